This design comes from an exercise in tuning for small area, a short achievable clock period and few clock cycles per item on the open sky130 flow, not from production work. At most, simulation tests tie the RTL to the original design; equivalence was not proved. Order is by start time. A run may have started before the one above it ended, and the first run may already hold edits. The series may have gaps, and a smaller design here may also do less where the tests do not look. The RTL of runs 2 to 5, 19, 21 and 24 was laid out without a check of its function.

$ cat run.sh
#!/bin/bash
# synth_recipe.tcl (not shown) runs the flow's synth.tcl, then flattens the netlist and writes it again
# the make line also repeats each setting of config.mk as NAME=value (left out here)
make -C /OpenROAD-flow-scripts/flow DESIGN_CONFIG=/design/flow/config.mk WORK_HOME=/design/flow/orfs CLKGATE_MAP_FILE= SYNTH_SCRIPT=/design/flow/synth_recipe.tcl finish
$ cat config.mk
export PLATFORM = sky130hd
export DESIGN_NAME = itch_decoder_top
export DESIGN_NICKNAME = itch_decoder_top
export VERILOG_FILES = /design/flow/design.v
export SDC_FILE = /design/flow/constraint.sdc
export NUM_CORES = 4
export LEC_CHECK = 0
export CAP_MARGIN = 20
export CORE_AREA = 5 5 455 455
export DIE_AREA = 0 0 460 460
export SLEW_MARGIN = 20
$ cat constraint.sdc
create_clock -name core_clock -period 3.3 [get_ports {clk}]
set_input_delay 0.6600 -clock core_clock [delete_from_list [all_inputs] [get_ports {clk}]]
set_output_delay 0.6600 -clock core_clock [all_outputs]
set_load 0.01 [all_outputs]
$ cat design.v
package t2t_pkg;
    parameter int unsigned MAC_CLK_FREQ_MHZ  = 156;     
    parameter int unsigned CORE_CLK_FREQ_MHZ = 300;     
    parameter int unsigned PCIE_CLK_FREQ_MHZ = 125;     
    parameter int unsigned CSR_CLK_FREQ_MHZ  = 100;     
    parameter int unsigned AXI_DATA_WIDTH    = 64;      
    parameter int unsigned AXI_KEEP_WIDTH    = AXI_DATA_WIDTH / 8;
    parameter int unsigned TIMESTAMP_WIDTH   = 64;      
    parameter int unsigned MAX_SYMBOLS       = 1024;
    parameter int unsigned SYMBOL_IDX_WIDTH  = $clog2(MAX_SYMBOLS);   
    parameter int unsigned SYMBOL_KEY_WIDTH  = 64;      
    parameter int unsigned BOOK_BANKS        = 4;
    parameter int unsigned PRICE_WIDTH       = 32;
    parameter int unsigned QTY_WIDTH         = 32;
    parameter int unsigned DMA_RECORD_BYTES  = 64;
    parameter int unsigned DMA_RING_DEPTH    = 65536;
    parameter int unsigned DMA_IDX_WIDTH     = $clog2(DMA_RING_DEPTH);   
    parameter int unsigned ITCH_SEQ_WIDTH    = 32;
    parameter int unsigned ITCH_ORDERID_WIDTH = 64;
    typedef enum logic [7:0] {
        ITCH_SYSTEM_EVENT       = 8'h53,   
        ITCH_STOCK_DIRECTORY    = 8'h52,   
        ITCH_STOCK_TRADING_ACTION = 8'h48,  
        ITCH_REG_SHO            = 8'h59,   
        ITCH_MARKET_PARTICIPANT = 8'h4C,   
        ITCH_MWCB_DECLINE       = 8'h56,   
        ITCH_MWCB_STATUS        = 8'h57,   
        ITCH_IPO_QUOTE          = 8'h4B,   
        ITCH_ADD_ORDER          = 8'h41,   
        ITCH_ADD_ORDER_MPID     = 8'h46,   
        ITCH_ORDER_EXECUTED     = 8'h45,   
        ITCH_ORDER_EXECUTED_PX  = 8'h43,   
        ITCH_ORDER_CANCEL       = 8'h58,   
        ITCH_ORDER_DELETE       = 8'h44,   
        ITCH_ORDER_REPLACE      = 8'h55,   
        ITCH_TRADE              = 8'h50,   
        ITCH_CROSS_TRADE        = 8'h51,   
        ITCH_BROKEN_TRADE       = 8'h42,   
        ITCH_NOII               = 8'h49,   
        ITCH_RPII               = 8'h4E,   
        ITCH_UNKNOWN            = 8'hFF
    } itch_msg_type_e;
    typedef enum logic {
        SIDE_BID = 1'b0,
        SIDE_ASK = 1'b1
    } side_e;
    typedef enum logic [3:0] {
        RISK_ACCEPT          = 4'h0,
        RISK_PRICE_BAND      = 4'h1,
        RISK_TOKEN_BUCKET    = 4'h2,
        RISK_POSITION_LIMIT  = 4'h3,
        RISK_KILL_SWITCH     = 4'h4,
        RISK_STALE_DATA      = 4'h5,
        RISK_SEQ_GAP         = 4'h6,
        RISK_HALT            = 4'h7,
        RISK_UNKNOWN_SYMBOL  = 4'h8,
        RISK_RESERVED        = 4'hF
    } risk_reason_e;
    typedef enum logic [3:0] {
        PARSE_OK             = 4'h0,
        PARSE_CRC_ERROR      = 4'h1,
        PARSE_LENGTH_ERROR   = 4'h2,
        PARSE_IP_CHECKSUM    = 4'h3,
        PARSE_UNSUPPORTED    = 4'h4,
        PARSE_TRUNCATED      = 4'h5
    } parse_error_e;
    typedef struct packed {
        logic [TIMESTAMP_WIDTH-1:0] ingress_ts;    
        logic                       crc_ok;         
        logic                       is_multicast;   
        logic [1:0]                 vlan_count;     
        logic [3:0]                 error_flags;    
    } mac_tuser_t;
    typedef struct packed {
        logic [TIMESTAMP_WIDTH-1:0] ingress_ts;
        logic [31:0]                src_ip;
        logic [31:0]                dst_ip;
        logic [15:0]                src_port;
        logic [15:0]                dst_port;
        logic [15:0]                udp_len;
        logic [15:0]                payload_offset;   
        logic [3:0]                 parse_error;
        logic                       is_valid;
    } parsed_pkt_t;
    typedef struct packed {
        logic [TIMESTAMP_WIDTH-1:0] ingress_ts;
        logic [TIMESTAMP_WIDTH-1:0] decode_ts;
        logic [ITCH_SEQ_WIDTH-1:0]  seq_num;
        itch_msg_type_e             msg_type;
        logic [SYMBOL_KEY_WIDTH-1:0] symbol_key;
        logic [SYMBOL_IDX_WIDTH-1:0] symbol_idx;
        logic                       symbol_valid;
        side_e                      side;
        logic [PRICE_WIDTH-1:0]     price;
        logic [QTY_WIDTH-1:0]       qty;
        logic [ITCH_ORDERID_WIDTH-1:0] order_id;
        logic                       is_book_update;   
        logic                       stale;            
        logic [3:0]                 error_flags;
    } itch_msg_t;
    typedef struct packed {
        logic [PRICE_WIDTH-1:0]     bid_px;
        logic [QTY_WIDTH-1:0]       bid_qty;
        logic [PRICE_WIDTH-1:0]     ask_px;
        logic [QTY_WIDTH-1:0]       ask_qty;
        logic [TIMESTAMP_WIDTH-1:0] last_update_ts;
        logic                       valid;
    } tob_entry_t;
    typedef struct packed {
        logic [TIMESTAMP_WIDTH-1:0] ingress_ts;
        logic [TIMESTAMP_WIDTH-1:0] book_ts;
        logic [SYMBOL_IDX_WIDTH-1:0] symbol_idx;
        tob_entry_t                 tob;
        logic [PRICE_WIDTH-1:0]     last_trade_px;
        logic [QTY_WIDTH-1:0]       last_trade_qty;
        logic                       tob_changed;
        logic                       trade_occurred;
        logic                       stale;
        itch_msg_type_e             trigger_msg_type;
    } book_event_t;
    typedef struct packed {
        book_event_t                book_event;
        logic [31:0]                ref_price;        
        logic signed [31:0]         position;         
        logic [31:0]                notional;         
    } risk_input_t;
    typedef struct packed {
        logic                       accept;
        risk_reason_e               reason;
        logic [TIMESTAMP_WIDTH-1:0] decision_ts;
        book_event_t                book_event;       
    } risk_output_t;
    typedef struct packed {
        logic [63:0]                reserved_hi;      
        logic [15:0]                pad;
        logic [15:0]                payload_crc16;
        logic [31:0]                feature2;         
        logic [31:0]                feature1;         
        logic [31:0]                feature0;         
        logic [31:0]                ref_px;
        logic [31:0]                price;
        logic [31:0]                qty;
        logic [7:0]                 flags;
        logic [7:0]                 side;
        logic [15:0]                sym_idx;
        logic [63:0]                ts_dec;
        logic [63:0]                ts_ing;
        logic [31:0]                reserved_lo;
        logic [31:0]                seq;
    } dma_record_t;
    typedef enum logic [11:0] {
        CSR_BUILD_ID        = 12'h000,
        CSR_CTRL            = 12'h004,
        CSR_PRICE_BAND_BPS  = 12'h008,
        CSR_TOKEN_RATE      = 12'h00C,
        CSR_POSITION_LIMIT  = 12'h010,
        CSR_STALE_USEC      = 12'h014,
        CSR_SEQ_GAP_THR     = 12'h018,
        CSR_KILL            = 12'h01C,
        CSR_SYMTAB_DATA     = 12'h020,
        CSR_SYMTAB_COMMIT   = 12'h040,
        CSR_LAT_HIST_BASE   = 12'h100,
        CSR_DROPS           = 12'h180,
        CSR_CRC_BAD         = 12'h184,
        CSR_SEQ_GAPS        = 12'h188,
        CSR_ACCEPTS         = 12'h18C,
        CSR_BLOCKS          = 12'h190,
        CSR_EVENT_LOG       = 12'h200,
        CSR_RING_BASE_LO    = 12'h300,
        CSR_RING_BASE_HI    = 12'h304,
        CSR_RING_LEN        = 12'h308,
        CSR_PROD_IDX        = 12'h320,
        CSR_CONS_IDX_SHADOW = 12'h324,
        CSR_MSIX_CFG        = 12'h328
    } csr_addr_e;
endpackage
module itch_decoder #(
    parameter int unsigned MAX_MSG_BYTES = 64
) (
    input  logic                    clk,
    input  logic                    rst_n,
    input  logic [MAX_MSG_BYTES*8-1:0] s_axis_tdata,
    input  logic [7:0]              s_axis_tkeep,       
    input  logic                    s_axis_tlast,
    input  logic [95:0]             s_axis_tuser,       
    input  logic                    s_axis_tvalid,
    output logic                    s_axis_tready,
    output t2t_pkg::itch_msg_t               decoded_msg,
    output logic                    decoded_valid,
    input  logic                    decoded_ready,
    output logic [t2t_pkg::SYMBOL_KEY_WIDTH-1:0] sym_lookup_key,
    output logic                    sym_lookup_valid,
    input  logic [t2t_pkg::SYMBOL_IDX_WIDTH-1:0] sym_lookup_idx,
    input  logic                    sym_lookup_hit,
    input  logic                    sym_lookup_ready,
    output logic [31:0]             stat_add_orders,
    output logic [31:0]             stat_executes,
    output logic [31:0]             stat_cancels,
    output logic [31:0]             stat_deletes,
    output logic [31:0]             stat_replaces,
    output logic [31:0]             stat_trades,
    output logic [31:0]             stat_unknown
);
    typedef enum logic [2:0] {
        DEC_IDLE,
        DEC_PARSE,
        DEC_LOOKUP,
        DEC_EMIT
    } dec_state_e;
    dec_state_e state;
    logic [MAX_MSG_BYTES*8-1:0] msg_data;
    logic [7:0]  msg_len;
    logic [31:0] msg_seq;
    logic [7:0]  msg_type;
    logic [7:0]  msg_flags;
    logic [63:0] ingress_ts;
    logic [15:0] stock_locate;
    logic [15:0] tracking_num;
    logic [47:0] itch_timestamp;
    logic [63:0] order_ref;
    logic [7:0]  side_char;
    logic [31:0] shares;
    logic [63:0] stock_symbol;
    logic [31:0] price;
    logic [63:0] new_order_ref;      
    logic [31:0] canceled_shares;    
    logic [31:0] executed_shares;    
    logic [31:0] execution_price;    
    logic [63:0] match_number;       
    t2t_pkg::itch_msg_t   decoded_reg;
    logic        decode_valid;
    always_ff @(posedge clk or negedge rst_n) begin
        if (!rst_n) begin
            state         <= DEC_IDLE;
            msg_data      <= '0;
            msg_len       <= '0;
            msg_seq       <= '0;
            msg_type      <= '0;
            msg_flags     <= '0;
            ingress_ts    <= '0;
            decoded_reg   <= '0;
            decode_valid  <= 1'b0;
        end else begin
            case (state)
                DEC_IDLE: begin
                    decode_valid <= 1'b0;
                    if (s_axis_tvalid && s_axis_tready) begin
                        msg_data   <= s_axis_tdata;
                        msg_len    <= s_axis_tkeep;
                        msg_seq    <= s_axis_tuser[95:64];
                        msg_type   <= s_axis_tuser[63:56];
                        msg_flags  <= s_axis_tuser[55:48];
                        ingress_ts <= s_axis_tuser[47:0];
                        state <= DEC_PARSE;
                    end
                end
                DEC_PARSE: begin
                    stock_locate   <= {msg_data[8 +: 8], msg_data[16 +: 8]};
                    tracking_num   <= {msg_data[24 +: 8], msg_data[32 +: 8]};
                    itch_timestamp <= {msg_data[40 +: 8], msg_data[48 +: 8], msg_data[56 +: 8], msg_data[64 +: 8], msg_data[72 +: 8], msg_data[80 +: 8]};
                    decoded_reg.ingress_ts   <= ingress_ts;
                    decoded_reg.decode_ts    <= '0;   
                    decoded_reg.seq_num      <= msg_seq;
                    decoded_reg.msg_type     <= t2t_pkg::itch_msg_type_e'(msg_type);
                    decoded_reg.stale        <= msg_flags[7];   
                    decoded_reg.error_flags  <= msg_flags[3:0];
                    case (msg_type)
                        8'h41: begin   
                            order_ref    <= {msg_data[88 +: 8], msg_data[96 +: 8], msg_data[104 +: 8], msg_data[112 +: 8], msg_data[120 +: 8], msg_data[128 +: 8], msg_data[136 +: 8], msg_data[144 +: 8]};
                            side_char    <= msg_data[152 +: 8];
                            shares       <= {msg_data[160 +: 8], msg_data[168 +: 8], msg_data[176 +: 8], msg_data[184 +: 8]};
                            stock_symbol <= {msg_data[192 +: 8], msg_data[200 +: 8], msg_data[208 +: 8], msg_data[216 +: 8], msg_data[224 +: 8], msg_data[232 +: 8], msg_data[240 +: 8], msg_data[248 +: 8]};
                            price        <= {msg_data[256 +: 8], msg_data[264 +: 8], msg_data[272 +: 8], msg_data[280 +: 8]};
                            decoded_reg.order_id      <= {msg_data[88 +: 8], msg_data[96 +: 8], msg_data[104 +: 8], msg_data[112 +: 8], msg_data[120 +: 8], msg_data[128 +: 8], msg_data[136 +: 8], msg_data[144 +: 8]};
                            decoded_reg.side          <= (msg_data[152 +: 8] == 8'h42) ? t2t_pkg::SIDE_BID : t2t_pkg::SIDE_ASK;
                            decoded_reg.qty           <= {msg_data[160 +: 8], msg_data[168 +: 8], msg_data[176 +: 8], msg_data[184 +: 8]};
                            decoded_reg.symbol_key    <= {msg_data[192 +: 8], msg_data[200 +: 8], msg_data[208 +: 8], msg_data[216 +: 8], msg_data[224 +: 8], msg_data[232 +: 8], msg_data[240 +: 8], msg_data[248 +: 8]};
                            decoded_reg.price         <= {msg_data[256 +: 8], msg_data[264 +: 8], msg_data[272 +: 8], msg_data[280 +: 8]};
                            decoded_reg.is_book_update <= 1'b1;
                            state <= DEC_LOOKUP;
                        end
                        8'h46: begin   
                            order_ref    <= {msg_data[88 +: 8], msg_data[96 +: 8], msg_data[104 +: 8], msg_data[112 +: 8], msg_data[120 +: 8], msg_data[128 +: 8], msg_data[136 +: 8], msg_data[144 +: 8]};
                            side_char    <= msg_data[152 +: 8];
                            shares       <= {msg_data[160 +: 8], msg_data[168 +: 8], msg_data[176 +: 8], msg_data[184 +: 8]};
                            stock_symbol <= {msg_data[192 +: 8], msg_data[200 +: 8], msg_data[208 +: 8], msg_data[216 +: 8], msg_data[224 +: 8], msg_data[232 +: 8], msg_data[240 +: 8], msg_data[248 +: 8]};
                            price        <= {msg_data[256 +: 8], msg_data[264 +: 8], msg_data[272 +: 8], msg_data[280 +: 8]};
                            decoded_reg.order_id      <= {msg_data[88 +: 8], msg_data[96 +: 8], msg_data[104 +: 8], msg_data[112 +: 8], msg_data[120 +: 8], msg_data[128 +: 8], msg_data[136 +: 8], msg_data[144 +: 8]};
                            decoded_reg.side          <= (msg_data[152 +: 8] == 8'h42) ? t2t_pkg::SIDE_BID : t2t_pkg::SIDE_ASK;
                            decoded_reg.qty           <= {msg_data[160 +: 8], msg_data[168 +: 8], msg_data[176 +: 8], msg_data[184 +: 8]};
                            decoded_reg.symbol_key    <= {msg_data[192 +: 8], msg_data[200 +: 8], msg_data[208 +: 8], msg_data[216 +: 8], msg_data[224 +: 8], msg_data[232 +: 8], msg_data[240 +: 8], msg_data[248 +: 8]};
                            decoded_reg.price         <= {msg_data[256 +: 8], msg_data[264 +: 8], msg_data[272 +: 8], msg_data[280 +: 8]};
                            decoded_reg.is_book_update <= 1'b1;
                            state <= DEC_LOOKUP;
                        end
                        8'h45: begin   
                            order_ref       <= {msg_data[88 +: 8], msg_data[96 +: 8], msg_data[104 +: 8], msg_data[112 +: 8], msg_data[120 +: 8], msg_data[128 +: 8], msg_data[136 +: 8], msg_data[144 +: 8]};
                            executed_shares <= {msg_data[152 +: 8], msg_data[160 +: 8], msg_data[168 +: 8], msg_data[176 +: 8]};
                            match_number    <= {msg_data[184 +: 8], msg_data[192 +: 8], msg_data[200 +: 8], msg_data[208 +: 8], msg_data[216 +: 8], msg_data[224 +: 8], msg_data[232 +: 8], msg_data[240 +: 8]};
                            decoded_reg.order_id      <= {msg_data[88 +: 8], msg_data[96 +: 8], msg_data[104 +: 8], msg_data[112 +: 8], msg_data[120 +: 8], msg_data[128 +: 8], msg_data[136 +: 8], msg_data[144 +: 8]};
                            decoded_reg.qty           <= {msg_data[152 +: 8], msg_data[160 +: 8], msg_data[168 +: 8], msg_data[176 +: 8]};
                            decoded_reg.is_book_update <= 1'b1;
                            state <= DEC_EMIT;   
                        end
                        8'h43: begin   
                            order_ref       <= {msg_data[88 +: 8], msg_data[96 +: 8], msg_data[104 +: 8], msg_data[112 +: 8], msg_data[120 +: 8], msg_data[128 +: 8], msg_data[136 +: 8], msg_data[144 +: 8]};
                            executed_shares <= {msg_data[152 +: 8], msg_data[160 +: 8], msg_data[168 +: 8], msg_data[176 +: 8]};
                            match_number    <= {msg_data[184 +: 8], msg_data[192 +: 8], msg_data[200 +: 8], msg_data[208 +: 8], msg_data[216 +: 8], msg_data[224 +: 8], msg_data[232 +: 8], msg_data[240 +: 8]};
                            execution_price <= {msg_data[256 +: 8], msg_data[264 +: 8], msg_data[272 +: 8], msg_data[280 +: 8]};
                            decoded_reg.order_id      <= {msg_data[88 +: 8], msg_data[96 +: 8], msg_data[104 +: 8], msg_data[112 +: 8], msg_data[120 +: 8], msg_data[128 +: 8], msg_data[136 +: 8], msg_data[144 +: 8]};
                            decoded_reg.qty           <= {msg_data[152 +: 8], msg_data[160 +: 8], msg_data[168 +: 8], msg_data[176 +: 8]};
                            decoded_reg.price         <= {msg_data[256 +: 8], msg_data[264 +: 8], msg_data[272 +: 8], msg_data[280 +: 8]};
                            decoded_reg.is_book_update <= 1'b1;
                            state <= DEC_EMIT;
                        end
                        8'h58: begin   
                            order_ref        <= {msg_data[88 +: 8], msg_data[96 +: 8], msg_data[104 +: 8], msg_data[112 +: 8], msg_data[120 +: 8], msg_data[128 +: 8], msg_data[136 +: 8], msg_data[144 +: 8]};
                            canceled_shares  <= {msg_data[152 +: 8], msg_data[160 +: 8], msg_data[168 +: 8], msg_data[176 +: 8]};
                            decoded_reg.order_id      <= {msg_data[88 +: 8], msg_data[96 +: 8], msg_data[104 +: 8], msg_data[112 +: 8], msg_data[120 +: 8], msg_data[128 +: 8], msg_data[136 +: 8], msg_data[144 +: 8]};
                            decoded_reg.qty           <= {msg_data[152 +: 8], msg_data[160 +: 8], msg_data[168 +: 8], msg_data[176 +: 8]};
                            decoded_reg.is_book_update <= 1'b1;
                            state <= DEC_EMIT;
                        end
                        8'h44: begin   
                            order_ref <= {msg_data[88 +: 8], msg_data[96 +: 8], msg_data[104 +: 8], msg_data[112 +: 8], msg_data[120 +: 8], msg_data[128 +: 8], msg_data[136 +: 8], msg_data[144 +: 8]};
                            decoded_reg.order_id      <= {msg_data[88 +: 8], msg_data[96 +: 8], msg_data[104 +: 8], msg_data[112 +: 8], msg_data[120 +: 8], msg_data[128 +: 8], msg_data[136 +: 8], msg_data[144 +: 8]};
                            decoded_reg.qty           <= '0;
                            decoded_reg.is_book_update <= 1'b1;
                            state <= DEC_EMIT;
                        end
                        8'h55: begin   
                            order_ref     <= {msg_data[88 +: 8], msg_data[96 +: 8], msg_data[104 +: 8], msg_data[112 +: 8], msg_data[120 +: 8], msg_data[128 +: 8], msg_data[136 +: 8], msg_data[144 +: 8]};
                            new_order_ref <= {msg_data[152 +: 8], msg_data[160 +: 8], msg_data[168 +: 8], msg_data[176 +: 8], msg_data[184 +: 8], msg_data[192 +: 8], msg_data[200 +: 8], msg_data[208 +: 8]};
                            shares        <= {msg_data[216 +: 8], msg_data[224 +: 8], msg_data[232 +: 8], msg_data[240 +: 8]};
                            price         <= {msg_data[248 +: 8], msg_data[256 +: 8], msg_data[264 +: 8], msg_data[272 +: 8]};
                            decoded_reg.order_id      <= {msg_data[152 +: 8], msg_data[160 +: 8], msg_data[168 +: 8], msg_data[176 +: 8], msg_data[184 +: 8], msg_data[192 +: 8], msg_data[200 +: 8], msg_data[208 +: 8]};   
                            decoded_reg.qty           <= {msg_data[216 +: 8], msg_data[224 +: 8], msg_data[232 +: 8], msg_data[240 +: 8]};
                            decoded_reg.price         <= {msg_data[248 +: 8], msg_data[256 +: 8], msg_data[264 +: 8], msg_data[272 +: 8]};
                            decoded_reg.is_book_update <= 1'b1;
                            state <= DEC_EMIT;
                        end
                        8'h50: begin   
                            order_ref    <= {msg_data[88 +: 8], msg_data[96 +: 8], msg_data[104 +: 8], msg_data[112 +: 8], msg_data[120 +: 8], msg_data[128 +: 8], msg_data[136 +: 8], msg_data[144 +: 8]};
                            side_char    <= msg_data[152 +: 8];
                            shares       <= {msg_data[160 +: 8], msg_data[168 +: 8], msg_data[176 +: 8], msg_data[184 +: 8]};
                            stock_symbol <= {msg_data[192 +: 8], msg_data[200 +: 8], msg_data[208 +: 8], msg_data[216 +: 8], msg_data[224 +: 8], msg_data[232 +: 8], msg_data[240 +: 8], msg_data[248 +: 8]};
                            price        <= {msg_data[256 +: 8], msg_data[264 +: 8], msg_data[272 +: 8], msg_data[280 +: 8]};
                            match_number <= {msg_data[288 +: 8], msg_data[296 +: 8], msg_data[304 +: 8], msg_data[312 +: 8], msg_data[320 +: 8], msg_data[328 +: 8], msg_data[336 +: 8], msg_data[344 +: 8]};
                            decoded_reg.order_id      <= {msg_data[88 +: 8], msg_data[96 +: 8], msg_data[104 +: 8], msg_data[112 +: 8], msg_data[120 +: 8], msg_data[128 +: 8], msg_data[136 +: 8], msg_data[144 +: 8]};
                            decoded_reg.side          <= (msg_data[152 +: 8] == 8'h42) ? t2t_pkg::SIDE_BID : t2t_pkg::SIDE_ASK;
                            decoded_reg.qty           <= {msg_data[160 +: 8], msg_data[168 +: 8], msg_data[176 +: 8], msg_data[184 +: 8]};
                            decoded_reg.symbol_key    <= {msg_data[192 +: 8], msg_data[200 +: 8], msg_data[208 +: 8], msg_data[216 +: 8], msg_data[224 +: 8], msg_data[232 +: 8], msg_data[240 +: 8], msg_data[248 +: 8]};
                            decoded_reg.price         <= {msg_data[256 +: 8], msg_data[264 +: 8], msg_data[272 +: 8], msg_data[280 +: 8]};
                            decoded_reg.is_book_update <= 1'b1;
                            state <= DEC_LOOKUP;
                        end
                        8'h53: begin   
                            decoded_reg.is_book_update <= 1'b0;
                            state <= DEC_EMIT;
                        end
                        8'h52: begin   
                            stock_symbol <= {msg_data[88 +: 8], msg_data[96 +: 8], msg_data[104 +: 8], msg_data[112 +: 8], msg_data[120 +: 8], msg_data[128 +: 8], msg_data[136 +: 8], msg_data[144 +: 8]};
                            decoded_reg.symbol_key    <= {msg_data[88 +: 8], msg_data[96 +: 8], msg_data[104 +: 8], msg_data[112 +: 8], msg_data[120 +: 8], msg_data[128 +: 8], msg_data[136 +: 8], msg_data[144 +: 8]};
                            decoded_reg.is_book_update <= 1'b0;
                            state <= DEC_LOOKUP;
                        end
                        default: begin
                            decoded_reg.is_book_update <= 1'b0;
                            decoded_reg.error_flags   <= 4'hF;
                            state <= DEC_EMIT;
                        end
                    endcase
                end
                DEC_LOOKUP: begin
                    if (sym_lookup_ready) begin
                        decoded_reg.symbol_idx   <= sym_lookup_idx;
                        decoded_reg.symbol_valid <= sym_lookup_hit;
                        state <= DEC_EMIT;
                    end
                end
                DEC_EMIT: begin
                    decode_valid <= 1'b1;
                    if (decoded_ready) begin
                        state <= DEC_IDLE;
                    end
                end
            endcase
        end
    end
    assign sym_lookup_key   = decoded_reg.symbol_key;
    assign sym_lookup_valid = (state == DEC_LOOKUP);
    assign decoded_msg   = decoded_reg;
    assign decoded_valid = (state == DEC_EMIT);
    assign s_axis_tready = (state == DEC_IDLE);
    always_ff @(posedge clk or negedge rst_n) begin
        if (!rst_n) begin
            stat_add_orders <= '0;
            stat_executes   <= '0;
            stat_cancels    <= '0;
            stat_deletes    <= '0;
            stat_replaces   <= '0;
            stat_trades     <= '0;
            stat_unknown    <= '0;
        end else if (decoded_valid && decoded_ready) begin
            case (decoded_reg.msg_type)
                t2t_pkg::ITCH_ADD_ORDER, t2t_pkg::ITCH_ADD_ORDER_MPID:
                    stat_add_orders <= stat_add_orders + 1'b1;
                t2t_pkg::ITCH_ORDER_EXECUTED, t2t_pkg::ITCH_ORDER_EXECUTED_PX:
                    stat_executes <= stat_executes + 1'b1;
                t2t_pkg::ITCH_ORDER_CANCEL:
                    stat_cancels <= stat_cancels + 1'b1;
                t2t_pkg::ITCH_ORDER_DELETE:
                    stat_deletes <= stat_deletes + 1'b1;
                t2t_pkg::ITCH_ORDER_REPLACE:
                    stat_replaces <= stat_replaces + 1'b1;
                t2t_pkg::ITCH_TRADE:
                    stat_trades <= stat_trades + 1'b1;
                default:
                    stat_unknown <= stat_unknown + 1'b1;
            endcase
        end
    end
endmodule
module itch_decoder_top (
    input  logic          clk,
    input  logic          rst_n,
    input  logic [511:0]  s_axis_tdata,
    input  logic [7:0]    s_axis_tkeep,
    input  logic          s_axis_tlast,
    input  logic [95:0]   s_axis_tuser,
    input  logic          s_axis_tvalid,
    output logic          s_axis_tready,
    output logic [63:0]   dec_ingress_ts,
    output logic [63:0]   dec_decode_ts,
    output logic [31:0]   dec_seq_num,
    output logic [7:0]    dec_msg_type,
    output logic [63:0]   dec_symbol_key,
    output logic [9:0]    dec_symbol_idx,
    output logic          dec_symbol_valid,
    output logic          dec_side,
    output logic [31:0]   dec_price,
    output logic [31:0]   dec_qty,
    output logic [63:0]   dec_order_id,
    output logic          dec_is_book_update,
    output logic          dec_stale,
    output logic [3:0]    dec_error_flags,
    output logic          decoded_valid,
    input  logic          decoded_ready,
    output logic [63:0]   sym_lookup_key,
    output logic          sym_lookup_valid,
    input  logic [9:0]    sym_lookup_idx,
    input  logic          sym_lookup_hit,
    input  logic          sym_lookup_ready,
    output logic [31:0]   stat_add_orders,
    output logic [31:0]   stat_executes,
    output logic [31:0]   stat_cancels,
    output logic [31:0]   stat_deletes,
    output logic [31:0]   stat_replaces,
    output logic [31:0]   stat_trades,
    output logic [31:0]   stat_unknown
);
    t2t_pkg::itch_msg_t decoded_msg;
    itch_decoder #(
        .MAX_MSG_BYTES (64)
    ) u_decoder (
        .clk              (clk),
        .rst_n            (rst_n),
        .s_axis_tdata     (s_axis_tdata),
        .s_axis_tkeep     (s_axis_tkeep),
        .s_axis_tlast     (s_axis_tlast),
        .s_axis_tuser     (s_axis_tuser),
        .s_axis_tvalid    (s_axis_tvalid),
        .s_axis_tready    (s_axis_tready),
        .decoded_msg      (decoded_msg),
        .decoded_valid    (decoded_valid),
        .decoded_ready    (decoded_ready),
        .sym_lookup_key   (sym_lookup_key),
        .sym_lookup_valid (sym_lookup_valid),
        .sym_lookup_idx   (sym_lookup_idx),
        .sym_lookup_hit   (sym_lookup_hit),
        .sym_lookup_ready (sym_lookup_ready),
        .stat_add_orders  (stat_add_orders),
        .stat_executes    (stat_executes),
        .stat_cancels     (stat_cancels),
        .stat_deletes     (stat_deletes),
        .stat_replaces    (stat_replaces),
        .stat_trades      (stat_trades),
        .stat_unknown     (stat_unknown)
    );
    assign dec_ingress_ts     = decoded_msg.ingress_ts;
    assign dec_decode_ts      = decoded_msg.decode_ts;
    assign dec_seq_num        = decoded_msg.seq_num;
    assign dec_msg_type       = decoded_msg.msg_type;
    assign dec_symbol_key     = decoded_msg.symbol_key;
    assign dec_symbol_idx     = decoded_msg.symbol_idx;
    assign dec_symbol_valid   = decoded_msg.symbol_valid;
    assign dec_side           = decoded_msg.side;
    assign dec_price          = decoded_msg.price;
    assign dec_qty            = decoded_msg.qty;
    assign dec_order_id       = decoded_msg.order_id;
    assign dec_is_book_update = decoded_msg.is_book_update;
    assign dec_stale          = decoded_msg.stale;
    assign dec_error_flags    = decoded_msg.error_flags;
endmodule
==> results_dict.tcl, run 1 <==
set metrics [dict create \
    clock_latency_ns 0.77 \
    ys_seq_elements 817 \
    num_vias 26900 \
    fmax_ghz 0.321 \
    cp_top_family "buffers and inverters" \
    cts_max_level 3 \
    fin_crit_sh_pct 94.4 \
    path_class "register to output port" \
    fin_nets 4473 \
    critPathMaxFanout 4 \
    r2r_start "u_decoder.decoded_reg[215]" \
    layout_commonest_cell "clkdlybuf4s50_1" \
    portBuffers 897 \
    tightest_slew_ns 0.861 \
    slowest_delay_ns 0.88 \
    synth-main-ff-cell "dfrtp_1" \
    dr.first_iter.drc_count 2057 \
    drcViolationCount 0 \
    cts_inserted_buffers 99 \
    slew_headroom_pct 42.1 \
    ys_seq_area_share_pct 58.0 \
    slowest_stage "clkdlybuf4s50_1" \
    postSynthAreaPerCell_um2 12.0 \
    drtPass1Iterations 8 \
    core-area_mm2 0.202 \
    rsz0062_at_grt "no" \
    cts_tree "yes" \
    crit_buf_inv 2 \
    netlist_top_cells_area "dfrtp_1, mux2_2, xnor2_1, nand2_1, buf_4" \
    crit_arrival_ns 2.45 \
    outcome "finished clean" \
    start_util_pct 17.4 \
    postCtsSetupRepairBufs 0 \
    reg2reg_to "u_decoder.stat_replaces[21]" \
    worst_ep_required_time_ns 2.64 \
    fin_crit_ns 3.11 \
    synth_warnings 1 \
    hold_viol_final 0 \
    clk_path_buf_depth 3 \
    grtUsageTotal_pct 15.2 \
    routed_via_density 4.08 \
    core.rowCount 165 \
    r2r_slack_ns 0.50 \
    end_kind "output port" \
    drv_slew 0 \
    drt-total-wl_um 166000 \
    synth-edff-count 0 \
    syn-cell-area_mm2 0.0352 \
    wl_per_cell_um 25.1 \
    antenna_found_initial 98 \
    dp_hpwl_um 132000 \
    clockRootBuffer "clkbuf_16" \
    ios 1302 \
    fp.dieH_um 460 \
    reg2reg_depth 6 \
    ant_nets 0 \
    clkTransAtPathRegs_ns 0.06 \
    layout-drive-gt1-share_pct 17.7 \
    mostFrequentLayoutCells "clkdlybuf4s50_1, dfrtp_1, mux2_2" \
    largest_register_ffs 298 \
    grt_max_degree 129 \
    synth_top_area_cell "dfrtp_1" \
    hold_path_class "input pin to async pin" \
    grt_pass1_wl_um 227000 \
    die_area_mm2 0.212 \
    stdcell_area_mm2 0.0508 \
    synthArstFlopShare_pct 100 \
    clock-sinks 817 \
    skew_ns 0.0793 \
    grt_pass1_vias 27500 \
    dpl_cell_area_mm2 0.0474 \
    grt_overflow 0 \
    maxCapViolations 0 \
    ys_types 63 \
    die_x_um 460 \
    areaGrowthSynthToFinish_pct 44.3 \
    gp_congestion 0.884 \
    syn_inst 2941 \
    setup.worst_path.start_class "register" \
    crit_chain "inv_1 > ha_1 > clkdlybuf4s50_1" \
    setup_viol_count_final 0 \
    synth_top_area_share_pct 58.0 \
    fin_tns_setup_ns 0 \
]
==> cells by family after synthesis <==
group,after synthesis,share of synthesized area (%)
flops,817,58.0
mux,462,14.5
other cells,1,0.0106
compound gates,285,4.87
fa+ha+maj,12,0.426
simple gates,817,11.5
xor+xnor,221,5.49
buf+inv,326,5.16
==> layout make-up <==
class,count,area (um^2)
Clock inverter,45,556
Timing Repair Buffer,997,10100
Sequential cell,817,20400
Antenna cell,22,55.1
Multi-Input combinational cell,1877,13300
Tap cell,2672,3340
Clock buffer,138,2810
Inverter,36,135
Fill cell,21300,151000
==> cells in the mapped netlist, types with 2 or more instances <==
cell	number
a21oi_1	69
nor4b_1	3
buf_6	2
and2_1	9
nor4b_2	2
a21o_1	2
o21ai_0	73
and4_1	28
buf_2	30
mux2i_1	64
nand4_1	56
ha_1	12
or3_1	2
o22a_1	5
nor3_1	36
and3_1	66
or2_2	2
and3b_1	3
a222oi_1	33
o211ai_1	3
nand3b_1	3
or3b_1	2
nor2b_1	5
xor2_1	87
buf_4	144
buf_1	12
nor3_2	6
nor3b_1	7
nand2_1	312
a31oi_1	65
clkbuf_1	102
nor2_1	160
nand3_1	71
inv_1	36
nor4_4	2
o21ai_1	30
nand2b_1	8
nor4bb_1	2
nor4_1	17
mux2_2	398
dfrtp_1	817
xnor2_1	134
==> stage by stage <==
| stage | setup slack, ns | utilization [%] | hold slack, ns | std cells |
|---|---|---|---|---|
| global route | 0.00530 | 25.2 | 0.428 | 6589 |
| global placement | 0.121 | 23.5 | 0.458 | 6398 |
| finish | 0.186 | 25.2 | 0.443 | 6604 |
| floorplan | 1.02 | - | 0.364 | 3020 |
| detailed placement | 0.122 | 23.5 | 0.459 | 6398 |
| CTS | 0.0939 | 25.1 | 0.393 | 6582 |
==> layer usage <==
metal  GRT usage, %  part of all wire (%)  routed length [um]
met5              0                  0.27                 442
met4           5.52                   4.0                6560
met3           6.76                    11               18600
met2           22.9                    43               71800
met1           19.1                    41               68400
==> worst max path at each step <==
stage / startpoint / end / slack (ns) / depth (start not counted)
after detailed placement: decoded_ready / u_decoder.stat_replaces[29] / 0.12 / 8
after floorplan: u_decoder.decoded_reg[214] / u_decoder.stat_unknown[5] / 1.02 / 6
final: u_decoder.state[0] / sym_lookup_valid / 0.19 / 3
after global placement: decoded_ready / u_decoder.stat_replaces[31] / 0.12 / 8
after global routing: u_decoder.state[0] / sym_lookup_valid / 0.005 / 3
after CTS: u_decoder.decoded_reg[211] / dec_msg_type[1] / 0.09 / 2
==> repair_timing <==
item,4_1_cts,5_1_grt
endpoints found under the setup margin,2,0
hold endpoints to repair,42,0
hold buffers,1,0
resized for setup,2,0
Testbench counts, summed over its fixed seeds: cycles 56,782, items 16,000.
Power of run 1 is not shown: the default activity estimate is doubtful for this run.
==> inputs of run 2 (changes only) <==
==> design.v (replaced) <==
package t2t_pkg;
    parameter int unsigned MAC_CLK_FREQ_MHZ  = 156;     
    parameter int unsigned CORE_CLK_FREQ_MHZ = 300;     
    parameter int unsigned PCIE_CLK_FREQ_MHZ = 125;     
    parameter int unsigned CSR_CLK_FREQ_MHZ  = 100;     
    parameter int unsigned AXI_DATA_WIDTH    = 64;      
    parameter int unsigned AXI_KEEP_WIDTH    = AXI_DATA_WIDTH / 8;
    parameter int unsigned TIMESTAMP_WIDTH   = 64;      
    parameter int unsigned MAX_SYMBOLS       = 1024;
    parameter int unsigned SYMBOL_IDX_WIDTH  = $clog2(MAX_SYMBOLS);   
    parameter int unsigned SYMBOL_KEY_WIDTH  = 64;      
    parameter int unsigned BOOK_BANKS        = 4;
    parameter int unsigned PRICE_WIDTH       = 32;
    parameter int unsigned QTY_WIDTH         = 32;
    parameter int unsigned DMA_RECORD_BYTES  = 64;
    parameter int unsigned DMA_RING_DEPTH    = 65536;
    parameter int unsigned DMA_IDX_WIDTH     = $clog2(DMA_RING_DEPTH);   
    parameter int unsigned ITCH_SEQ_WIDTH    = 32;
    parameter int unsigned ITCH_ORDERID_WIDTH = 64;
    typedef enum logic [7:0] {
        ITCH_SYSTEM_EVENT       = 8'h53,   
        ITCH_STOCK_DIRECTORY    = 8'h52,   
        ITCH_STOCK_TRADING_ACTION = 8'h48,  
        ITCH_REG_SHO            = 8'h59,   
        ITCH_MARKET_PARTICIPANT = 8'h4C,   
        ITCH_MWCB_DECLINE       = 8'h56,   
        ITCH_MWCB_STATUS        = 8'h57,   
        ITCH_IPO_QUOTE          = 8'h4B,   
        ITCH_ADD_ORDER          = 8'h41,   
        ITCH_ADD_ORDER_MPID     = 8'h46,   
        ITCH_ORDER_EXECUTED     = 8'h45,   
        ITCH_ORDER_EXECUTED_PX  = 8'h43,   
        ITCH_ORDER_CANCEL       = 8'h58,   
        ITCH_ORDER_DELETE       = 8'h44,   
        ITCH_ORDER_REPLACE      = 8'h55,   
        ITCH_TRADE              = 8'h50,   
        ITCH_CROSS_TRADE        = 8'h51,   
        ITCH_BROKEN_TRADE       = 8'h42,   
        ITCH_NOII               = 8'h49,   
        ITCH_RPII               = 8'h4E,   
        ITCH_UNKNOWN            = 8'hFF
    } itch_msg_type_e;
    typedef enum logic {
        SIDE_BID = 1'b0,
        SIDE_ASK = 1'b1
    } side_e;
    typedef enum logic [3:0] {
        RISK_ACCEPT          = 4'h0,
        RISK_PRICE_BAND      = 4'h1,
        RISK_TOKEN_BUCKET    = 4'h2,
        RISK_POSITION_LIMIT  = 4'h3,
        RISK_KILL_SWITCH     = 4'h4,
        RISK_STALE_DATA      = 4'h5,
        RISK_SEQ_GAP         = 4'h6,
        RISK_HALT            = 4'h7,
        RISK_UNKNOWN_SYMBOL  = 4'h8,
        RISK_RESERVED        = 4'hF
    } risk_reason_e;
    typedef enum logic [3:0] {
        PARSE_OK             = 4'h0,
        PARSE_CRC_ERROR      = 4'h1,
        PARSE_LENGTH_ERROR   = 4'h2,
        PARSE_IP_CHECKSUM    = 4'h3,
        PARSE_UNSUPPORTED    = 4'h4,
        PARSE_TRUNCATED      = 4'h5
    } parse_error_e;
    typedef struct packed {
        logic [TIMESTAMP_WIDTH-1:0] ingress_ts;    
        logic                       crc_ok;         
        logic                       is_multicast;   
        logic [1:0]                 vlan_count;     
        logic [3:0]                 error_flags;    
    } mac_tuser_t;
    typedef struct packed {
        logic [TIMESTAMP_WIDTH-1:0] ingress_ts;
        logic [31:0]                src_ip;
        logic [31:0]                dst_ip;
        logic [15:0]                src_port;
        logic [15:0]                dst_port;
        logic [15:0]                udp_len;
        logic [15:0]                payload_offset;   
        logic [3:0]                 parse_error;
        logic                       is_valid;
    } parsed_pkt_t;
    typedef struct packed {
        logic [TIMESTAMP_WIDTH-1:0] ingress_ts;
        logic [TIMESTAMP_WIDTH-1:0] decode_ts;
        logic [ITCH_SEQ_WIDTH-1:0]  seq_num;
        itch_msg_type_e             msg_type;
        logic [SYMBOL_KEY_WIDTH-1:0] symbol_key;
        logic [SYMBOL_IDX_WIDTH-1:0] symbol_idx;
        logic                       symbol_valid;
        side_e                      side;
        logic [PRICE_WIDTH-1:0]     price;
        logic [QTY_WIDTH-1:0]       qty;
        logic [ITCH_ORDERID_WIDTH-1:0] order_id;
        logic                       is_book_update;   
        logic                       stale;            
        logic [3:0]                 error_flags;
    } itch_msg_t;
    typedef struct packed {
        logic [PRICE_WIDTH-1:0]     bid_px;
        logic [QTY_WIDTH-1:0]       bid_qty;
        logic [PRICE_WIDTH-1:0]     ask_px;
        logic [QTY_WIDTH-1:0]       ask_qty;
        logic [TIMESTAMP_WIDTH-1:0] last_update_ts;
        logic                       valid;
    } tob_entry_t;
    typedef struct packed {
        logic [TIMESTAMP_WIDTH-1:0] ingress_ts;
        logic [TIMESTAMP_WIDTH-1:0] book_ts;
        logic [SYMBOL_IDX_WIDTH-1:0] symbol_idx;
        tob_entry_t                 tob;
        logic [PRICE_WIDTH-1:0]     last_trade_px;
        logic [QTY_WIDTH-1:0]       last_trade_qty;
        logic                       tob_changed;
        logic                       trade_occurred;
        logic                       stale;
        itch_msg_type_e             trigger_msg_type;
    } book_event_t;
    typedef struct packed {
        book_event_t                book_event;
        logic [31:0]                ref_price;        
        logic signed [31:0]         position;         
        logic [31:0]                notional;         
    } risk_input_t;
    typedef struct packed {
        logic                       accept;
        risk_reason_e               reason;
        logic [TIMESTAMP_WIDTH-1:0] decision_ts;
        book_event_t                book_event;       
    } risk_output_t;
    typedef struct packed {
        logic [63:0]                reserved_hi;      
        logic [15:0]                pad;
        logic [15:0]                payload_crc16;
        logic [31:0]                feature2;         
        logic [31:0]                feature1;         
        logic [31:0]                feature0;         
        logic [31:0]                ref_px;
        logic [31:0]                price;
        logic [31:0]                qty;
        logic [7:0]                 flags;
        logic [7:0]                 side;
        logic [15:0]                sym_idx;
        logic [63:0]                ts_dec;
        logic [63:0]                ts_ing;
        logic [31:0]                reserved_lo;
        logic [31:0]                seq;
    } dma_record_t;
    typedef enum logic [11:0] {
        CSR_BUILD_ID        = 12'h000,
        CSR_CTRL            = 12'h004,
        CSR_PRICE_BAND_BPS  = 12'h008,
        CSR_TOKEN_RATE      = 12'h00C,
        CSR_POSITION_LIMIT  = 12'h010,
        CSR_STALE_USEC      = 12'h014,
        CSR_SEQ_GAP_THR     = 12'h018,
        CSR_KILL            = 12'h01C,
        CSR_SYMTAB_DATA     = 12'h020,
        CSR_SYMTAB_COMMIT   = 12'h040,
        CSR_LAT_HIST_BASE   = 12'h100,
        CSR_DROPS           = 12'h180,
        CSR_CRC_BAD         = 12'h184,
        CSR_SEQ_GAPS        = 12'h188,
        CSR_ACCEPTS         = 12'h18C,
        CSR_BLOCKS          = 12'h190,
        CSR_EVENT_LOG       = 12'h200,
        CSR_RING_BASE_LO    = 12'h300,
        CSR_RING_BASE_HI    = 12'h304,
        CSR_RING_LEN        = 12'h308,
        CSR_PROD_IDX        = 12'h320,
        CSR_CONS_IDX_SHADOW = 12'h324,
        CSR_MSIX_CFG        = 12'h328
    } csr_addr_e;
endpackage
module itch_decoder #(
    parameter int unsigned MAX_MSG_BYTES = 64
) (
    input  logic                    clk,
    input  logic                    rst_n,
    input  logic [MAX_MSG_BYTES*8-1:0] s_axis_tdata,
    input  logic [7:0]              s_axis_tkeep,
    input  logic                    s_axis_tlast,
    input  logic [95:0]             s_axis_tuser,
    input  logic                    s_axis_tvalid,
    output logic                    s_axis_tready,
    output t2t_pkg::itch_msg_t      decoded_msg,
    output logic                    decoded_valid,
    input  logic                    decoded_ready,
    output logic [t2t_pkg::SYMBOL_KEY_WIDTH-1:0] sym_lookup_key,
    output logic                    sym_lookup_valid,
    input  logic [t2t_pkg::SYMBOL_IDX_WIDTH-1:0] sym_lookup_idx,
    input  logic                    sym_lookup_hit,
    input  logic                    sym_lookup_ready,
    output logic [31:0]             stat_add_orders,
    output logic [31:0]             stat_executes,
    output logic [31:0]             stat_cancels,
    output logic [31:0]             stat_deletes,
    output logic [31:0]             stat_replaces,
    output logic [31:0]             stat_trades,
    output logic [31:0]             stat_unknown
);
    logic [7:0] in_type;
    logic       in_u, in_r, in_d, in_ecx;
    logic [63:0] in_order_id, in_symbol;
    logic [31:0] in_qty, in_price;
    logic        in_side;
    assign in_type = s_axis_tuser[63:56];
    assign in_u    = (in_type == 8'h55);
    assign in_r    = (in_type == 8'h52);
    assign in_d    = (in_type == 8'h44);
    assign in_ecx  = (in_type == 8'h45) || (in_type == 8'h43) || (in_type == 8'h58);
    assign in_order_id = in_u ?
        {s_axis_tdata[152 +: 8], s_axis_tdata[160 +: 8], s_axis_tdata[168 +: 8], s_axis_tdata[176 +: 8],
         s_axis_tdata[184 +: 8], s_axis_tdata[192 +: 8], s_axis_tdata[200 +: 8], s_axis_tdata[208 +: 8]} :
        {s_axis_tdata[88 +: 8],  s_axis_tdata[96 +: 8],  s_axis_tdata[104 +: 8], s_axis_tdata[112 +: 8],
         s_axis_tdata[120 +: 8], s_axis_tdata[128 +: 8], s_axis_tdata[136 +: 8], s_axis_tdata[144 +: 8]};
    assign in_symbol = in_r ?
        {s_axis_tdata[88 +: 8],  s_axis_tdata[96 +: 8],  s_axis_tdata[104 +: 8], s_axis_tdata[112 +: 8],
         s_axis_tdata[120 +: 8], s_axis_tdata[128 +: 8], s_axis_tdata[136 +: 8], s_axis_tdata[144 +: 8]} :
        {s_axis_tdata[192 +: 8], s_axis_tdata[200 +: 8], s_axis_tdata[208 +: 8], s_axis_tdata[216 +: 8],
         s_axis_tdata[224 +: 8], s_axis_tdata[232 +: 8], s_axis_tdata[240 +: 8], s_axis_tdata[248 +: 8]};
    always_comb begin
        if (in_u)
            in_qty = {s_axis_tdata[216 +: 8], s_axis_tdata[224 +: 8], s_axis_tdata[232 +: 8], s_axis_tdata[240 +: 8]};
        else if (in_d)
            in_qty = '0;
        else if (in_ecx)
            in_qty = {s_axis_tdata[152 +: 8], s_axis_tdata[160 +: 8], s_axis_tdata[168 +: 8], s_axis_tdata[176 +: 8]};
        else
            in_qty = {s_axis_tdata[160 +: 8], s_axis_tdata[168 +: 8], s_axis_tdata[176 +: 8], s_axis_tdata[184 +: 8]};
    end
    assign in_price = in_u ?
        {s_axis_tdata[248 +: 8], s_axis_tdata[256 +: 8], s_axis_tdata[264 +: 8], s_axis_tdata[272 +: 8]} :
        {s_axis_tdata[256 +: 8], s_axis_tdata[264 +: 8], s_axis_tdata[272 +: 8], s_axis_tdata[280 +: 8]};
    assign in_side = (s_axis_tdata[152 +: 8] != 8'h42);
    logic        full;         
    logic        lk_done;      
    logic [47:0] r_ts;
    logic [31:0] r_seq;
    logic [7:0]  r_type;
    logic        r_stale;
    logic [3:0]  r_flags;
    logic [63:0] r_order_id;
    logic [63:0] r_symbol;
    logic [31:0] r_qty;
    logic [31:0] r_price;
    logic        r_side;
    logic        r_needs_lk;   
    logic [9:0]  r_idx;
    logic        r_hit;
    logic r_a, r_f, r_e, r_c, r_x, r_dl, r_u, r_p, r_s, r_r;
    logic r_known, ans_ok, take;
    assign r_a  = (r_type == 8'h41);
    assign r_f  = (r_type == 8'h46);
    assign r_e  = (r_type == 8'h45);
    assign r_c  = (r_type == 8'h43);
    assign r_x  = (r_type == 8'h58);
    assign r_dl = (r_type == 8'h44);
    assign r_u  = (r_type == 8'h55);
    assign r_p  = (r_type == 8'h50);
    assign r_s  = (r_type == 8'h53);
    assign r_r  = (r_type == 8'h52);
    assign r_known    = r_a | r_f | r_e | r_c | r_x | r_dl | r_u | r_p | r_s | r_r;
    assign ans_ok        = !r_needs_lk || lk_done || sym_lookup_ready;
    assign decoded_valid = full && ans_ok;
    assign take          = decoded_valid && decoded_ready;
    assign s_axis_tready = !full || take;
    always_ff @(posedge clk or negedge rst_n) begin
        if (!rst_n) begin
            full    <= 1'b0;
            lk_done <= 1'b0;
        end else if (s_axis_tready) begin
            full    <= s_axis_tvalid;
            lk_done <= 1'b0;
        end else if (sym_lookup_ready) begin
            lk_done <= 1'b1;
        end
    end
    always_ff @(posedge clk) begin
        if (s_axis_tready) begin
            r_ts       <= s_axis_tuser[47:0];
            r_seq      <= s_axis_tuser[95:64];
            r_type     <= in_type;
            r_stale    <= s_axis_tuser[55];
            r_flags    <= s_axis_tuser[51:48];
            r_order_id <= in_order_id;
            r_symbol   <= in_symbol;
            r_qty      <= in_qty;
            r_price    <= in_price;
            r_side     <= in_side;
            r_needs_lk <= (in_type == 8'h41) || (in_type == 8'h46) || (in_type == 8'h50) || in_r;
        end
        if (!lk_done) begin
            r_idx <= sym_lookup_idx;
            r_hit <= sym_lookup_hit;
        end
    end
    assign sym_lookup_valid = full && r_needs_lk && !lk_done;
    assign sym_lookup_key   = r_symbol;
    always_comb begin
        decoded_msg                = '0;
        decoded_msg.ingress_ts     = {16'h0, r_ts};
        decoded_msg.decode_ts      = '0;
        decoded_msg.seq_num        = r_seq;
        decoded_msg.msg_type       = t2t_pkg::itch_msg_type_e'(r_type);
        decoded_msg.symbol_key     = r_symbol;
        decoded_msg.symbol_idx     = lk_done ? r_idx : sym_lookup_idx;
        decoded_msg.symbol_valid   = lk_done ? r_hit : sym_lookup_hit;
        decoded_msg.side           = t2t_pkg::side_e'(r_side);
        decoded_msg.price          = r_price;
        decoded_msg.qty            = r_qty;
        decoded_msg.order_id       = r_order_id;
        decoded_msg.is_book_update = r_known && !r_s && !r_r;
        decoded_msg.stale          = r_stale;
        decoded_msg.error_flags    = r_known ? r_flags : 4'hF;
    end
    always_ff @(posedge clk or negedge rst_n) begin
        if (!rst_n) begin
            stat_add_orders <= '0;
            stat_executes   <= '0;
            stat_cancels    <= '0;
            stat_deletes    <= '0;
            stat_replaces   <= '0;
            stat_trades     <= '0;
            stat_unknown    <= '0;
        end else if (take) begin
            if (r_a || r_f)      stat_add_orders <= stat_add_orders + 1'b1;
            else if (r_e || r_c) stat_executes   <= stat_executes + 1'b1;
            else if (r_x)        stat_cancels    <= stat_cancels + 1'b1;
            else if (r_dl)       stat_deletes    <= stat_deletes + 1'b1;
            else if (r_u)        stat_replaces   <= stat_replaces + 1'b1;
            else if (r_p)        stat_trades     <= stat_trades + 1'b1;
            else                 stat_unknown    <= stat_unknown + 1'b1;
        end
    end
endmodule
module itch_decoder_top (
    input  logic          clk,
    input  logic          rst_n,
    input  logic [511:0]  s_axis_tdata,
    input  logic [7:0]    s_axis_tkeep,
    input  logic          s_axis_tlast,
    input  logic [95:0]   s_axis_tuser,
    input  logic          s_axis_tvalid,
    output logic          s_axis_tready,
    output logic [63:0]   dec_ingress_ts,
    output logic [63:0]   dec_decode_ts,
    output logic [31:0]   dec_seq_num,
    output logic [7:0]    dec_msg_type,
    output logic [63:0]   dec_symbol_key,
    output logic [9:0]    dec_symbol_idx,
    output logic          dec_symbol_valid,
    output logic          dec_side,
    output logic [31:0]   dec_price,
    output logic [31:0]   dec_qty,
    output logic [63:0]   dec_order_id,
    output logic          dec_is_book_update,
    output logic          dec_stale,
    output logic [3:0]    dec_error_flags,
    output logic          decoded_valid,
    input  logic          decoded_ready,
    output logic [63:0]   sym_lookup_key,
    output logic          sym_lookup_valid,
    input  logic [9:0]    sym_lookup_idx,
    input  logic          sym_lookup_hit,
    input  logic          sym_lookup_ready,
    output logic [31:0]   stat_add_orders,
    output logic [31:0]   stat_executes,
    output logic [31:0]   stat_cancels,
    output logic [31:0]   stat_deletes,
    output logic [31:0]   stat_replaces,
    output logic [31:0]   stat_trades,
    output logic [31:0]   stat_unknown
);
    t2t_pkg::itch_msg_t decoded_msg;
    itch_decoder #(
        .MAX_MSG_BYTES (64)
    ) u_decoder (
        .clk              (clk),
        .rst_n            (rst_n),
        .s_axis_tdata     (s_axis_tdata),
        .s_axis_tkeep     (s_axis_tkeep),
        .s_axis_tlast     (s_axis_tlast),
        .s_axis_tuser     (s_axis_tuser),
        .s_axis_tvalid    (s_axis_tvalid),
        .s_axis_tready    (s_axis_tready),
        .decoded_msg      (decoded_msg),
        .decoded_valid    (decoded_valid),
        .decoded_ready    (decoded_ready),
        .sym_lookup_key   (sym_lookup_key),
        .sym_lookup_valid (sym_lookup_valid),
        .sym_lookup_idx   (sym_lookup_idx),
        .sym_lookup_hit   (sym_lookup_hit),
        .sym_lookup_ready (sym_lookup_ready),
        .stat_add_orders  (stat_add_orders),
        .stat_executes    (stat_executes),
        .stat_cancels     (stat_cancels),
        .stat_deletes     (stat_deletes),
        .stat_replaces    (stat_replaces),
        .stat_trades      (stat_trades),
        .stat_unknown     (stat_unknown)
    );
    assign dec_ingress_ts     = decoded_msg.ingress_ts;
    assign dec_decode_ts      = decoded_msg.decode_ts;
    assign dec_seq_num        = decoded_msg.seq_num;
    assign dec_msg_type       = decoded_msg.msg_type;
    assign dec_symbol_key     = decoded_msg.symbol_key;
    assign dec_symbol_idx     = decoded_msg.symbol_idx;
    assign dec_symbol_valid   = decoded_msg.symbol_valid;
    assign dec_side           = decoded_msg.side;
    assign dec_price          = decoded_msg.price;
    assign dec_qty            = decoded_msg.qty;
    assign dec_order_id       = decoded_msg.order_id;
    assign dec_is_book_update = decoded_msg.is_book_update;
    assign dec_stale          = decoded_msg.stale;
    assign dec_error_flags    = decoded_msg.error_flags;
endmodule
--- a/config.mk
+++ b/config.mk
@@ -7,5 +7,5 @@
 export LEC_CHECK = 0
 export CAP_MARGIN = 20
-export CORE_AREA = 5 5 455 455
-export DIE_AREA = 0 0 460 460
+export CORE_MARGIN = 2
+export CORE_UTILIZATION = 45
 export SLEW_MARGIN = 20
==> run 2 against run 1 <==
  * The run now fails in 3_2_place_iop
  * Area after synthesis decreased by 34%
  * Synthesized cell count is 42% lower
==> results_dict.tcl, run 2 <==
set metrics [dict create \
    outcome "aborted with a tool error" \
    haltStage "3_2_place_iop" \
    error "[ERROR PPL-0024] Number of IO pins (1302) exceeds maximum number of available positions (834). Increase the die perimeter from 927.24um to 1770.72um." \
    start_util_pct 45.5 \
    synth_compound_area_share_pct 1.55 \
    synth_top_area_share_pct 36.9 \
    synth-adder-area-share_pct 0.375 \
    netlist_top_cells_area "edfxtp_1, dfrtp_1, mux2_2, xnor2_1, buf_4" \
    syn-cell-area_mm2 0.0234 \
    synth_top_area_cell "edfxtp_1" \
    synth_xor_area_share_pct 8.21 \
    core.rowCount 83 \
    synth-edff-count 287 \
    die_x_um 232 \
    synth_common_cells "edfxtp_1, dfrtp_1, mux2_2, buf_4, xnor2_1" \
    fp.dieH_um 232 \
    syn_inst 1707 \
    synth_mux_area_share_pct 9.86 \
    synth_warnings 1 \
    synth.most_common_cell "edfxtp_1" \
    ys_types 54 \
    synth-main-ff-cell "edfxtp_1" \
    synth-simple-area-share_pct 11.8 \
    ys_seq_elements 524 \
    synthArstFlopShare_pct 43.1 \
    synth_top_family_by_area "simple AND/OR/NAND/NOR gates" \
    postSynthAreaPerCell_um2 13.7 \
    ys_seq_area_share_pct 62.1 \
]
run 2: cell types whose count changed after synthesis, sizes merged, moves of 64 or more:
cell / before / now
nand2: 312 / 78
edfxtp: 0 / 287
a21oi: 69 / 5
mux2: 398 / 176
o21ai: 103 / 2
a31oi: 65 / 0
dfrtp: 817 / 226
nor2: 160 / 64
clkbuf: 102 / 24
run 2: kinds of logic after synthesis:
| kind of cell | after synthesis |
|---|---|
| compound gates | 44 |
| xor+xnor | 219 |
| fa+ha+maj | 7 |
| buf+inv | 222 |
| flops | 524 |
| mux | 208 |
| other cells | 1 |
| simple gates | 482 |
==> inputs of run 3 (changes only) <==
--- a/config.mk
+++ b/config.mk
@@ -8,4 +8,5 @@
 export CAP_MARGIN = 20
 export CORE_MARGIN = 2
-export CORE_UTILIZATION = 45
+export CORE_UTILIZATION = 60
+export SETUP_SLACK_MARGIN = 1.0
 export SLEW_MARGIN = 20
==> run 3 against run 2 <==
  * The run again fails in 3_2_place_iop
  * Synthesized cell count stayed put
  * Area after synthesis stayed put
==> results_dict.tcl, run 3 <==
set metrics [dict create \
    outcome "aborted with a tool error" \
    haltStage "3_2_place_iop" \
    error "[ERROR PPL-0024] Number of IO pins (1302) exceeds maximum number of available positions (722). Increase the die perimeter from 805.16um to 1770.72um." \
    fp.dieH_um 201 \
    start_util_pct 60.6 \
    synth_warnings 1 \
    ys_types 54 \
    synth-main-ff-cell "edfxtp_1" \
    ys_seq_elements 524 \
    synth-edff-count 287 \
    syn-cell-area_mm2 0.0234 \
    syn_inst 1707 \
    synth.most_common_cell "edfxtp_1" \
    postSynthAreaPerCell_um2 13.7 \
    synth_top_area_cell "edfxtp_1" \
    die_x_um 201 \
    synth_common_cells "edfxtp_1, dfrtp_1, mux2_2, buf_4, xnor2_1" \
    synth_top_area_share_pct 36.9 \
    ys_seq_area_share_pct 62.1 \
    netlist_top_cells_area "edfxtp_1, dfrtp_1, mux2_2, xnor2_1, buf_4" \
    core.rowCount 72 \
    synthArstFlopShare_pct 43.1 \
]
## run 3: cell counts after synthesis
Identical to the previous run, type by type.
## run 3: kinds of logic after synthesis
group / Yosys count / share of synthesized area, %
flops: 524 / 62.1
buf+inv: 222 / 6.13
xor+xnor: 219 / 8.21
other cells: 1 / 0.0161
simple gates: 482 / 11.8
mux: 208 / 9.86
fa+ha+maj: 7 / 0.375
compound gates: 44 / 1.55
==> inputs of run 4 (changes only) <==
--- a/design.v
+++ b/design.v
@@ -203,5 +203,5 @@
 );
     logic [7:0] in_type;
-    logic       in_u, in_r, in_d, in_ecx;
+    logic       in_u, in_r, in_d, in_ecx, in_s, in_book;
     logic [63:0] in_order_id, in_symbol;
     logic [31:0] in_qty, in_price;
@@ -212,4 +212,6 @@
     assign in_d    = (in_type == 8'h44);
     assign in_ecx  = (in_type == 8'h45) || (in_type == 8'h43) || (in_type == 8'h58);
+    assign in_s    = (in_type == 8'h53);
+    assign in_book = (in_type == 8'h41) || (in_type == 8'h46) || (in_type == 8'h50) || in_ecx || in_d || in_u;
     assign in_order_id = in_u ?
         {s_axis_tdata[152 +: 8], s_axis_tdata[160 +: 8], s_axis_tdata[168 +: 8], s_axis_tdata[176 +: 8],
@@ -236,11 +238,12 @@
         {s_axis_tdata[256 +: 8], s_axis_tdata[264 +: 8], s_axis_tdata[272 +: 8], s_axis_tdata[280 +: 8]};
     assign in_side = (s_axis_tdata[152 +: 8] != 8'h42);
-    logic        full;         
-    logic        lk_done;      
+    logic        emit_r;
+    logic        look_r;
     logic [47:0] r_ts;
     logic [31:0] r_seq;
     logic [7:0]  r_type;
     logic        r_stale;
-    logic [3:0]  r_flags;
+    logic [3:0]  r_err;        
+    logic        r_book;       
     logic [63:0] r_order_id;
     logic [63:0] r_symbol;
@@ -248,9 +251,8 @@
     logic [31:0] r_price;
     logic        r_side;
-    logic        r_needs_lk;   
     logic [9:0]  r_idx;
     logic        r_hit;
-    logic r_a, r_f, r_e, r_c, r_x, r_dl, r_u, r_p, r_s, r_r;
-    logic r_known, ans_ok, take;
+    logic in_needs_lk, take;
+    logic r_a, r_f, r_e, r_c, r_x, r_dl, r_u, r_p;
     assign r_a  = (r_type == 8'h41);
     assign r_f  = (r_type == 8'h46);
@@ -261,20 +263,18 @@
     assign r_u  = (r_type == 8'h55);
     assign r_p  = (r_type == 8'h50);
-    assign r_s  = (r_type == 8'h53);
-    assign r_r  = (r_type == 8'h52);
-    assign r_known    = r_a | r_f | r_e | r_c | r_x | r_dl | r_u | r_p | r_s | r_r;
-    assign ans_ok        = !r_needs_lk || lk_done || sym_lookup_ready;
-    assign decoded_valid = full && ans_ok;
+    assign in_needs_lk = (in_type == 8'h41) || (in_type == 8'h46) || (in_type == 8'h50) || in_r;
+    assign decoded_valid = emit_r || (look_r && sym_lookup_ready);
     assign take          = decoded_valid && decoded_ready;
-    assign s_axis_tready = !full || take;
+    assign s_axis_tready = !(emit_r || look_r) || take;
     always_ff @(posedge clk or negedge rst_n) begin
         if (!rst_n) begin
-            full    <= 1'b0;
-            lk_done <= 1'b0;
+            emit_r <= 1'b0;
+            look_r <= 1'b0;
         end else if (s_axis_tready) begin
-            full    <= s_axis_tvalid;
-            lk_done <= 1'b0;
-        end else if (sym_lookup_ready) begin
-            lk_done <= 1'b1;
+            emit_r <= s_axis_tvalid && !in_needs_lk;
+            look_r <= s_axis_tvalid && in_needs_lk;
+        end else if (look_r && sym_lookup_ready) begin
+            emit_r <= 1'b1;
+            look_r <= 1'b0;
         end
     end
@@ -285,5 +285,6 @@
             r_type     <= in_type;
             r_stale    <= s_axis_tuser[55];
-            r_flags    <= s_axis_tuser[51:48];
+            r_err      <= (in_book || in_s || in_r) ? s_axis_tuser[51:48] : 4'hF;
+            r_book     <= in_book;
             r_order_id <= in_order_id;
             r_symbol   <= in_symbol;
@@ -291,12 +292,11 @@
             r_price    <= in_price;
             r_side     <= in_side;
-            r_needs_lk <= (in_type == 8'h41) || (in_type == 8'h46) || (in_type == 8'h50) || in_r;
         end
-        if (!lk_done) begin
+        if (!emit_r) begin
             r_idx <= sym_lookup_idx;
             r_hit <= sym_lookup_hit;
         end
     end
-    assign sym_lookup_valid = full && r_needs_lk && !lk_done;
+    assign sym_lookup_valid = look_r;
     assign sym_lookup_key   = r_symbol;
     always_comb begin
@@ -307,13 +307,13 @@
         decoded_msg.msg_type       = t2t_pkg::itch_msg_type_e'(r_type);
         decoded_msg.symbol_key     = r_symbol;
-        decoded_msg.symbol_idx     = lk_done ? r_idx : sym_lookup_idx;
-        decoded_msg.symbol_valid   = lk_done ? r_hit : sym_lookup_hit;
+        decoded_msg.symbol_idx     = emit_r ? r_idx : sym_lookup_idx;
+        decoded_msg.symbol_valid   = emit_r ? r_hit : sym_lookup_hit;
         decoded_msg.side           = t2t_pkg::side_e'(r_side);
         decoded_msg.price          = r_price;
         decoded_msg.qty            = r_qty;
         decoded_msg.order_id       = r_order_id;
-        decoded_msg.is_book_update = r_known && !r_s && !r_r;
+        decoded_msg.is_book_update = r_book;
         decoded_msg.stale          = r_stale;
-        decoded_msg.error_flags    = r_known ? r_flags : 4'hF;
+        decoded_msg.error_flags    = r_err;
     end
     always_ff @(posedge clk or negedge rst_n) begin
==> flow/run.sh (new file) <==
#!/bin/bash
# Own layout flow: the standard flow (standard.sh) with these changes:
#  - port buffers are buf_2 cells instead of the delay buffer buffer_ports picks by default
#    (every port still gets its own buffer);
#  - pins may sit one routing track apart, so the die can be much smaller than the pin count
#    would otherwise allow; the clock pin is placed alone mid-left (pins_pre.tcl).
# Each ORFS step logs to orfs/logs/...; standard.sh's own output goes to standard.log.
set -euo pipefail
here=$(pwd)
half=$(awk '/^export DIE_AREA/ {print ($5 + $7) / 2}' config.mk)
export BUFFER_PORTS_ARGS="-buffer_cell sky130_fd_sc_hd__buf_2"
export PLACE_PINS_ARGS="-min_distance 1 -min_distance_in_tracks -corner_avoidance 15 -exclude left:$(( ${half%.*} - 8 ))-$(( ${half%.*} + 8 ))"
export PRE_IO_PLACEMENT_TCL="$here/flow/pins_pre.tcl"
echo "PLACE_PINS_ARGS=$PLACE_PINS_ARGS" > run.log
bash standard.sh > standard.log 2>&1
==> flow/pins_pre.tcl (new file) <==
# Put the clock pin alone in the middle of the left edge; place_pins keeps the
# stretch around it free (see PLACE_PINS_ARGS in run.sh), so no other pin sits
# one track from it.
set die [ord::get_die_area]
set ymid [expr {([lindex $die 1] + [lindex $die 3]) / 2.0}]
place_pin -pin_name clk -layer met3 -location [list 0.4 $ymid] -force_to_die_boundary
==> standard.sh (new file) <==
#!/bin/bash
# synth_recipe.tcl (not shown) runs the flow's synth.tcl, then flattens the netlist and writes it again
# the make line also repeats each setting of config.mk as NAME=value (left out here)
make -C /OpenROAD-flow-scripts/flow DESIGN_CONFIG=/design/flow/config.mk WORK_HOME=/design/flow/orfs CLKGATE_MAP_FILE= SYNTH_SCRIPT=/design/flow/synth_recipe.tcl "${@:-finish}"
--- a/config.mk
+++ b/config.mk
@@ -7,6 +7,8 @@
 export LEC_CHECK = 0
 export CAP_MARGIN = 20
-export CORE_MARGIN = 2
-export CORE_UTILIZATION = 60
-export SETUP_SLACK_MARGIN = 1.0
+export CORE_AREA = 5 5 235 235
+export CTS_CLUSTER_DIAMETER = 100
+export CTS_CLUSTER_SIZE = 30
+export DIE_AREA = 0 0 240 240
+export SETUP_SLACK_MARGIN = 1.2
 export SLEW_MARGIN = 20
removed: run.sh
==> run 4 against run 3 <==
  * Now clean on timing, DRC and antenna
  * Synthesized cell count is 16% higher
  * Area after synthesis about the same
==> results_dict.tcl, run 4 <==
set metrics [dict create \
    gp_congestion 0.963 \
    cts_tree "yes" \
    synth_top_area_cell "edfxtp_1" \
    grt_max_degree 109 \
    setup.worst_path.start_class "register" \
    die_x_um 240 \
    dp_hpwl_um 69600 \
    syn-cell-area_mm2 0.0234 \
    ys_seq_area_share_pct 62.0 \
    ant_nets 0 \
    hold_viol_final 0 \
    synth_top_area_share_pct 36.9 \
    postSynthAreaPerCell_um2 11.8 \
    tightest_slew_ns 1.00 \
    worst_ep_required_time_ns 3.77 \
    die_area_mm2 0.0576 \
    skew_ns 0.0669 \
    synth_top_family_by_area "simple AND/OR/NAND/NOR gates" \
    synth_warnings 1 \
    num_vias 19400 \
    end_kind "register" \
    synth_xor_area_share_pct 8.24 \
    fmax_ghz 0.394 \
    drv_slew 0 \
    clock-sinks 524 \
    areaGrowthSynthToFinish_pct 34.7 \
    slew_headroom_pct 33.2 \
    critPathMaxFanout 5 \
    synth_mux_area_share_pct 3.85 \
    clk_path_buf_depth 3 \
    ios 1301 \
    fp.dieH_um 240 \
    grtUsageTotal_pct 29.0 \
    start_util_pct 44.6 \
    clockRootBuffer "clkbuf_16" \
    path_class "register to register" \
    synth_compound_area_share_pct 1.60 \
    layout-drive-gt1-share_pct 45.8 \
    setup_viol_count_final 0 \
    n_fill_cell 4405 \
    drt-total-wl_um 91300 \
    maxCapViolations 0 \
    synth_common_cells "nand2_1, edfxtp_1, dfrtp_1, buf_4, xnor2_1" \
    cts_hold_buffers 0 \
    syn_inst 1980 \
    grt_pass1_wl_um 125000 \
    routed_via_density 5.32 \
    synthArstFlopShare_pct 43.1 \
    hold_path_class "input pin to async pin" \
    fin_crit_sh_pct 76.9 \
    fin_crit_ns 2.54 \
    fin_nets 3547 \
    synth.most_common_cell "nand2_1" \
    core-area_mm2 0.0524 \
    dr.first_iter.drc_count 1186 \
    wl_per_cell_um 25.0 \
    core.rowCount 84 \
    synth-edff-count 287 \
    layout_commonest_cell "buf_2" \
    grt_pass1_vias 18800 \
    ys_types 58 \
    grt_overflow 0 \
    cts_max_level 1 \
    mostFrequentLayoutCells "buf_2, nand2_1, edfxtp_1" \
    rsz0062_at_grt "yes" \
    outcome "finished clean" \
    netlist_top_cells_area "edfxtp_1, dfrtp_1, nand2_1, xnor2_1, buf_4" \
    r2r_slack_ns 0.76 \
    synth-adder-area-share_pct 0.375 \
    clock_latency_ns 0.61 \
    drtPass1Iterations 5 \
    final_util_pct 60.0 \
    ys_seq_elements 524 \
    portBuffers 897 \
    antenna_found_initial 44 \
    drcViolationCount 0 \
    crit_arrival_ns 3.00 \
    synth-simple-area-share_pct 17.7 \
    synth-main-ff-cell "edfxtp_1" \
    clkTransAtPathRegs_ns 0.11 \
    cts_inserted_buffers 23 \
]
==> run 4: cell types whose count changed after synthesis, moves of 11 or more <==
cell / before / now
o211ai_1: 1 / 32
nor2_1: 64 / 52
o2bb2ai_1: 32 / 0
mux2i_1: 32 / 1
mux2_2: 176 / 79
buf_2: 19 / 3
nand2_1: 76 / 469
and4_1: 16 / 27
clkbuf_1: 24 / 57
==> run 4: critical path, stage by stage, from the launching register on <==
cell and delay, ns:
edfxtp_1 0.40, or4b_4 0.55, or4_4 0.46, buf_12 0.15, buf_4 0.15, nor4_4 0.28
buf_6 0.20, nand4_1 0.12, xnor2_1 0.15
==> run 4: layout make-up <==
| type | instances | area [um^2] | share of cell area (%) |
|---|---|---|---|
| sequential | 524 | 14500 | 46.0 |
| multi-input combinational | 1301 | 9110 | 28.9 |
| timing repair buffer | 1029 | 6040 | 19.2 |
| tap | 688 | 861 | 2.73 |
| clock buffer | 32 | 619 | 1.97 |
| clock inverter | 10 | 156 | 0.497 |
| inverter | 28 | 109 | 0.346 |
| antenna | 32 | 80.1 | 0.254 |
==> run 4: cells by family (layout without fill, tap and decap cells) <==
group           after synthesis  after routing
mux                          80             80
flops                       524            524
buf+inv                     237           1099
other cells                   1            112
fa+ha+maj                     7              7
compound gates               53             53
simple gates                858            861
xor+xnor                    220            220
==> run 4: repair_timing <==
action / in CTS / in global routing
setup endpoints to repair: 503 / 241
gates resized for setup: 98 / 150
gates cloned: 7 / 4
setup buffers: 63 / 31
pin swaps: 50 / 81
==> run 4: path summary, 6_finish.rpt <==
kind | cells after the start | start | to
max in group asynchronous | 2 | rst_n | u_decoder.stat_cancels[21]
min | 1 | rst_n | u_decoder.stat_deletes[8]
min reg2reg | 1 | u_decoder.stat_cancels[31] | u_decoder.stat_cancels[31]
max | 8 | u_decoder.r_type[4] | u_decoder.stat_executes[29]
min in group core_clock | 1 | s_axis_tuser[39] | u_decoder.r_ts[39]
max reg2reg | 8 | u_decoder.r_type[4] | u_decoder.stat_executes[29]
==> run 4: stage by stage <==
step	cell area (um^2)	cells	setup WS (ns)	hold WS, ns	TNS (ns)
final	31500	3644	0.763	0.0123	0
after global routing	31400	3629	0.688	0.0453	0
after CTS	30400	3577	0.700	0.0106	0
after detailed placement	28600	3465	0.482	0.453	0
after global placement	28600	3465	0.501	0.455	0
after floorplan	24600	2059	-2.38	0.364	-666.12
==> run 4: routing by layer <==
| metal | up-vias | GRT usage (%) | share of wire, % |
|---|---|---|---|
| li1 | 8519 | - | - |
| met1 | 9481 | 35.8 | 36 |
| met2 | 1090 | 42.2 | 42 |
| met3 | 269 | 16.0 | 15 |
| met4 | 22 | 12.8 | 6.1 |
| met5 | - | 0 | 0.13 |
Power of run 4 is not shown: the default activity estimate is doubtful for this run.
==> inputs of run 5 (changes only) <==
--- a/config.mk
+++ b/config.mk
@@ -8,6 +8,4 @@
 export CAP_MARGIN = 20
 export CORE_AREA = 5 5 235 235
-export CTS_CLUSTER_DIAMETER = 100
-export CTS_CLUSTER_SIZE = 30
 export DIE_AREA = 0 0 240 240
 export SETUP_SLACK_MARGIN = 1.2
==> run 5 against run 4 <==
  * Still clean on timing, DRC and antenna
  * Routed wire length increased by 1.8%
  * Design area rose by 4.5%
  * Die area stayed put
==> results_dict.tcl, run 5 <==
set metrics [dict create \
    r2r_start "u_decoder.r_type[4]" \
    outcome "finished clean" \
    layout-drive-gt1-share_pct 47.2 \
    hold_path_class "input pin to async pin" \
    synth-main-ff-cell "edfxtp_1" \
    clkTransAtPathRegs_ns 0.06 \
    grt_pass1_vias 19400 \
    synth_top_area_share_pct 36.9 \
    synthArstFlopShare_pct 43.1 \
    slew_headroom_pct 33.3 \
    wl_per_cell_um 25.0 \
    skew_ns 0.0240 \
    cts_max_level 2 \
    clock_latency_ns 0.62 \
    core-area_mm2 0.0524 \
    ys_types 58 \
    layout_commonest_cell "buf_2" \
    pre_cts_ws_ns 0.482 \
    layout_setup_ws_ns 0.770 \
    cts_inserted_buffers 56 \
    ys_seq_area_share_pct 62.0 \
    end_kind "register" \
    fmax_ghz 0.395 \
    fp.dieH_um 240 \
    cts_tree "yes" \
    dr.first_iter.drc_count 1439 \
    maxCapViolations 0 \
    ant_nets 0 \
    areaGrowthSynthToFinish_pct 40.7 \
    hold_viol_final 0 \
    grt_max_degree 109 \
    reg2reg_depth 6 \
    final_util_pct 62.7 \
    tightest_slew_ns 1.00 \
    fin_nets 3581 \
    start_util_pct 44.6 \
    syn-cell-area_mm2 0.0234 \
    gp_congestion 0.963 \
    n_fill_cell 4220 \
    dp_hpwl_um 69600 \
    portBuffers 897 \
    reg2reg_to "u_decoder.stat_deletes[11]" \
    synth_common_cells "nand2_1, edfxtp_1, dfrtp_1, buf_4, xnor2_1" \
    setup.worst_path.start_class "register" \
    synth_warnings 1 \
    worst_ep_required_time_ns 3.84 \
    dpl_cell_area_mm2 0.0286 \
    fin_tns_setup_ns 0 \
    grt_overflow 0 \
    grt_pass1_wl_um 128000 \
    rsz0062_at_grt "yes" \
    die_x_um 240 \
    die_area_mm2 0.0576 \
    drcViolationCount 0 \
    drtPass1Iterations 5 \
    clockRootBuffer "clkbuf_16" \
    setup_viol_count_final 0 \
    drt-total-wl_um 92900 \
    synth.most_common_cell "nand2_1" \
    drv_slew 0 \
    ys_seq_elements 524 \
    fin_crit_ns 2.53 \
    ios 1301 \
    cts_hold_buffers 0 \
    netlist_top_cells_area "edfxtp_1, dfrtp_1, nand2_1, xnor2_1, buf_4" \
    path_class "register to register" \
    core.rowCount 84 \
    synth_top_area_cell "edfxtp_1" \
    fin_crit_sh_pct 76.7 \
    mostFrequentLayoutCells "buf_2, nand2_1, edfxtp_1" \
    postSynthAreaPerCell_um2 11.8 \
    r2r_slack_ns 0.77 \
    grtUsageTotal_pct 29.7 \
    synth-edff-count 287 \
    crit_arrival_ns 3.07 \
    clk_path_buf_depth 3 \
    antenna_found_initial 49 \
    num_vias 19800 \
    stdcell_area_mm2 0.0329 \
    syn_inst 1980 \
    clock-sinks 524 \
    critPathMaxFanout 5 \
    routed_via_density 5.33 \
]
==> run 5: per-layer routing <==
| layer | vias up | wire [um] | global-route usage [%] |
|---|---|---|---|
| li1 | 8643 | - | - |
| met5 | - | 163 | 0 |
| met1 | 9562 | 33300 | 36.2 |
| met4 | 24 | 5450 | 14.1 |
| met3 | 289 | 14500 | 16.9 |
| met2 | 1254 | 39500 | 42.7 |
==> run 5: critical path, cell delays in order, from the launching register on <==
cell	delay (ns)
edfxtp_1	0.40
or4b_4	0.55
buf_4	0.17
or4b_4	0.55
or3_4	0.43
nor4_2	0.20
xnor2_1	0.15
==> run 5: stage by stage <==
step / hold slack [ns] / cells
after floorplan: 0.364 / 2059
after global placement: 0.455 / 3465
after detailed placement: 0.453 / 3465
after CTS: 0.00521 / 3654
after global routing: 0.0466 / 3694
final: 0.00877 / 3709
==> run 5: cells by family (layout without fill, tap and decap cells) <==
kind of cell | Yosys count | after routing | share of synthesized area (%)
simple gates | 858 | 861 | 17.7
flops | 524 | 524 | 62.0
buf+inv | 237 | 1162 | 6.20
xor+xnor | 220 | 220 | 8.25
mux | 80 | 80 | 3.85
compound gates | 53 | 53 | 1.60
fa+ha+maj | 7 | 7 | 0.375
other cells | 1 | 114 | 0.0160
==> run 5: how the worst max path moves through the flow <==
stage | start | endpoint | slack (ns) | cells after the start
global route | u_decoder.r_type[4] | u_decoder.stat_executes[18] | 0.69 | 7
CTS | u_decoder.r_type[4] | u_decoder.stat_add_orders[26] | 0.71 | 5
global placement | u_decoder.r_type[4] | u_decoder.stat_deletes[11] | 0.50 | 5
finish | u_decoder.r_type[4] | u_decoder.stat_deletes[11] | 0.77 | 6
detailed placement | u_decoder.r_type[4] | u_decoder.stat_deletes[11] | 0.48 | 5
floorplan | u_decoder.emit_r | s_axis_tready | -2.38 | 1
==> run 5: cell type report <==
| cell class | instances | area, um^2 | share of cell area (%) |
|---|---|---|---|
| Sequential cell | 524 | 14500 | 44.1 |
| Multi-Input combinational cell | 1301 | 9310 | 28.3 |
| Timing Repair Buffer | 1030 | 6150 | 18.7 |
| Clock buffer | 72 | 1540 | 4.69 |
| Tap cell | 688 | 861 | 2.62 |
| Clock inverter | 32 | 335 | 1.02 |
| Inverter | 28 | 109 | 0.331 |
| Antenna cell | 34 | 85.1 | 0.259 |
==> run 5: timing repair <==
| action | in CTS | in global routing |
|---|---|---|
| gates cloned | 6 | 4 |
| pin swaps | 79 | 104 |
| resized for setup | 171 | 127 |
| buffers inserted | 79 | 17 |
| setup endpoints to repair | 508 | 291 |
Power of run 5 is not shown: the default activity estimate is doubtful for this run.
==> inputs of run 6 (changes only) <==
--- a/design.v
+++ b/design.v
@@ -254,13 +254,17 @@
     logic        r_hit;
     logic in_needs_lk, take;
-    logic r_a, r_f, r_e, r_c, r_x, r_dl, r_u, r_p;
-    assign r_a  = (r_type == 8'h41);
-    assign r_f  = (r_type == 8'h46);
-    assign r_e  = (r_type == 8'h45);
-    assign r_c  = (r_type == 8'h43);
-    assign r_x  = (r_type == 8'h58);
-    assign r_dl = (r_type == 8'h44);
-    assign r_u  = (r_type == 8'h55);
-    assign r_p  = (r_type == 8'h50);
+    logic [6:0] r_cls, in_cls;
+    always_comb begin
+        in_cls = 7'b1000000;
+        case (in_type)
+            8'h41, 8'h46: in_cls = 7'b0000001;
+            8'h45, 8'h43: in_cls = 7'b0000010;
+            8'h58:        in_cls = 7'b0000100;
+            8'h44:        in_cls = 7'b0001000;
+            8'h55:        in_cls = 7'b0010000;
+            8'h50:        in_cls = 7'b0100000;
+            default:      in_cls = 7'b1000000;
+        endcase
+    end
     assign in_needs_lk = (in_type == 8'h41) || (in_type == 8'h46) || (in_type == 8'h50) || in_r;
     assign decoded_valid = emit_r || (look_r && sym_lookup_ready);
@@ -284,4 +288,5 @@
             r_seq      <= s_axis_tuser[95:64];
             r_type     <= in_type;
+            r_cls      <= in_cls;
             r_stale    <= s_axis_tuser[55];
             r_err      <= (in_book || in_s || in_r) ? s_axis_tuser[51:48] : 4'hF;
@@ -326,12 +331,12 @@
             stat_trades     <= '0;
             stat_unknown    <= '0;
-        end else if (take) begin
-            if (r_a || r_f)      stat_add_orders <= stat_add_orders + 1'b1;
-            else if (r_e || r_c) stat_executes   <= stat_executes + 1'b1;
-            else if (r_x)        stat_cancels    <= stat_cancels + 1'b1;
-            else if (r_dl)       stat_deletes    <= stat_deletes + 1'b1;
-            else if (r_u)        stat_replaces   <= stat_replaces + 1'b1;
-            else if (r_p)        stat_trades     <= stat_trades + 1'b1;
-            else                 stat_unknown    <= stat_unknown + 1'b1;
+        end else begin
+            if (take && r_cls[0]) stat_add_orders <= stat_add_orders + 1'b1;
+            if (take && r_cls[1]) stat_executes   <= stat_executes + 1'b1;
+            if (take && r_cls[2]) stat_cancels    <= stat_cancels + 1'b1;
+            if (take && r_cls[3]) stat_deletes    <= stat_deletes + 1'b1;
+            if (take && r_cls[4]) stat_replaces   <= stat_replaces + 1'b1;
+            if (take && r_cls[5]) stat_trades     <= stat_trades + 1'b1;
+            if (take && r_cls[6]) stat_unknown    <= stat_unknown + 1'b1;
         end
     end
==> run 6 against run 5 <==
  * Still clean
  * Maximum frequency increased by 5.7%
  * Via count shrank 12%
  * Flip-flop and latch count rose by 7
  * Routed wire length is 7.9% lower
  * First-iteration DRC count is 5.1% lower
  * Synthesized cell count down 15%
  * Clock-buffer cell count up 1
  * Sequential share of layout area increased by 3.6 points
  * Critical path depth down 2
  * Hold slack improved by 0.072 ns
  * Register-to-register slack better by 0.20 ns
  * Critical path type is now register to output port
  * Critical endpoint is now dec_symbol_idx[9]
==> results_dict.tcl, run 6 <==
set metrics [dict create \
    drv_slew 0 \
    dr.first_iter.drc_count 1366 \
    fp.dieH_um 240 \
    fmax_ghz 0.418 \
    setup_viol_count_final 0 \
    layout-drive-gt1-share_pct 48.9 \
    cts_inserted_buffers 56 \
    num_vias 17500 \
    clockRootBuffer "clkbuf_16" \
    clock-sinks 531 \
    areaGrowthSynthToFinish_pct 33.4 \
    clk_path_buf_depth 3 \
    cts_tree "yes" \
    mostFrequentLayoutCells "buf_2, edfxtp_1, dfrtp_1" \
    synth_compound_area_share_pct 2.00 \
    layout_commonest_cell "buf_2" \
    worst_ep_required_time_ns 2.64 \
    synth_mux_area_share_pct 8.71 \
    crit_arrival_ns 1.73 \
    crit_path_frequent_cell "buf_6" \
    synth-adder-area-share_pct 0.379 \
    synth-edff-count 294 \
    fin_crit_ns 2.39 \
    synth_common_cells "edfxtp_1, dfrtp_1, mux2_2, buf_4, xnor2_1" \
    core-area_mm2 0.0524 \
    stdcell_area_mm2 0.0308 \
    die_area_mm2 0.0576 \
    critPathMaxFanout 8 \
    cp_top_family "flip-flops" \
    hold_viol_final 0 \
    ys_seq_elements 531 \
    postSynthAreaPerCell_um2 13.7 \
    ant_nets 0 \
    crit_buf_inv 3 \
    synth_top_family_by_area "simple AND/OR/NAND/NOR gates" \
    fin_crit_sh_pct 72.6 \
    syn-cell-area_mm2 0.0231 \
    drcViolationCount 0 \
    n_fill_cell 4365 \
    synth-main-ff-cell "edfxtp_1" \
    slew_headroom_pct 59.7 \
    end_kind "output port" \
    syn_inst 1688 \
    slowest_stage "dfrtp_2" \
    hold_path_class "input pin to async pin" \
    clkTransAtPathRegs_ns 0.06 \
    drtPass1Iterations 5 \
    drt-total-wl_um 85600 \
    path_class "register to output port" \
    outcome "finished clean" \
    ios 1301 \
    gp_congestion 0.969 \
    grt_pass1_vias 17200 \
    setup.worst_path.start_class "register" \
    dp_hpwl_um 67500 \
    grt_max_degree 135 \
    grt_pass1_wl_um 117000 \
    tightest_slew_ns 0.599 \
    synth_xor_area_share_pct 8.26 \
    routed_via_density 5.22 \
    synthArstFlopShare_pct 42.6 \
    fin_nets 3218 \
    netlist_top_cells_area "edfxtp_1, dfrtp_1, mux2_2, xnor2_1, buf_4" \
    ys_seq_area_share_pct 63.6 \
    core.rowCount 84 \
    reg2reg_depth 7 \
    cts_max_level 2 \
    synth_top_area_cell "edfxtp_1" \
    cp_num_cells 4 \
    rsz0062_at_grt "yes" \
    synth_top_area_share_pct 38.2 \
    die_x_um 240 \
    cts_hold_buffers 0 \
    wl_per_cell_um 25.5 \
    grt_overflow 0 \
    skew_ns 0.0161 \
    ys_types 53 \
    dpl_cell_area_mm2 0.0283 \
    maxCapViolations 0 \
    crit_chain "buf_12 > buf_6 > mux2_4 > buf_6" \
    synth.most_common_cell "edfxtp_1" \
    clock_latency_ns 0.61 \
    portBuffers 897 \
    grtUsageTotal_pct 27.5 \
    antenna_found_initial 63 \
    start_util_pct 44.1 \
    synth-simple-area-share_pct 11.1 \
    slowest_delay_ns 0.44 \
    synth_warnings 1 \
]
run 6: layout make-up:
type / count / area (um^2) / area share [%]
Inverter: 26 / 100 / 0.324
Clock inverter: 31 / 283 / 0.917
Tap cell: 688 / 861 / 2.79
Clock buffer: 73 / 1590 / 5.15
Sequential cell: 531 / 14700 / 47.7
Antenna cell: 40 / 100 / 0.324
Timing Repair Buffer: 945 / 5140 / 16.7
Multi-Input combinational cell: 1018 / 8070 / 26.1
run 6: metrics by stage:
stage	util, %	hold slack (ns)	TNS [ns]	worst slack (ns)	instances
floorplan	-	0.364	-721.14	-2.51	1767
global placement	53.9	0.450	0	0.554	3184
detailed placement	53.9	0.456	0	0.569	3184
CTS	57.8	0.0619	0	0.884	3297
global route	58.7	0.0987	0	0.829	3330
finish	58.8	0.0808	0	0.905	3352
run 6: final timing paths:
check                                                   start                             to  slack (ns)
worst max-delay path                         u_decoder.emit_r              dec_symbol_idx[9]        0.91
worst min-delay path                                    rst_n      u_decoder.stat_trades[25]        0.08
worst max register to register               u_decoder.emit_r      u_decoder.stat_trades[26]        0.97
worst min register to register  u_decoder.stat_add_orders[31]  u_decoder.stat_add_orders[31]        0.46
max in group asynchronous                               rst_n     u_decoder.stat_executes[0]        2.36
min in group core_clock                      s_axis_tuser[27]             u_decoder.r_ts[27]        0.23
run 6: cell families (layout without fill, tap and decap cells):
| kind of cell | count (synthesis) | in the layout |
|---|---|---|
| AO/OA/AOI/OAI | 53 | 53 |
| XOR/XNOR | 218 | 218 |
| adder cells (fa/ha/maj) | 7 | 7 |
| buffers and inverters | 218 | 1075 |
| flip-flops | 531 | 531 |
| multiplexers | 179 | 179 |
| other | 1 | 120 |
| AND/OR/NAND/NOR | 481 | 481 |
run 6: what timing repair did:
| item | 4_1_cts | 5_1_grt |
|---|---|---|
| pin swaps | 5 | 14 |
| gates resized for setup | 22 | 65 |
| endpoints found under the setup margin | 64 | 340 |
| gates cloned | 0 | 3 |
| buffers inserted | 9 | 12 |
run 6: metal layers:
layer | wire length (um) | vias to the layer above | track usage [%] | part of all wire, %
li1 | - | 7679 | - | -
met1 | 29900 | 8521 | 31.9 | 35
met2 | 38000 | 1009 | 41.3 | 44
met3 | 11800 | 240 | 14.9 | 14
met4 | 5580 | 46 | 14.1 | 6.5
met5 | 269 | - | 0 | 0.31
Testbench counts for the RTL of run 6, summed over its fixed seeds: cycles 17,920, items 16,000.
Power of run 6 is not shown: the default activity estimate is doubtful for this run.
==> inputs of run 7 (changes only) <==
--- a/config.mk
+++ b/config.mk
@@ -8,4 +8,6 @@
 export CAP_MARGIN = 20
 export CORE_AREA = 5 5 235 235
+export CTS_CLUSTER_DIAMETER = 100
+export CTS_CLUSTER_SIZE = 30
 export DIE_AREA = 0 0 240 240
 export SETUP_SLACK_MARGIN = 1.2
==> run 7 against run 6 <==
  * Still clean
  * Final cell count down 2.1%
  * Hold slack better by 0.0087 ns
  * Setup slack better by 0.0095 ns
==> results_dict.tcl, run 7 <==
set metrics [dict create \
    outcome "finished clean" \
    drcViolationCount 0 \
    clkTransAtPathRegs_ns 0.12 \
    fin_crit_sh_pct 72.3 \
    dr.first_iter.drc_count 1335 \
    antenna_found_initial 65 \
    ios 1301 \
    mostFrequentLayoutCells "buf_2, edfxtp_1, dfrtp_1" \
    layout_commonest_cell "buf_2" \
    die_area_mm2 0.0576 \
    cts_max_level 1 \
    ant_nets 0 \
    drtPass1Iterations 5 \
    rsz0062_at_grt "yes" \
    hold_path_class "input pin to async pin" \
    seq_area_mm2 0.0147 \
    portBuffers 897 \
    grt_max_degree 135 \
    dp.cells 3184 \
    synthArstFlopShare_pct 42.6 \
    synth_common_cells "edfxtp_1, dfrtp_1, mux2_2, buf_4, xnor2_1" \
    stdcell_area_mm2 0.0297 \
    clock_latency_ns 0.60 \
    clk_path_buf_depth 3 \
    syn_inst 1688 \
    cts_inserted_buffers 23 \
    maxCapViolations 0 \
    netlist_top_cells_area "edfxtp_1, dfrtp_1, mux2_2, xnor2_1, buf_4" \
    layout-drive-gt1-share_pct 47.9 \
    drv_slew 0 \
    setup_viol_count_final 0 \
    synth-adder-area-share_pct 0.379 \
    synth_warnings 1 \
    core.rowCount 84 \
    dp_hpwl_um 67500 \
    synth-main-ff-cell "edfxtp_1" \
    fp.dieH_um 240 \
    areaGrowthSynthToFinish_pct 28.5 \
    layout_setup_ws_ns 0.915 \
    cts_hold_buffers 0 \
    start_util_pct 44.1 \
    multi_input_area_mm2 0.00808 \
    grt_overflow 0 \
    clock-sinks 531 \
    stdcell_count 3282 \
    ys_types 53 \
    path_class "register to output port" \
    core-area_mm2 0.0524 \
    routed_via_density 5.24 \
    ys_seq_area_share_pct 63.6 \
    die_x_um 240 \
    fmax_ghz 0.419 \
    synth-simple-area-share_pct 11.1 \
    postSynthAreaPerCell_um2 13.7 \
    synth.most_common_cell "edfxtp_1" \
    synth_top_area_cell "edfxtp_1" \
    slew_headroom_pct 60.0 \
    synth_top_family_by_area "simple AND/OR/NAND/NOR gates" \
    dpl_cell_area_mm2 0.0283 \
    critPathMaxFanout 7 \
    fin_crit_ns 2.39 \
    fin_tns_setup_ns 0 \
    drt-total-wl_um 84500 \
    setup.worst_path.start_class "register" \
    n_fill_cell 4456 \
    ys_seq_elements 531 \
    syn-cell-area_mm2 0.0231 \
    synth_top_area_share_pct 38.2 \
    synth_compound_area_share_pct 2.00 \
    grt_pass1_vias 16900 \
    tightest_slew_ns 0.594 \
    gp_congestion 0.969 \
    hold_viol_final 0 \
    skew_ns 0.0429 \
    synth-edff-count 294 \
    crit_arrival_ns 1.73 \
    num_vias 17200 \
    cts_tree "yes" \
    grtUsageTotal_pct 27.0 \
    worst_ep_required_time_ns 2.64 \
    synth_xor_area_share_pct 8.26 \
    clockRootBuffer "clkbuf_16" \
    end_kind "output port" \
    wl_per_cell_um 25.7 \
    synth_mux_area_share_pct 8.71 \
    grt_pass1_wl_um 116000 \
    fin_nets 3185 \
    pre_cts_ws_ns 0.569 \
]
run 7: cell counts after synthesis:
No cell type changed its count.
run 7: final cells by class:
cell class                      count  area share, %
Sequential cell                   531           49.5
Multi-Input combinational cell   1018           27.2
Timing Repair Buffer              945           17.4
Tap cell                          688           2.90
Clock buffer                       26           1.97
Clock inverter                      9          0.362
Inverter                           26          0.337
Antenna cell                       39          0.328
run 7: logic make-up after synthesis:
family | Yosys count
xor gates and xnor gates | 218
buffers and inverters | 218
muxes | 179
DFF | 531
AOI/OAI and AO/OA | 53
other | 1
adders and majority gates | 7
and+or+nand+nor | 481
run 7: repair_timing:
action | 4_1_cts | 5_1_grt
gates resized for setup | 61 | 37
pin swaps | 8 | 15
endpoints found under the setup margin | 69 | 391
setup buffers | 10 | 11
gates cloned | 1 | 2
run 7: critical path: stages, from the launching register on:
cell and delay [ns]:
dfrtp_2 0.46, buf_12 0.14, buf_16 0.13, mux2_2 0.29
buf_6 0.14
run 7: path summary, 6_finish.rpt:
kind / startpoint / end / slack (ns) / cells after the start
worst max-delay path: u_decoder.emit_r / dec_symbol_idx[4] / 0.91 / 4
worst min-delay path: rst_n / u_decoder.stat_trades[27] / 0.09 / 1
worst max register to register: u_decoder.emit_r / u_decoder.stat_trades[31] / 0.99 / 8
worst min register to register: u_decoder.stat_cancels[31] / u_decoder.stat_cancels[31] / 0.47 / 1
max in group asynchronous: rst_n / u_decoder.stat_replaces[7] / 2.34 / 2
min in group core_clock: s_axis_tuser[39] / u_decoder.r_ts[39] / 0.23 / 1
run 7: routing by layer:
metal | wire length, um | GRT usage, % | vias to the layer above | share of wire, %
met2 | 37700 | 40.9 | 924 | 45
li1 | - | - | 7554 | -
met4 | 5590 | 13.2 | 50 | 6.6
met1 | 29700 | 32.2 | 8469 | 35
met3 | 11300 | 13.4 | 215 | 13
met5 | 276 | 0 | - | 0.33
run 7: metrics by stage:
stage	util, %	hold WS (ns)
after floorplan	-	0.364
after global placement	53.9	0.450
after detailed placement	53.9	0.456
after CTS	55.9	0.0838
after global routing	56.6	0.125
final	56.7	0.0895
Power of run 7 is not shown: the default activity estimate is doubtful for this run.
==> inputs of run 8 (changes only) <==
--- a/flow/run.sh
+++ b/flow/run.sh
@@ -1,5 +1,5 @@
 #!/bin/bash
 # Own layout flow: the standard flow (standard.sh) with these changes:
-#  - port buffers are buf_2 cells instead of the delay buffer buffer_ports picks by default
+#  - port buffers are buf_1 cells instead of the delay buffer buffer_ports picks by default
 #    (every port still gets its own buffer);
 #  - pins may sit one routing track apart, so the die can be much smaller than the pin count
@@ -9,5 +9,5 @@
 here=$(pwd)
 half=$(awk '/^export DIE_AREA/ {print ($5 + $7) / 2}' config.mk)
-export BUFFER_PORTS_ARGS="-buffer_cell sky130_fd_sc_hd__buf_2"
+export BUFFER_PORTS_ARGS="-buffer_cell sky130_fd_sc_hd__buf_1"
 export PLACE_PINS_ARGS="-min_distance 1 -min_distance_in_tracks -corner_avoidance 15 -exclude left:$(( ${half%.*} - 8 ))-$(( ${half%.*} + 8 ))"
 export PRE_IO_PLACEMENT_TCL="$here/flow/pins_pre.tcl"
--- a/config.mk
+++ b/config.mk
@@ -8,6 +8,5 @@
 export CAP_MARGIN = 20
 export CORE_AREA = 5 5 235 235
-export CTS_CLUSTER_DIAMETER = 100
-export CTS_CLUSTER_SIZE = 30
+export CTS_BUF_LIST = sky130_fd_sc_hd__clkbuf_4 sky130_fd_sc_hd__clkbuf_8
 export DIE_AREA = 0 0 240 240
 export SETUP_SLACK_MARGIN = 1.2
==> run 8 against run 7 <==
  * Still clean on timing, DRC and antenna
  * Clock skew fell by 0.0090 ns
  * Core utilization fell by 0.40 points
  * First-iteration DRC count fell by 0.82%
==> results_dict.tcl, run 8 <==
set metrics [dict create \
    ys_seq_elements 531 \
    fin_tns_setup_ns 0 \
    hold_path_class "input pin to register" \
    clockRootBuffer "clkbuf_8" \
    fin_crit_sh_pct 74.0 \
    cts_max_level 3 \
    clkTransAtPathRegs_ns 0.06 \
    multi_input_area_mm2 0.00799 \
    dp.cells 3190 \
    grt-busiest-layer "met2" \
    grtUsageTotal_pct 27.0 \
    clock-sinks 531 \
    stdcell_count 3398 \
    end_kind "register" \
    grt_pass1_wl_um 115000 \
    netlist_top_cells_area "edfxtp_1, dfrtp_1, mux2_2, xnor2_1, buf_4" \
    cts_inserted_buffers 91 \
    grt_pass1_vias 17500 \
    ys_types 53 \
    rsz0062_at_grt "yes" \
    ys_seq_area_share_pct 63.6 \
    maxCapViolations 0 \
    final_util_pct 56.3 \
    wl_per_cell_um 24.6 \
    n_fill_cell 4594 \
    syn-cell-area_mm2 0.0231 \
    drv_slew 0 \
    hold_viol_final 0 \
    crit_arrival_ns 2.98 \
    drtPass1Iterations 5 \
    skew_ns 0.0339 \
    layout_commonest_cell "buf_1" \
    fin_crit_ns 2.44 \
    postSynthAreaPerCell_um2 13.7 \
    fin_nets 3251 \
    path_class "register to register" \
    grt_max_degree 118 \
    die_x_um 240 \
    gp_congestion 0.963 \
    start_util_pct 44.1 \
    critPathMaxFanout 16 \
    dp_hpwl_um 65800 \
    drcViolationCount 0 \
    routed_via_density 5.17 \
    synth_top_area_cell "edfxtp_1" \
    grt_overflow 0 \
    grtUsageMet1_pct 31.0 \
    die_area_mm2 0.0576 \
    r2r_slack_ns 0.86 \
    core.rowCount 84 \
    synth.most_common_cell "edfxtp_1" \
    slew_headroom_pct 49.5 \
    synth-main-ff-cell "edfxtp_1" \
    whs_ns 0.143 \
    tightest_slew_ns 0.758 \
    core-area_mm2 0.0524 \
    syn_inst 1688 \
    num_vias 17600 \
    clk_path_buf_depth 3 \
    seq_area_mm2 0.0147 \
    cts_tree "yes" \
    worst_ep_required_time_ns 3.84 \
    areaGrowthSynthToFinish_pct 27.6 \
    setup_viol_count_final 0 \
    use_met2_pct 39.4 \
    setup.worst_path.start_class "register" \
    dr.first_iter.drc_count 1324 \
    portBuffers 897 \
    ant_nets 0 \
    layout-drive-gt1-share_pct 18.1 \
    synth_warnings 1 \
    drt-total-wl_um 83500 \
    ios 1301 \
    met3_usage_pct 14.7 \
    clock_latency_ns 0.68 \
    synth_top_area_share_pct 38.2 \
    antenna_found_initial 38 \
    fp.dieH_um 240 \
    mostFrequentLayoutCells "buf_1, edfxtp_1, dfrtp_1" \
    synthArstFlopShare_pct 42.6 \
    synth-edff-count 294 \
    fmax_ghz 0.409 \
    outcome "finished clean" \
    synth_common_cells "edfxtp_1, dfrtp_1, mux2_2, buf_4, xnor2_1" \
]
## run 8: critical path, cell delays in order (launching register included)
cell and delay [ns]:
dfrtp_1 0.37, buf_12 0.17, a21oi_4 0.04, buf_4 0.19
or4_4 0.59, or4_4 0.62, nand2b_4 0.19, xnor2_2 0.15
## run 8: timing repair
item / 4_1_cts / 5_1_grt
resized for setup: 46 / 36
setup endpoints to repair: 96 / 103
endpoints found under the hold margin: 29 / 0
pin swaps: 5 / 2
hold buffers: 1 / 0
setup buffers: 8 / 7
## run 8: worst paths after layout
path                                                  from                          end  cells after the start
worst max-delay path                      u_decoder.emit_r    u_decoder.stat_trades[26]                      7
worst min-delay path                      s_axis_tuser[30]           u_decoder.r_ts[30]                      1
worst max register to register            u_decoder.emit_r    u_decoder.stat_trades[26]                      7
worst min register to register  u_decoder.stat_unknown[31]   u_decoder.stat_unknown[31]                      1
max in group asynchronous                            rst_n  u_decoder.stat_executes[17]                      3
min in group asynchronous                            rst_n    u_decoder.stat_trades[30]                      2
## run 8: cell families (layout without fill, tap and decap cells)
family	count (synthesis)	in the layout	synth area share (%)
other	1	104	0.0162
flip-flops	531	531	63.6
adder cells (fa/ha/maj)	7	7	0.379
AND/OR/NAND/NOR	481	481	11.1
XOR/XNOR	218	218	8.26
buffers and inverters	218	1137	5.96
AO/OA/AOI/OAI	53	53	2.00
multiplexers	179	179	8.71
## run 8: routing by layer
metal | wire, um | up-vias | share of wire [%]
li1 | - | 7731 | -
met1 | 29200 | 8528 | 35
met2 | 36000 | 1029 | 43
met3 | 11700 | 251 | 14
met4 | 6390 | 32 | 7.7
met5 | 188 | - | 0.23
## run 8: layout make-up
type / instances / share of cell area [%]
clock inverters: 34 / 0.810
inverters: 26 / 0.348
diodes: 24 / 0.204
flip-flops and latches: 531 / 49.9
repair buffers: 943 / 13.3
clock buffers: 134 / 5.51
well taps: 688 / 2.92
multi-input cells: 1018 / 27.1
## run 8: per-stage QoR
step	instance area [um^2]	worst slack, ns
after floorplan	24200	-2.51
after global placement	27200	0.491
after detailed placement	27200	0.504
after CTS	29300	0.831
after global routing	29500	0.783
final	29500	0.856
Power of run 8 is not shown: the default activity estimate is doubtful for this run.
==> inputs of run 9 (changes only) <==
--- a/design.v
+++ b/design.v
@@ -238,6 +238,9 @@
         {s_axis_tdata[256 +: 8], s_axis_tdata[264 +: 8], s_axis_tdata[272 +: 8], s_axis_tdata[280 +: 8]};
     assign in_side = (s_axis_tdata[152 +: 8] != 8'h42);
-    logic        emit_r;
-    logic        look_r;
+    logic        emit_r, look_r, empty_r;
+    logic        emit_i, look_i;
+    logic        hold_r;
+    logic        load;         
+    logic        take_i;       
     logic [47:0] r_ts;
     logic [31:0] r_seq;
@@ -270,23 +273,44 @@
     assign decoded_valid = emit_r || (look_r && sym_lookup_ready);
     assign take          = decoded_valid && decoded_ready;
-    assign s_axis_tready = !(emit_r || look_r) || take;
+    assign s_axis_tready = empty_r || take;
+    assign take_i = decoded_ready && (emit_i || (look_i && sym_lookup_ready));
+    assign load   = empty_r || take_i;
     always_ff @(posedge clk or negedge rst_n) begin
         if (!rst_n) begin
-            emit_r <= 1'b0;
-            look_r <= 1'b0;
+            emit_r  <= 1'b0;
+            look_r  <= 1'b0;
+            empty_r <= 1'b1;
         end else if (s_axis_tready) begin
-            emit_r <= s_axis_tvalid && !in_needs_lk;
-            look_r <= s_axis_tvalid && in_needs_lk;
+            emit_r  <= s_axis_tvalid && !in_needs_lk;
+            look_r  <= s_axis_tvalid && in_needs_lk;
+            empty_r <= !s_axis_tvalid;
         end else if (look_r && sym_lookup_ready) begin
-            emit_r <= 1'b1;
-            look_r <= 1'b0;
+            emit_r  <= 1'b1;
+            look_r  <= 1'b0;
+        end
+    end
+    always_ff @(posedge clk or negedge rst_n) begin
+        if (!rst_n) begin
+            emit_i <= 1'b0;
+            look_i <= 1'b0;
+            hold_r <= 1'b0;
+        end else if (load) begin
+            emit_i <= !in_needs_lk;
+            look_i <= in_needs_lk;
+            hold_r <= 1'b0;
+        end else if (sym_lookup_ready) begin
+            if (look_i) begin
+                emit_i <= 1'b1;
+                look_i <= 1'b0;
+            end
+            hold_r <= 1'b1;
         end
     end
     always_ff @(posedge clk) begin
-        if (s_axis_tready) begin
+        if (load) begin
             r_ts       <= s_axis_tuser[47:0];
             r_seq      <= s_axis_tuser[95:64];
             r_type     <= in_type;
-            r_cls      <= in_cls;
+            r_cls      <= s_axis_tvalid ? in_cls : 7'b0;
             r_stale    <= s_axis_tuser[55];
             r_err      <= (in_book || in_s || in_r) ? s_axis_tuser[51:48] : 4'hF;
@@ -298,5 +322,5 @@
             r_side     <= in_side;
         end
-        if (!emit_r) begin
+        if (!hold_r) begin
             r_idx <= sym_lookup_idx;
             r_hit <= sym_lookup_hit;
@@ -312,6 +336,6 @@
         decoded_msg.msg_type       = t2t_pkg::itch_msg_type_e'(r_type);
         decoded_msg.symbol_key     = r_symbol;
-        decoded_msg.symbol_idx     = emit_r ? r_idx : sym_lookup_idx;
-        decoded_msg.symbol_valid   = emit_r ? r_hit : sym_lookup_hit;
+        decoded_msg.symbol_idx     = hold_r ? r_idx : sym_lookup_idx;
+        decoded_msg.symbol_valid   = hold_r ? r_hit : sym_lookup_hit;
         decoded_msg.side           = t2t_pkg::side_e'(r_side);
         decoded_msg.price          = r_price;
@@ -332,11 +356,11 @@
             stat_unknown    <= '0;
         end else begin
-            if (take && r_cls[0]) stat_add_orders <= stat_add_orders + 1'b1;
-            if (take && r_cls[1]) stat_executes   <= stat_executes + 1'b1;
-            if (take && r_cls[2]) stat_cancels    <= stat_cancels + 1'b1;
-            if (take && r_cls[3]) stat_deletes    <= stat_deletes + 1'b1;
-            if (take && r_cls[4]) stat_replaces   <= stat_replaces + 1'b1;
-            if (take && r_cls[5]) stat_trades     <= stat_trades + 1'b1;
-            if (take && r_cls[6]) stat_unknown    <= stat_unknown + 1'b1;
+            if (take_i && r_cls[0]) stat_add_orders <= stat_add_orders + 1'b1;
+            if (take_i && r_cls[1]) stat_executes   <= stat_executes + 1'b1;
+            if (take_i && r_cls[2]) stat_cancels    <= stat_cancels + 1'b1;
+            if (take_i && r_cls[3]) stat_deletes    <= stat_deletes + 1'b1;
+            if (take_i && r_cls[4]) stat_replaces   <= stat_replaces + 1'b1;
+            if (take_i && r_cls[5]) stat_trades     <= stat_trades + 1'b1;
+            if (take_i && r_cls[6]) stat_unknown    <= stat_unknown + 1'b1;
         end
     end
==> run 9 against run 8 <==
  * Still clean on timing, DRC and antenna
  * Hold slack improved by 0.0096 ns
  * Setup slack better by 0.10 ns
  * Synthesized cell count shrank 1.0%
  * Core utilization up 0.26 points
  * First-iteration DRC count is 2.0% higher
  * Final cell count down 0.18%
  * Design area rose by 0.45%
  * Maximum frequency increased by 4.3%
  * Die area unchanged
  * Non-clock buffer count rose by 11
==> results_dict.tcl, run 9 <==
set metrics [dict create \
    worst_ep_required_time_ns 2.64 \
    cts_tree "yes" \
    hold_viol_final 0 \
    synth_warnings 1 \
    synth_top_area_share_pct 37.9 \
    synthArstFlopShare_pct 43.0 \
    setup.worst_path.start_class "register" \
    syn-cell-area_mm2 0.0233 \
    grt_overflow 0 \
    cts_max_level 3 \
    clockRootBuffer "clkbuf_8" \
    clock-sinks 535 \
    crit_arrival_ns 1.68 \
    die_x_um 240 \
    wl_per_cell_um 26.6 \
    routed_via_density 5.32 \
    hold_path_class "input pin to register" \
    fin_nets 3248 \
    synth-main-ff-cell "edfxtp_1" \
    syn_inst 1671 \
    drt-total-wl_um 90300 \
    setup_viol_count_final 0 \
    clk_path_buf_depth 3 \
    fmax_ghz 0.427 \
    path_class "register to output port" \
    layout-drive-gt1-share_pct 17.7 \
    portBuffers 897 \
    synth_common_cells "edfxtp_1, dfrtp_1, mux2_2, xnor2_1, buf_4" \
    netlist_top_cells_area "edfxtp_1, dfrtp_1, mux2_2, xnor2_1, buf_4" \
    ys_types 57 \
    grt_pass1_wl_um 124000 \
    core-area_mm2 0.0524 \
    ys_seq_elements 535 \
    n_fill_cell 4627 \
    stdcell_area_mm2 0.0296 \
    clkTransAtPathRegs_ns 0.06 \
    fp.dieH_um 240 \
    postSynthAreaPerCell_um2 13.9 \
    synth.most_common_cell "edfxtp_1" \
    grt_max_degree 73 \
    synth-edff-count 294 \
    outcome "finished clean" \
    synth_top_area_cell "edfxtp_1" \
    ios 1301 \
    fin_crit_ns 2.34 \
    core.rowCount 84 \
    slew_headroom_pct 55.5 \
    end_kind "output port" \
    fin_crit_sh_pct 71.0 \
    grtUsageTotal_pct 29.4 \
    antenna_found_initial 45 \
    rsz0062_at_grt "yes" \
    dp_hpwl_um 71900 \
    ant_nets 0 \
    dpl_cell_area_mm2 0.0274 \
    critPathMaxFanout 6 \
    drtPass1Iterations 5 \
    ys_seq_area_share_pct 63.6 \
    clock_latency_ns 0.67 \
    tightest_slew_ns 0.659 \
    drcViolationCount 0 \
    areaGrowthSynthToFinish_pct 27.3 \
    maxCapViolations 0 \
    r2r_slack_ns 1.30 \
    grt_pass1_vias 17800 \
    skew_ns 0.0236 \
    num_vias 18000 \
    die_area_mm2 0.0576 \
    drv_slew 0 \
    gp_congestion 1.03 \
    dr.first_iter.drc_count 1350 \
    mostFrequentLayoutCells "buf_1, edfxtp_1, dfrtp_1" \
    start_util_pct 44.4 \
    cts_inserted_buffers 91 \
    layout_commonest_cell "buf_1" \
]
==> run 9: path summary, 6_finish.rpt <==
path                                      startpoint                          to  cells after the start
max                                 u_decoder.hold_r           dec_symbol_idx[6]                      3
min                                  s_axis_tuser[9]           u_decoder.r_ts[9]                      1
max reg2reg                u_decoder.stat_unknown[5]  u_decoder.stat_unknown[28]                      5
min reg2reg                u_decoder.stat_trades[31]   u_decoder.stat_trades[31]                      1
max in group asynchronous                      rst_n  u_decoder.stat_deletes[13]                      3
min in group asynchronous                      rst_n   u_decoder.stat_trades[31]                      2
==> run 9: kinds of logic (layout without fill, tap and decap cells) <==
| kind of cell | Yosys count | in the layout | share of synthesized area, % |
|---|---|---|---|
| xor+xnor | 218 | 218 | 8.20 |
| compound gates | 51 | 51 | 1.89 |
| buf+inv | 201 | 1131 | 5.78 |
| fa+ha+maj | 7 | 7 | 0.376 |
| simple gates | 479 | 479 | 11.5 |
| flops | 535 | 535 | 63.6 |
| other cells | 1 | 104 | 0.0161 |
| mux | 179 | 179 | 8.65 |
==> run 9: critical path, cell delays in order (launching register included) <==
cell,delay (ns)
dfrtp_2,0.42
buf_6,0.15
mux2_4,0.31
buf_6,0.13
==> run 9: metrics by stage <==
step | setup WS (ns) | utilization [%] | cells | TNS (ns) | hold slack, ns
2_1_floorplan | -0.0638 | - | 1750 | -18.81 | 0.364
3_3_place_gp | 0.453 | 52.2 | 3183 | 0 | 0.456
3_5_place_dp | 0.446 | 52.2 | 3183 | 0 | 0.462
4_1_cts | 0.911 | 56.1 | 3361 | 0 | 0.0886
5_1_grt | 0.865 | 56.5 | 3378 | 0 | 0.0947
6_report | 0.957 | 56.5 | 3392 | 0 | 0.152
==> run 9: layout make-up <==
class	instances	area [um^2]	share of cell area [%]
clock buffer	134	1630	5.48
inverter	12	45.0	0.152
multi-input combinational	1014	7960	26.8
sequential	535	14800	50.0
clock inverter	31	161	0.544
tap	688	861	2.90
antenna	24	60.1	0.203
timing repair buffer	954	4120	13.9
==> run 9: routing by layer <==
layer,vias to the layer above,share of wire [%],wire (um),track usage (%)
li1,7797,-,-,-
met1,8889,35,31900,34.5
met2,1059,45,40200,44.3
met3,253,13,11800,15.0
met4,36,6.8,6120,15.6
met5,-,0.22,198,0
==> run 9: timing repair <==
item | 4_1_cts | 5_1_grt
hold buffers | 1 | 0
pin swaps | 4 | 5
cloned | 0 | 0
endpoints found under the hold margin | 24 | 0
resized for setup | 75 | 40
setup buffers | 12 | 7
setup endpoints to repair | 74 | 74
Testbench counts for the RTL of run 9, summed over its fixed seeds: cycles 17,920, items 16,000.
Power of run 9 is not shown: the default activity estimate is doubtful for this run.
==> inputs of run 10 (changes only) <==
--- a/config.mk
+++ b/config.mk
@@ -8,5 +8,6 @@
 export CAP_MARGIN = 20
 export CORE_AREA = 5 5 235 235
-export CTS_BUF_LIST = sky130_fd_sc_hd__clkbuf_4 sky130_fd_sc_hd__clkbuf_8
+export CTS_CLUSTER_DIAMETER = 100
+export CTS_CLUSTER_SIZE = 30
 export DIE_AREA = 0 0 240 240
 export SETUP_SLACK_MARGIN = 1.2
==> run 10 against run 9 <==
  * Flip-flop and latch count is the same
  * Critical endpoint is now dec_symbol_idx[7]
  * Highest routed layer unchanged
  * Routed wire length shrank 1.2%
  * Register-to-register slack lost 0.02 ns
  * Clock-buffer cell count shrank 107
  * Hold slack lost 0.10 ns
  * Design area shrank 3.8%
  * Critical path depth is the same
==> results_dict.tcl, run 10 <==
set metrics [dict create \
    cts_hold_buffers 0 \
    postSynthAreaPerCell_um2 13.9 \
    tightest_slew_ns 0.670 \
    synth_common_cells "edfxtp_1, dfrtp_1, mux2_2, xnor2_1, buf_4" \
    outcome "finished clean" \
    ios 1301 \
    fin_crit_sh_pct 69.0 \
    grt_overflow 0 \
    fp.dieH_um 240 \
    grt_pass1_vias 17200 \
    syn-cell-area_mm2 0.0233 \
    start_util_pct 44.4 \
    layout-drive-gt1-share_pct 12.6 \
    layout_commonest_cell "buf_1" \
    ant_nets 0 \
    gp_congestion 1.03 \
    areaGrowthSynthToFinish_pct 22.4 \
    synth_top_area_cell "edfxtp_1" \
    stdcell_area_mm2 0.0285 \
    synth_warnings 1 \
    fin_nets 3176 \
    clock-sinks 535 \
    grt_pass1_wl_um 121000 \
    ys_seq_elements 535 \
    netlist_top_cells_area "edfxtp_1, dfrtp_1, mux2_2, xnor2_1, buf_4" \
    path_class "register to output port" \
    clk_path_buf_depth 3 \
    synth_mux_area_share_pct 8.65 \
    drcViolationCount 0 \
    die_x_um 240 \
    synth-simple-area-share_pct 11.5 \
    synth-adder-area-share_pct 0.376 \
    setup.worst_path.start_class "register" \
    fin_crit_ns 2.28 \
    drv_slew 0 \
    drtPass1Iterations 5 \
    cts_inserted_buffers 23 \
    synth.most_common_cell "edfxtp_1" \
    die_area_mm2 0.0576 \
    grt_max_degree 73 \
    fmax_ghz 0.439 \
    final_util_pct 54.4 \
    slew_headroom_pct 54.7 \
    hold_path_class "input pin to async pin" \
    setup_viol_count_final 0 \
    worst_ep_required_time_ns 2.64 \
    core-area_mm2 0.0524 \
    synth_top_area_share_pct 37.9 \
    cts_tree "yes" \
    dp_hpwl_um 71900 \
    cts_max_level 1 \
    rsz0062_at_grt "yes" \
    ys_seq_area_share_pct 63.6 \
    mostFrequentLayoutCells "buf_1, edfxtp_1, dfrtp_1" \
    synth_top_family_by_area "simple AND/OR/NAND/NOR gates" \
    clockRootBuffer "clkbuf_16" \
    drt-total-wl_um 89200 \
    syn_inst 1671 \
    num_vias 17600 \
    dr.first_iter.drc_count 1418 \
    seq_area_mm2 0.0148 \
    ys_types 57 \
    antenna_found_initial 46 \
    hold_viol_final 0 \
    routed_via_density 5.41 \
    synthArstFlopShare_pct 43.0 \
    dpl_cell_area_mm2 0.0274 \
    multi_input_area_mm2 0.00794 \
    reg2reg_depth 5 \
    portBuffers 897 \
    end_kind "output port" \
    maxCapViolations 0 \
    synth-edff-count 294 \
    wl_per_cell_um 27.4 \
    n_fill_cell 4689 \
    skew_ns 0.0308 \
    clock_latency_ns 0.59 \
    critPathMaxFanout 6 \
    clkTransAtPathRegs_ns 0.12 \
    synth-main-ff-cell "edfxtp_1" \
    synth_compound_area_share_pct 1.89 \
    grtUsageTotal_pct 28.6 \
    fin_tns_setup_ns 0 \
    synth_xor_area_share_pct 8.20 \
    crit_arrival_ns 1.62 \
    core.rowCount 84 \
]
run 10: cell types whose count changed in the layout (fill, tap and decap cells not counted), moves of 6 or more:
| cell | previous run | this run |
|---|---|---|
| clkbuf_4 | 36 | 1 |
| buf_2 | 19 | 4 |
| clkbuf_8 | 99 | 0 |
| buf_1 | 845 | 878 |
| clkbuf_2 | 18 | 1 |
| buf_4 | 40 | 34 |
| clkinv_1 | 20 | 0 |
| clkbuf_16 | 0 | 25 |
run 10: area by class of cell:
cell class,instances,area share [%]
clock buffer,27,2.07
antenna,22,0.193
timing repair buffer,950,14.4
inverter,12,0.158
clock inverter,6,0.377
multi-input combinational,1014,27.9
sequential,535,51.9
tap,688,3.02
run 10: worst max-delay path, stage by stage, from the launching register on:
cell and delay (ns):
dfrtp_2 0.39, buf_6 0.16, mux2_2 0.36, buf_6 0.14
run 10: routing by layer:
layer	global-route usage [%]	wire (um)
met3	12.7	11100
met4	15.4	6170
met5	0	275
met2	43.4	39800
met1	34.4	31900
run 10: cell families (layout without fill, tap and decap cells):
family | count (synthesis) | after routing
fa+ha+maj | 7 | 7
compound gates | 51 | 51
buf+inv | 201 | 995
simple gates | 479 | 479
xor+xnor | 218 | 218
other cells | 1 | 102
flops | 535 | 535
mux | 179 | 179
run 10: timing repair:
| item | CTS | global route |
|---|---|---|
| resized for setup | 52 | 24 |
| setup buffers | 7 | 7 |
| pin swaps | 4 | 6 |
| gates cloned | 0 | 2 |
| setup endpoints to repair | 161 | 92 |
run 10: metrics by stage:
stage	setup slack (ns)	hold slack, ns	std cells
2_1_floorplan	-0.0638	0.364	1750
3_3_place_gp	0.453	0.456	3183
3_5_place_dp	0.446	0.462	3183
4_1_cts	1.02	0.0321	3223
5_1_grt	0.971	0.0480	3243
6_report	1.02	0.0522	3254
run 10: worst paths after layout:
| path | startpoint | endpoint | slack (ns) |
|---|---|---|---|
| worst max-delay path | u_decoder.hold_r | dec_symbol_idx[7] | 1.02 |
| worst min-delay path | rst_n | u_decoder.stat_trades[24] | 0.05 |
| worst max register to register | u_decoder.stat_unknown[5] | u_decoder.stat_unknown[27] | 1.28 |
| worst min register to register | u_decoder.stat_trades[31] | u_decoder.stat_trades[31] | 0.48 |
| max in group asynchronous | rst_n | u_decoder.stat_deletes[26] | 2.34 |
| min in group core_clock | s_axis_tuser[18] | u_decoder.r_ts[18] | 0.23 |
Power of run 10 is not shown: the default activity estimate is doubtful for this run.
==> inputs of run 11 (changes only) <==
--- a/design.v
+++ b/design.v
@@ -322,5 +322,5 @@
             r_side     <= in_side;
         end
-        if (!hold_r) begin
+        if (look_i) begin
             r_idx <= sym_lookup_idx;
             r_hit <= sym_lookup_hit;
--- a/config.mk
+++ b/config.mk
@@ -8,6 +8,6 @@
 export CAP_MARGIN = 20
 export CORE_AREA = 5 5 235 235
-export CTS_CLUSTER_DIAMETER = 100
-export CTS_CLUSTER_SIZE = 30
+export CTS_CLUSTER_DIAMETER = 80
+export CTS_CLUSTER_SIZE = 24
 export DIE_AREA = 0 0 240 240
 export SETUP_SLACK_MARGIN = 1.2
==> run 11 against run 10 <==
  * Design area up 2.7%
  * Non-clock buffer count is 16 higher
  * Register-to-register slack is essentially flat
  * Routed wire length decreased by 0.76%
  * Global-route usage decreased by 0.36 points
  * Core utilization increased by 1.5 points
  * Hold slack better by 0.14 ns
  * Flip-flop and latch count stayed put
  * Critical path depth stayed put
  * Maximum frequency about the same
  * Synthesized cell count unchanged
==> results_dict.tcl, run 11 <==
set metrics [dict create \
    mostFrequentLayoutCells "buf_1, edfxtp_1, dfrtp_1" \
    start_util_pct 44.6 \
    drv_slew 0 \
    drt-total-wl_um 88500 \
    final_util_pct 55.8 \
    crit_arrival_ns 1.62 \
    clock_latency_ns 0.63 \
    synth_common_cells "edfxtp_1, dfrtp_1, mux2_2, xnor2_1, buf_4" \
    hold_viol_final 0 \
    portBuffers 897 \
    wl_per_cell_um 26.9 \
    cts_max_level 1 \
    setup.worst_path.start_class "register" \
    num_vias 17700 \
    grt_pass1_wl_um 120000 \
    areaGrowthSynthToFinish_pct 25.1 \
    grt_pass1_vias 17300 \
    drtPass1Iterations 5 \
    ys_seq_area_share_pct 63.7 \
    clock-sinks 535 \
    ys_types 56 \
    antenna_found_initial 34 \
    synth-main-ff-cell "edfxtp_1" \
    ant_nets 0 \
    crit_chain "buf_6 > mux2_2 > buf_6" \
    critPathMaxFanout 6 \
    drcViolationCount 0 \
    grt_max_degree 59 \
    fin_crit_sh_pct 69.0 \
    syn-cell-area_mm2 0.0234 \
    n_fill_cell 4640 \
    synth_top_area_share_pct 39.1 \
    cts_hold_buffers 0 \
    cp_top_family "flip-flops" \
    netlist_top_cells_area "edfxtp_1, dfrtp_1, mux2_2, xnor2_1, buf_4" \
    skew_ns 0.0352 \
    worst_ep_required_time_ns 2.64 \
    synth.most_common_cell "edfxtp_1" \
    grt_overflow 0 \
    fin_crit_ns 2.28 \
    fmax_ghz 0.439 \
    clkTransAtPathRegs_ns 0.10 \
    layout_commonest_cell "buf_1" \
    routed_via_density 5.36 \
    fp.dieH_um 240 \
    dp_hpwl_um 70100 \
    core.rowCount 84 \
    dr.first_iter.drc_count 1388 \
    core-area_mm2 0.0524 \
    ys_seq_elements 535 \
    r2r_slack_ns 1.27 \
    synthArstFlopShare_pct 43.0 \
    gp_congestion 1.02 \
    syn_inst 1671 \
    path_class "register to output port" \
    grtUsageTotal_pct 28.2 \
    crit_path_frequent_cell "buf_6" \
    layout-drive-gt1-share_pct 14.4 \
    setup_viol_count_final 0 \
    maxCapViolations 0 \
    die_x_um 240 \
    clk_path_buf_depth 3 \
    synth-edff-count 305 \
    hold_path_class "input pin to register" \
    outcome "finished clean" \
    ios 1301 \
    slowest_delay_ns 0.39 \
    end_kind "output port" \
    slew_headroom_pct 39.1 \
    cts_tree "yes" \
    rsz0062_at_grt "yes" \
    tightest_slew_ns 0.913 \
    synth_warnings 1 \
    fin_nets 3203 \
    cts_inserted_buffers 31 \
    postSynthAreaPerCell_um2 14.0 \
    crit_buf_inv 2 \
    clockRootBuffer "clkbuf_16" \
    synth_top_area_cell "edfxtp_1" \
    die_area_mm2 0.0576 \
    slowest_stage "dfrtp_2" \
]
## run 11: changes by cell type after synthesis
cell and delta:
edfxtp_1 +11, dfxtp_1 -11
## run 11: cell families (layout without fill, tap and decap cells)
| family | Yosys count | in the layout | synth area share [%] |
|---|---|---|---|
| flops | 535 | 535 | 63.7 |
| compound gates | 51 | 51 | 1.88 |
| simple gates | 479 | 482 | 11.5 |
| xor+xnor | 218 | 218 | 8.16 |
| fa+ha+maj | 7 | 7 | 0.374 |
| buf+inv | 201 | 1036 | 5.75 |
| mux | 179 | 179 | 8.61 |
| other cells | 1 | 96 | 0.0160 |
## run 11: final timing paths
path / start / end / depth (start not counted)
max: u_decoder.hold_r / dec_symbol_idx[5] / 3
min: s_axis_tuser[18] / u_decoder.r_ts[18] / 1
max reg2reg: u_decoder.stat_unknown[11] / u_decoder.stat_unknown[27] / 5
min reg2reg: u_decoder.stat_trades[31] / u_decoder.stat_trades[31] / 1
max in group asynchronous: rst_n / u_decoder.stat_replaces[21] / 2
min in group asynchronous: rst_n / u_decoder.stat_unknown[21] / 1
## run 11: area by class of cell
class / count / area, um^2 / area share (%)
Antenna cell: 16 / 40.0 / 0.137
Timing Repair Buffer: 966 / 4390 / 15.0
Multi-Input combinational cell: 1017 / 8010 / 27.4
Inverter: 12 / 45.0 / 0.154
Clock buffer: 37 / 808 / 2.76
Clock inverter: 21 / 206 / 0.705
Tap cell: 688 / 861 / 2.94
Sequential cell: 535 / 14900 / 51.0
## run 11: stage by stage
step	instances	worst slack [ns]	TNS, ns	hold WS [ns]	cell area (um^2)
after global routing	3280	0.960	0	0.159	29300
after global placement	3184	0.288	0	0.454	27600
after detailed placement	3184	0.276	0	0.457	27600
final	3292	1.02	0	0.187	29300
after CTS	3259	0.985	0	0.154	29000
after floorplan	1750	-0.0687	-20.25	0.364	24300
## run 11: layer usage
layer	routed length [um]	vias up	GRT usage, %
li1	-	7657	-
met3	11300	237	13.7
met1	32700	8745	34.5
met2	38100	980	41.6
met4	6180	42	14.8
met5	254	-	0
## run 11: repair_timing
action                                  4_1_cts  5_1_grt
pin swaps                                     4       10
endpoints found under the setup margin      433      240
setup buffers                                14       10
gates cloned                                  3        7
gates resized for setup                      57       27
Testbench counts for the RTL of run 11, summed over its fixed seeds: cycles 17,920, items 16,000.
Power of run 11 is not shown: the default activity estimate is doubtful for this run.
==> inputs of run 12 (changes only) <==
--- a/config.mk
+++ b/config.mk
@@ -11,4 +11,4 @@
 export CTS_CLUSTER_SIZE = 24
 export DIE_AREA = 0 0 240 240
-export SETUP_SLACK_MARGIN = 1.2
+export SETUP_SLACK_MARGIN = 1.5
 export SLEW_MARGIN = 20
==> run 12 against run 11 <==
  * Flip-flop and latch count stayed put
  * Core utilization increased by 13 points
  * Highest routed layer unchanged
  * Critical endpoint is now dec_symbol_idx[2]
  * Synthesized cell count did not move
  * Clock skew shrank 0.0096 ns
==> results_dict.tcl, run 12 <==
set metrics [dict create \
    drt-total-wl_um 98500 \
    grt_pass1_wl_um 132000 \
    dpl_cell_area_mm2 0.0278 \
    postSynthAreaPerCell_um2 14.0 \
    use_met2_pct 48.1 \
    fin_nets 3566 \
    fp.dieH_um 240 \
    synthArstFlopShare_pct 43.0 \
    fmax_ghz 0.443 \
    grt_overflow 0 \
    cts_inserted_buffers 35 \
    maxCapViolations 0 \
    worst_ep_required_time_ns 2.64 \
    reg2reg_to "u_decoder.stat_deletes[31]" \
    layout_setup_ws_ns 1.04 \
    core.rowCount 84 \
    ys_types 56 \
    pre_cts_ws_ns 0.342 \
    critPathMaxFanout 6 \
    grtUsageTotal_pct 31.1 \
    ios 1301 \
    die_x_um 240 \
    setup_viol_count_final 0 \
    dp_hpwl_um 69900 \
    ys_seq_elements 535 \
    drcViolationCount 0 \
    r2r_slack_ns 1.36 \
    end_kind "output port" \
    wl_per_cell_um 26.9 \
    grtUsageMet1_pct 36.5 \
    ys_seq_area_share_pct 63.7 \
    met3_usage_pct 12.7 \
    tightest_slew_ns 0.681 \
    cts_max_level 2 \
    r2r_start "u_decoder.stat_deletes[5]" \
    syn_inst 1671 \
    drv_slew 0 \
    crit_arrival_ns 1.60 \
    portBuffers 897 \
    gp_congestion 1.03 \
    synth_top_area_share_pct 39.1 \
    stdcell_area_mm2 0.0360 \
    cts_tree "yes" \
    path_class "register to output port" \
    clockRootBuffer "clkbuf_16" \
    ant_nets 0 \
    synth.most_common_cell "edfxtp_1" \
    core-area_mm2 0.0524 \
    fin_tns_setup_ns 0 \
    synth-edff-count 305 \
    num_vias 19800 \
    routed_via_density 5.40 \
    die_area_mm2 0.0576 \
    areaGrowthSynthToFinish_pct 53.7 \
    setup.worst_path.start_class "register" \
    slew_headroom_pct 54.6 \
    reg2reg_depth 6 \
    fin_crit_ns 2.26 \
    layout-drive-gt1-share_pct 47.7 \
    clkTransAtPathRegs_ns 0.09 \
    grt-busiest-layer "met2" \
    antenna_found_initial 34 \
    hold_viol_final 0 \
    synth-main-ff-cell "edfxtp_1" \
    synth_warnings 1 \
    synth_top_area_cell "edfxtp_1" \
    outcome "finished clean" \
    grt_pass1_vias 19500 \
    skew_ns 0.0256 \
    drtPass1Iterations 5 \
    clock-sinks 535 \
    hold_path_class "input pin to async pin" \
    netlist_top_cells_area "edfxtp_1, dfrtp_1, mux2_2, xnor2_1, buf_4" \
    start_util_pct 44.6 \
    syn-cell-area_mm2 0.0234 \
    fin_crit_sh_pct 68.5 \
    dr.first_iter.drc_count 1381 \
    synth_common_cells "edfxtp_1, dfrtp_1, mux2_2, xnor2_1, buf_4" \
    mostFrequentLayoutCells "buf_1, buf_4, buf_6" \
    clk_path_buf_depth 3 \
    rsz0062_at_grt "yes" \
    grt_max_degree 71 \
    layout_commonest_cell "buf_1" \
    clock_latency_ns 0.59 \
]
[run 12: cell families after synthesis]
logic type | Yosys count | share of synthesized area (%)
AND/OR/NAND/NOR | 479 | 11.5
buffers and inverters | 201 | 5.75
multiplexers | 179 | 8.61
XOR/XNOR | 218 | 8.16
other | 1 | 0.0160
adder cells (fa/ha/maj) | 7 | 0.374
AO/OA/AOI/OAI | 51 | 1.88
flip-flops | 535 | 63.7
[run 12: area by class of cell]
type / instances / area [um^2]
multi-input combinational: 1017 / 8970
clock buffer: 39 / 912
inverter: 12 / 45.0
fill: 3782 / 16500
sequential: 535 / 15000
tap: 688 / 861
clock inverter: 22 / 214
timing repair buffer: 1325 / 9950
antenna: 20 / 50.0
[run 12: routing by layer]
metal | vias up | routed length [um]
met5 | - | 166
met4 | 28 | 7240
met3 | 278 | 12000
met2 | 1187 | 45100
met1 | 9847 | 33900
li1 | 8425 | -
[run 12: worst max-delay path by stage]
stage	start	end	cells after the start
CTS	u_decoder.hold_r	dec_symbol_idx[0]	3
finish	u_decoder.hold_r	dec_symbol_idx[2]	3
global route	u_decoder.hold_r	dec_symbol_idx[0]	3
global placement	s_axis_tuser[63]	u_decoder.r_order_id[27]	6
detailed placement	s_axis_tuser[62]	u_decoder.r_order_id[35]	6
floorplan	sym_lookup_ready	u_decoder.r_book	3
[run 12: timing repair]
action | in CTS | in global routing
gates resized for setup | 883 | 392
gates cloned | 22 | 2
pin swaps | 38 | 102
endpoints found under the setup margin | 1183 | 959
buffers inserted | 300 | 71
hold buffers | 0 | 0
[run 12: worst max-delay path, stage by stage (launching register included)]
cell and delay (ns):
dfrtp_2 0.43, buf_6 0.15, mux2_4 0.30, buf_6 0.14
[run 12: through the flow]
step	hold WS [ns]	util (%)	std cells
2_1_floorplan	0.364	-	1750
3_3_place_gp	0.452	53.0	3182
3_5_place_dp	0.459	53.0	3182
4_1_cts	0.113	65.1	3565
5_1_grt	0.160	68.5	3647
6_report	0.137	68.6	3658
Power of run 12 is not shown: the default activity estimate is doubtful for this run.
==> inputs of run 13 (changes only) <==
--- a/config.mk
+++ b/config.mk
@@ -11,4 +11,4 @@
 export CTS_CLUSTER_SIZE = 24
 export DIE_AREA = 0 0 240 240
-export SETUP_SLACK_MARGIN = 1.5
+export SETUP_SLACK_MARGIN = 1.0
 export SLEW_MARGIN = 20
==> run 13 against run 12 <==
  * Sequential share of layout area increased by 9.7 points
  * Routed wire length is 14% lower
  * Final cell count fell by 10%
  * Area after synthesis unchanged
  * Clock skew decreased by 0.0017 ns
  * Critical path depth stayed put
  * Design area down 19%
  * Core utilization is 13 points lower
  * Synthesized cell count is the same
  * Largest cell class unchanged
  * Flip-flop and latch count unchanged
  * Critical endpoint is now dec_symbol_idx[4]
  * Clock-buffer cell count grew 10
==> results_dict.tcl, run 13 <==
set metrics [dict create \
    drtPass1Iterations 5 \
    areaGrowthSynthToFinish_pct 24.3 \
    fin_nets 3187 \
    drt-total-wl_um 84600 \
    outcome "finished clean" \
    skew_ns 0.0239 \
    fp.dieH_um 240 \
    cts_tree "yes" \
    ant_nets 0 \
    dr.first_iter.drc_count 1283 \
    synth_top_area_share_pct 39.1 \
    setup_viol_count_final 0 \
    grt_max_degree 95 \
    ios 1301 \
    pre_cts_ws_ns 0.346 \
    die_area_mm2 0.0576 \
    mostFrequentLayoutCells "buf_1, edfxtp_1, dfrtp_1" \
    fin_crit_sh_pct 68.8 \
    start_util_pct 44.6 \
    grt_pass1_vias 17100 \
    clock_latency_ns 0.59 \
    synth-edff-count 305 \
    worst_ep_required_time_ns 2.64 \
    wl_per_cell_um 25.8 \
    hold_viol_final 0 \
    netlist_top_cells_area "edfxtp_1, dfrtp_1, mux2_2, xnor2_1, buf_4" \
    synth_warnings 1 \
    gp_congestion 0.978 \
    die_x_um 240 \
    grtUsageTotal_pct 27.3 \
    slew_headroom_pct 55.6 \
    tightest_slew_ns 0.659 \
    grt_overflow 0 \
    ys_types 56 \
    layout-drive-gt1-share_pct 13.4 \
    antenna_found_initial 29 \
    fin_crit_ns 2.27 \
    path_class "register to output port" \
    portBuffers 897 \
    end_kind "output port" \
    postSynthAreaPerCell_um2 14.0 \
    layout_commonest_cell "buf_1" \
    synth_common_cells "edfxtp_1, dfrtp_1, mux2_2, xnor2_1, buf_4" \
    crit_arrival_ns 1.61 \
    maxCapViolations 0 \
    final_util_pct 55.5 \
    hold_path_class "input pin to async pin" \
    rsz0062_at_grt "yes" \
    setup.worst_path.start_class "register" \
    clockRootBuffer "clkbuf_16" \
    layout_setup_ws_ns 1.03 \
    drv_slew 0 \
    num_vias 17400 \
    synth_top_area_cell "edfxtp_1" \
    syn_inst 1671 \
    synth-main-ff-cell "edfxtp_1" \
    cts_max_level 2 \
    clock-sinks 535 \
    syn-cell-area_mm2 0.0234 \
    clkTransAtPathRegs_ns 0.08 \
    clk_path_buf_depth 3 \
    fmax_ghz 0.440 \
    synthArstFlopShare_pct 43.0 \
    n_fill_cell 4580 \
    routed_via_density 5.29 \
    cts_inserted_buffers 38 \
    dp_hpwl_um 68000 \
    grt_pass1_wl_um 116000 \
    drcViolationCount 0 \
    core-area_mm2 0.0524 \
    synth.most_common_cell "edfxtp_1" \
    ys_seq_area_share_pct 63.7 \
    core.rowCount 84 \
    critPathMaxFanout 6 \
    ys_seq_elements 535 \
]
## run 13: layout make-up
type	instances	area, um^2	area share, %
timing repair buffer	946	4010	13.8
tap	688	861	2.96
sequential	535	14900	51.3
multi-input combinational	1014	7890	27.1
inverter	12	45.0	0.155
antenna	22	55.1	0.189
clock inverter	16	208	0.714
clock buffer	49	1100	3.77
## run 13: routing by layer
layer  vias to the layer above  share of wire [%]  track usage [%]
li1                       7640                  -                -
met4                        24                6.8             14.2
met5                         -               0.17            0.589
met1                      8547                 35             31.3
met2                       952                 46             43.2
met3                       208                 13             12.4
## run 13: cell families after synthesis
group,Yosys count,synth area share [%]
xor+xnor,218,8.16
buf+inv,201,5.75
compound gates,51,1.88
mux,179,8.61
fa+ha+maj,7,0.374
other cells,1,0.0160
simple gates,479,11.5
flops,535,63.7
## run 13: per-stage QoR
step	area, um^2	setup TNS [ns]	hold WS, ns	cells
floorplan	24200	-20.25	0.364	1750
global placement	27500	0	0.457	3186
detailed placement	27500	0	0.457	3186
CTS	28900	0	0.117	3258
global route	29100	0	0.152	3270
finish	29100	0	0.124	3282
## run 13: path summary, 6_finish.rpt
path	from	to	slack [ns]	depth (start not counted)
min in group core_clock	s_axis_tuser[32]	u_decoder.r_ts[32]	0.23	1
setup reg to reg	u_decoder.stat_unknown[11]	u_decoder.stat_unknown[27]	1.16	5
max in group asynchronous	rst_n	u_decoder.stat_deletes[21]	2.15	2
setup / recovery	u_decoder.hold_r	dec_symbol_idx[4]	1.03	3
hold reg to reg	u_decoder.stat_executes[31]	u_decoder.stat_executes[31]	0.47	1
hold / removal	rst_n	u_decoder.stat_trades[13]	0.12	1
## run 13: repair_timing
item / in CTS / in global routing
buffers inserted: 7 / 2
endpoints found under the hold margin: 0 / 0
pin swaps: 4 / 1
hold buffers: 0 / 0
resized for setup: 14 / 46
setup endpoints to repair: 48 / 251
## run 13: worst max-delay path, cell delays in order, from the launching register on
cell      delay (ns)
dfrtp_2         0.40
buf_12          0.12
mux2_2          0.33
clkbuf_2        0.19
Power of run 13 is not shown: the default activity estimate is doubtful for this run.
==> inputs of run 14 (changes only) <==
--- a/config.mk
+++ b/config.mk
@@ -7,8 +7,8 @@
 export LEC_CHECK = 0
 export CAP_MARGIN = 20
-export CORE_AREA = 5 5 235 235
+export CORE_AREA = 5 5 221 221
 export CTS_CLUSTER_DIAMETER = 80
 export CTS_CLUSTER_SIZE = 24
-export DIE_AREA = 0 0 240 240
-export SETUP_SLACK_MARGIN = 1.0
+export DIE_AREA = 0 0 226 226
+export SETUP_SLACK_MARGIN = 1.2
 export SLEW_MARGIN = 20
==> run 14 against run 13 <==
  * Still clean on timing, DRC and antenna
  * Setup slack gained 0.059 ns
  * Design area is 0.49% higher
  * Clock skew shrank 0.0049 ns
  * Critical path type unchanged
  * Critical endpoint unchanged
  * Largest cell class unchanged
==> results_dict.tcl, run 14 <==
set metrics [dict create \
    outcome "finished clean" \
    cts_hold_buffers 0 \
    mostFrequentLayoutCells "buf_1, edfxtp_1, dfrtp_1" \
    crit_chain "buf_6 > mux2_2 > buf_6" \
    grt_overflow 0 \
    reg2reg_depth 6 \
    path_class "register to output port" \
    dp.cells 3101 \
    synth_top_area_cell "edfxtp_1" \
    ys_seq_area_share_pct 63.7 \
    wl_per_cell_um 28.7 \
    grt_pass1_wl_um 124000 \
    ys_seq_elements 535 \
    synth_xor_area_share_pct 8.16 \
    slowest_stage "dfrtp_2" \
    ios 1301 \
    cp_top_family "flip-flops" \
    synth_common_cells "edfxtp_1, dfrtp_1, mux2_2, xnor2_1, buf_4" \
    crit_path_frequent_cell "buf_6" \
    drt-total-wl_um 92800 \
    hold_viol_final 0 \
    clock-sinks 535 \
    drv_slew 0 \
    synth_top_family_by_area "simple AND/OR/NAND/NOR gates" \
    stdcell_count 3232 \
    crit_arrival_ns 1.55 \
    synth_mux_area_share_pct 8.61 \
    fin_nets 3197 \
    clock_latency_ns 0.57 \
    die_area_mm2 0.0511 \
    fin_crit_ns 2.21 \
    cts_tree "yes" \
    tightest_slew_ns 0.884 \
    cts_inserted_buffers 34 \
    dp_hpwl_um 74400 \
    hold_path_class "input pin to async pin" \
    drcViolationCount 0 \
    postSynthAreaPerCell_um2 14.0 \
    fp.dieH_um 226 \
    slowest_delay_ns 0.38 \
    end_kind "output port" \
    ys_types 56 \
    drtPass1Iterations 5 \
    synth_compound_area_share_pct 1.88 \
    fmax_ghz 0.452 \
    netlist_top_cells_area "edfxtp_1, dfrtp_1, mux2_2, xnor2_1, buf_4" \
    die_x_um 226 \
    dr.first_iter.drc_count 1577 \
    maxCapViolations 0 \
    core-area_mm2 0.0464 \
    synthArstFlopShare_pct 43.0 \
    final_util_pct 63.0 \
    clk_path_buf_depth 3 \
    layout_commonest_cell "buf_1" \
    slew_headroom_pct 40.5 \
    critPathMaxFanout 6 \
    syn_inst 1671 \
    synth-adder-area-share_pct 0.374 \
    grt_pass1_vias 17300 \
    ant_nets 0 \
    grt_max_degree 116 \
    setup_viol_count_final 0 \
    cts_max_level 2 \
    synth-edff-count 305 \
    cp_num_cells 3 \
    skew_ns 0.0190 \
    crit_buf_inv 2 \
    core.rowCount 79 \
    synth_warnings 1 \
    synth_top_area_share_pct 39.1 \
    clkTransAtPathRegs_ns 0.09 \
    routed_via_density 5.59 \
    fin_crit_sh_pct 67.0 \
    clockRootBuffer "clkbuf_16" \
    synth-simple-area-share_pct 11.5 \
    start_util_pct 50.5 \
    layout-drive-gt1-share_pct 14.4 \
    areaGrowthSynthToFinish_pct 24.9 \
    syn-cell-area_mm2 0.0234 \
    gp_congestion 1.04 \
    setup.worst_path.start_class "register" \
    antenna_found_initial 65 \
    rsz0062_at_grt "yes" \
    portBuffers 897 \
    synth.most_common_cell "edfxtp_1" \
    synth-main-ff-cell "edfxtp_1" \
    worst_ep_required_time_ns 2.64 \
    num_vias 18100 \
    grtUsageTotal_pct 34.1 \
]
run 14: cell counts after synthesis:
No cell type changed its count.
run 14: path summary, 6_finish.rpt:
kind	start	to	slack, ns
max	u_decoder.hold_r	dec_symbol_idx[4]	1.09
min	rst_n	u_decoder.stat_add_orders[7]	0.22
max reg2reg	u_decoder.look_i	u_decoder.r_ts[24]	1.30
min reg2reg	u_decoder.stat_trades[31]	u_decoder.stat_trades[31]	0.47
max in group asynchronous	rst_n	u_decoder.hold_r	2.54
min in group core_clock	s_axis_tuser[86]	u_decoder.r_seq[22]	0.26
run 14: timing repair:
| item | 4_1_cts | 5_1_grt |
|---|---|---|
| gates resized for setup | 63 | 33 |
| gates cloned | 1 | 0 |
| pin swaps | 8 | 8 |
| setup buffers | 13 | 13 |
| endpoints found under the setup margin | 519 | 298 |
| hold endpoints to repair | 0 | 0 |
run 14: per-layer routing:
| layer | up-vias | GRT usage (%) | part of all wire [%] |
|---|---|---|---|
| met5 | - | 0 | 0.11 |
| met4 | 18 | 26.5 | 9.8 |
| met3 | 340 | 16.9 | 13 |
| met2 | 1106 | 49.6 | 43 |
| met1 | 8937 | 38.1 | 34 |
| li1 | 7676 | - | - |
run 14: layout make-up:
class	count	area, um^2
flip-flops and latches	535	14900
clock buffers	37	926
repair buffers	959	4160
diodes	43	108
multi-input cells	1015	8010
fillers	3790	17100
inverters	12	45.0
well taps	607	759
clock inverters	24	295
run 14: stage by stage:
| stage | setup WS (ns) | TNS, ns | hold WS [ns] | cell area [um^2] |
|---|---|---|---|---|
| 6_report | 1.09 | 0 | 0.220 | 29200 |
| 5_1_grt | 1.02 | 0 | 0.228 | 29200 |
| 4_1_cts | 1.04 | 0 | 0.228 | 28900 |
| 3_5_place_dp | 0.279 | 0 | 0.456 | 27400 |
| 3_3_place_gp | 0.285 | 0 | 0.457 | 27400 |
| 2_1_floorplan | -0.0687 | -20.25 | 0.364 | 24300 |
run 14: cell families (layout without fill, tap and decap cells):
kind of cell / count (synthesis) / count (layout)
flops: 535 / 535
mux: 179 / 179
compound gates: 51 / 52
buf+inv: 201 / 1032
xor+xnor: 218 / 218
fa+ha+maj: 7 / 7
other cells: 1 / 123
simple gates: 479 / 479
Power of run 14 is not shown: the default activity estimate is doubtful for this run.
==> inputs of run 15 (changes only) <==
--- a/flow/run.sh
+++ b/flow/run.sh
@@ -10,5 +10,5 @@
 half=$(awk '/^export DIE_AREA/ {print ($5 + $7) / 2}' config.mk)
 export BUFFER_PORTS_ARGS="-buffer_cell sky130_fd_sc_hd__buf_1"
-export PLACE_PINS_ARGS="-min_distance 1 -min_distance_in_tracks -corner_avoidance 15 -exclude left:$(( ${half%.*} - 8 ))-$(( ${half%.*} + 8 ))"
+export PLACE_PINS_ARGS="-min_distance 1 -min_distance_in_tracks -corner_avoidance 10 -exclude left:$(( ${half%.*} - 8 ))-$(( ${half%.*} + 8 ))"
 export PRE_IO_PLACEMENT_TCL="$here/flow/pins_pre.tcl"
 echo "PLACE_PINS_ARGS=$PLACE_PINS_ARGS" > run.log
--- a/config.mk
+++ b/config.mk
@@ -7,8 +7,8 @@
 export LEC_CHECK = 0
 export CAP_MARGIN = 20
-export CORE_AREA = 5 5 221 221
+export CORE_AREA = 5 5 209 209
 export CTS_CLUSTER_DIAMETER = 80
 export CTS_CLUSTER_SIZE = 24
-export DIE_AREA = 0 0 226 226
+export DIE_AREA = 0 0 214 214
 export SETUP_SLACK_MARGIN = 1.2
 export SLEW_MARGIN = 20
==> run 15 against run 14 <==
  * Maximum frequency is 2.8% lower
  * Via count is 1.5% higher
  * Global-route usage is 4.1 points higher
  * Still clean on timing, DRC and antenna
==> results_dict.tcl, run 15 <==
set metrics [dict create \
    ys_types 56 \
    netlist_top_cells_area "edfxtp_1, dfrtp_1, mux2_2, xnor2_1, buf_4" \
    syn-cell-area_mm2 0.0234 \
    clock-sinks 535 \
    multi_input_area_mm2 0.00803 \
    num_vias 18400 \
    seq_area_mm2 0.0149 \
    synth_top_area_share_pct 39.1 \
    drcViolationCount 0 \
    reg2reg_to "u_decoder.emit_r" \
    drt-total-wl_um 93400 \
    ys_seq_elements 535 \
    synth-adder-area-share_pct 0.374 \
    ant_nets 0 \
    slew_headroom_pct 52.6 \
    synth_compound_area_share_pct 1.88 \
    r2r_slack_ns 1.20 \
    fp.dieH_um 214 \
    drtPass1Iterations 5 \
    whs_ns 0.0558 \
    drv_slew 0 \
    mostFrequentLayoutCells "buf_1, edfxtp_1, dfrtp_1" \
    areaGrowthSynthToFinish_pct 24.4 \
    postSynthAreaPerCell_um2 14.0 \
    cts_tree "yes" \
    dr.first_iter.drc_count 1853 \
    gp_congestion 1.07 \
    critPathMaxFanout 3 \
    tightest_slew_ns 0.704 \
    fin_tns_setup_ns 0 \
    start_util_pct 57.1 \
    fin_nets 3204 \
    fin_crit_sh_pct 68.9 \
    synth_top_area_cell "edfxtp_1" \
    grtUsageTotal_pct 38.2 \
    outcome "finished clean" \
    dp_hpwl_um 74600 \
    layout-drive-gt1-share_pct 14.9 \
    hold_viol_final 0 \
    worst_ep_required_time_ns 2.64 \
    r2r_start "u_decoder.look_r" \
    synth-edff-count 305 \
    n_fill_cell 3079 \
    crit_arrival_ns 1.62 \
    skew_ns 0.0239 \
    ys_seq_area_share_pct 63.7 \
    rsz0062_at_grt "yes" \
    setup_viol_count_final 0 \
    dp.cells 3024 \
    cts_inserted_buffers 31 \
    synth_warnings 1 \
    grt_pass1_wl_um 128000 \
    antenna_found_initial 58 \
    stdcell_count 3175 \
    clockRootBuffer "clkbuf_16" \
    clkTransAtPathRegs_ns 0.09 \
    die_area_mm2 0.0458 \
    clk_path_buf_depth 3 \
    syn_inst 1671 \
    synth_xor_area_share_pct 8.16 \
    synth_top_family_by_area "simple AND/OR/NAND/NOR gates" \
    grt_max_degree 86 \
    hold_path_class "input pin to async pin" \
    fmax_ghz 0.440 \
    synth-main-ff-cell "edfxtp_1" \
    core.rowCount 74 \
    grt_overflow 0 \
    clock_latency_ns 0.63 \
    cp-endpoint "dec_symbol_idx[9]" \
    critPathLaunch "u_decoder.hold_r" \
    synthArstFlopShare_pct 43.0 \
    ios 1301 \
    wl_per_cell_um 29.4 \
    reg2reg_depth 13 \
    synth_mux_area_share_pct 8.61 \
    layout_commonest_cell "buf_1" \
    portBuffers 897 \
    core-area_mm2 0.0410 \
    die_x_um 214 \
    synth-simple-area-share_pct 11.5 \
    fin_crit_ns 2.28 \
    synth_common_cells "edfxtp_1, dfrtp_1, mux2_2, xnor2_1, buf_4" \
    routed_via_density 5.78 \
    path_class "register to output port" \
    synth.most_common_cell "edfxtp_1" \
    maxCapViolations 0 \
    grt_pass1_vias 18100 \
    cts_max_level 1 \
    setup.worst_path.start_class "register" \
    end_kind "output port" \
]
## run 15: repair_timing
action	in CTS	in global routing
gates cloned	0	3
buffers inserted	20	16
hold buffers	0	0
endpoints found under the setup margin	512	346
resized for setup	63	42
pin swaps	4	9
## run 15: final cells by class
type                            count  area share, %
Multi-Input combinational cell   1015           27.6
Sequential cell                   535           51.3
Timing Repair Buffer              969           14.9
Clock inverter                     19          0.627
Clock buffer                       39           2.77
Tap cell                          532           2.29
Inverter                           12          0.155
Antenna cell                       54          0.464
## run 15: logic make-up after synthesis
kind of cell | after synthesis
flip-flops | 535
AND/OR/NAND/NOR | 479
XOR/XNOR | 218
buffers and inverters | 201
multiplexers | 179
AO/OA/AOI/OAI | 51
adder cells (fa/ha/maj) | 7
other | 1
## run 15: worst min path at each step
stage,startpoint,endpoint,slack [ns]
CTS,rst_n,u_decoder.stat_trades[26],0.06
floorplan,rst_n,u_decoder.emit_i,0.36
global placement,u_decoder.stat_trades[31],u_decoder.stat_trades[31],0.45
detailed placement,u_decoder.stat_replaces[31],u_decoder.stat_replaces[31],0.46
finish,rst_n,u_decoder.stat_trades[26],0.06
global route,rst_n,u_decoder.stat_trades[26],0.08
## run 15: layer usage
metal	global-route usage [%]	wire [um]	vias up
li1	-	-	7725
met1	40.1	29400	8864
met2	52.3	39100	1376
met3	20.9	13500	373
met4	39.6	11300	12
met5	1.15	76	-
## run 15: worst max-delay path, cell delays in order, from the launching register on
cell and delay, ns:
dfrtp_2 0.39, buf_4 0.13, mux2_2 0.35, buf_6 0.14
## run 15: through the flow
step           worst slack, ns  utilization, %  area (um^2)
2_1_floorplan          -0.0687               -        24300
3_3_place_gp             0.428            66.5        27300
3_5_place_dp             0.376            66.5        27300
4_1_cts                   1.02            69.7        28600
5_1_grt                  0.968            70.9        29100
6_report                  1.02            71.0        29100
Power of run 15 is not shown: the default activity estimate is doubtful for this run.
==> inputs of run 16 (changes only) <==
--- a/flow/run.sh
+++ b/flow/run.sh
@@ -10,5 +10,5 @@
 half=$(awk '/^export DIE_AREA/ {print ($5 + $7) / 2}' config.mk)
 export BUFFER_PORTS_ARGS="-buffer_cell sky130_fd_sc_hd__buf_1"
-export PLACE_PINS_ARGS="-min_distance 1 -min_distance_in_tracks -corner_avoidance 10 -exclude left:$(( ${half%.*} - 8 ))-$(( ${half%.*} + 8 ))"
+export PLACE_PINS_ARGS="-min_distance 1 -min_distance_in_tracks -corner_avoidance 15 -exclude left:$(( ${half%.*} - 8 ))-$(( ${half%.*} + 8 ))"
 export PRE_IO_PLACEMENT_TCL="$here/flow/pins_pre.tcl"
 echo "PLACE_PINS_ARGS=$PLACE_PINS_ARGS" > run.log
--- a/config.mk
+++ b/config.mk
@@ -7,8 +7,9 @@
 export LEC_CHECK = 0
 export CAP_MARGIN = 20
-export CORE_AREA = 5 5 209 209
+export CORE_AREA = 5 5 221 221
 export CTS_CLUSTER_DIAMETER = 80
 export CTS_CLUSTER_SIZE = 24
-export DIE_AREA = 0 0 214 214
-export SETUP_SLACK_MARGIN = 1.2
+export DIE_AREA = 0 0 226 226
+export PLACE_DENSITY = 0.7
+export SETUP_SLACK_MARGIN = 1.1
 export SLEW_MARGIN = 20
==> run 16 against run 15 <==
  * Still clean on timing, DRC and antenna
  * Clock skew fell by 0.0012 ns
  * Routed wire length barely moved
  * First-iteration DRC count fell by 13%
  * Non-clock buffer count fell by 17
  * Hold slack improved by 0.11 ns
  * Critical endpoint is now dec_symbol_idx[0]
==> results_dict.tcl, run 16 <==
set metrics [dict create \
    clock_latency_ns 0.61 \
    fmax_ghz 0.440 \
    r2r_start "u_decoder.look_i" \
    routed_via_density 5.63 \
    cts_tree "yes" \
    gp_congestion 1.11 \
    cts_inserted_buffers 31 \
    areaGrowthSynthToFinish_pct 23.3 \
    syn-cell-area_mm2 0.0234 \
    grt_pass1_wl_um 125000 \
    hold_path_class "input pin to async pin" \
    layout_commonest_cell "buf_1" \
    met3_usage_pct 16.2 \
    ant_nets 0 \
    critPathLaunch "u_decoder.hold_r" \
    outcome "finished clean" \
    fin_crit_ns 2.27 \
    portBuffers 897 \
    clkTransAtPathRegs_ns 0.10 \
    clock-sinks 535 \
    grtUsageTotal_pct 34.0 \
    slew_headroom_pct 42.8 \
    mostFrequentLayoutCells "buf_1, edfxtp_1, dfrtp_1" \
    drtPass1Iterations 5 \
    crit_chain "buf_6 > mux2_2 > buf_6" \
    synth_common_cells "edfxtp_1, dfrtp_1, mux2_2, xnor2_1, buf_4" \
    num_vias 18200 \
    dr.first_iter.drc_count 1620 \
    ys_types 56 \
    maxCapViolations 0 \
    start_util_pct 50.5 \
    fin_tns_setup_ns 0 \
    die_x_um 226 \
    r2r_slack_ns 1.21 \
    cp-endpoint "dec_symbol_idx[0]" \
    drt-total-wl_um 93300 \
    reg2reg_to "u_decoder.r_seq[24]" \
    grt_max_degree 66 \
    worst_ep_required_time_ns 2.64 \
    antenna_found_initial 63 \
    cts_max_level 1 \
    syn_inst 1671 \
    wl_per_cell_um 28.9 \
    synth_top_area_share_pct 39.1 \
    reg2reg_depth 4 \
    synth_warnings 1 \
    crit_path_frequent_cell "buf_6" \
    fp.dieH_um 226 \
    drv_slew 0 \
    path_class "register to output port" \
    setup_viol_count_final 0 \
    rsz0062_at_grt "yes" \
    synth_top_area_cell "edfxtp_1" \
    ys_seq_elements 535 \
    setup.worst_path.start_class "register" \
    clk_path_buf_depth 3 \
    ios 1301 \
    clockRootBuffer "clkbuf_16" \
    layout-drive-gt1-share_pct 13.2 \
    netlist_top_cells_area "edfxtp_1, dfrtp_1, mux2_2, xnor2_1, buf_4" \
    end_kind "output port" \
    dp.cells 3104 \
    fin_nets 3187 \
    ys_seq_area_share_pct 63.7 \
    synth-main-ff-cell "edfxtp_1" \
    n_fill_cell 3752 \
    skew_ns 0.0227 \
    dp_hpwl_um 74900 \
    core.rowCount 79 \
    stdcell_count 3232 \
    fin_crit_sh_pct 68.9 \
    grt_pass1_vias 17700 \
    synth-edff-count 305 \
    cts_hold_buffers 0 \
    tightest_slew_ns 0.858 \
    grt-busiest-layer "met2" \
    core-area_mm2 0.0464 \
    critPathMaxFanout 6 \
    grt_overflow 0 \
    die_area_mm2 0.0511 \
    synth.most_common_cell "edfxtp_1" \
    drcViolationCount 0 \
    grtUsageMet1_pct 36.9 \
    postSynthAreaPerCell_um2 14.0 \
    hold_viol_final 0 \
    synthArstFlopShare_pct 43.0 \
    slowest_stage "dfrtp_2" \
    crit_arrival_ns 1.61 \
    use_met2_pct 50.2 \
    slowest_delay_ns 0.39 \
]
run 16: cell counts after synthesis:
No cell type changed its count.
run 16: cell families after synthesis:
logic type,share of synthesized area [%]
DFF,63.7
buffers and inverters,5.75
xor gates and xnor gates,8.16
muxes,8.61
other,0.0160
and+or+nand+nor,11.5
adders and majority gates,0.374
AOI/OAI and AO/OA,1.88
run 16: what timing repair did:
action                     CTS  global route
setup buffers               11             5
gates resized for setup     26            38
setup endpoints to repair  234            94
pin swaps                    3             3
cloned                       0             1
run 16: worst min path at each step:
| stage | depth (start not counted) | end | slack (ns) |
|---|---|---|---|
| finish | 1 | u_decoder.stat_executes[12] | 0.17 |
| global route | 1 | u_decoder.r_seq[26] | 0.19 |
| CTS | 1 | u_decoder.stat_executes[12] | 0.18 |
| detailed placement | 1 | u_decoder.stat_executes[31] | 0.47 |
| global placement | 1 | u_decoder.stat_cancels[31] | 0.46 |
| floorplan | 0 | u_decoder.emit_i | 0.36 |
run 16: layout make-up:
type | count | area [um^2] | area share (%)
Sequential cell | 535 | 14900 | 51.7
Multi-Input combinational cell | 1015 | 7920 | 27.5
Timing Repair Buffer | 952 | 4050 | 14.0
Clock buffer | 40 | 831 | 2.88
Tap cell | 607 | 759 | 2.63
Clock inverter | 17 | 190 | 0.659
Antenna cell | 54 | 135 | 0.468
Inverter | 12 | 45.0 | 0.156
run 16: through the flow:
| step | worst slack (ns) | util [%] | area, um^2 | hold WS (ns) |
|---|---|---|---|---|
| floorplan | -0.0687 | - | 24300 | 0.364 |
| global placement | 0.439 | 59.1 | 27400 | 0.458 |
| detailed placement | 0.401 | 59.1 | 27400 | 0.470 |
| CTS | 0.929 | 61.6 | 28600 | 0.178 |
| global route | 0.977 | 62.1 | 28800 | 0.186 |
| finish | 1.03 | 62.2 | 28900 | 0.167 |
run 16: layer usage:
metal | share of wire [%] | vias to the layer above
met2 | 44 | 1271
met1 | 32 | 8891
li1 | - | 7684
met4 | 10 | 10
met3 | 14 | 352
met5 | 0.060 | -
run 16: critical path: cells and delay by family, from the launching register on:
| family | cells | cell delay, ns |
|---|---|---|
| buffers and inverters | 2 | 0.27 |
| DFF | 1 | 0.39 |
| muxes | 1 | 0.35 |
Power of run 16 is not shown: the default activity estimate is doubtful for this run.
==> inputs of run 17 (changes only) <==
--- a/config.mk
+++ b/config.mk
@@ -8,8 +8,7 @@
 export CAP_MARGIN = 20
 export CORE_AREA = 5 5 221 221
-export CTS_CLUSTER_DIAMETER = 80
-export CTS_CLUSTER_SIZE = 24
+export CTS_CLUSTER_DIAMETER = 90
+export CTS_CLUSTER_SIZE = 27
 export DIE_AREA = 0 0 226 226
-export PLACE_DENSITY = 0.7
-export SETUP_SLACK_MARGIN = 1.1
+export SETUP_SLACK_MARGIN = 1.2
 export SLEW_MARGIN = 20
==> run 17 against run 16 <==
  * Core utilization shrank 0.21 points
  * Die area unchanged
  * Area after synthesis is the same
  * Design area down 0.33%
  * Final cell count shrank 0.46%
  * Routed wire length fell by 1.1%
  * Setup slack better by 0.034 ns
  * Maximum frequency increased by 1.5%
  * Non-clock buffer count increased by 4
  * First-iteration DRC count is 1.6% higher
  * Synthesized cell count unchanged
  * Hold slack improved by 0.016 ns
==> results_dict.tcl, run 17 <==
set metrics [dict create \
    dr.first_iter.drc_count 1646 \
    hold_path_class "input pin to async pin" \
    setup.worst_path.start_class "register" \
    hold_viol_final 0 \
    cts_max_level 1 \
    synthArstFlopShare_pct 43.0 \
    clock-sinks 535 \
    fin_crit_sh_pct 67.8 \
    dp_hpwl_um 74400 \
    postSynthAreaPerCell_um2 14.0 \
    end_kind "output port" \
    slew_headroom_pct 47.0 \
    mostFrequentLayoutCells "buf_1, edfxtp_1, dfrtp_1" \
    areaGrowthSynthToFinish_pct 22.9 \
    skew_ns 0.0190 \
    grt_max_degree 116 \
    ys_types 56 \
    pre_cts_ws_ns 0.279 \
    core-area_mm2 0.0464 \
    synth_top_area_share_pct 39.1 \
    crit_path_frequent_cell "buf_6" \
    syn-cell-area_mm2 0.0234 \
    fin_crit_ns 2.24 \
    ios 1301 \
    ys_seq_elements 535 \
    die_x_um 226 \
    stdcell_area_mm2 0.0288 \
    start_util_pct 50.5 \
    num_vias 17900 \
    cts_tree "yes" \
    drtPass1Iterations 5 \
    layout_setup_ws_ns 1.06 \
    wl_per_cell_um 28.7 \
    slowest_delay_ns 0.43 \
    layout-drive-gt1-share_pct 13.5 \
    crit_arrival_ns 1.58 \
    core.rowCount 79 \
    tightest_slew_ns 0.787 \
    final_util_pct 62.0 \
    crit_chain "buf_6 > mux2_4 > buf_6" \
    synth.most_common_cell "edfxtp_1" \
    die_area_mm2 0.0511 \
    cts_inserted_buffers 25 \
    synth-edff-count 305 \
    grt_pass1_wl_um 124000 \
    synth-main-ff-cell "edfxtp_1" \
    netlist_top_cells_area "edfxtp_1, dfrtp_1, mux2_2, xnor2_1, buf_4" \
    clock_latency_ns 0.60 \
    clkTransAtPathRegs_ns 0.10 \
    dpl_cell_area_mm2 0.0274 \
    path_class "register to output port" \
    drt-total-wl_um 92300 \
    synth_top_area_cell "edfxtp_1" \
    fmax_ghz 0.447 \
    worst_ep_required_time_ns 2.64 \
    portBuffers 897 \
    critPathMaxFanout 6 \
    drcViolationCount 0 \
    setup_viol_count_final 0 \
    synth_warnings 1 \
    fp.dieH_um 226 \
    maxCapViolations 0 \
    ys_seq_area_share_pct 63.7 \
    layout_commonest_cell "buf_1" \
    grtUsageTotal_pct 33.8 \
    routed_via_density 5.57 \
    outcome "finished clean" \
    cts_hold_buffers 0 \
    fin_nets 3185 \
    syn_inst 1671 \
    grt_pass1_vias 17200 \
    rsz0062_at_grt "yes" \
    grt_overflow 0 \
    slowest_stage "dfrtp_2" \
    synth_common_cells "edfxtp_1, dfrtp_1, mux2_2, xnor2_1, buf_4" \
    drv_slew 0 \
    clk_path_buf_depth 3 \
    ant_nets 0 \
    antenna_found_initial 65 \
    clockRootBuffer "clkbuf_16" \
    gp_congestion 1.04 \
]
run 17: cell counts after synthesis:
No cell type changed its count.
run 17: cell families (layout without fill, tap and decap cells):
group | after synthesis | in the layout | synth area share (%)
xor gates and xnor gates | 218 | 218 | 8.16
DFF | 535 | 535 | 63.7
adders and majority gates | 7 | 7 | 0.374
muxes | 179 | 179 | 8.61
other | 1 | 127 | 0.0160
buffers and inverters | 201 | 1013 | 5.75
and+or+nand+nor | 479 | 479 | 11.5
AOI/OAI and AO/OA | 51 | 52 | 1.88
run 17: layer usage:
| metal | global-route usage [%] | up-vias | share of wire (%) |
|---|---|---|---|
| li1 | - | 7652 | - |
| met1 | 38.6 | 8759 | 34 |
| met2 | 48.9 | 1151 | 43 |
| met3 | 15.9 | 340 | 13 |
| met4 | 26.1 | 22 | 10 |
| met5 | 0.949 | - | 0.13 |
run 17: critical path, delay by kind of cell (launching register included):
family / cells / cell delay (ns)
buf+inv: 2 / 0.27
flops: 1 / 0.43
mux: 1 / 0.30
run 17: layout make-up:
class,count,area [um^2]
timing repair buffer,956,4160
fill,3835,17600
sequential,535,14900
clock buffer,37,671
multi-input combinational,1015,8020
inverter,12,45.0
antenna,47,118
tap,607,759
clock inverter,8,67.6
run 17: metrics by stage:
step / setup TNS (ns) / instances / hold WS (ns)
after CTS: 0 / 3161 / 0.200
after global routing: 0 / 3202 / 0.205
after detailed placement: 0 / 3101 / 0.456
final: 0 / 3217 / 0.183
after floorplan: -20.25 / 1750 / 0.364
after global placement: 0 / 3101 / 0.457
run 17: path summary, 6_finish.rpt:
| kind | startpoint | depth (start not counted) | slack [ns] | endpoint |
|---|---|---|---|---|
| max reg2reg | u_decoder.look_i | 5 | 1.26 | u_decoder.r_order_id[59] |
| min in group core_clock | s_axis_tuser[73] | 1 | 0.24 | u_decoder.r_seq[9] |
| max in group asynchronous | rst_n | 2 | 2.60 | u_decoder.stat_unknown[5] |
| min | rst_n | 2 | 0.18 | u_decoder.stat_unknown[12] |
| max | u_decoder.hold_r | 3 | 1.06 | dec_symbol_idx[0] |
| min reg2reg | u_decoder.stat_trades[31] | 1 | 0.47 | u_decoder.stat_trades[31] |
run 17: timing repair:
item	in CTS	in global routing
pin swaps	8	9
buffers inserted	14	9
hold endpoints to repair	0	0
resized for setup	67	33
cloned	1	0
setup endpoints to repair	527	309
Power of run 17 is not shown: the default activity estimate is doubtful for this run.
==> inputs of run 18 (changes only) <==
--- a/config.mk
+++ b/config.mk
@@ -7,8 +7,8 @@
 export LEC_CHECK = 0
 export CAP_MARGIN = 20
-export CORE_AREA = 5 5 221 221
+export CORE_AREA = 5 5 215 215
 export CTS_CLUSTER_DIAMETER = 90
 export CTS_CLUSTER_SIZE = 27
-export DIE_AREA = 0 0 226 226
+export DIE_AREA = 0 0 220 220
 export SETUP_SLACK_MARGIN = 1.2
 export SLEW_MARGIN = 20
==> run 18 against run 17 <==
  * Largest cell class unchanged
  * Critical endpoint is now dec_symbol_idx[5]
  * Register-to-register slack better by 0.02 ns
  * Maximum frequency is 1.2% lower
  * Critical path type unchanged
  * Via count is 1.8% higher
  * Clock skew is 0.0097 ns higher
  * Flip-flop and latch count stayed put
==> results_dict.tcl, run 18 <==
set metrics [dict create \
    reg2reg_depth 5 \
    synth_common_cells "edfxtp_1, dfrtp_1, mux2_2, xnor2_1, buf_4" \
    cp_num_cells 3 \
    gp_congestion 1.05 \
    crit_path_frequent_cell "buf_6" \
    clock-sinks 535 \
    ys_seq_elements 535 \
    crit_chain "buf_6 > mux2_4 > buf_6" \
    die_x_um 220 \
    path_class "register to output port" \
    slew_headroom_pct 40.2 \
    crit_arrival_ns 1.61 \
    synth-simple-area-share_pct 11.5 \
    slowest_delay_ns 0.43 \
    clkTransAtPathRegs_ns 0.11 \
    fin_crit_ns 2.27 \
    die_area_mm2 0.0484 \
    cts_tree "yes" \
    slowest_stage "dfrtp_2" \
    stdcell_area_mm2 0.0289 \
    synth-adder-area-share_pct 0.374 \
    end_kind "output port" \
    core.rowCount 77 \
    synth_compound_area_share_pct 1.88 \
    setup.worst_path.start_class "register" \
    cts_max_level 1 \
    clockRootBuffer "clkbuf_16" \
    critPathLaunch "u_decoder.hold_r" \
    dpl_cell_area_mm2 0.0274 \
    clock_latency_ns 0.60 \
    drt-total-wl_um 96900 \
    cts_inserted_buffers 25 \
    areaGrowthSynthToFinish_pct 23.4 \
    grt_max_degree 96 \
    drtPass1Iterations 5 \
    hold_viol_final 0 \
    syn_inst 1671 \
    start_util_pct 53.3 \
    synth_top_area_cell "edfxtp_1" \
    grt_overflow 0 \
    grtUsageTotal_pct 37.3 \
    grt_pass1_vias 17300 \
    wl_per_cell_um 30.3 \
    dp.cells 3086 \
    fmax_ghz 0.441 \
    r2r_start "u_decoder.look_i" \
    drv_slew 0 \
    mostFrequentLayoutCells "buf_1, edfxtp_1, dfrtp_1" \
    routed_via_density 5.70 \
    tightest_slew_ns 0.887 \
    critPathMaxFanout 6 \
    synth_top_area_share_pct 39.1 \
    fp.dieH_um 220 \
    layout-drive-gt1-share_pct 14.4 \
    antenna_found_initial 59 \
    outcome "finished clean" \
    synth_top_family_by_area "simple AND/OR/NAND/NOR gates" \
    portBuffers 897 \
    crit_buf_inv 2 \
    synth.most_common_cell "edfxtp_1" \
    fin_nets 3193 \
    num_vias 18200 \
    pre_cts_ws_ns 0.279 \
    setup_viol_count_final 0 \
    hold_path_class "input pin to async pin" \
    dr.first_iter.drc_count 1848 \
    maxCapViolations 0 \
    grt_pass1_wl_um 127000 \
    synth_warnings 1 \
    clk_path_buf_depth 3 \
    ios 1301 \
    layout_setup_ws_ns 1.03 \
    layout_commonest_cell "buf_1" \
    skew_ns 0.0287 \
    netlist_top_cells_area "edfxtp_1, dfrtp_1, mux2_2, xnor2_1, buf_4" \
    core-area_mm2 0.0439 \
    syn-cell-area_mm2 0.0234 \
    stdcell_count 3202 \
    worst_ep_required_time_ns 2.64 \
    drcViolationCount 0 \
    ys_seq_area_share_pct 63.7 \
    r2r_slack_ns 1.28 \
    ant_nets 0 \
    postSynthAreaPerCell_um2 14.0 \
    synthArstFlopShare_pct 43.0 \
    cp_top_family "flip-flops" \
    synth_mux_area_share_pct 8.61 \
    cts_hold_buffers 0 \
    ys_types 56 \
    synth-main-ff-cell "edfxtp_1" \
    synth-edff-count 305 \
    synth_xor_area_share_pct 8.16 \
    dp_hpwl_um 77600 \
    fin_crit_sh_pct 68.7 \
    rsz0062_at_grt "yes" \
]
[run 18: final cells by class]
type                    instances  area (um^2)
repair buffers                961         4210
clock buffers                  31          689
flip-flops and latches        535        14900
clock inverters                 7         96.3
multi-input cells            1018         8060
fillers                      3634        15000
diodes                         46          115
well taps                     592          741
inverters                      12         45.0
[run 18: metrics by stage]
stage	TNS [ns]	utilization [%]	hold WS [ns]
finish	0	65.7	0.206
global route	0	65.7	0.205
CTS	0	65.0	0.196
detailed placement	0	62.3	0.458
global placement	0	62.3	0.459
floorplan	-20.25	-	0.364
[run 18: worst paths after layout]
| path | endpoint |
|---|---|
| setup / recovery | dec_symbol_idx[5] |
| hold / removal | u_decoder.stat_trades[14] |
| hold reg to reg | u_decoder.stat_add_orders[31] |
| min in group core_clock | u_decoder.r_ts[11] |
| setup reg to reg | u_decoder.r_order_id[53] |
| max in group asynchronous | u_decoder.stat_trades[29] |
[run 18: kinds of logic (layout without fill, tap and decap cells)]
kind of cell	after synthesis	count (layout)
DFF	535	535
and+or+nand+nor	479	480
xor gates and xnor gates	218	218
buffers and inverters	201	1011
muxes	179	179
AOI/OAI and AO/OA	51	54
adders and majority gates	7	7
other	1	126
[run 18: repair_timing]
action / CTS / global route
setup buffers: 18 / 8
pin swaps: 8 / 9
cloned: 3 / 3
gates resized for setup: 73 / 31
endpoints found under the setup margin: 266 / 168
[run 18: worst reg2reg max path, stage by stage (launching register included)]
cell      delay, ns
dfrtp_1        0.42
a21o_1         0.16
buf_4          0.21
nand2_4        0.13
nand2b_4       0.31
buf_4          0.47
[run 18: metal layers]
metal  global-route usage (%)  vias up  share of wire [%]
li1                         -     7667                  -
met1                     41.4     8893                 33
met2                     53.7     1272                 42
met3                     18.3      390                 14
met4                     31.3       22                 11
met5                    0.729        -               0.14
Power of run 18 is not shown: the default activity estimate is doubtful for this run.
==> inputs of run 19 (changes only) <==
--- a/design.v
+++ b/design.v
@@ -322,5 +322,10 @@
             r_side     <= in_side;
         end
-        if (look_i) begin
+    end
+    always_ff @(posedge clk) begin
+        if (load) begin
+            r_idx <= '0;
+            r_hit <= 1'b0;
+        end else if (look_i && sym_lookup_ready) begin
             r_idx <= sym_lookup_idx;
             r_hit <= sym_lookup_hit;
@@ -336,6 +341,6 @@
         decoded_msg.msg_type       = t2t_pkg::itch_msg_type_e'(r_type);
         decoded_msg.symbol_key     = r_symbol;
-        decoded_msg.symbol_idx     = hold_r ? r_idx : sym_lookup_idx;
-        decoded_msg.symbol_valid   = hold_r ? r_hit : sym_lookup_hit;
+        decoded_msg.symbol_idx     = r_idx | (sym_lookup_idx & {10{!hold_r}});
+        decoded_msg.symbol_valid   = r_hit | (sym_lookup_hit & !hold_r);
         decoded_msg.side           = t2t_pkg::side_e'(r_side);
         decoded_msg.price          = r_price;
--- a/config.mk
+++ b/config.mk
@@ -7,8 +7,8 @@
 export LEC_CHECK = 0
 export CAP_MARGIN = 20
-export CORE_AREA = 5 5 215 215
+export CORE_AREA = 5 5 221 221
 export CTS_CLUSTER_DIAMETER = 90
 export CTS_CLUSTER_SIZE = 27
-export DIE_AREA = 0 0 220 220
+export DIE_AREA = 0 0 226 226
 export SETUP_SLACK_MARGIN = 1.2
 export SLEW_MARGIN = 20
==> run 19 against run 18 <==
  * Via count increased by 0.21%
  * Non-clock buffer count increased by 2
  * Area after synthesis is essentially flat
  * Routed wire length increased by 2.3%
  * Design area fell by 0.19%
  * Setup slack better by 0.095 ns
  * Sequential share of layout area decreased by 0.31 points
  * Maximum frequency up 4.4%
  * Clock skew is 0.011 ns lower
  * Hold slack lost 0.017 ns
  * Critical path type is now input pin to register
  * Critical path depth up 4
  * Global-route usage down 1.5 points
==> results_dict.tcl, run 19 <==
set metrics [dict create \
    clock-sinks 535 \
    worst_ep_required_time_ns 3.67 \
    fin_tns_setup_ns 0 \
    skew_ns 0.0174 \
    stdcell_count 3273 \
    setup_viol_count_final 0 \
    slew_headroom_pct 41.9 \
    ys_seq_area_share_pct 63.3 \
    mostFrequentLayoutCells "buf_1, edfxtp_1, dfrtp_1" \
    syn-cell-area_mm2 0.0234 \
    clkTransAtPathRegs_ns 0.11 \
    core-area_mm2 0.0464 \
    n_fill_cell 3884 \
    drv_slew 0 \
    num_vias 18300 \
    cts_inserted_buffers 26 \
    fmax_ghz 0.460 \
    antenna_found_initial 77 \
    tightest_slew_ns 0.863 \
    start_util_pct 50.5 \
    cts_hold_buffers 0 \
    pre_cts_ws_ns 0.466 \
    layout_setup_ws_ns 1.13 \
    rsz0062_at_grt "yes" \
    synth_warnings 1 \
    netlist_top_cells_area "edfxtp_1, dfrtp_1, mux2_2, xnor2_1, buf_4" \
    critPathMaxFanout 24 \
    dp_hpwl_um 80300 \
    outcome "finished clean" \
    cts_tree "yes" \
    synth.most_common_cell "edfxtp_1" \
    areaGrowthSynthToFinish_pct 23.2 \
    hold_path_class "input pin to async pin" \
    setup.worst_path.start_class "input pin" \
    crit_arrival_ns 2.54 \
    ant_nets 0 \
    reg2reg_depth 6 \
    fin_crit_ns 2.17 \
    synth_top_area_share_pct 37.7 \
    fin_nets 3224 \
    ios 1301 \
    end_kind "register" \
    synth_common_cells "edfxtp_1, dfrtp_1, xnor2_1, mux2_2, buf_4" \
    hold_viol_final 0 \
    clk_path_buf_depth 3 \
    portBuffers 897 \
    layout-drive-gt1-share_pct 13.6 \
    drtPass1Iterations 5 \
    fin_crit_sh_pct 65.8 \
    drcViolationCount 0 \
    ys_seq_elements 535 \
    grt_pass1_vias 17100 \
    cts_max_level 1 \
    grt_overflow 0 \
    layout_commonest_cell "buf_1" \
    r2r_slack_ns 1.32 \
    synth-edff-count 294 \
    ys_types 52 \
    drt-total-wl_um 99100 \
    die_area_mm2 0.0511 \
    die_x_um 226 \
    reg2reg_to "u_decoder.stat_add_orders[30]" \
    dr.first_iter.drc_count 1602 \
    r2r_start "u_decoder.stat_add_orders[11]" \
    fp.dieH_um 226 \
    syn_inst 1706 \
    wl_per_cell_um 30.3 \
    gp_congestion 1.12 \
    synthArstFlopShare_pct 43.0 \
    synth_top_area_cell "edfxtp_1" \
    grt_max_degree 65 \
    grtUsageTotal_pct 35.8 \
    clockRootBuffer "clkbuf_16" \
    clock_latency_ns 0.61 \
    routed_via_density 5.59 \
    postSynthAreaPerCell_um2 13.7 \
    maxCapViolations 0 \
    core.rowCount 79 \
    path_class "input pin to register" \
    synth-main-ff-cell "edfxtp_1" \
    grt_pass1_wl_um 129000 \
    dp.cells 3136 \
]
-- run 19: routing by layer --
layer | part of all wire (%) | wire length, um | GRT usage (%) | vias up
li1 | - | - | - | 7731
met1 | 32 | 31300 | 38.3 | 8958
met2 | 44 | 43100 | 52.0 | 1199
met3 | 13 | 13100 | 16.6 | 370
met4 | 11 | 11400 | 33.8 | 24
met5 | 0.16 | 157 | 0 | -
-- run 19: cell type report --
cell class | instances | area [um^2] | area share [%]
well taps | 607 | 759 | 2.63
inverters | 11 | 43.8 | 0.152
diodes | 62 | 155 | 0.538
repair buffers | 963 | 4310 | 14.9
multi-input cells | 1047 | 7870 | 27.3
clock inverters | 13 | 178 | 0.616
flip-flops and latches | 535 | 14800 | 51.4
clock buffers | 35 | 706 | 2.45
-- run 19: timing repair --
action	CTS	global route
buffers inserted	16	5
endpoints found under the setup margin	157	118
resized for setup	40	43
cloned	1	5
pin swaps	9	7
-- run 19: kinds of logic after synthesis --
group,Yosys count,share of synthesized area [%]
xor gates and xnor gates,219,8.20
other,1,0.0160
DFF,535,63.3
AOI/OAI and AO/OA,72,2.17
muxes,183,8.72
adders and majority gates,7,0.374
and+or+nand+nor,486,11.4
buffers and inverters,203,5.81
-- run 19: per-stage QoR --
step	hold WS [ns]	instance area, um^2	utilization (%)
after floorplan	0.364	24000	-
after global placement	0.442	27200	58.6
after detailed placement	0.447	27200	58.6
after CTS	0.202	28400	61.2
after global routing	0.202	28800	62.1
final	0.189	28800	62.2
-- run 19: critical path, stage by stage --
cell	delay, ns
buf_6	0.10
or3b_4	0.45
nor2_4	0.21
and4_4	0.38
buf_4	0.16
buf_12	0.18
mux2_2	0.37
-- run 19: worst max path at each step --
| stage | slack, ns | from | cells past startpoint | to |
|---|---|---|---|---|
| after CTS | 1.15 | u_decoder.look_r | 3 | s_axis_tready |
| after global placement | 0.49 | s_axis_tuser[63] | 7 | u_decoder.r_qty[0] |
| after detailed placement | 0.47 | s_axis_tuser[63] | 7 | u_decoder.r_qty[0] |
| final | 1.13 | s_axis_tuser[61] | 7 | u_decoder.r_price[20] |
| after global routing | 1.11 | u_decoder.look_r | 3 | s_axis_tready |
| after floorplan | 0.98 | sym_lookup_ready | 5 | u_decoder.r_book |
Power of run 19 is not shown: the default activity estimate is doubtful for this run.
==> inputs of run 20 (changes only) <==
--- a/design.v
+++ b/design.v
@@ -214,10 +214,15 @@
     assign in_s    = (in_type == 8'h53);
     assign in_book = (in_type == 8'h41) || (in_type == 8'h46) || (in_type == 8'h50) || in_ecx || in_d || in_u;
-    assign in_order_id = in_u ?
+    logic sel_u, sel_r, sel_d, sel_ecx;
+    assign sel_u   = in_type[4] & in_type[0];
+    assign sel_r   = in_type[4] & in_type[1];
+    assign sel_d   = in_type[2] & !in_type[1] & !in_type[0];
+    assign sel_ecx = in_type[3] | (in_type[0] & (in_type[1] | in_type[2]));
+    assign in_order_id = sel_u ?
         {s_axis_tdata[152 +: 8], s_axis_tdata[160 +: 8], s_axis_tdata[168 +: 8], s_axis_tdata[176 +: 8],
          s_axis_tdata[184 +: 8], s_axis_tdata[192 +: 8], s_axis_tdata[200 +: 8], s_axis_tdata[208 +: 8]} :
         {s_axis_tdata[88 +: 8],  s_axis_tdata[96 +: 8],  s_axis_tdata[104 +: 8], s_axis_tdata[112 +: 8],
          s_axis_tdata[120 +: 8], s_axis_tdata[128 +: 8], s_axis_tdata[136 +: 8], s_axis_tdata[144 +: 8]};
-    assign in_symbol = in_r ?
+    assign in_symbol = sel_r ?
         {s_axis_tdata[88 +: 8],  s_axis_tdata[96 +: 8],  s_axis_tdata[104 +: 8], s_axis_tdata[112 +: 8],
          s_axis_tdata[120 +: 8], s_axis_tdata[128 +: 8], s_axis_tdata[136 +: 8], s_axis_tdata[144 +: 8]} :
@@ -225,14 +230,14 @@
          s_axis_tdata[224 +: 8], s_axis_tdata[232 +: 8], s_axis_tdata[240 +: 8], s_axis_tdata[248 +: 8]};
     always_comb begin
-        if (in_u)
+        if (sel_u)
             in_qty = {s_axis_tdata[216 +: 8], s_axis_tdata[224 +: 8], s_axis_tdata[232 +: 8], s_axis_tdata[240 +: 8]};
-        else if (in_d)
+        else if (sel_d)
             in_qty = '0;
-        else if (in_ecx)
+        else if (sel_ecx)
             in_qty = {s_axis_tdata[152 +: 8], s_axis_tdata[160 +: 8], s_axis_tdata[168 +: 8], s_axis_tdata[176 +: 8]};
         else
             in_qty = {s_axis_tdata[160 +: 8], s_axis_tdata[168 +: 8], s_axis_tdata[176 +: 8], s_axis_tdata[184 +: 8]};
     end
-    assign in_price = in_u ?
+    assign in_price = sel_u ?
         {s_axis_tdata[248 +: 8], s_axis_tdata[256 +: 8], s_axis_tdata[264 +: 8], s_axis_tdata[272 +: 8]} :
         {s_axis_tdata[256 +: 8], s_axis_tdata[264 +: 8], s_axis_tdata[272 +: 8], s_axis_tdata[280 +: 8]};
==> run 20 against run 19 <==
  * Critical path depth down 4
  * Clock-buffer cell count up 3
  * Hold slack better by 0.029 ns
  * Setup slack worse by 0.023 ns
  * Sequential share of layout area up 0.82 points
  * Highest routed layer unchanged
  * Critical endpoint is now dec_symbol_idx[2]
  * Design area down 1.6%
==> results_dict.tcl, run 20 <==
set metrics [dict create \
    ios 1301 \
    drt-total-wl_um 96000 \
    clockRootBuffer "clkbuf_16" \
    drv_slew 0 \
    drtPass1Iterations 5 \
    dp_hpwl_um 77900 \
    grt_pass1_wl_um 130000 \
    gp_congestion 1.02 \
    start_util_pct 50.5 \
    maxCapViolations 0 \
    r2r_slack_ns 1.24 \
    end_kind "output port" \
    ys_seq_area_share_pct 63.2 \
    synthArstFlopShare_pct 43.0 \
    fin_nets 3438 \
    setup_viol_count_final 0 \
    reg2reg_to "u_decoder.stat_unknown[26]" \
    layout_commonest_cell "buf_1" \
    die_x_um 226 \
    drcViolationCount 0 \
    ant_nets 0 \
    portBuffers 897 \
    synth_warnings 1 \
    synth_mux_area_share_pct 4.78 \
    cts_max_level 1 \
    ys_seq_elements 535 \
    grt_pass1_vias 18100 \
    fin_crit_ns 2.20 \
    netlist_top_cells_area "edfxtp_1, dfrtp_1, nand2_1, xnor2_1, buf_4" \
    cts_tree "yes" \
    core-area_mm2 0.0464 \
    hold_depth 1 \
    tightest_slew_ns 0.736 \
    outcome "finished clean" \
    grtUsageTotal_pct 35.2 \
    worst_ep_required_time_ns 2.64 \
    fin_tns_setup_ns 0 \
    crit_arrival_ns 1.54 \
    n_fill_cell 4045 \
    dr.first_iter.drc_count 2107 \
    hold_end "u_decoder.r_ts[40]" \
    fin_crit_sh_pct 66.5 \
    skew_ns 0.0255 \
    clock_latency_ns 0.60 \
    critPathMaxFanout 6 \
    synth-edff-count 294 \
    synth_top_area_cell "edfxtp_1" \
    clock-sinks 535 \
    reg2reg_depth 6 \
    critPathLaunch "u_decoder.hold_r" \
    setup.worst_path.start_class "register" \
    cts_inserted_buffers 26 \
    seq_area_mm2 0.0148 \
    clkTransAtPathRegs_ns 0.11 \
    rsz0062_at_grt "yes" \
    synth_top_area_share_pct 37.7 \
    grt_overflow 0 \
    multi_input_area_mm2 0.00773 \
    antenna_found_initial 47 \
    fmax_ghz 0.456 \
    hold_path_class "input pin to register" \
    synth-simple-area-share_pct 15.8 \
    min_from "s_axis_tuser[40]" \
    synth_compound_area_share_pct 1.76 \
    wl_per_cell_um 27.7 \
    synth-adder-area-share_pct 0.374 \
    routed_via_density 5.50 \
    grt_max_degree 97 \
    areaGrowthSynthToFinish_pct 21.1 \
    synth.most_common_cell "nand2_1" \
    ys_types 53 \
    clk_path_buf_depth 3 \
    synth_common_cells "nand2_1, edfxtp_1, dfrtp_1, xnor2_1, buf_4" \
    syn-cell-area_mm2 0.0234 \
    hold_viol_final 0 \
    syn_inst 1948 \
    path_class "register to output port" \
    mostFrequentLayoutCells "buf_1, nand2_1, edfxtp_1" \
    slew_headroom_pct 51.0 \
    synth_top_family_by_area "simple AND/OR/NAND/NOR gates" \
    postSynthAreaPerCell_um2 12.0 \
    fp.dieH_um 226 \
    layout-drive-gt1-share_pct 8.20 \
    synth-main-ff-cell "edfxtp_1" \
    synth_xor_area_share_pct 8.19 \
    r2r_start "u_decoder.stat_unknown[1]" \
    num_vias 19100 \
    core.rowCount 79 \
    die_area_mm2 0.0511 \
]
[run 20: cell count changes in the layout (fill, tap and decap cells not counted), sizes merged, moves of 9 or more]
cell / change
o21ai: +16
xnor2: -26
inv: +9
xor2: +26
a221o: -17
nor3b: -20
mux2i: +16
nor2: +31
nand2: +310
buf: -15
diode: -21
mux2: -96
and3: -12
[run 20: per-layer routing]
metal | routed length [um] | vias to the layer above | global-route usage, %
met5 | 218 | - | 1.33
met4 | 9010 | 22 | 26.1
met3 | 13200 | 310 | 14.5
met2 | 40600 | 1274 | 49.7
met1 | 33000 | 9225 | 43.1
li1 | - | 8244 | -
[run 20: logic make-up (layout without fill, tap and decap cells)]
logic type / count (synthesis) / in the layout
compound gates: 71 / 71
xor+xnor: 219 / 219
fa+ha+maj: 7 / 7
buf+inv: 219 / 1009
flops: 535 / 535
mux: 103 / 103
other cells: 1 / 121
simple gates: 793 / 794
[run 20: final cells by class]
class,count,area share [%]
Sequential cell,535,52.2
Multi-Input combinational cell,1274,27.2
Timing Repair Buffer,942,14.2
Clock buffer,38,2.68
Tap cell,607,2.68
Antenna cell,41,0.362
Clock inverter,10,0.353
Inverter,18,0.251
Timing Repair inverter,1,0.0265
[run 20: critical path, stage by stage (launching register included)]
cell        delay, ns
dfrtp_2          0.44
clkinvlp_4       0.18
a21o_1           0.20
buf_6            0.13
[run 20: how the worst max path moves through the flow]
stage | slack (ns) | to | depth (start not counted)
floorplan | 1.04 | u_decoder.r_book | 5
global placement | 0.50 | u_decoder.stat_add_orders[31] | 6
detailed placement | 0.46 | u_decoder.stat_add_orders[27] | 6
CTS | 1.05 | dec_symbol_idx[2] | 3
global route | 1.03 | s_axis_tready | 4
finish | 1.10 | dec_symbol_idx[2] | 3
[run 20: what timing repair did]
item                                    CTS  global route
endpoints found under the setup margin   97           186
pin swaps                                10             5
hold buffers                              1             0
buffers inserted                          6             4
endpoints found under the hold margin    13             0
gates cloned                              1             2
gates resized for setup                  51            24
[run 20: metrics by stage]
stage	std cells	area, um^2	hold slack (ns)	setup slack [ns]	util, %
6_report	3466	28400	0.217	1.10	61.2
5_1_grt	3453	28300	0.204	1.03	61.1
3_5_place_dp	3363	27000	0.451	0.459	58.3
4_1_cts	3419	28100	0.200	1.05	60.6
3_3_place_gp	3363	27000	0.442	0.498	58.3
2_1_floorplan	2027	23800	0.364	1.04	-
Testbench counts for the RTL of run 20, summed over its fixed seeds: cycles 17,920, items 16,000.
Power of run 20 is not shown: the default activity estimate is doubtful for this run.
==> inputs of run 21 (changes only) <==
--- a/design.v
+++ b/design.v
@@ -244,6 +244,6 @@
     assign in_side = (s_axis_tdata[152 +: 8] != 8'h42);
     logic        emit_r, look_r, empty_r;
-    logic        emit_i, look_i;
-    logic        hold_r;
+    logic        look_i;
+    logic        pass_r;
     logic        load;         
     logic        take_i;       
@@ -261,5 +261,5 @@
     logic [9:0]  r_idx;
     logic        r_hit;
-    logic in_needs_lk, take;
+    logic in_needs_lk;
     logic [6:0] r_cls, in_cls;
     always_comb begin
@@ -277,7 +277,6 @@
     assign in_needs_lk = (in_type == 8'h41) || (in_type == 8'h46) || (in_type == 8'h50) || in_r;
     assign decoded_valid = emit_r || (look_r && sym_lookup_ready);
-    assign take          = decoded_valid && decoded_ready;
-    assign s_axis_tready = empty_r || take;
-    assign take_i = decoded_ready && (emit_i || (look_i && sym_lookup_ready));
+    assign s_axis_tready = empty_r || (decoded_ready && (!look_r || sym_lookup_ready));
+    assign take_i = decoded_ready && (!look_i || sym_lookup_ready);
     assign load   = empty_r || take_i;
     always_ff @(posedge clk or negedge rst_n) begin
@@ -297,17 +296,12 @@
     always_ff @(posedge clk or negedge rst_n) begin
         if (!rst_n) begin
-            emit_i <= 1'b0;
             look_i <= 1'b0;
-            hold_r <= 1'b0;
+            pass_r <= 1'b1;
         end else if (load) begin
-            emit_i <= !in_needs_lk;
             look_i <= in_needs_lk;
-            hold_r <= 1'b0;
+            pass_r <= 1'b1;
         end else if (sym_lookup_ready) begin
-            if (look_i) begin
-                emit_i <= 1'b1;
-                look_i <= 1'b0;
-            end
-            hold_r <= 1'b1;
+            look_i <= 1'b0;
+            pass_r <= 1'b0;
         end
     end
@@ -346,6 +340,6 @@
         decoded_msg.msg_type       = t2t_pkg::itch_msg_type_e'(r_type);
         decoded_msg.symbol_key     = r_symbol;
-        decoded_msg.symbol_idx     = r_idx | (sym_lookup_idx & {10{!hold_r}});
-        decoded_msg.symbol_valid   = r_hit | (sym_lookup_hit & !hold_r);
+        decoded_msg.symbol_idx     = r_idx | (sym_lookup_idx & {10{pass_r}});
+        decoded_msg.symbol_valid   = r_hit | (sym_lookup_hit & pass_r);
         decoded_msg.side           = t2t_pkg::side_e'(r_side);
         decoded_msg.price          = r_price;
==> run 21 against run 20 <==
  * Hold slack got worse by 0.18 ns
  * Non-clock buffer count fell by 3
  * Highest routed layer unchanged
  * Core utilization fell by 0.55 points
==> results_dict.tcl, run 21 <==
set metrics [dict create \
    cts_inserted_buffers 25 \
    outcome "finished clean" \
    layout_commonest_cell "buf_1" \
    core.rowCount 79 \
    synthArstFlopShare_pct 42.9 \
    areaGrowthSynthToFinish_pct 19.5 \
    stdcell_area_mm2 0.0281 \
    antenna_found_initial 31 \
    tightest_slew_ns 0.759 \
    wl_per_cell_um 26.9 \
    synth-edff-count 294 \
    hold_path_class "input pin to async pin" \
    ys_seq_elements 534 \
    synth_warnings 1 \
    synth_top_area_cell "edfxtp_1" \
    grt_overflow 0 \
    rsz0062_at_grt "yes" \
    fin_nets 3437 \
    whs_ns 0.0376 \
    synth_top_area_share_pct 37.5 \
    start_util_pct 50.7 \
    ant_nets 0 \
    core-area_mm2 0.0464 \
    synth.most_common_cell "nand2_1" \
    die_x_um 226 \
    setup_viol_count_final 0 \
    clock-sinks 534 \
    ys_types 52 \
    ys_seq_area_share_pct 62.8 \
    gp_congestion 1.01 \
    synth-main-ff-cell "edfxtp_1" \
    die_area_mm2 0.0511 \
    syn_inst 1950 \
    slowest_stage "dfstp_2" \
    end_kind "output port" \
    fin_crit_ns 2.22 \
    syn-cell-area_mm2 0.0235 \
    grt_max_degree 90 \
    crit_arrival_ns 1.56 \
    postSynthAreaPerCell_um2 12.1 \
    maxCapViolations 0 \
    grt_pass1_wl_um 126000 \
    clockRootBuffer "clkbuf_16" \
    fmax_ghz 0.450 \
    clock_latency_ns 0.59 \
    ios 1301 \
    dpl_cell_area_mm2 0.0270 \
    hold_viol_final 0 \
    grtUsageTotal_pct 33.8 \
    slew_headroom_pct 49.4 \
    cts_hold_buffers 0 \
    portBuffers 897 \
    cts_tree "yes" \
    netlist_top_cells_area "edfxtp_1, dfrtp_1, nand2_1, xnor2_1, buf_4" \
    dp_hpwl_um 74900 \
    skew_ns 0.0228 \
    dr.first_iter.drc_count 1509 \
    fin_tns_setup_ns 0 \
    fp.dieH_um 226 \
    clk_path_buf_depth 3 \
    drtPass1Iterations 5 \
    crit_chain "buf_12 > a21o_1 > buf_6" \
    critPathMaxFanout 6 \
    drv_slew 0 \
    drt-total-wl_um 92300 \
    routed_via_density 5.47 \
    fin_crit_sh_pct 67.3 \
    layout-drive-gt1-share_pct 7.82 \
    num_vias 18800 \
    drcViolationCount 0 \
    slowest_delay_ns 0.58 \
    final_util_pct 60.7 \
    synth_common_cells "nand2_1, edfxtp_1, dfrtp_1, xnor2_1, buf_4" \
    mostFrequentLayoutCells "buf_1, nand2_1, edfxtp_1" \
    worst_ep_required_time_ns 2.64 \
    grt_pass1_vias 18000 \
    path_class "register to output port" \
    cts_max_level 1 \
    clkTransAtPathRegs_ns 0.11 \
    setup.worst_path.start_class "register" \
]
-- run 21: layout make-up --
class                   count  area [um^2]
clock inverters             8         71.3
inverters                  16         60.1
flip-flops and latches    534        14800
clock buffers              37          691
well taps                 607          759
diodes                     12         30.0
fillers                  4029        18200
repair buffers            939         3910
multi-input cells        1281         7820
-- run 21: kinds of logic (layout without fill, tap and decap cells) --
group | Yosys count | after routing | synth area share (%)
other | 1 | 92 | 0.0159
flip-flops | 534 | 534 | 62.8
XOR/XNOR | 219 | 219 | 8.19
multiplexers | 103 | 103 | 4.76
AND/OR/NAND/NOR | 799 | 800 | 16.3
buffers and inverters | 215 | 1000 | 5.80
AO/OA/AOI/OAI | 72 | 72 | 1.75
adder cells (fa/ha/maj) | 7 | 7 | 0.372
-- run 21: path summary, 6_finish.rpt --
path | start | endpoint | slack (ns) | depth (start not counted)
worst max-delay path | u_decoder.pass_r | dec_symbol_idx[7] | 1.08 | 3
worst min-delay path | rst_n | u_decoder.stat_cancels[7] | 0.04 | 1
worst max register to register | u_decoder.stat_deletes[0] | u_decoder.stat_deletes[26] | 1.28 | 6
worst min register to register | u_decoder.r_hit | u_decoder.r_hit | 0.46 | 2
max in group asynchronous | rst_n | u_decoder.stat_trades[27] | 2.40 | 2
min in group core_clock | s_axis_tuser[47] | u_decoder.r_ts[47] | 0.23 | 1
-- run 21: stage by stage --
step	setup WS (ns)	cells
finish	1.08	3434
global route	1.02	3432
CTS	1.06	3414
detailed placement	0.517	3364
global placement	0.642	3364
floorplan	1.11	2029
-- run 21: repair_timing --
action,CTS,global route
gates resized for setup,43,19
setup endpoints to repair,29,107
pin swaps,8,9
gates cloned,0,1
setup buffers,5,7
-- run 21: metal layers --
| layer | vias to the layer above | share of wire [%] | track usage, % |
|---|---|---|---|
| met3 | 290 | 12 | 13.7 |
| met2 | 1172 | 45 | 52.7 |
| met1 | 9083 | 32 | 36.8 |
| met4 | 22 | 10 | 25.8 |
| li1 | 8216 | - | - |
| met5 | - | 0.13 | 0 |
-- run 21: worst max-delay path: cells and delay by family, from the launching register on --
kind / cells / cell delay (ns)
AO/OA/AOI/OAI: 1 / 0.14
flip-flops: 1 / 0.58
buffers and inverters: 2 / 0.25
Power of run 21 is not shown: the default activity estimate is doubtful for this run.
==> inputs of run 22 (changes only) <==
--- a/design.v
+++ b/design.v
@@ -297,5 +297,5 @@
         if (!rst_n) begin
             look_i <= 1'b0;
-            pass_r <= 1'b1;
+            pass_r <= 1'b0;      
         end else if (load) begin
             look_i <= in_needs_lk;
==> run 22 against run 21 <==
  * Still clean on timing, DRC and antenna
  * Flip-flop and latch count is the same
  * Clock skew is 0.0042 ns lower
  * Core utilization increased by 0.28 points
  * Non-clock buffer count is 1 higher
  * Setup slack better by 0.067 ns
  * Final cell count grew 0.12%
  * Global-route usage about the same
  * Critical path type unchanged
==> results_dict.tcl, run 22 <==
set metrics [dict create \
    grt-busiest-layer "met2" \
    netlist_top_cells_area "edfxtp_1, dfrtp_1, nand2_1, xnor2_1, buf_4" \
    synth_top_area_cell "edfxtp_1" \
    drcViolationCount 0 \
    maxCapViolations 0 \
    fin_crit_sh_pct 65.3 \
    critPathLaunch "u_decoder.pass_r" \
    drv_slew 0 \
    ys_types 52 \
    fp.dieH_um 226 \
    clk_path_buf_depth 3 \
    cts_max_level 1 \
    rsz0062_at_grt "yes" \
    synth-main-ff-cell "edfxtp_1" \
    hold_path_class "input pin to async pin" \
    core-area_mm2 0.0464 \
    layout_setup_ws_ns 1.15 \
    dp_hpwl_um 74700 \
    multi_input_area_mm2 0.00782 \
    syn_inst 1950 \
    worst_ep_required_time_ns 2.64 \
    fmax_ghz 0.464 \
    reg2reg_depth 6 \
    reg2reg_to "u_decoder.stat_add_orders[20]" \
    clkTransAtPathRegs_ns 0.11 \
    syn-cell-area_mm2 0.0235 \
    ys_seq_area_share_pct 62.8 \
    clock-sinks 534 \
    synth_top_area_share_pct 37.5 \
    gp_congestion 1.05 \
    ios 1301 \
    seq_area_mm2 0.0148 \
    clock_latency_ns 0.61 \
    hold_viol_final 0 \
    grt_overflow 0 \
    setup.worst_path.start_class "register" \
    synth_warnings 1 \
    drtPass1Iterations 5 \
    portBuffers 897 \
    grt_pass1_vias 17700 \
    path_class "register to output port" \
    cts_tree "yes" \
    crit_buf_inv 2 \
    die_area_mm2 0.0511 \
    tightest_slew_ns 0.689 \
    fin_nets 3439 \
    synth.most_common_cell "nand2_1" \
    slew_headroom_pct 53.7 \
    areaGrowthSynthToFinish_pct 20.1 \
    cp-endpoint "dec_symbol_idx[7]" \
    skew_ns 0.0186 \
    cp_num_cells 3 \
    die_x_um 226 \
    clockRootBuffer "clkbuf_16" \
    start_util_pct 50.7 \
    slowest_stage "dfrtp_2" \
    fin_crit_ns 2.15 \
    postSynthAreaPerCell_um2 12.1 \
    ys_seq_elements 534 \
    dr.first_iter.drc_count 1619 \
    critPathMaxFanout 3 \
    layout-drive-gt1-share_pct 8.12 \
    core.rowCount 79 \
    slowest_delay_ns 0.44 \
    drt-total-wl_um 91800 \
    met3_usage_pct 14.9 \
    fin_tns_setup_ns 0 \
    pre_cts_ws_ns 0.690 \
    routed_via_density 5.42 \
    grtUsageTotal_pct 33.8 \
    outcome "finished clean" \
    cp_top_family "flip-flops" \
    antenna_found_initial 25 \
    grt_pass1_wl_um 125000 \
    ant_nets 0 \
    num_vias 18600 \
    grt_max_degree 97 \
    r2r_slack_ns 1.31 \
    synth-edff-count 294 \
    cts_inserted_buffers 26 \
    mostFrequentLayoutCells "buf_1, nand2_1, edfxtp_1" \
    crit_arrival_ns 1.49 \
    grtUsageMet1_pct 36.3 \
    wl_per_cell_um 26.7 \
    layout_commonest_cell "buf_1" \
    r2r_start "u_decoder.stat_add_orders[1]" \
    use_met2_pct 51.3 \
    crit_chain "buf_4 > a21o_1 > buf_6" \
    setup_viol_count_final 0 \
    synth_common_cells "nand2_1, edfxtp_1, dfrtp_1, xnor2_1, buf_4" \
    n_fill_cell 4008 \
    end_kind "output port" \
    synthArstFlopShare_pct 42.9 \
]
==> run 22: changes by cell type after synthesis <==
| cell | previous run | this run |
|---|---|---|
| dfrtp_1 | 227 | 228 |
| dfstp_2 | 2 | 1 |
==> run 22: final cells by class <==
cell class | count | share of cell area, %
Sequential cell | 534 | 52.3
Multi-Input combinational cell | 1281 | 27.7
Timing Repair Buffer | 940 | 14.0
Tap cell | 607 | 2.69
Clock buffer | 38 | 2.57
Clock inverter | 10 | 0.403
Inverter | 16 | 0.213
Antenna cell | 12 | 0.106
==> run 22: worst min-delay path by stage <==
stage | slack [ns] | to | cells past startpoint
2_1_floorplan | 0.36 | u_decoder.emit_r | 0
3_3_place_gp | 0.44 | u_decoder.r_idx[0] | 2
3_5_place_dp | 0.45 | u_decoder.r_hit | 2
4_1_cts | 0.06 | u_decoder.stat_replaces[7] | 1
5_1_grt | 0.08 | u_decoder.stat_replaces[7] | 1
6_report | 0.06 | u_decoder.stat_replaces[7] | 1
==> run 22: per-layer routing <==
layer,vias up,wire length (um)
met3,288,11300
met2,1071,40900
li1,8224,-
met4,18,9750
met1,9021,29800
met5,-,117
==> run 22: worst reg2reg max path, stage by stage (launching register included) <==
cell and delay, ns:
dfrtp_1 0.44, ha_1 0.20, nand4_1 0.17, or4b_1 0.58, nor3_2 0.21, nand3_1 0.13, xnor2_1 0.14
==> run 22: what timing repair did <==
action / in CTS / in global routing
gates resized for setup: 38 / 25
buffers inserted: 5 / 4
hold buffers: 0 / 0
pin swaps: 9 / 8
endpoints found under the hold margin: 0 / 0
gates cloned: 0 / 1
setup endpoints to repair: 24 / 114
==> run 22: cells by family (layout without fill, tap and decap cells) <==
| logic type | after synthesis | in the layout | share of synthesized area (%) |
|---|---|---|---|
| mux | 103 | 103 | 4.76 |
| flops | 534 | 534 | 62.8 |
| other cells | 1 | 92 | 0.0159 |
| simple gates | 799 | 800 | 16.3 |
| fa+ha+maj | 7 | 7 | 0.372 |
| xor+xnor | 219 | 219 | 8.19 |
| compound gates | 72 | 72 | 1.75 |
| buf+inv | 215 | 1004 | 5.80 |
==> run 22: per-stage QoR <==
step,instance area [um^2],util (%),hold slack (ns),cells
after detailed placement,27100,58.5,0.450,3368
after floorplan,23900,-,0.364,2029
after CTS,28100,60.6,0.0644,3421
after global placement,27100,58.5,0.442,3368
after global routing,28200,60.9,0.0812,3432
final,28300,60.9,0.0552,3438
Testbench counts for the RTL of run 22, summed over its fixed seeds: cycles 17,920, items 16,000.
Power of run 22 is not shown: the default activity estimate is doubtful for this run.
==> inputs of run 23 (changes only) <==
--- a/config.mk
+++ b/config.mk
@@ -11,4 +11,4 @@
 export CTS_CLUSTER_SIZE = 27
 export DIE_AREA = 0 0 226 226
-export SETUP_SLACK_MARGIN = 1.2
+export SETUP_SLACK_MARGIN = 1.3
 export SLEW_MARGIN = 20
==> run 23 against run 22 <==
  * Synthesized cell count unchanged
  * Non-clock buffer count rose by 12
  * First-iteration DRC count up 4.7%
  * Die area unchanged
  * Design area increased by 0.99%
  * Flip-flop and latch count is the same
  * Critical endpoint is now dec_symbol_valid
==> results_dict.tcl, run 23 <==
set metrics [dict create \
    outcome "finished clean" \
    slowest_delay_ns 0.44 \
    fin_crit_sh_pct 64.5 \
    grt_pass1_wl_um 124000 \
    slowest_stage "dfrtp_2" \
    mostFrequentLayoutCells "buf_1, nand2_1, edfxtp_1" \
    synth_top_area_share_pct 37.5 \
    netlist_top_cells_area "edfxtp_1, dfrtp_1, nand2_1, xnor2_1, buf_4" \
    clock-sinks 534 \
    fp.dieH_um 226 \
    cts_inserted_buffers 26 \
    num_vias 18800 \
    ant_nets 0 \
    die_x_um 226 \
    fin_tns_setup_ns 0 \
    ys_seq_elements 534 \
    crit_arrival_ns 1.47 \
    dp_hpwl_um 72600 \
    reg2reg_depth 6 \
    synth-main-ff-cell "edfxtp_1" \
    postSynthAreaPerCell_um2 12.1 \
    core.rowCount 79 \
    portBuffers 897 \
    syn-cell-area_mm2 0.0235 \
    fmax_ghz 0.470 \
    cts_max_level 1 \
    ys_types 52 \
    clkTransAtPathRegs_ns 0.11 \
    synth-edff-count 294 \
    layout-drive-gt1-share_pct 12.6 \
    synth_top_area_cell "edfxtp_1" \
    grtUsageTotal_pct 33.0 \
    synth_common_cells "nand2_1, edfxtp_1, dfrtp_1, xnor2_1, buf_4" \
    cts_tree "yes" \
    synthArstFlopShare_pct 42.9 \
    clk_path_buf_depth 3 \
    layout_commonest_cell "buf_1" \
    whs_ns 0.0352 \
    rsz0062_at_grt "yes" \
    areaGrowthSynthToFinish_pct 21.3 \
    clockRootBuffer "clkbuf_16" \
    slew_headroom_pct 51.6 \
    routed_via_density 5.45 \
    synth_warnings 1 \
    synth.most_common_cell "nand2_1" \
    setup_viol_count_final 0 \
    grt_pass1_vias 18000 \
    die_area_mm2 0.0511 \
    fin_crit_ns 2.13 \
    drt-total-wl_um 90000 \
    drcViolationCount 0 \
    crit_chain "buf_6 > a21o_1 > buf_6" \
    grt_max_degree 99 \
    worst_ep_required_time_ns 2.64 \
    core-area_mm2 0.0464 \
    dp.cells 3364 \
    reg2reg_to "u_decoder.stat_add_orders[20]" \
    grt_overflow 0 \
    syn_inst 1950 \
    gp_congestion 1.04 \
    dr.first_iter.drc_count 1695 \
    maxCapViolations 0 \
    setup.worst_path.start_class "register" \
    ios 1301 \
    end_kind "output port" \
    path_class "register to output port" \
    antenna_found_initial 28 \
    r2r_slack_ns 1.31 \
    critPathMaxFanout 6 \
    fin_nets 3452 \
    stdcell_count 3454 \
    wl_per_cell_um 26.1 \
    r2r_start "u_decoder.stat_add_orders[0]" \
    drv_slew 0 \
    crit_path_frequent_cell "buf_6" \
    start_util_pct 50.7 \
    hold_viol_final 0 \
    cts_hold_buffers 0 \
    drtPass1Iterations 6 \
    hold_path_class "input pin to async pin" \
    tightest_slew_ns 0.726 \
    skew_ns 0.0213 \
    ys_seq_area_share_pct 62.8 \
    clock_latency_ns 0.60 \
]
run 23: area by class of cell:
cell class              count  area, um^2
well taps                 607         759
flip-flops and latches    534       14800
fillers                  4024       17800
diodes                     15        37.5
multi-input cells        1282        7900
clock inverters            11         131
clock buffers              37         723
repair buffers            952        4120
inverters                  16        60.1
run 23: repair_timing:
| item | in CTS | in global routing |
|---|---|---|
| setup endpoints to repair | 209 | 142 |
| hold endpoints to repair | 0 | 0 |
| setup buffers | 7 | 18 |
| gates cloned | 1 | 1 |
| gates resized for setup | 101 | 96 |
| pin swaps | 5 | 21 |
run 23: worst max-delay path, delay by kind of cell, from the launching register on:
kind	cells	cell delay, ns
buf+inv	2	0.28
flops	1	0.44
compound gates	1	0.17
run 23: kinds of logic after synthesis:
group | count (synthesis) | share of synthesized area (%)
DFF | 534 | 62.8
adders and majority gates | 7 | 0.372
other | 1 | 0.0159
xor gates and xnor gates | 219 | 8.19
AOI/OAI and AO/OA | 72 | 1.75
muxes | 103 | 4.76
buffers and inverters | 215 | 5.80
and+or+nand+nor | 799 | 16.3
run 23: stage by stage:
| step | setup WS, ns | util (%) | cell area (um^2) |
|---|---|---|---|
| after floorplan | 1.11 | - | 23900 |
| after global placement | 0.601 | 58.3 | 27000 |
| after detailed placement | 0.580 | 58.3 | 27000 |
| after CTS | 1.14 | 60.7 | 28100 |
| after global routing | 1.14 | 61.5 | 28500 |
| final | 1.17 | 61.5 | 28500 |
run 23: worst max path at each step:
stage | startpoint | endpoint | slack, ns | depth (start not counted)
2_1_floorplan | sym_lookup_ready | u_decoder.r_book | 1.11 | 4
3_3_place_gp | sym_lookup_ready | u_decoder.stat_unknown[22] | 0.60 | 6
3_5_place_dp | sym_lookup_ready | u_decoder.stat_unknown[22] | 0.58 | 6
4_1_cts | u_decoder.pass_r | dec_symbol_idx[1] | 1.14 | 2
5_1_grt | u_decoder.pass_r | dec_symbol_idx[9] | 1.14 | 3
6_report | u_decoder.pass_r | dec_symbol_valid | 1.17 | 3
run 23: per-layer routing:
| layer | GRT usage (%) | routed length [um] | vias up |
|---|---|---|---|
| met2 | 51.4 | 40800 | 1113 |
| met3 | 12.9 | 10100 | 268 |
| li1 | - | - | 8257 |
| met1 | 35.8 | 29500 | 9148 |
| met5 | 0 | 149 | - |
| met4 | 26.8 | 9470 | 24 |
Power of run 23 is not shown: the default activity estimate is doubtful for this run.
==> inputs of run 24 (changes only) <==
--- a/design.v
+++ b/design.v
@@ -245,5 +245,5 @@
     logic        emit_r, look_r, empty_r;
     logic        look_i;
-    logic        pass_r;
+    logic        pass_r, pass2_r;
     logic        load;         
     logic        take_i;       
@@ -277,5 +277,5 @@
     assign in_needs_lk = (in_type == 8'h41) || (in_type == 8'h46) || (in_type == 8'h50) || in_r;
     assign decoded_valid = emit_r || (look_r && sym_lookup_ready);
-    assign s_axis_tready = empty_r || (decoded_ready && (!look_r || sym_lookup_ready));
+    assign s_axis_tready = (empty_r || decoded_ready) && (!look_r || sym_lookup_ready);
     assign take_i = decoded_ready && (!look_i || sym_lookup_ready);
     assign load   = empty_r || take_i;
@@ -296,12 +296,15 @@
     always_ff @(posedge clk or negedge rst_n) begin
         if (!rst_n) begin
-            look_i <= 1'b0;
-            pass_r <= 1'b0;      
+            look_i  <= 1'b0;
+            pass_r  <= 1'b0;     
+            pass2_r <= 1'b0;
         end else if (load) begin
-            look_i <= in_needs_lk;
-            pass_r <= 1'b1;
+            look_i  <= in_needs_lk;
+            pass_r  <= 1'b1;
+            pass2_r <= 1'b1;
         end else if (sym_lookup_ready) begin
-            look_i <= 1'b0;
-            pass_r <= 1'b0;
+            look_i  <= 1'b0;
+            pass_r  <= 1'b0;
+            if (look_i) pass2_r <= 1'b0;
         end
     end
@@ -340,5 +343,5 @@
         decoded_msg.msg_type       = t2t_pkg::itch_msg_type_e'(r_type);
         decoded_msg.symbol_key     = r_symbol;
-        decoded_msg.symbol_idx     = r_idx | (sym_lookup_idx & {10{pass_r}});
+        decoded_msg.symbol_idx     = r_idx | {sym_lookup_idx[9:5] & {5{pass2_r}}, sym_lookup_idx[4:0] & {5{pass_r}}};
         decoded_msg.symbol_valid   = r_hit | (sym_lookup_hit & pass_r);
         decoded_msg.side           = t2t_pkg::side_e'(r_side);
==> run 24 against run 23 <==
  * Via count fell by 0.43%
  * Synthesized cell count barely moved
  * Design area barely moved
  * Non-clock buffer count down 5
  * Clock-buffer cell count is the same
  * Register-to-register slack improved by 0.05 ns
  * Maximum frequency decreased by 2.7%
  * Area after synthesis shrank 0.11%
  * Critical path type unchanged
==> results_dict.tcl, run 24 <==
set metrics [dict create \
    layout_commonest_cell "buf_1" \
    fmax_ghz 0.457 \
    synth_top_area_share_pct 37.6 \
    tightest_slew_ns 0.752 \
    rsz0062_at_grt "yes" \
    maxCapViolations 0 \
    synth-edff-count 294 \
    num_vias 18700 \
    synth_common_cells "nand2_1, edfxtp_1, dfrtp_1, xnor2_1, buf_4" \
    antenna_found_initial 46 \
    seq_area_mm2 0.0148 \
    fin_tns_setup_ns 0 \
    hold_viol_final 0 \
    skew_ns 0.0175 \
    clk_path_buf_depth 3 \
    cts_inserted_buffers 26 \
    grtUsageTotal_pct 33.9 \
    dr.first_iter.drc_count 1630 \
    clockRootBuffer "clkbuf_16" \
    ant_nets 0 \
    grt_pass1_vias 18000 \
    synth_top_area_cell "edfxtp_1" \
    grt_max_degree 97 \
    ys_types 51 \
    synthArstFlopShare_pct 43.0 \
    netlist_top_cells_area "edfxtp_1, dfrtp_1, nand2_1, xnor2_1, buf_4" \
    end_kind "output port" \
    cts_hold_buffers 0 \
    reg2reg_depth 6 \
    postSynthAreaPerCell_um2 12.1 \
    crit_arrival_ns 1.53 \
    layout-drive-gt1-share_pct 11.2 \
    critPathMaxFanout 3 \
    portBuffers 897 \
    cts_max_level 1 \
    drcViolationCount 0 \
    ys_seq_area_share_pct 63.0 \
    fin_crit_sh_pct 66.3 \
    grt_overflow 0 \
    syn_inst 1949 \
    path_class "register to output port" \
    die_area_mm2 0.0511 \
    routed_via_density 5.41 \
    synth_warnings 1 \
    ios 1301 \
    grt_pass1_wl_um 126000 \
    fp.dieH_um 226 \
    drt-total-wl_um 92600 \
    start_util_pct 50.7 \
    die_x_um 226 \
    clock_latency_ns 0.59 \
    synth.most_common_cell "nand2_1" \
    ys_seq_elements 535 \
    gp_congestion 1.02 \
    outcome "finished clean" \
    mostFrequentLayoutCells "buf_1, nand2_1, edfxtp_1" \
    multi_input_area_mm2 0.00777 \
    worst_ep_required_time_ns 2.64 \
    synth-main-ff-cell "edfxtp_1" \
    fin_nets 3443 \
    clkTransAtPathRegs_ns 0.10 \
    slew_headroom_pct 49.8 \
    core-area_mm2 0.0464 \
    drv_slew 0 \
    n_fill_cell 4045 \
    setup_viol_count_final 0 \
    drtPass1Iterations 6 \
    core.rowCount 79 \
    fin_crit_ns 2.19 \
    wl_per_cell_um 26.7 \
    setup.worst_path.start_class "register" \
    dp_hpwl_um 74700 \
    syn-cell-area_mm2 0.0235 \
    clock-sinks 535 \
    cts_tree "yes" \
    areaGrowthSynthToFinish_pct 21.3 \
    hold_path_class "input pin to async pin" \
]
==> run 24: path summary, 6_finish.rpt <==
kind | slack, ns | startpoint | endpoint
worst max register to register | 1.36 | u_decoder.look_i | u_decoder.stat_add_orders[24]
worst min register to register | 0.47 | u_decoder.r_idx[1] | u_decoder.r_idx[1]
worst max-delay path | 1.11 | u_decoder.empty_r | s_axis_tready
worst min-delay path | 0.14 | rst_n | u_decoder.stat_unknown[16]
max in group asynchronous | 2.29 | rst_n | u_decoder.stat_trades[13]
min in group core_clock | 0.22 | s_axis_tuser[94] | u_decoder.r_seq[30]
==> run 24: per-stage QoR <==
stage          instance area, um^2  util (%)  hold slack [ns]  cells  worst slack, ns
2_1_floorplan                23900         -            0.364   2028            0.993
6_report                     28500      61.5            0.136   3465             1.11
5_1_grt                      28500      61.4            0.169   3454             1.05
4_1_cts                      28200      60.8            0.138   3414             1.09
3_3_place_gp                 27100      58.4            0.442   3359            0.472
3_5_place_dp                 27100      58.4            0.450   3359            0.415
==> run 24: kinds of logic (layout without fill, tap and decap cells) <==
group	after synthesis	count (layout)	synth area share (%)
other	1	116	0.0160
multiplexers	103	103	4.77
AO/OA/AOI/OAI	74	74	1.76
XOR/XNOR	219	219	8.16
buffers and inverters	219	1011	5.87
AND/OR/NAND/NOR	791	793	16.0
adder cells (fa/ha/maj)	7	7	0.373
flip-flops	535	535	63.0
==> run 24: cell type report <==
class                           instances  area share, %
Sequential cell                       535           52.0
Multi-Input combinational cell       1276           27.2
Timing Repair Buffer                  947           14.5
Tap cell                              607           2.66
Clock buffer                           37           2.65
Clock inverter                         10          0.364
Antenna cell                           36          0.316
Inverter                               17          0.268
==> run 24: worst max-delay path: stages, from the launching register on <==
cell and delay [ns]:
dfstp_2 0.56, nor2_2 0.05, a21oi_2 0.18, buf_6 0.15
==> run 24: timing repair <==
action | in CTS | in global routing
pin swaps | 14 | 13
setup endpoints to repair | 408 | 183
cloned | 2 | 0
buffers inserted | 6 | 15
resized for setup | 101 | 62
==> run 24: routing by layer <==
layer | vias up | wire length, um | GRT usage (%)
met1 | 9032 | 30700 | 37.6
met4 | 12 | 8760 | 26.3
met3 | 326 | 12700 | 16.8
li1 | 8227 | - | -
met2 | 1132 | 40400 | 49.8
met5 | - | 83 | 0
Power of run 24 is not shown: the default activity estimate is doubtful for this run.
==> inputs of run 25 (changes only) <==
--- a/design.v
+++ b/design.v
@@ -243,5 +243,5 @@
         {s_axis_tdata[256 +: 8], s_axis_tdata[264 +: 8], s_axis_tdata[272 +: 8], s_axis_tdata[280 +: 8]};
     assign in_side = (s_axis_tdata[152 +: 8] != 8'h42);
-    logic        emit_r, look_r, empty_r;
+    logic        emit_r, look_r, full_r;
     logic        look_i;
     logic        pass_r, pass2_r;
@@ -277,16 +277,16 @@
     assign in_needs_lk = (in_type == 8'h41) || (in_type == 8'h46) || (in_type == 8'h50) || in_r;
     assign decoded_valid = emit_r || (look_r && sym_lookup_ready);
-    assign s_axis_tready = (empty_r || decoded_ready) && (!look_r || sym_lookup_ready);
+    assign s_axis_tready = (!full_r || decoded_ready) && (!look_r || sym_lookup_ready);
     assign take_i = decoded_ready && (!look_i || sym_lookup_ready);
-    assign load   = empty_r || take_i;
+    assign load   = !full_r || take_i;
     always_ff @(posedge clk or negedge rst_n) begin
         if (!rst_n) begin
             emit_r  <= 1'b0;
             look_r  <= 1'b0;
-            empty_r <= 1'b1;
+            full_r  <= 1'b0;
         end else if (s_axis_tready) begin
             emit_r  <= s_axis_tvalid && !in_needs_lk;
             look_r  <= s_axis_tvalid && in_needs_lk;
-            empty_r <= !s_axis_tvalid;
+            full_r  <= s_axis_tvalid;
         end else if (look_r && sym_lookup_ready) begin
             emit_r  <= 1'b1;
--- a/config.mk
+++ b/config.mk
@@ -11,4 +11,4 @@
 export CTS_CLUSTER_SIZE = 27
 export DIE_AREA = 0 0 226 226
-export SETUP_SLACK_MARGIN = 1.3
+export SETUP_SLACK_MARGIN = 1.4
 export SLEW_MARGIN = 20
==> run 25 against run 24 <==
  * Clock skew increased by 0.011 ns
  * Routed wire length increased by 8.8%
  * Highest routed layer unchanged
  * Largest cell class unchanged
  * Non-clock buffer count rose by 181
  * Global-route usage is 2.8 points higher
  * Final cell count rose by 5.1%
  * Via count up 5.6%
==> results_dict.tcl, run 25 <==
set metrics [dict create \
    die_x_um 226 \
    hold_path_class "input pin to async pin" \
    grt_pass1_wl_um 134000 \
    tightest_slew_ns 0.781 \
    ios 1301 \
    areaGrowthSynthToFinish_pct 30.7 \
    grt_overflow 0 \
    mostFrequentLayoutCells "buf_1, nand2_1, edfxtp_1" \
    grt_max_degree 79 \
    fin_tns_setup_ns 0 \
    path_class "register to output port" \
    slew_headroom_pct 47.9 \
    fin_nets 3609 \
    core-area_mm2 0.0464 \
    setup_viol_count_final 0 \
    stdcell_area_mm2 0.0307 \
    setup.worst_path.start_class "register" \
    dp.cells 3353 \
    ys_types 52 \
    drv_slew 0 \
    grtUsageTotal_pct 36.7 \
    reg2reg_depth 6 \
    synth_common_cells "nand2_1, edfxtp_1, dfrtp_1, xnor2_1, buf_4" \
    rsz0062_at_grt "yes" \
    antenna_found_initial 63 \
    stdcell_count 3641 \
    synth-edff-count 294 \
    ant_nets 0 \
    wl_per_cell_um 27.7 \
    clockRootBuffer "clkbuf_16" \
    fin_crit_ns 2.11 \
    slowest_stage "dfrtp_1" \
    routed_via_density 5.43 \
    grt_pass1_vias 19000 \
    layout-drive-gt1-share_pct 23.7 \
    gp_congestion 1.14 \
    start_util_pct 50.7 \
    critPathMaxFanout 4 \
    synth-main-ff-cell "edfxtp_1" \
    drtPass1Iterations 5 \
    skew_ns 0.0285 \
    maxCapViolations 0 \
    netlist_top_cells_area "edfxtp_1, dfrtp_1, nand2_1, xnor2_1, buf_4" \
    synth.most_common_cell "nand2_1" \
    worst_ep_required_time_ns 2.64 \
    syn_inst 1935 \
    dp_hpwl_um 79600 \
    synth_warnings 1 \
    portBuffers 897 \
    slowest_delay_ns 0.40 \
    clock-sinks 535 \
    clkTransAtPathRegs_ns 0.11 \
    end_kind "output port" \
    crit_chain "nor2b_2 > nor2_1 > buf_4" \
    ys_seq_elements 535 \
    clock_latency_ns 0.61 \
    die_area_mm2 0.0511 \
    fin_crit_sh_pct 63.9 \
    syn-cell-area_mm2 0.0235 \
    layout_commonest_cell "buf_1" \
    num_vias 19800 \
    synthArstFlopShare_pct 43.0 \
    cts_tree "yes" \
    dr.first_iter.drc_count 1642 \
    fmax_ghz 0.474 \
    cts_inserted_buffers 25 \
    crit_arrival_ns 1.45 \
    fp.dieH_um 226 \
    hold_viol_final 0 \
    synth_top_area_cell "edfxtp_1" \
    drcViolationCount 0 \
    cts_max_level 1 \
    postSynthAreaPerCell_um2 12.1 \
    final_util_pct 66.2 \
    ys_seq_area_share_pct 63.0 \
    outcome "finished clean" \
    core.rowCount 79 \
    clk_path_buf_depth 3 \
    drt-total-wl_um 101000 \
    synth_top_area_share_pct 37.6 \
    dpl_cell_area_mm2 0.0271 \
]
==> run 25: timing repair <==
item	in CTS	in global routing
gates resized for setup	325	195
endpoints found under the setup margin	579	386
setup buffers	91	101
hold buffers	0	0
gates cloned	2	2
pin swaps	13	24
==> run 25: final cells by class <==
class                           instances  area (um^2)
Clock inverter                          9         88.8
Sequential cell                       535        14800
Multi-Input combinational cell       1267         7930
Inverter                               12         45.0
Fill cell                            3861        15700
Timing Repair Buffer                 1128         6210
Tap cell                              607          759
Clock buffer                           37          713
Antenna cell                           46          115
==> run 25: path summary, 6_finish.rpt <==
check                                   startpoint                           end  slack, ns
max in group asynchronous                    rst_n             u_decoder.pass2_r       2.26
worst max register to register    u_decoder.look_i    u_decoder.stat_deletes[25]       1.41
min in group core_clock           s_axis_tuser[64]            u_decoder.r_seq[0]       0.20
worst min register to register  u_decoder.r_idx[6]            u_decoder.r_idx[6]       0.46
worst max-delay path              u_decoder.full_r                 s_axis_tready       1.19
worst min-delay path                         rst_n  u_decoder.stat_add_orders[9]       0.15
==> run 25: cells by family after synthesis <==
kind of cell | share of synthesized area [%]
AND/OR/NAND/NOR | 16.2
flip-flops | 63.0
XOR/XNOR | 8.09
buffers and inverters | 5.74
multiplexers | 4.81
AO/OA/AOI/OAI | 1.83
adder cells (fa/ha/maj) | 0.373
other | 0.0160
==> run 25: routing by layer <==
| metal | routed length (um) | vias up | GRT usage [%] |
|---|---|---|---|
| met5 | 129 | - | 0.285 |
| met4 | 12900 | 20 | 39.7 |
| met3 | 12100 | 413 | 15.9 |
| met2 | 44000 | 1219 | 53.0 |
| met1 | 31700 | 9560 | 37.9 |
| li1 | - | 8564 | - |
==> run 25: stage by stage <==
step	hold WS, ns	setup WS (ns)
2_1_floorplan	0.364	0.997
3_3_place_gp	0.441	0.499
3_5_place_dp	0.449	0.506
4_1_cts	0.163	1.16
5_1_grt	0.194	1.15
6_report	0.152	1.19
==> run 25: critical path, delay by kind of cell (launching register included) <==
family                 cells  cell delay (ns)
flip-flops                 1             0.40
buffers and inverters      1             0.16
AND/OR/NAND/NOR            2             0.29
Testbench counts for the RTL of run 25, summed over its fixed seeds: cycles 17,920, items 16,000.
Power of run 25 is not shown: the default activity estimate is doubtful for this run.
==> inputs of run 26 (changes only) <==
--- a/config.mk
+++ b/config.mk
@@ -11,4 +11,4 @@
 export CTS_CLUSTER_SIZE = 27
 export DIE_AREA = 0 0 226 226
-export SETUP_SLACK_MARGIN = 1.4
+export SETUP_SLACK_MARGIN = 1.3
 export SLEW_MARGIN = 20
==> run 26 against run 25 <==
  * Critical endpoint is now dec_symbol_idx[2]
  * Core utilization is 4.8 points lower
  * Largest cell class unchanged
  * Setup slack better by 0.0017 ns
  * Via count is 3.3% lower
==> results_dict.tcl, run 26 <==
set metrics [dict create \
    cts_hold_buffers 0 \
    gp_congestion 1.08 \
    synth_common_cells "nand2_1, edfxtp_1, dfrtp_1, xnor2_1, buf_4" \
    hold_viol_final 0 \
    drt-total-wl_um 100000 \
    dp.cells 3354 \
    worst_ep_required_time_ns 2.64 \
    grt_max_degree 97 \
    cts_max_level 1 \
    portBuffers 897 \
    cts_tree "yes" \
    tightest_slew_ns 0.863 \
    hold_path_class "input pin to async pin" \
    netlist_top_cells_area "edfxtp_1, dfrtp_1, nand2_1, xnor2_1, buf_4" \
    layout_commonest_cell "buf_1" \
    dp_hpwl_um 81600 \
    die_area_mm2 0.0511 \
    syn-cell-area_mm2 0.0235 \
    drv_slew 0 \
    cts_inserted_buffers 25 \
    clockRootBuffer "clkbuf_16" \
    grt_pass1_wl_um 134000 \
    critPathMaxFanout 7 \
    skew_ns 0.0192 \
    syn_inst 1935 \
    final_util_pct 61.4 \
    postSynthAreaPerCell_um2 12.1 \
    clk_path_buf_depth 3 \
    setup_viol_count_final 0 \
    synth.most_common_cell "nand2_1" \
    dr.first_iter.drc_count 1764 \
    fin_crit_ns 2.11 \
    crit_chain "a21o_1 > buf_1" \
    fin_nets 3434 \
    core.rowCount 79 \
    layout-drive-gt1-share_pct 11.1 \
    clock-sinks 535 \
    wl_per_cell_um 28.9 \
    grtUsageTotal_pct 36.8 \
    synth_warnings 1 \
    setup.worst_path.start_class "register" \
    end_kind "output port" \
    grt_pass1_vias 18300 \
    maxCapViolations 0 \
    ys_seq_area_share_pct 63.0 \
    synth-main-ff-cell "edfxtp_1" \
    slowest_delay_ns 0.47 \
    crit_arrival_ns 1.45 \
    ant_nets 0 \
    synth_top_area_share_pct 37.6 \
    clkTransAtPathRegs_ns 0.11 \
    grt_overflow 0 \
    stdcell_area_mm2 0.0285 \
    synth_top_area_cell "edfxtp_1" \
    fin_crit_sh_pct 63.9 \
    start_util_pct 50.7 \
    path_class "register to output port" \
    clock_latency_ns 0.59 \
    outcome "finished clean" \
    synthArstFlopShare_pct 43.0 \
    routed_via_density 5.51 \
    stdcell_count 3467 \
    dpl_cell_area_mm2 0.0271 \
    drcViolationCount 0 \
    ios 1301 \
    mostFrequentLayoutCells "buf_1, nand2_1, edfxtp_1" \
    synth-edff-count 294 \
    die_x_um 226 \
    fp.dieH_um 226 \
    slew_headroom_pct 42.5 \
    ys_seq_elements 535 \
    core-area_mm2 0.0464 \
    drtPass1Iterations 5 \
    fmax_ghz 0.474 \
    fin_tns_setup_ns 0 \
    slowest_stage "dfrtp_2" \
    num_vias 19100 \
    areaGrowthSynthToFinish_pct 21.1 \
    rsz0062_at_grt "yes" \
    ys_types 52 \
    antenna_found_initial 73 \
]
## run 26: per-layer routing
layer / share of wire [%] / wire length [um] / vias up / track usage [%]
li1: - / - / 8238 / -
met1: 32 / 32200 / 9253 / 40.0
met2: 44 / 43700 / 1232 / 54.5
met3: 12 / 12300 / 361 / 15.9
met4: 12 / 11800 / 34 / 33.3
met5: 0.22 / 218 / - / 0
## run 26: worst paths after layout
check / startpoint / end / slack, ns / cells after the start
setup / recovery: u_decoder.pass_r / dec_symbol_idx[2] / 1.19 / 2
hold reg to reg: u_decoder.r_hit / u_decoder.r_hit / 0.46 / 2
hold / removal: rst_n / u_decoder.stat_unknown[13] / 0.13 / 1
min in group core_clock: s_axis_tuser[70] / u_decoder.r_seq[6] / 0.22 / 1
max in group asynchronous: rst_n / u_decoder.stat_trades[21] / 2.26 / 2
setup reg to reg: u_decoder.stat_add_orders[8] / u_decoder.stat_add_orders[29] / 1.37 / 6
## run 26: logic make-up after synthesis
logic type / after synthesis / synth area share (%)
buffers and inverters: 212 / 5.74
adder cells (fa/ha/maj): 7 / 0.373
AND/OR/NAND/NOR: 784 / 16.2
flip-flops: 535 / 63.0
multiplexers: 104 / 4.81
other: 1 / 0.0160
XOR/XNOR: 217 / 8.09
AO/OA/AOI/OAI: 75 / 1.83
## run 26: repair_timing
action,CTS,global route
gates resized for setup,100,54
setup endpoints to repair,492,117
setup buffers,6,13
cloned,1,0
pin swaps,13,8
## run 26: final cells by class
cell class / count / area (um^2)
fillers: 4108 / 17900
flip-flops and latches: 535 / 14800
multi-input cells: 1268 / 7820
repair buffers: 952 / 4120
well taps: 607 / 759
clock buffers: 36 / 668
diodes: 50 / 125
clock inverters: 7 / 98.8
inverters: 12 / 45.0
## run 26: worst max-delay path, delay by kind of cell (launching register included)
family / cells / cell delay, ns
AOI/OAI and AO/OA: 1 / 0.23
buffers and inverters: 1 / 0.15
DFF: 1 / 0.47
## run 26: stage by stage
stage / hold WS, ns / setup WS [ns]
floorplan: 0.364 / 0.997
global placement: 0.441 / 0.470
detailed placement: 0.448 / 0.415
CTS: 0.141 / 1.16
global route: 0.174 / 1.14
finish: 0.130 / 1.19
Power of run 26 is not shown: the default activity estimate is doubtful for this run.
==> inputs of run 27 (changes only) <==
--- a/config.mk
+++ b/config.mk
@@ -7,8 +7,8 @@
 export LEC_CHECK = 0
 export CAP_MARGIN = 20
-export CORE_AREA = 5 5 221 221
+export CORE_AREA = 5 5 227 227
 export CTS_CLUSTER_DIAMETER = 90
 export CTS_CLUSTER_SIZE = 27
-export DIE_AREA = 0 0 226 226
+export DIE_AREA = 0 0 232 232
 export SETUP_SLACK_MARGIN = 1.3
 export SLEW_MARGIN = 20
==> run 27 against run 26 <==
  * Still clean on timing, DRC and antenna
  * Clock-buffer cell count down 2
  * Non-clock buffer count decreased by 2
  * Global-route usage shrank 3.0 points
  * Core utilization fell by 2.8 points
  * Critical path type unchanged
  * Critical endpoint is now s_axis_tready
  * Largest cell class unchanged
  * Highest routed layer unchanged
==> results_dict.tcl, run 27 <==
set metrics [dict create \
    maxCapViolations 0 \
    clk_path_buf_depth 3 \
    netlist_top_cells_area "edfxtp_1, dfrtp_1, nand2_1, xnor2_1, buf_4" \
    grt_pass1_vias 17800 \
    synth-edff-count 294 \
    die_area_mm2 0.0538 \
    path_class "register to output port" \
    fin_crit_sh_pct 63.8 \
    synth.most_common_cell "nand2_1" \
    syn_inst 1935 \
    stdcell_count 3520 \
    synth_top_area_share_pct 37.6 \
    fin_nets 3432 \
    tightest_slew_ns 0.823 \
    core.rowCount 81 \
    clock_latency_ns 0.61 \
    fin_crit_ns 2.10 \
    ys_seq_area_share_pct 63.0 \
    reg2reg_depth 5 \
    dr.first_iter.drc_count 1449 \
    critPathMaxFanout 4 \
    rsz0062_at_grt "yes" \
    ant_nets 0 \
    grt_overflow 0 \
    layout-drive-gt1-share_pct 11.1 \
    layout_commonest_cell "buf_1" \
    clkTransAtPathRegs_ns 0.10 \
    syn-cell-area_mm2 0.0235 \
    fin_tns_setup_ns 0 \
    antenna_found_initial 77 \
    outcome "finished clean" \
    synth_common_cells "nand2_1, edfxtp_1, dfrtp_1, xnor2_1, buf_4" \
    synth_top_area_cell "edfxtp_1" \
    clockRootBuffer "clkbuf_16" \
    synthArstFlopShare_pct 43.0 \
    num_vias 18900 \
    cts_hold_buffers 0 \
    hold_viol_final 0 \
    mostFrequentLayoutCells "buf_1, nand2_1, edfxtp_1" \
    fp.dieH_um 232 \
    ys_types 52 \
    crit_arrival_ns 1.44 \
    ios 1301 \
    start_util_pct 48.1 \
    grt_pass1_wl_um 131000 \
    ys_seq_elements 535 \
    grt_max_degree 134 \
    cts_inserted_buffers 26 \
    end_kind "output port" \
    synth-main-ff-cell "edfxtp_1" \
    n_fill_cell 4423 \
    hold_path_class "input pin to async pin" \
    dp_hpwl_um 79200 \
    portBuffers 897 \
    cts_max_level 1 \
    skew_ns 0.0177 \
    setup_viol_count_final 0 \
    core-area_mm2 0.0488 \
    drt-total-wl_um 97400 \
    cts_tree "yes" \
    fmax_ghz 0.475 \
    slew_headroom_pct 45.1 \
    worst_ep_required_time_ns 2.64 \
    wl_per_cell_um 27.7 \
    setup.worst_path.start_class "register" \
    postSynthAreaPerCell_um2 12.1 \
    gp_congestion 1.07 \
    die_x_um 232 \
    final_util_pct 58.6 \
    drv_slew 0 \
    clock-sinks 535 \
    drcViolationCount 0 \
    routed_via_density 5.37 \
    synth_warnings 1 \
    grtUsageTotal_pct 33.9 \
    areaGrowthSynthToFinish_pct 21.8 \
    dp.cells 3412 \
    drtPass1Iterations 6 \
]
-- run 27: changes by cell type in the layout (fill, tap and decap cells not counted), moves of 2 or more --
cell	change
diode_2	-5
buf_12	+2
buf_4	-3
nor4_4	+2
nor4b_1	+2
buf_1	+6
nor3_4	+2
clkbuf_2	+2
nor4b_2	-2
clkbuf_16	+2
buf_2	-8
clkinv_4	+3
clkbuf_1	-3
-- run 27: cells by family after synthesis --
logic type	after synthesis	share of synthesized area, %
AO/OA/AOI/OAI	75	1.83
AND/OR/NAND/NOR	784	16.2
multiplexers	104	4.81
other	1	0.0160
XOR/XNOR	217	8.09
adder cells (fa/ha/maj)	7	0.373
buffers and inverters	212	5.74
flip-flops	535	63.0
-- run 27: per-stage QoR --
step                worst slack, ns  hold slack [ns]  area [um^2]
finish                         1.20            0.141        28600
global route                   1.13            0.165        28600
CTS                            1.14            0.134        28300
detailed placement            0.519            0.448        27200
global placement              0.520            0.441        27200
floorplan                     0.997            0.364        23900
-- run 27: final cells by class --
class,count,area (um^2),share of cell area (%)
sequential,535,14800,51.8
multi-input combinational,1267,7840,27.4
timing repair buffer,950,4110,14.4
tap,664,831,2.90
clock buffer,34,702,2.45
clock inverter,13,154,0.538
antenna,45,113,0.393
inverter,12,45.0,0.157
-- run 27: critical path, stage by stage, from the launching register on --
cell	delay, ns
dfrtp_1	0.43
nor2b_4	0.14
nor2_2	0.13
buf_6	0.13
-- run 27: path summary, 6_finish.rpt --
check                                             endpoint  slack (ns)                from
worst max-delay path                         s_axis_tready        1.20    u_decoder.look_r
worst min-delay path            u_decoder.stat_unknown[18]        0.14               rst_n
worst max register to register    u_decoder.r_order_id[18]        1.36    u_decoder.look_i
worst min register to register          u_decoder.r_idx[3]        0.46  u_decoder.r_idx[3]
max in group asynchronous       u_decoder.stat_deletes[18]        2.41               rst_n
min in group core_clock                 u_decoder.r_seq[0]        0.21    s_axis_tuser[64]
-- run 27: layer usage --
metal / GRT usage (%) / vias to the layer above / part of all wire [%]
li1: - / 8233 / -
met1: 36.7 / 9131 / 33
met2: 50.5 / 1180 / 43
met3: 16.8 / 329 / 14
met4: 26.3 / 46 / 10
met5: 0 / - / 0.28
-- run 27: repair_timing --
item	CTS	global route
setup endpoints to repair	278	154
pin swaps	15	6
gates resized for setup	93	57
setup buffers	8	7
Power of run 27 is not shown: the default activity estimate is doubtful for this run.
==> inputs of run 28 (changes only) <==
--- a/config.mk
+++ b/config.mk
@@ -7,8 +7,8 @@
 export LEC_CHECK = 0
 export CAP_MARGIN = 20
-export CORE_AREA = 5 5 227 227
-export CTS_CLUSTER_DIAMETER = 90
+export CORE_AREA = 5 5 221 221
+export CTS_CLUSTER_DIAMETER = 60
 export CTS_CLUSTER_SIZE = 27
-export DIE_AREA = 0 0 232 232
+export DIE_AREA = 0 0 226 226
 export SETUP_SLACK_MARGIN = 1.3
 export SLEW_MARGIN = 20
==> run 28 against run 27 <==
  * Still clean
  * Setup slack got worse by 0.012 ns
  * Global-route usage is 3.3 points higher
  * Clock skew is 0.0059 ns higher
  * Area after synthesis did not move
  * Flip-flop and latch count unchanged
  * Non-clock buffer count is 4 lower
  * Hold slack got worse by 0.013 ns
  * Critical path depth shrank 1
  * Routed wire length up 3.3%
  * Core utilization grew 3.8 points
  * Highest routed layer unchanged
==> results_dict.tcl, run 28 <==
set metrics [dict create \
    outcome "finished clean" \
    dp_hpwl_um 81600 \
    hold_path_class "input pin to async pin" \
    die_area_mm2 0.0511 \
    clock-sinks 535 \
    grt_max_degree 97 \
    layout_commonest_cell "buf_1" \
    drv_slew 0 \
    use_met2_pct 54.7 \
    setup.worst_path.start_class "register" \
    ios 1301 \
    skew_ns 0.0236 \
    cts_tree "yes" \
    fmax_ghz 0.472 \
    syn-cell-area_mm2 0.0235 \
    critPathMaxFanout 7 \
    core.rowCount 79 \
    fin_crit_sh_pct 64.1 \
    syn_inst 1935 \
    ant_nets 0 \
    die_x_um 226 \
    cts_max_level 2 \
    tightest_slew_ns 0.856 \
    start_util_pct 50.7 \
    core-area_mm2 0.0464 \
    setup_viol_count_final 0 \
    ys_seq_area_share_pct 63.0 \
    clockRootBuffer "clkbuf_16" \
    maxCapViolations 0 \
    synth_top_area_share_pct 37.6 \
    clock_latency_ns 0.60 \
    routed_via_density 5.54 \
    drcViolationCount 0 \
    layout-drive-gt1-share_pct 11.1 \
    mostFrequentLayoutCells "buf_1, nand2_1, edfxtp_1" \
    end_kind "output port" \
    netlist_top_cells_area "edfxtp_1, dfrtp_1, nand2_1, xnor2_1, buf_4" \
    grt_pass1_vias 18500 \
    ys_types 52 \
    antenna_found_initial 67 \
    slowest_stage "dfrtp_2" \
    synth-main-ff-cell "edfxtp_1" \
    cp_top_family "flip-flops" \
    ys_seq_elements 535 \
    fin_crit_ns 2.12 \
    crit_arrival_ns 1.46 \
    portBuffers 897 \
    grtUsageMet1_pct 39.2 \
    fp.dieH_um 226 \
    cts_hold_buffers 0 \
    path_class "register to output port" \
    grt_overflow 0 \
    synth_warnings 1 \
    gp_congestion 1.08 \
    drt-total-wl_um 101000 \
    clkTransAtPathRegs_ns 0.09 \
    cts_inserted_buffers 40 \
    synth-edff-count 294 \
    num_vias 19300 \
    fin_nets 3443 \
    crit_chain "a21o_1 > buf_1" \
    grt-busiest-layer "met2" \
    grtUsageTotal_pct 37.2 \
    wl_per_cell_um 28.8 \
    grt_pass1_wl_um 135000 \
    met3_usage_pct 17.4 \
    slew_headroom_pct 42.9 \
    dr.first_iter.drc_count 1723 \
    hold_viol_final 0 \
    crit_buf_inv 1 \
    synth_top_area_cell "edfxtp_1" \
    drtPass1Iterations 5 \
    areaGrowthSynthToFinish_pct 23.1 \
    clk_path_buf_depth 3 \
    synth_common_cells "nand2_1, edfxtp_1, dfrtp_1, xnor2_1, buf_4" \
    synthArstFlopShare_pct 43.0 \
    synth.most_common_cell "nand2_1" \
    rsz0062_at_grt "yes" \
    n_fill_cell 4048 \
    slowest_delay_ns 0.43 \
    worst_ep_required_time_ns 2.64 \
    fin_tns_setup_ns 0 \
    postSynthAreaPerCell_um2 12.1 \
]
-- run 28: cell counts after synthesis --
No cell type changed its count.
-- run 28: what timing repair did --
| action | CTS | global route |
|---|---|---|
| buffers inserted | 7 | 6 |
| cloned | 1 | 0 |
| endpoints found under the hold margin | 0 | 0 |
| resized for setup | 89 | 35 |
| pin swaps | 15 | 9 |
| endpoints found under the setup margin | 480 | 126 |
-- run 28: worst paths after layout --
check / slack [ns] / depth (start not counted) / from / to
setup / recovery: 1.18 / 2 / u_decoder.pass_r / dec_symbol_idx[2]
hold / removal: 0.13 / 1 / rst_n / u_decoder.stat_unknown[17]
setup reg to reg: 1.36 / 5 / u_decoder.stat_add_orders[7] / u_decoder.stat_add_orders[20]
hold reg to reg: 0.46 / 2 / u_decoder.r_idx[7] / u_decoder.r_idx[7]
max in group asynchronous: 2.25 / 2 / rst_n / u_decoder.stat_trades[15]
min in group core_clock: 0.23 / 1 / s_axis_tuser[91] / u_decoder.r_seq[27]
-- run 28: metrics by stage --
| step | worst slack [ns] | util [%] | cells | hold WS, ns | instance area (um^2) |
|---|---|---|---|---|---|
| 2_1_floorplan | 0.997 | - | 2014 | 0.364 | 23900 |
| 3_3_place_gp | 0.470 | 58.4 | 3354 | 0.441 | 27100 |
| 3_5_place_dp | 0.415 | 58.4 | 3354 | 0.448 | 27100 |
| 4_1_cts | 1.19 | 61.9 | 3434 | 0.145 | 28700 |
| 5_1_grt | 1.18 | 62.3 | 3467 | 0.176 | 28900 |
| 6_report | 1.18 | 62.4 | 3489 | 0.128 | 28900 |
-- run 28: cells by family after synthesis --
logic type / synth area share, %
other cells: 0.0160
compound gates: 1.83
mux: 4.81
xor+xnor: 8.09
flops: 63.0
fa+ha+maj: 0.373
simple gates: 16.2
buf+inv: 5.74
-- run 28: layout make-up --
| cell class | count | area [um^2] | share of cell area [%] |
|---|---|---|---|
| Multi-Input combinational cell | 1268 | 7820 | 27.0 |
| Timing Repair Buffer | 946 | 4050 | 14.0 |
| Clock buffer | 51 | 1130 | 3.89 |
| Clock inverter | 21 | 200 | 0.692 |
| Sequential cell | 535 | 14800 | 51.2 |
| Inverter | 12 | 45.0 | 0.156 |
| Antenna cell | 49 | 123 | 0.424 |
| Tap cell | 607 | 759 | 2.62 |
-- run 28: per-layer routing --
layer | routed length [um] | up-vias | share of wire [%]
met2 | 43800 | 1227 | 44
met1 | 31800 | 9402 | 32
met4 | 11900 | 40 | 12
li1 | - | 8276 | -
met3 | 12900 | 387 | 13
met5 | 236 | - | 0.23
Power of run 28 is not shown: the default activity estimate is doubtful for this run.
==> inputs of run 29 (changes only) <==
--- a/config.mk
+++ b/config.mk
@@ -8,7 +8,8 @@
 export CAP_MARGIN = 20
 export CORE_AREA = 5 5 221 221
-export CTS_CLUSTER_DIAMETER = 60
+export CTS_CLUSTER_DIAMETER = 90
 export CTS_CLUSTER_SIZE = 27
 export DIE_AREA = 0 0 226 226
+export PLACE_DENSITY = 0.68
 export SETUP_SLACK_MARGIN = 1.3
 export SLEW_MARGIN = 20
==> run 29 against run 28 <==
  * Setup slack better by 0.061 ns
  * First-iteration DRC count up 6.6%
  * Global-route usage down 1.2 points
  * Hold slack gained 0.020 ns
  * Die area unchanged
  * Flip-flop and latch count is the same
  * Register-to-register slack got worse by 0.06 ns
  * Non-clock buffer count is 8 higher
  * Highest routed layer unchanged
  * Clock skew increased by 0.0048 ns
  * Clock-buffer cell count shrank 18
  * Via count down 0.11%
  * Synthesized cell count unchanged
==> results_dict.tcl, run 29 <==
set metrics [dict create \
    mostFrequentLayoutCells "buf_1, nand2_1, edfxtp_1" \
    outcome "finished clean" \
    maxCapViolations 0 \
    grt_max_degree 97 \
    clkTransAtPathRegs_ns 0.10 \
    gp_congestion 1.04 \
    die_x_um 226 \
    r2r_start "u_decoder.look_i" \
    reg2reg_to "u_decoder.r_price[9]" \
    end_kind "output port" \
    fin_tns_setup_ns 0 \
    rsz0062_at_grt "yes" \
    drv_slew 0 \
    clk_path_buf_depth 3 \
    worst_ep_required_time_ns 2.64 \
    setup.worst_path.start_class "register" \
    synth_warnings 1 \
    fmax_ghz 0.487 \
    ys_seq_area_share_pct 63.0 \
    critPathMaxFanout 4 \
    hold_viol_final 0 \
    synth_common_cells "nand2_1, edfxtp_1, dfrtp_1, xnor2_1, buf_4" \
    clock_latency_ns 0.61 \
    layout_setup_ws_ns 1.24 \
    path_class "register to output port" \
    ys_seq_elements 535 \
    tightest_slew_ns 1.14 \
    skew_ns 0.0284 \
    portBuffers 897 \
    fp.dieH_um 226 \
    antenna_found_initial 55 \
    ys_types 52 \
    drtPass1Iterations 8 \
    synth_top_area_cell "edfxtp_1" \
    core-area_mm2 0.0464 \
    grt_overflow 0 \
    ios 1301 \
    grt_pass1_wl_um 132000 \
    syn-cell-area_mm2 0.0235 \
    slew_headroom_pct 23.8 \
    final_util_pct 61.8 \
    synthArstFlopShare_pct 43.0 \
    drt-total-wl_um 98100 \
    hold_path_class "input pin to async pin" \
    synth-edff-count 294 \
    grtUsageTotal_pct 36.0 \
    setup_viol_count_final 0 \
    layout_commonest_cell "buf_1" \
    core.rowCount 79 \
    synth_top_area_share_pct 37.6 \
    fin_crit_sh_pct 62.3 \
    crit_arrival_ns 1.40 \
    dr.first_iter.drc_count 1836 \
    crit_chain "nor2b_4 > nor2_1 > buf_4" \
    slowest_delay_ns 0.42 \
    syn_inst 1935 \
    layout-drive-gt1-share_pct 11.9 \
    r2r_slack_ns 1.30 \
    cts_inserted_buffers 27 \
    clockRootBuffer "clkbuf_16" \
    cts_hold_buffers 0 \
    die_area_mm2 0.0511 \
    routed_via_density 5.57 \
    areaGrowthSynthToFinish_pct 21.8 \
    netlist_top_cells_area "edfxtp_1, dfrtp_1, nand2_1, xnor2_1, buf_4" \
    fin_crit_ns 2.06 \
    ant_nets 0 \
    synth.most_common_cell "nand2_1" \
    num_vias 19300 \
    drcViolationCount 0 \
    n_fill_cell 3931 \
    fin_nets 3437 \
    cts_tree "yes" \
    cts_max_level 1 \
    clock-sinks 535 \
    slowest_stage "dfrtp_1" \
    reg2reg_depth 4 \
    start_util_pct 50.7 \
    wl_per_cell_um 28.3 \
    synth-main-ff-cell "edfxtp_1" \
    pre_cts_ws_ns 0.518 \
    postSynthAreaPerCell_um2 12.1 \
    grt_pass1_vias 18400 \
    dp_hpwl_um 78000 \
]
==> run 29: cell counts after synthesis <==
No cell type changed its count.
==> run 29: per-stage QoR <==
step,hold WS [ns],cell area (um^2),instances
2_1_floorplan,0.364,23900,2014
3_3_place_gp,0.442,27000,3350
3_5_place_dp,0.450,27000,3350
4_1_cts,0.167,28300,3411
5_1_grt,0.197,28600,3455
6_report,0.148,28600,3466
==> run 29: worst max path at each step <==
| stage | cells after the start | slack [ns] | startpoint | end |
|---|---|---|---|---|
| floorplan | 4 | 1.0 | sym_lookup_ready | u_decoder.r_book |
| global placement | 6 | 0.60 | s_axis_tuser[58] | u_decoder.r_qty[10] |
| detailed placement | 6 | 0.52 | s_axis_tuser[58] | u_decoder.r_qty[10] |
| CTS | 3 | 1.20 | u_decoder.look_r | s_axis_tready |
| global route | 3 | 1.17 | u_decoder.look_r | s_axis_tready |
| finish | 3 | 1.24 | u_decoder.look_r | s_axis_tready |
==> run 29: area by class of cell <==
cell class | count | area, um^2 | share of cell area, %
Clock buffer | 33 | 708 | 2.47
Antenna cell | 44 | 110 | 0.385
Tap cell | 607 | 759 | 2.65
Multi-Input combinational cell | 1267 | 7860 | 27.4
Sequential cell | 535 | 14800 | 51.8
Inverter | 12 | 45.0 | 0.157
Clock inverter | 14 | 165 | 0.577
Timing Repair Buffer | 954 | 4170 | 14.6
==> run 29: metal layers <==
| layer | track usage (%) | wire (um) | share of wire, % | up-vias |
|---|---|---|---|---|
| li1 | - | - | - | 8241 |
| met1 | 39.1 | 30700 | 31 | 9350 |
| met2 | 51.8 | 41800 | 43 | 1316 |
| met3 | 14.6 | 12700 | 13 | 392 |
| met4 | 36.7 | 12800 | 13 | 12 |
| met5 | 0.285 | 81 | 0.083 | - |
==> run 29: cell families (layout without fill, tap and decap cells) <==
logic type	after synthesis	after routing	synth area share, %
fa+ha+maj	7	7	0.373
xor+xnor	217	217	8.09
simple gates	784	784	16.2
compound gates	75	75	1.83
other cells	1	124	0.0160
mux	104	104	4.81
buf+inv	212	1013	5.74
flops	535	535	63.0
==> run 29: repair_timing <==
item,in CTS,in global routing
setup endpoints to repair,439,355
resized for setup,96,74
pin swaps,12,12
buffers inserted,12,11
cloned,2,0
==> run 29: critical path, delay by kind of cell, from the launching register on <==
family,cells,cell delay [ns]
buffers and inverters,1,0.15
AND/OR/NAND/NOR,2,0.24
flip-flops,1,0.42
Power of run 29 is not shown: the default activity estimate is doubtful for this run.
==> inputs of run 30 (changes only) <==
--- a/config.mk
+++ b/config.mk
@@ -11,5 +11,5 @@
 export CTS_CLUSTER_SIZE = 27
 export DIE_AREA = 0 0 226 226
-export PLACE_DENSITY = 0.68
+export PLACE_DENSITY = 0.76
 export SETUP_SLACK_MARGIN = 1.3
 export SLEW_MARGIN = 20
==> run 30 against run 29 <==
  * Still clean
  * Area after synthesis is the same
  * Register-to-register slack lost 0.02 ns
  * Maximum frequency decreased by 0.21%
  * Synthesized cell count is the same
  * Global-route usage rose by 1.2 points
  * Flip-flop and latch count unchanged
  * Critical path depth decreased by 1
  * Sequential share of layout area is 0.18 points lower
  * Hold slack better by 0.061 ns
  * Critical endpoint is now dec_symbol_idx[1]
  * Largest cell class unchanged
==> results_dict.tcl, run 30 <==
set metrics [dict create \
    path_class "register to output port" \
    ant_nets 0 \
    synth_warnings 1 \
    hold_viol_final 0 \
    setup.worst_path.start_class "register" \
    fin_crit_ns 2.06 \
    layout-drive-gt1-share_pct 11.1 \
    tightest_slew_ns 0.660 \
    ys_seq_area_share_pct 63.0 \
    hold_depth 1 \
    clkTransAtPathRegs_ns 0.11 \
    setup_viol_count_final 0 \
    cts_inserted_buffers 26 \
    synth_top_area_cell "edfxtp_1" \
    clockRootBuffer "clkbuf_16" \
    crit_chain "a21o_1 > buf_6" \
    antenna_found_initial 76 \
    multi_input_area_mm2 0.00787 \
    skew_ns 0.0273 \
    slowest_stage "dfrtp_2" \
    grt_pass1_wl_um 135000 \
    stdcell_area_mm2 0.0287 \
    syn_inst 1935 \
    r2r_slack_ns 1.28 \
    worst_ep_required_time_ns 2.64 \
    end_kind "output port" \
    cp_top_family "flip-flops" \
    reg2reg_depth 7 \
    synth_common_cells "nand2_1, edfxtp_1, dfrtp_1, xnor2_1, buf_4" \
    mostFrequentLayoutCells "buf_1, nand2_1, edfxtp_1" \
    final_util_pct 62.0 \
    fin_tns_setup_ns 0 \
    r2r_start "u_decoder.look_i" \
    slew_headroom_pct 55.8 \
    areaGrowthSynthToFinish_pct 22.2 \
    synth_top_area_share_pct 37.6 \
    grt_overflow 0 \
    hold_path_class "input pin to register" \
    start_util_pct 50.7 \
    drcViolationCount 0 \
    crit_arrival_ns 1.40 \
    rsz0062_at_grt "yes" \
    synth-edff-count 294 \
    stdcell_count 3482 \
    gp_congestion 1.08 \
    ios 1301 \
    dpl_cell_area_mm2 0.0270 \
    grt_pass1_vias 18600 \
    synth_top_family_by_area "simple AND/OR/NAND/NOR gates" \
    die_area_mm2 0.0511 \
    ys_types 52 \
    drtPass1Iterations 6 \
    synth_mux_area_share_pct 4.81 \
    grt_max_degree 97 \
    seq_area_mm2 0.0148 \
    drt-total-wl_um 102000 \
    synth_compound_area_share_pct 1.83 \
    cts_max_level 1 \
    syn-cell-area_mm2 0.0235 \
    wl_per_cell_um 29.2 \
    synth-simple-area-share_pct 16.2 \
    synth-adder-area-share_pct 0.373 \
    core.rowCount 79 \
    fmax_ghz 0.486 \
    grtUsageTotal_pct 37.2 \
    crit_buf_inv 1 \
    clock-sinks 535 \
    core-area_mm2 0.0464 \
    fp.dieH_um 226 \
    ys_seq_elements 535 \
    dr.first_iter.drc_count 2122 \
    num_vias 19500 \
    dp_hpwl_um 82400 \
    clk_path_buf_depth 3 \
    slowest_delay_ns 0.47 \
    hold_end "u_decoder.r_ts[46]" \
    drv_slew 0 \
    dp.cells 3347 \
    routed_via_density 5.60 \
    synth_xor_area_share_pct 8.09 \
    synth.most_common_cell "nand2_1" \
    maxCapViolations 0 \
    cts_tree "yes" \
    min_from "s_axis_tuser[46]" \
    outcome "finished clean" \
    fin_nets 3438 \
    fin_crit_sh_pct 62.4 \
    clock_latency_ns 0.62 \
    netlist_top_cells_area "edfxtp_1, dfrtp_1, nand2_1, xnor2_1, buf_4" \
    n_fill_cell 3861 \
    portBuffers 897 \
    critPathMaxFanout 7 \
    postSynthAreaPerCell_um2 12.1 \
    synth-main-ff-cell "edfxtp_1" \
    die_x_um 226 \
    synthArstFlopShare_pct 43.0 \
    layout_commonest_cell "buf_1" \
    reg2reg_to "u_decoder.stat_cancels[15]" \
]
## run 30: worst max path at each step
| stage | from | end | slack [ns] | cells past startpoint |
|---|---|---|---|---|
| after floorplan | sym_lookup_ready | u_decoder.r_book | 1.0 | 4 |
| after global placement | sym_lookup_ready | u_decoder.stat_deletes[29] | 0.44 | 6 |
| after detailed placement | sym_lookup_ready | u_decoder.stat_deletes[29] | 0.33 | 6 |
| after CTS | u_decoder.look_r | s_axis_tready | 1.18 | 3 |
| after global routing | u_decoder.look_r | s_axis_tready | 1.19 | 3 |
| final | u_decoder.pass_r | dec_symbol_idx[1] | 1.24 | 2 |
## run 30: area by class of cell
type                    instances  area share, %
inverters                      12          0.157
diodes                         60          0.523
clock inverters                10          0.549
repair buffers                956           14.7
multi-input cells            1267           27.4
clock buffers                  35           2.46
flip-flops and latches        535           51.6
well taps                     607           2.64
## run 30: timing repair
| action | in CTS | in global routing |
|---|---|---|
| hold buffers | 1 | 0 |
| pin swaps | 14 | 8 |
| hold endpoints to repair | 7 | 0 |
| endpoints found under the setup margin | 326 | 176 |
| buffers inserted | 13 | 16 |
| gates resized for setup | 107 | 76 |
## run 30: metrics by stage
step / hold slack [ns] / setup WS (ns)
3_3_place_gp: 0.441 / 0.435
6_report: 0.209 / 1.24
5_1_grt: 0.204 / 1.19
3_5_place_dp: 0.450 / 0.333
4_1_cts: 0.202 / 1.18
2_1_floorplan: 0.364 / 0.997
## run 30: cells by family after synthesis
kind of cell    after synthesis
compound gates               75
other cells                   1
fa+ha+maj                     7
simple gates                784
xor+xnor                    217
flops                       535
mux                         104
buf+inv                     212
## run 30: layer usage
metal	vias to the layer above	wire length, um	global-route usage [%]
li1	8256	-	-
met1	9455	32200	40.5
met2	1369	43100	53.3
met3	402	14100	18.3
met4	24	12100	33.2
met5	-	281	2.37
Power of run 30 is not shown: the default activity estimate is doubtful for this run.

-- re-timing with driven ports --
In the flow no input, the clock included, has a driving cell. The finished layouts below were timed again as built, in two steps.
Step 1: set_driving_cell puts a clkbuf_16 on clk and a buf_2 on each other input, an assumption about the parent block.
Step 2 moves the port delays by t, midway between the first and last clock arrival at a register: inputs arrive t later, outputs are due t later. That takes back most of the time a late clock gives input paths.
a / b / c = no drivers / after step 1 / after step 2; a / b = the first two.
run | t (ns) | setup WS [ns] | cell pins on the clock port's net
run 1 | 0.801 | 0.186 / 0.111 / 0.086 | 1
run 4 | 0.615 | 0.763 / 0.763 / 0.401 | 1
run 5 | 0.653 | 0.770 / 0.770 / 0.543 | 1
run 6 | 0.641 | 0.905 / 0.862 / 0.427 | 1
run 7 | 0.619 | 0.915 / 0.870 / 0.498 | 1
run 8 | 0.704 | 0.856 / 0.856 / 0.337 | 1
run 9 | 0.699 | 0.957 / 0.916 / 0.480 | 1
run 10 | 0.612 | 1.021 / 0.980 / 0.551 | 1
run 11 | 0.659 | 1.021 / 0.978 / 0.568 | 1
run 12 | 0.617 | 1.041 / 0.999 / 0.508 | 1
run 13 | 0.613 | 1.028 / 0.986 / 0.454 | 1
run 14 | 0.602 | 1.088 / 1.045 / 0.588 | 1
run 15 | 0.652 | 1.025 / 0.983 / 0.602 | 1
run 16 | 0.649 | 1.028 / 0.981 / 0.362 | 1
run 17 | 0.627 | 1.062 / 1.018 / 0.593 | 1
run 18 | 0.634 | 1.033 / 0.989 / 0.585 | 1
run 19 | 0.642 | 1.128 / 1.092 / 0.486 | 1
run 20 | 0.637 | 1.105 / 1.059 / 0.572 | 1
run 21 | 0.627 | 1.079 / 1.034 / 0.601 | 1
run 22 | 0.641 | 1.145 / 1.098 / 0.703 | 1
run 23 | 0.629 | 1.172 / 1.130 / 0.707 | 1
run 24 | 0.635 | 1.113 / 1.048 / 0.690 | 1
run 25 | 0.643 | 1.190 / 1.147 / 0.827 | 1
run 26 | 0.637 | 1.192 / 1.148 / 0.712 | 1
run 27 | 0.648 | 1.196 / 1.150 / 0.688 | 1
run 28 | 0.629 | 1.184 / 1.139 / 0.749 | 1
run 29 | 0.635 | 1.245 / 1.202 / 0.585 | 1
run 30 | 0.647 | 1.240 / 1.193 / 0.791 | 1
After both steps every run listed still meets setup and hold. The setup slack of run 16, which loses most, moves by -0.047 ns with the drivers and by -0.666 ns with both steps.
